This design comes from an exercise in tuning for small area, a short achievable clock period and few clock cycles per item on the open sky130 flow, not from production work. RTL that was checked went through simulation tests only; none was proved equivalent to the original. The runs stand in the order in which they began. Some may have run side by side, so a run need not build on the results above it, and the first need not be the original design. Not every run is shown, and edits may drop behaviour that the tests do not exercise. Only the layout flow was run in runs 2 and 3; the RTL was not checked for function there. Power and IR drop assume default switching activity.

==> flow/design.v <==
`timescale 1ns/10ps
module IOTDF( clk, rst, in_en, iot_in, fn_sel, busy, valid, iot_out);
input          clk;
input          rst;
input          in_en;
input  [7:0]   iot_in;
input  [2:0]   fn_sel;
output         busy;
output         valid;
output [127:0] iot_out;
localparam ENCRYPT = 1, DECRYPT = 2, CRC_GEN = 3, TOP2MAX = 4, LAST2MIN = 5;
localparam FUNC_LEFT_1 = 0, FUNC_LEFT_2 = 1, FUNC_RIGHT_1 = 2, FUNC_RIGHT_2 = 3, FUNC_KEEP = 4;
reg [3:0]cnt_read_r, cnt_read_w;  
reg [2:0]cnt_round_r, cnt_round_w;  
reg [1:0]start_output_flag_r, start_output_flag_w;  
reg [2:0] fn_sel_r;
wire [2:0]fn_sel_w = fn_sel;
reg [127:0]iot_in_r, iot_in_w;
reg valid_r;
reg [127:0]iot_out1_r, iot_out1_w;
reg [127:0]iot_out2_r, iot_out2_w;
wire [63:0]IP_out;
wire [31:0]IP_out_L, IP_out_R;
wire [63:0]FP_in, FP_out;
wire [31:0]XOR_out, XOR_in1, XOR_in2;
reg [31:0]MUX_out1_63_32, MUX_out1_31_0;
wire [63:0]MUX_out1_127_64;
wire [55:0]MUX_sub_key_gen_in;
reg [2:0]sub_key_gen_func;
wire [55:0]PC1_out;
wire [47:0]KEY;
wire [55:0]KEY_before_PC2_w, KEY_before_PC2_r;  
wire [2:0]CRC_remainder;
reg [10:0]crc_dividend_in;
reg [127:0]crc_iot_out1_w;
reg Is_in_biggerthan_out1_r, Is_in_biggerthan_out1_w;  
reg Is_in_biggerthan_out2_r, Is_in_biggerthan_out2_w;  
wire Is_in_biggerthan_out1_8b, Is_in_biggerthan_out2_8b;  
wire Is_in_equal_out1_8b, Is_in_equal_out2_8b;  
reg [7:0]cmp_in_in, cmp_in_out1, cmp_in_out2;  
assign busy = 0;
assign valid = valid_r; 
assign iot_out = ((fn_sel_r==TOP2MAX || fn_sel_r==LAST2MIN) && cnt_read_r==1)? iot_out1_r:iot_out2_r;  
always@(*)begin
	cnt_read_w = (in_en)?cnt_read_r + 1'b1:cnt_read_r;
end
always@(posedge clk or posedge rst)begin
	if(rst) cnt_read_r <= 0;
	else cnt_read_r <= cnt_read_w;
end
always@(*)begin
	cnt_round_w = (cnt_read_r==15)? cnt_round_r + 1'b1:cnt_round_r;
end
always@(posedge clk or posedge rst)begin
	if(rst) cnt_round_r <= 0;
	else cnt_round_r <= cnt_round_w;
end
always@(*)begin
	if(start_output_flag_r==0 && cnt_read_r==15)start_output_flag_w = 1;
	else if(start_output_flag_r==1 && cnt_read_r==15)start_output_flag_w = 2;
	else start_output_flag_w = start_output_flag_r;
end
always@(posedge clk or posedge rst)begin
	if(rst) start_output_flag_r <= 0;
	else start_output_flag_r <= start_output_flag_w;
end
always@(posedge clk)begin  
	if(rst)begin end
	else fn_sel_r <= fn_sel_w;
end
always@(posedge clk or posedge rst)begin
	if(rst) valid_r <= 1'b0;
	else if((fn_sel_r==TOP2MAX || fn_sel_r==LAST2MIN))begin
		valid_r <= ((cnt_read_r==0 || cnt_read_r==1) && cnt_round_r==0 && start_output_flag_r == 2);
	end
	else begin
		valid_r <= (cnt_read_r==0 && start_output_flag_r == 2);
	end 
end
always@(posedge clk)begin
	if(rst)begin end
	else iot_in_r <= iot_in_w;
end
always@(*)begin
	iot_out1_w = iot_out1_r;
	if(fn_sel_r==ENCRYPT || fn_sel_r==DECRYPT)begin
		iot_out1_w[63:0] = {MUX_out1_63_32, MUX_out1_31_0};
		iot_out1_w[119:64] = KEY_before_PC2_w;
	end
	else if(fn_sel_r==CRC_GEN)begin
		if(cnt_read_r==0)iot_out1_w = iot_in_r;
		else iot_out1_w = crc_iot_out1_w;
	end
	else begin  
		if(cnt_round_r==1 && cnt_read_r==0)begin  
			iot_out1_w = iot_in_r; 
		end
		else if(cnt_read_r==0)begin  
			if((fn_sel_r==TOP2MAX  &&   Is_in_biggerthan_out1_w &&  Is_in_biggerthan_out2_w)||
			   (fn_sel_r==LAST2MIN && (!Is_in_biggerthan_out1_w)&&(!Is_in_biggerthan_out2_w))) iot_out1_w = iot_in_r;
		end
	end
end
always@(posedge clk)begin
	if(rst)begin end
	else iot_out1_r <= iot_out1_w;
end
always@(*)begin
	iot_out2_w = iot_out2_r;
	if(fn_sel_r==ENCRYPT || fn_sel_r==DECRYPT)begin
		if(cnt_read_r==0)iot_out2_w[63:0] = FP_out;  
		if(cnt_read_r==1)iot_out2_w[127:64] = iot_in_r[127:64];  
	end
	else if(fn_sel_r==CRC_GEN)begin
		if(cnt_read_r==0)iot_out2_w = CRC_remainder; 
	end
	else begin  
		if(cnt_round_r==1 && cnt_read_r==0)begin  
			iot_out2_w = (fn_sel_r==TOP2MAX)? 0:{128{1'b1}};  
		end
		else if(cnt_read_r==0)begin  
			if(fn_sel_r==TOP2MAX && Is_in_biggerthan_out2_w)begin
				if(Is_in_biggerthan_out1_w) iot_out2_w = iot_out1_r;
				else iot_out2_w = iot_in_r;
			end
			if(fn_sel_r==LAST2MIN && !Is_in_biggerthan_out2_w)begin
				if(!Is_in_biggerthan_out1_w) iot_out2_w = iot_out1_r;
				else iot_out2_w = iot_in_r;
			end
		end
	end
end
always@(posedge clk)begin
	if(rst)begin end
	else iot_out2_r <= iot_out2_w;
end
assign IP_out = {iot_in_r[ 6],iot_in_r[14],iot_in_r[22],iot_in_r[30]
			    ,iot_in_r[38],iot_in_r[46],iot_in_r[54],iot_in_r[62]
			    ,iot_in_r[ 4],iot_in_r[12],iot_in_r[20],iot_in_r[28]
			    ,iot_in_r[36],iot_in_r[44],iot_in_r[52],iot_in_r[60]
			    ,iot_in_r[ 2],iot_in_r[10],iot_in_r[18],iot_in_r[26]
			    ,iot_in_r[34],iot_in_r[42],iot_in_r[50],iot_in_r[58]
			    ,iot_in_r[ 0],iot_in_r[ 8],iot_in_r[16],iot_in_r[24]
			    ,iot_in_r[32],iot_in_r[40],iot_in_r[48],iot_in_r[56]
			    ,iot_in_r[ 7],iot_in_r[15],iot_in_r[23],iot_in_r[31]
			    ,iot_in_r[39],iot_in_r[47],iot_in_r[55],iot_in_r[63]
			    ,iot_in_r[ 5],iot_in_r[13],iot_in_r[21],iot_in_r[29]
			    ,iot_in_r[37],iot_in_r[45],iot_in_r[53],iot_in_r[61]
			    ,iot_in_r[ 3],iot_in_r[11],iot_in_r[19],iot_in_r[27]
			    ,iot_in_r[35],iot_in_r[43],iot_in_r[51],iot_in_r[59]
			    ,iot_in_r[ 1],iot_in_r[ 9],iot_in_r[17],iot_in_r[25]
			    ,iot_in_r[33],iot_in_r[41],iot_in_r[49],iot_in_r[57]};
assign 	{IP_out_L, IP_out_R} = IP_out;
assign FP_in = {XOR_out, iot_out1_r[31:0]};
assign FP_out = {FP_in[24],FP_in[56],FP_in[16],FP_in[48]
			    ,FP_in[ 8],FP_in[40],FP_in[ 0],FP_in[32]
			    ,FP_in[25],FP_in[57],FP_in[17],FP_in[49]
			    ,FP_in[ 9],FP_in[41],FP_in[ 1],FP_in[33]
			    ,FP_in[26],FP_in[58],FP_in[18],FP_in[50]
			    ,FP_in[10],FP_in[42],FP_in[ 2],FP_in[34]
			    ,FP_in[27],FP_in[59],FP_in[19],FP_in[51]
			    ,FP_in[11],FP_in[43],FP_in[ 3],FP_in[35]
			    ,FP_in[28],FP_in[60],FP_in[20],FP_in[52]
			    ,FP_in[12],FP_in[44],FP_in[ 4],FP_in[36]
			    ,FP_in[29],FP_in[61],FP_in[21],FP_in[53]
			    ,FP_in[13],FP_in[45],FP_in[ 5],FP_in[37]
			    ,FP_in[30],FP_in[62],FP_in[22],FP_in[54]
			    ,FP_in[14],FP_in[46],FP_in[ 6],FP_in[38]
			    ,FP_in[31],FP_in[63],FP_in[23],FP_in[55]
			    ,FP_in[15],FP_in[47],FP_in[ 7],FP_in[39]};
assign PC1_out = {iot_in_r[ 71],iot_in_r[ 79],iot_in_r[ 87],iot_in_r[95]
				 ,iot_in_r[103],iot_in_r[111],iot_in_r[119],iot_in_r[127]
				 ,iot_in_r[ 70],iot_in_r[ 78],iot_in_r[ 86],iot_in_r[94]
				 ,iot_in_r[102],iot_in_r[110],iot_in_r[118],iot_in_r[126]
				 ,iot_in_r[ 69],iot_in_r[ 77],iot_in_r[ 85],iot_in_r[93]
				 ,iot_in_r[101],iot_in_r[109],iot_in_r[117],iot_in_r[125]
				 ,iot_in_r[ 68],iot_in_r[ 76],iot_in_r[ 84],iot_in_r[92]
				 ,iot_in_r[ 65],iot_in_r[ 73],iot_in_r[ 81],iot_in_r[89]
				 ,iot_in_r[ 97],iot_in_r[105],iot_in_r[113],iot_in_r[121]
				 ,iot_in_r[ 66],iot_in_r[ 74],iot_in_r[ 82],iot_in_r[90]
				 ,iot_in_r[ 98],iot_in_r[106],iot_in_r[114],iot_in_r[122]
				 ,iot_in_r[ 67],iot_in_r[ 75],iot_in_r[ 83],iot_in_r[91]
				 ,iot_in_r[ 99],iot_in_r[107],iot_in_r[115],iot_in_r[123]
				 ,iot_in_r[100],iot_in_r[108],iot_in_r[116],iot_in_r[124]};
assign KEY_before_PC2_r = iot_out1_r[119:64];
assign KEY = {KEY_before_PC2_r[42],KEY_before_PC2_r[39],KEY_before_PC2_r[45],KEY_before_PC2_r[32]			     
			 ,KEY_before_PC2_r[55],KEY_before_PC2_r[51],KEY_before_PC2_r[53],KEY_before_PC2_r[28]			     
			 ,KEY_before_PC2_r[41],KEY_before_PC2_r[50],KEY_before_PC2_r[35],KEY_before_PC2_r[46]			     
			 ,KEY_before_PC2_r[33],KEY_before_PC2_r[37],KEY_before_PC2_r[44],KEY_before_PC2_r[52]			     
			 ,KEY_before_PC2_r[30],KEY_before_PC2_r[48],KEY_before_PC2_r[40],KEY_before_PC2_r[49]			     
			 ,KEY_before_PC2_r[29],KEY_before_PC2_r[36],KEY_before_PC2_r[43],KEY_before_PC2_r[54]			     
			 ,KEY_before_PC2_r[15],KEY_before_PC2_r[ 4],KEY_before_PC2_r[25],KEY_before_PC2_r[19]			     
			 ,KEY_before_PC2_r[ 9],KEY_before_PC2_r[ 1],KEY_before_PC2_r[26],KEY_before_PC2_r[16]			     
			 ,KEY_before_PC2_r[ 5],KEY_before_PC2_r[11],KEY_before_PC2_r[23],KEY_before_PC2_r[ 8]			     
			 ,KEY_before_PC2_r[12],KEY_before_PC2_r[ 7],KEY_before_PC2_r[17],KEY_before_PC2_r[ 0]			     
			 ,KEY_before_PC2_r[22],KEY_before_PC2_r[ 3],KEY_before_PC2_r[10],KEY_before_PC2_r[14]			
			 ,KEY_before_PC2_r[ 6],KEY_before_PC2_r[20],KEY_before_PC2_r[27],KEY_before_PC2_r[24]};
always@(*)begin
	if(fn_sel_r==1)begin  
		if(cnt_read_r==0||cnt_read_r==1||cnt_read_r==8||cnt_read_r==15) sub_key_gen_func = FUNC_LEFT_1;  
		else sub_key_gen_func = FUNC_LEFT_2;  
	end
	else begin  
		if(cnt_read_r==0||cnt_read_r==1||cnt_read_r==8||cnt_read_r==15) sub_key_gen_func = (cnt_read_r==0)? FUNC_KEEP:FUNC_RIGHT_1;  
		else sub_key_gen_func = FUNC_RIGHT_2;  
	end
end
Sub_Key Sub_Key_u(
	.sub_key_in(MUX_sub_key_gen_in),
	.func_in(sub_key_gen_func),
	.sub_key_out(KEY_before_PC2_w));	
F_Function F_Function_u(
.key_in(KEY),
.R_in(iot_out1_r[31:0]),
.F_out(XOR_in2));
assign XOR_in1 = iot_out1_r[63:32];
assign XOR_out = XOR_in1 ^ XOR_in2;
assign MUX_sub_key_gen_in = (cnt_read_r==0)? PC1_out:KEY_before_PC2_r;
always@(*)begin
	if(cnt_read_r==0)MUX_out1_63_32 = IP_out_L;
	else MUX_out1_63_32 = iot_out1_r[31:0];
end
always@(*)begin
	if(cnt_read_r==0)MUX_out1_31_0 = IP_out_R;
	else MUX_out1_31_0 = XOR_out;
end
CRC_Gen CRC_Gen_u(
.crc_dividend_in(crc_dividend_in),  
.crc_remainder_out(CRC_remainder));
always@(*)begin
	Is_in_biggerthan_out1_w = (Is_in_equal_out1_8b)? Is_in_biggerthan_out1_r:Is_in_biggerthan_out1_8b;
	Is_in_biggerthan_out2_w = (Is_in_equal_out2_8b)? Is_in_biggerthan_out2_r:Is_in_biggerthan_out2_8b;
end
always@(posedge clk)begin
	if(rst)begin end
	else begin
		Is_in_biggerthan_out1_r <= Is_in_biggerthan_out1_w;
		Is_in_biggerthan_out2_r <= Is_in_biggerthan_out2_w;
	end
end
always@(*)begin
	iot_in_w = iot_in_r;
	crc_iot_out1_w = iot_out1_r;
	case(cnt_read_r)
	1:begin
		cmp_in_in   =   iot_in_r[7:0];
		cmp_in_out1 = iot_out1_r[7:0];
		cmp_in_out2 = iot_out2_r[7:0];
		iot_in_w[15:8] = iot_in;
		crc_dividend_in = iot_out1_r[127:117];
		crc_iot_out1_w[119:117] = CRC_remainder;
	end
	2:begin
		cmp_in_in   =   iot_in_r[15:8];
		cmp_in_out1 = iot_out1_r[15:8];
		cmp_in_out2 = iot_out2_r[15:8];
		iot_in_w[23:16] = iot_in;
		crc_dividend_in = iot_out1_r[119:109];
		crc_iot_out1_w[111:109] = CRC_remainder;
	end
	3:begin
		cmp_in_in   =   iot_in_r[23:16];
		cmp_in_out1 = iot_out1_r[23:16];
		cmp_in_out2 = iot_out2_r[23:16];
		iot_in_w[31:24] = iot_in;
		crc_dividend_in = iot_out1_r[111:101];
		crc_iot_out1_w[103:101] = CRC_remainder;
	end
	4:begin
		cmp_in_in   =   iot_in_r[31:24];
		cmp_in_out1 = iot_out1_r[31:24];
		cmp_in_out2 = iot_out2_r[31:24];
		iot_in_w[39:32] = iot_in;
		crc_dividend_in = iot_out1_r[103:93];
		crc_iot_out1_w[95:93] = CRC_remainder;
	end
	5:begin
		cmp_in_in   =   iot_in_r[39:32];
		cmp_in_out1 = iot_out1_r[39:32];
		cmp_in_out2 = iot_out2_r[39:32];
		iot_in_w[47:40] = iot_in;
		crc_dividend_in = iot_out1_r[95:85];
		crc_iot_out1_w[87:85] = CRC_remainder;
	end
	6:begin
		cmp_in_in   =   iot_in_r[47:40];
		cmp_in_out1 = iot_out1_r[47:40];
		cmp_in_out2 = iot_out2_r[47:40];
		iot_in_w[55:48] = iot_in;
		crc_dividend_in = iot_out1_r[87:77];
		crc_iot_out1_w[79:77] = CRC_remainder;
	end
	7:begin
		cmp_in_in   =   iot_in_r[55:48];
		cmp_in_out1 = iot_out1_r[55:48];
		cmp_in_out2 = iot_out2_r[55:48];
		iot_in_w[63:56] = iot_in;
		crc_dividend_in = iot_out1_r[79:69];
		crc_iot_out1_w[71:69] = CRC_remainder;
	end
	8:begin
		cmp_in_in   =   iot_in_r[63:56];
		cmp_in_out1 = iot_out1_r[63:56];
		cmp_in_out2 = iot_out2_r[63:56];
		iot_in_w[71:64] = iot_in;
		crc_dividend_in = iot_out1_r[71:61];
		crc_iot_out1_w[63:61] = CRC_remainder;
	end
	9:begin
		cmp_in_in   =   iot_in_r[71:64];
		cmp_in_out1 = iot_out1_r[71:64];
		cmp_in_out2 = iot_out2_r[71:64];
		iot_in_w[79:72] = iot_in;
		crc_dividend_in = iot_out1_r[63:53];
		crc_iot_out1_w[55:53] = CRC_remainder;
	end
	10:begin
		cmp_in_in   =   iot_in_r[79:72];
		cmp_in_out1 = iot_out1_r[79:72];
		cmp_in_out2 = iot_out2_r[79:72];
		iot_in_w[87:80] = iot_in;
		crc_dividend_in = iot_out1_r[55:45];
		crc_iot_out1_w[47:45] = CRC_remainder;
	end
	11:begin
		cmp_in_in   =   iot_in_r[87:80];
		cmp_in_out1 = iot_out1_r[87:80];
		cmp_in_out2 = iot_out2_r[87:80];
		iot_in_w[95:88] = iot_in;
		crc_dividend_in = iot_out1_r[47:37];
		crc_iot_out1_w[39:37] = CRC_remainder;
	end
	12:begin
		cmp_in_in   =   iot_in_r[95:88];
		cmp_in_out1 = iot_out1_r[95:88];
		cmp_in_out2 = iot_out2_r[95:88];
		iot_in_w[103:96] = iot_in;
		crc_dividend_in = iot_out1_r[39:29];
		crc_iot_out1_w[31:29] = CRC_remainder;
	end
	13:begin
		cmp_in_in   =   iot_in_r[103:96];
		cmp_in_out1 = iot_out1_r[103:96];
		cmp_in_out2 = iot_out2_r[103:96];
		iot_in_w[111:104] = iot_in;
		crc_dividend_in = iot_out1_r[31:21];
		crc_iot_out1_w[23:21] = CRC_remainder;
	end
	14:begin
		cmp_in_in   =   iot_in_r[111:104];
		cmp_in_out1 = iot_out1_r[111:104];
		cmp_in_out2 = iot_out2_r[111:104];
		iot_in_w[119:112] = iot_in;
		crc_dividend_in = iot_out1_r[23:13];
		crc_iot_out1_w[15:13] = CRC_remainder;
	end
	15:begin
		cmp_in_in   =   iot_in_r[119:112];
		cmp_in_out1 = iot_out1_r[119:112];
		cmp_in_out2 = iot_out2_r[119:112];
		iot_in_w[127:120] = iot_in;
		crc_dividend_in = iot_out1_r[15:5];
		crc_iot_out1_w[7:5] = CRC_remainder;
	end
	0:begin
		cmp_in_in   =   iot_in_r[127:120];
		cmp_in_out1 = iot_out1_r[127:120];
		cmp_in_out2 = iot_out2_r[127:120];
		iot_in_w[7:0] = iot_in;
		crc_dividend_in = {iot_out1_r[7:0], 3'b0};
	end
	endcase
end
assign Is_in_biggerthan_out1_8b = (cmp_in_in > cmp_in_out1);
assign Is_in_biggerthan_out2_8b = (cmp_in_in > cmp_in_out2);
assign Is_in_equal_out1_8b = (cmp_in_in == cmp_in_out1);
assign Is_in_equal_out2_8b = (cmp_in_in == cmp_in_out2);
endmodule
module F_Function(
input   [47:0] key_in,
input   [31:0] R_in,
output  [31:0] F_out);
wire [47:0]expansion_out = {R_in[ 0],R_in[31],R_in[30],R_in[29]
						   ,R_in[28],R_in[27],R_in[28],R_in[27]
						   ,R_in[26],R_in[25],R_in[24],R_in[23]
						   ,R_in[24],R_in[23],R_in[22],R_in[21]
						   ,R_in[20],R_in[19],R_in[20],R_in[19]
						   ,R_in[18],R_in[17],R_in[16],R_in[15]
						   ,R_in[16],R_in[15],R_in[14],R_in[13]
						   ,R_in[12],R_in[11],R_in[12],R_in[11]
						   ,R_in[10],R_in[ 9],R_in[ 8],R_in[ 7]
						   ,R_in[ 8],R_in[ 7],R_in[ 6],R_in[ 5]
						   ,R_in[ 4],R_in[ 3],R_in[ 4],R_in[ 3]
						   ,R_in[ 2],R_in[ 1],R_in[ 0],R_in[31]};
wire [47:0]xor_out = key_in ^ expansion_out;
wire [5:0]S1_in = xor_out[47:42];
wire [5:0]S2_in = xor_out[41:36];
wire [5:0]S3_in = xor_out[35:30];
wire [5:0]S4_in = xor_out[29:24];
wire [5:0]S5_in = xor_out[23:18];
wire [5:0]S6_in = xor_out[17:12];
wire [5:0]S7_in = xor_out[11: 6];
wire [5:0]S8_in = xor_out[ 5: 0];
reg [3:0]S1_out;
reg [3:0]S2_out;
reg [3:0]S3_out;
reg [3:0]S4_out;
reg [3:0]S5_out;
reg [3:0]S6_out;
reg [3:0]S7_out;
reg [3:0]S8_out;
always@(*)begin
	case({S1_in[5], S1_in[0]})
		2'b00:begin
			case(S1_in[4:1])
				4'b0000: S1_out = 14;
				4'b0001: S1_out = 4;
				4'b0010: S1_out = 13;
				4'b0011: S1_out = 1;
				4'b0100: S1_out = 2;
				4'b0101: S1_out = 15;
				4'b0110: S1_out = 11;
				4'b0111: S1_out = 8;
				4'b1000: S1_out = 3;
				4'b1001: S1_out = 10;
				4'b1010: S1_out = 6;
				4'b1011: S1_out = 12;
				4'b1100: S1_out = 5;
				4'b1101: S1_out = 9;
				4'b1110: S1_out = 0;
				4'b1111: S1_out = 7;
			endcase
		end
		2'b01:begin
			case(S1_in[4:1])
				4'b0000: S1_out = 0;
				4'b0001: S1_out = 15;
				4'b0010: S1_out = 7;
				4'b0011: S1_out = 4;
				4'b0100: S1_out = 14;
				4'b0101: S1_out = 2;
				4'b0110: S1_out = 13;
				4'b0111: S1_out = 1;
				4'b1000: S1_out = 10;
				4'b1001: S1_out = 6;
				4'b1010: S1_out = 12;
				4'b1011: S1_out = 11;
				4'b1100: S1_out = 9;
				4'b1101: S1_out = 5;
				4'b1110: S1_out = 3;
				4'b1111: S1_out = 8;
			endcase
		end
		2'b10:begin
			case(S1_in[4:1])
				4'b0000: S1_out = 4;
				4'b0001: S1_out = 1;
				4'b0010: S1_out = 14;
				4'b0011: S1_out = 8;
				4'b0100: S1_out = 13;
				4'b0101: S1_out = 6;
				4'b0110: S1_out = 2;
				4'b0111: S1_out = 11;
				4'b1000: S1_out = 15;
				4'b1001: S1_out = 12;
				4'b1010: S1_out = 9;
				4'b1011: S1_out = 7;
				4'b1100: S1_out = 3;
				4'b1101: S1_out = 10;
				4'b1110: S1_out = 5;
				4'b1111: S1_out = 0;
			endcase
		end
		2'b11:begin
			case(S1_in[4:1])
				4'b0000: S1_out = 15;
				4'b0001: S1_out = 12;
				4'b0010: S1_out = 8;
				4'b0011: S1_out = 2;
				4'b0100: S1_out = 4;
				4'b0101: S1_out = 9;
				4'b0110: S1_out = 1;
				4'b0111: S1_out = 7;
				4'b1000: S1_out = 5;
				4'b1001: S1_out = 11;
				4'b1010: S1_out = 3;
				4'b1011: S1_out = 14;
				4'b1100: S1_out = 10;
				4'b1101: S1_out = 0;
				4'b1110: S1_out = 6;
				4'b1111: S1_out = 13;
			endcase
		end
	endcase
end
always@(*)begin
	case({S2_in[5], S2_in[0]})
		2'b00:begin
			case(S2_in[4:1])
				4'b0000: S2_out = 15;
				4'b0001: S2_out = 1;
				4'b0010: S2_out = 8;
				4'b0011: S2_out = 14;
				4'b0100: S2_out = 6;
				4'b0101: S2_out = 11;
				4'b0110: S2_out = 3;
				4'b0111: S2_out = 4;
				4'b1000: S2_out = 9;
				4'b1001: S2_out = 7;
				4'b1010: S2_out = 2;
				4'b1011: S2_out = 13;
				4'b1100: S2_out = 12;
				4'b1101: S2_out = 0;
				4'b1110: S2_out = 5;
				4'b1111: S2_out = 10;
			endcase
		end
		2'b01:begin
			case(S2_in[4:1])
				4'b0000: S2_out = 3;
				4'b0001: S2_out = 13;
				4'b0010: S2_out = 4;
				4'b0011: S2_out = 7;
				4'b0100: S2_out = 15;
				4'b0101: S2_out = 2;
				4'b0110: S2_out = 8;
				4'b0111: S2_out = 14;
				4'b1000: S2_out = 12;
				4'b1001: S2_out = 0;
				4'b1010: S2_out = 1;
				4'b1011: S2_out = 10;
				4'b1100: S2_out = 6;
				4'b1101: S2_out = 9;
				4'b1110: S2_out = 11;
				4'b1111: S2_out = 5;
			endcase
		end
		2'b10:begin
			case(S2_in[4:1])
				4'b0000: S2_out = 0;
				4'b0001: S2_out = 14;
				4'b0010: S2_out = 7;
				4'b0011: S2_out = 11;
				4'b0100: S2_out = 10;
				4'b0101: S2_out = 4;
				4'b0110: S2_out = 13;
				4'b0111: S2_out = 1;
				4'b1000: S2_out = 5;
				4'b1001: S2_out = 8;
				4'b1010: S2_out = 12;
				4'b1011: S2_out = 6;
				4'b1100: S2_out = 9;
				4'b1101: S2_out = 3;
				4'b1110: S2_out = 2;
				4'b1111: S2_out = 15;
			endcase
		end
		2'b11:begin
			case(S2_in[4:1])
				4'b0000: S2_out = 13;
				4'b0001: S2_out = 8;
				4'b0010: S2_out = 10;
				4'b0011: S2_out = 1;
				4'b0100: S2_out = 3;
				4'b0101: S2_out = 15;
				4'b0110: S2_out = 4;
				4'b0111: S2_out = 2;
				4'b1000: S2_out = 11;
				4'b1001: S2_out = 6;
				4'b1010: S2_out = 7;
				4'b1011: S2_out = 12;
				4'b1100: S2_out = 0;
				4'b1101: S2_out = 5;
				4'b1110: S2_out = 14;
				4'b1111: S2_out = 9;
			endcase
		end
	endcase
end
always@(*)begin
	case({S3_in[5], S3_in[0]})
		2'b00:begin
			case(S3_in[4:1])
				4'b0000: S3_out = 10;
				4'b0001: S3_out = 0;
				4'b0010: S3_out = 9;
				4'b0011: S3_out = 14;
				4'b0100: S3_out = 6;
				4'b0101: S3_out = 3;
				4'b0110: S3_out = 15;
				4'b0111: S3_out = 5;
				4'b1000: S3_out = 1;
				4'b1001: S3_out = 13;
				4'b1010: S3_out = 12;
				4'b1011: S3_out = 7;
				4'b1100: S3_out = 11;
				4'b1101: S3_out = 4;
				4'b1110: S3_out = 2;
				4'b1111: S3_out = 8;
			endcase
		end
		2'b01:begin
			case(S3_in[4:1])
				4'b0000: S3_out = 13;
				4'b0001: S3_out = 7;
				4'b0010: S3_out = 0;
				4'b0011: S3_out = 9;
				4'b0100: S3_out = 3;
				4'b0101: S3_out = 4;
				4'b0110: S3_out = 6;
				4'b0111: S3_out = 10;
				4'b1000: S3_out = 2;
				4'b1001: S3_out = 8;
				4'b1010: S3_out = 5;
				4'b1011: S3_out = 14;
				4'b1100: S3_out = 12;
				4'b1101: S3_out = 11;
				4'b1110: S3_out = 15;
				4'b1111: S3_out = 1;
			endcase
		end
		2'b10:begin
			case(S3_in[4:1])
				4'b0000: S3_out = 13;
				4'b0001: S3_out = 6;
				4'b0010: S3_out = 4;
				4'b0011: S3_out = 9;
				4'b0100: S3_out = 8;
				4'b0101: S3_out = 15;
				4'b0110: S3_out = 3;
				4'b0111: S3_out = 0;
				4'b1000: S3_out = 11;
				4'b1001: S3_out = 1;
				4'b1010: S3_out = 2;
				4'b1011: S3_out = 12;
				4'b1100: S3_out = 5;
				4'b1101: S3_out = 10;
				4'b1110: S3_out = 14;
				4'b1111: S3_out = 7;
			endcase
		end
		2'b11:begin
			case(S3_in[4:1])
				4'b0000: S3_out = 1;
				4'b0001: S3_out = 10;
				4'b0010: S3_out = 13;
				4'b0011: S3_out = 0;
				4'b0100: S3_out = 6;
				4'b0101: S3_out = 9;
				4'b0110: S3_out = 8;
				4'b0111: S3_out = 7;
				4'b1000: S3_out = 4;
				4'b1001: S3_out = 15;
				4'b1010: S3_out = 14;
				4'b1011: S3_out = 3;
				4'b1100: S3_out = 11;
				4'b1101: S3_out = 5;
				4'b1110: S3_out = 2;
				4'b1111: S3_out = 12;
			endcase
		end
	endcase
end
always@(*)begin
	case({S4_in[5], S4_in[0]})
		2'b00:begin
			case(S4_in[4:1])
				4'b0000: S4_out = 7;
				4'b0001: S4_out = 13;
				4'b0010: S4_out = 14;
				4'b0011: S4_out = 3;
				4'b0100: S4_out = 0;
				4'b0101: S4_out = 6;
				4'b0110: S4_out = 9;
				4'b0111: S4_out = 10;
				4'b1000: S4_out = 1;
				4'b1001: S4_out = 2;
				4'b1010: S4_out = 8;
				4'b1011: S4_out = 5;
				4'b1100: S4_out = 11;
				4'b1101: S4_out = 12;
				4'b1110: S4_out = 4;
				4'b1111: S4_out = 15;
			endcase
		end
		2'b01:begin
			case(S4_in[4:1])
				4'b0000: S4_out = 13;
				4'b0001: S4_out = 8;
				4'b0010: S4_out = 11;
				4'b0011: S4_out = 5;
				4'b0100: S4_out = 6;
				4'b0101: S4_out = 15;
				4'b0110: S4_out = 0;
				4'b0111: S4_out = 3;
				4'b1000: S4_out = 4;
				4'b1001: S4_out = 7;
				4'b1010: S4_out = 2;
				4'b1011: S4_out = 12;
				4'b1100: S4_out = 1;
				4'b1101: S4_out = 10;
				4'b1110: S4_out = 14;
				4'b1111: S4_out = 9;
			endcase
		end
		2'b10:begin
			case(S4_in[4:1])
				4'b0000: S4_out = 10;
				4'b0001: S4_out = 6;
				4'b0010: S4_out = 9;
				4'b0011: S4_out = 0;
				4'b0100: S4_out = 12;
				4'b0101: S4_out = 11;
				4'b0110: S4_out = 7;
				4'b0111: S4_out = 13;
				4'b1000: S4_out = 15;
				4'b1001: S4_out = 1;
				4'b1010: S4_out = 3;
				4'b1011: S4_out = 14;
				4'b1100: S4_out = 5;
				4'b1101: S4_out = 2;
				4'b1110: S4_out = 8;
				4'b1111: S4_out = 4;
			endcase
		end
		2'b11:begin
			case(S4_in[4:1])
				4'b0000: S4_out = 3;
				4'b0001: S4_out = 15;
				4'b0010: S4_out = 0;
				4'b0011: S4_out = 6;
				4'b0100: S4_out = 10;
				4'b0101: S4_out = 1;
				4'b0110: S4_out = 13;
				4'b0111: S4_out = 8;
				4'b1000: S4_out = 9;
				4'b1001: S4_out = 4;
				4'b1010: S4_out = 5;
				4'b1011: S4_out = 11;
				4'b1100: S4_out = 12;
				4'b1101: S4_out = 7;
				4'b1110: S4_out = 2;
				4'b1111: S4_out = 14;
			endcase
		end
	endcase
end
always@(*)begin
	case({S5_in[5], S5_in[0]})
		2'b00:begin
			case(S5_in[4:1])
				4'b0000: S5_out = 2;
				4'b0001: S5_out = 12;
				4'b0010: S5_out = 4;
				4'b0011: S5_out = 1;
				4'b0100: S5_out = 7;
				4'b0101: S5_out = 10;
				4'b0110: S5_out = 11;
				4'b0111: S5_out = 6;
				4'b1000: S5_out = 8;
				4'b1001: S5_out = 5;
				4'b1010: S5_out = 3;
				4'b1011: S5_out = 15;
				4'b1100: S5_out = 13;
				4'b1101: S5_out = 0;
				4'b1110: S5_out = 14;
				4'b1111: S5_out = 9;
			endcase
		end
		2'b01:begin
			case(S5_in[4:1])
				4'b0000: S5_out = 14;
				4'b0001: S5_out = 11;
				4'b0010: S5_out = 2;
				4'b0011: S5_out = 12;
				4'b0100: S5_out = 4;
				4'b0101: S5_out = 7;
				4'b0110: S5_out = 13;
				4'b0111: S5_out = 1;
				4'b1000: S5_out = 5;
				4'b1001: S5_out = 0;
				4'b1010: S5_out = 15;
				4'b1011: S5_out = 10;
				4'b1100: S5_out = 3;
				4'b1101: S5_out = 9;
				4'b1110: S5_out = 8;
				4'b1111: S5_out = 6;
			endcase
		end
		2'b10:begin
			case(S5_in[4:1])
				4'b0000: S5_out = 4;
				4'b0001: S5_out = 2;
				4'b0010: S5_out = 1;
				4'b0011: S5_out = 11;
				4'b0100: S5_out = 10;
				4'b0101: S5_out = 13;
				4'b0110: S5_out = 7;
				4'b0111: S5_out = 8;
				4'b1000: S5_out = 15;
				4'b1001: S5_out = 9;
				4'b1010: S5_out = 12;
				4'b1011: S5_out = 5;
				4'b1100: S5_out = 6;
				4'b1101: S5_out = 3;
				4'b1110: S5_out = 0;
				4'b1111: S5_out = 14;
			endcase
		end
		2'b11:begin
			case(S5_in[4:1])
				4'b0000: S5_out = 11;
				4'b0001: S5_out = 8;
				4'b0010: S5_out = 12;
				4'b0011: S5_out = 7;
				4'b0100: S5_out = 1;
				4'b0101: S5_out = 14;
				4'b0110: S5_out = 2;
				4'b0111: S5_out = 13;
				4'b1000: S5_out = 6;
				4'b1001: S5_out = 15;
				4'b1010: S5_out = 0;
				4'b1011: S5_out = 9;
				4'b1100: S5_out = 10;
				4'b1101: S5_out = 4;
				4'b1110: S5_out = 5;
				4'b1111: S5_out = 3;
			endcase
		end
	endcase
end
always@(*)begin
	case({S6_in[5], S6_in[0]})
		2'b00:begin
			case(S6_in[4:1])
				4'b0000: S6_out = 12;
				4'b0001: S6_out = 1;
				4'b0010: S6_out = 10;
				4'b0011: S6_out = 15;
				4'b0100: S6_out = 9;
				4'b0101: S6_out = 2;
				4'b0110: S6_out = 6;
				4'b0111: S6_out = 8;
				4'b1000: S6_out = 0;
				4'b1001: S6_out = 13;
				4'b1010: S6_out = 3;
				4'b1011: S6_out = 4;
				4'b1100: S6_out = 14;
				4'b1101: S6_out = 7;
				4'b1110: S6_out = 5;
				4'b1111: S6_out = 11;
			endcase
		end
		2'b01:begin
			case(S6_in[4:1])
				4'b0000: S6_out = 10;
				4'b0001: S6_out = 15;
				4'b0010: S6_out = 4;
				4'b0011: S6_out = 2;
				4'b0100: S6_out = 7;
				4'b0101: S6_out = 12;
				4'b0110: S6_out = 9;
				4'b0111: S6_out = 5;
				4'b1000: S6_out = 6;
				4'b1001: S6_out = 1;
				4'b1010: S6_out = 13;
				4'b1011: S6_out = 14;
				4'b1100: S6_out = 0;
				4'b1101: S6_out = 11;
				4'b1110: S6_out = 3;
				4'b1111: S6_out = 8;
			endcase
		end
		2'b10:begin
			case(S6_in[4:1])
				4'b0000: S6_out = 9;
				4'b0001: S6_out = 14;
				4'b0010: S6_out = 15;
				4'b0011: S6_out = 5;
				4'b0100: S6_out = 2;
				4'b0101: S6_out = 8;
				4'b0110: S6_out = 12;
				4'b0111: S6_out = 3;
				4'b1000: S6_out = 7;
				4'b1001: S6_out = 0;
				4'b1010: S6_out = 4;
				4'b1011: S6_out = 10;
				4'b1100: S6_out = 1;
				4'b1101: S6_out = 13;
				4'b1110: S6_out = 11;
				4'b1111: S6_out = 6;
			endcase
		end
		2'b11:begin
			case(S6_in[4:1])
				4'b0000: S6_out = 4;
				4'b0001: S6_out = 3;
				4'b0010: S6_out = 2;
				4'b0011: S6_out = 12;
				4'b0100: S6_out = 9;
				4'b0101: S6_out = 5;
				4'b0110: S6_out = 15;
				4'b0111: S6_out = 10;
				4'b1000: S6_out = 11;
				4'b1001: S6_out = 14;
				4'b1010: S6_out = 1;
				4'b1011: S6_out = 7;
				4'b1100: S6_out = 6;
				4'b1101: S6_out = 0;
				4'b1110: S6_out = 8;
				4'b1111: S6_out = 13;
			endcase
		end
	endcase
end
always@(*)begin
	case({S7_in[5], S7_in[0]})
		2'b00:begin
			case(S7_in[4:1])
				4'b0000: S7_out = 4;
				4'b0001: S7_out = 11;
				4'b0010: S7_out = 2;
				4'b0011: S7_out = 14;
				4'b0100: S7_out = 15;
				4'b0101: S7_out = 0;
				4'b0110: S7_out = 8;
				4'b0111: S7_out = 13;
				4'b1000: S7_out = 3;
				4'b1001: S7_out = 12;
				4'b1010: S7_out = 9;
				4'b1011: S7_out = 7;
				4'b1100: S7_out = 5;
				4'b1101: S7_out = 10;
				4'b1110: S7_out = 6;
				4'b1111: S7_out = 1;
			endcase
		end
		2'b01:begin
			case(S7_in[4:1])
				4'b0000: S7_out = 13;
				4'b0001: S7_out = 0;
				4'b0010: S7_out = 11;
				4'b0011: S7_out = 7;
				4'b0100: S7_out = 4;
				4'b0101: S7_out = 9;
				4'b0110: S7_out = 1;
				4'b0111: S7_out = 10;
				4'b1000: S7_out = 14;
				4'b1001: S7_out = 3;
				4'b1010: S7_out = 5;
				4'b1011: S7_out = 12;
				4'b1100: S7_out = 2;
				4'b1101: S7_out = 15;
				4'b1110: S7_out = 8;
				4'b1111: S7_out = 6;
			endcase
		end
		2'b10:begin
			case(S7_in[4:1])
				4'b0000: S7_out = 1;
				4'b0001: S7_out = 4;
				4'b0010: S7_out = 11;
				4'b0011: S7_out = 13;
				4'b0100: S7_out = 12;
				4'b0101: S7_out = 3;
				4'b0110: S7_out = 7;
				4'b0111: S7_out = 14;
				4'b1000: S7_out = 10;
				4'b1001: S7_out = 15;
				4'b1010: S7_out = 6;
				4'b1011: S7_out = 8;
				4'b1100: S7_out = 0;
				4'b1101: S7_out = 5;
				4'b1110: S7_out = 9;
				4'b1111: S7_out = 2;
			endcase
		end
		2'b11:begin
			case(S7_in[4:1])
				4'b0000: S7_out = 6;
				4'b0001: S7_out = 11;
				4'b0010: S7_out = 13;
				4'b0011: S7_out = 8;
				4'b0100: S7_out = 1;
				4'b0101: S7_out = 4;
				4'b0110: S7_out = 10;
				4'b0111: S7_out = 7;
				4'b1000: S7_out = 9;
				4'b1001: S7_out = 5;
				4'b1010: S7_out = 0;
				4'b1011: S7_out = 15;
				4'b1100: S7_out = 14;
				4'b1101: S7_out = 2;
				4'b1110: S7_out = 3;
				4'b1111: S7_out = 12;
			endcase
		end
	endcase
end
always@(*)begin
	case({S8_in[5], S8_in[0]})
		2'b00:begin
			case(S8_in[4:1])
				4'b0000: S8_out = 13;
				4'b0001: S8_out = 2;
				4'b0010: S8_out = 8;
				4'b0011: S8_out = 4;
				4'b0100: S8_out = 6;
				4'b0101: S8_out = 15;
				4'b0110: S8_out = 11;
				4'b0111: S8_out = 1;
				4'b1000: S8_out = 10;
				4'b1001: S8_out = 9;
				4'b1010: S8_out = 3;
				4'b1011: S8_out = 14;
				4'b1100: S8_out = 5;
				4'b1101: S8_out = 0;
				4'b1110: S8_out = 12;
				4'b1111: S8_out = 7;
			endcase
		end
		2'b01:begin
			case(S8_in[4:1])
				4'b0000: S8_out = 1;
				4'b0001: S8_out = 15;
				4'b0010: S8_out = 13;
				4'b0011: S8_out = 8;
				4'b0100: S8_out = 10;
				4'b0101: S8_out = 3;
				4'b0110: S8_out = 7;
				4'b0111: S8_out = 4;
				4'b1000: S8_out = 12;
				4'b1001: S8_out = 5;
				4'b1010: S8_out = 6;
				4'b1011: S8_out = 11;
				4'b1100: S8_out = 0;
				4'b1101: S8_out = 14;
				4'b1110: S8_out = 9;
				4'b1111: S8_out = 2;
			endcase
		end
		2'b10:begin
			case(S8_in[4:1])
				4'b0000: S8_out = 7;
				4'b0001: S8_out = 11;
				4'b0010: S8_out = 4;
				4'b0011: S8_out = 1;
				4'b0100: S8_out = 9;
				4'b0101: S8_out = 12;
				4'b0110: S8_out = 14;
				4'b0111: S8_out = 2;
				4'b1000: S8_out = 0;
				4'b1001: S8_out = 6;
				4'b1010: S8_out = 10;
				4'b1011: S8_out = 13;
				4'b1100: S8_out = 15;
				4'b1101: S8_out = 3;
				4'b1110: S8_out = 5;
				4'b1111: S8_out = 8;
			endcase
		end
		2'b11:begin
			case(S8_in[4:1])
				4'b0000: S8_out = 2;
				4'b0001: S8_out = 1;
				4'b0010: S8_out = 14;
				4'b0011: S8_out = 7;
				4'b0100: S8_out = 4;
				4'b0101: S8_out = 10;
				4'b0110: S8_out = 8;
				4'b0111: S8_out = 13;
				4'b1000: S8_out = 15;
				4'b1001: S8_out = 12;
				4'b1010: S8_out = 9;
				4'b1011: S8_out = 0;
				4'b1100: S8_out = 3;
				4'b1101: S8_out = 5;
				4'b1110: S8_out = 6;
				4'b1111: S8_out = 11;
			endcase
		end
	endcase
end
wire [31:0]P_in = {S1_out,S2_out,S3_out,S4_out,S5_out,S6_out,S7_out,S8_out};
assign F_out = {P_in[16],P_in[25],P_in[12],P_in[11]
			   ,P_in[ 3],P_in[20],P_in[ 4],P_in[15]
			   ,P_in[31],P_in[17],P_in[ 9],P_in[ 6]
			   ,P_in[27],P_in[14],P_in[ 1],P_in[22]
			   ,P_in[30],P_in[24],P_in[ 8],P_in[18]
			   ,P_in[ 0],P_in[ 5],P_in[29],P_in[23]
			   ,P_in[13],P_in[19],P_in[ 2],P_in[26]
			   ,P_in[10],P_in[21],P_in[28],P_in[ 7]};
endmodule
module Sub_Key(
input   [55:0] sub_key_in,
input   [2:0] func_in,
output  reg[55:0] sub_key_out);
localparam FUNC_LEFT_1 = 0, FUNC_LEFT_2 = 1, FUNC_RIGHT_1 = 2, FUNC_RIGHT_2 = 3, FUNC_KEEP = 4;
wire [27:0]sub_key_in_msb = sub_key_in[55:28];
wire [27:0]sub_key_in_lsb = sub_key_in[27:0];
wire [27:0]sub_key_in_msb_left_1 = {sub_key_in_msb[26:0], sub_key_in_msb[27]};
wire [27:0]sub_key_in_lsb_left_1 = {sub_key_in_lsb[26:0], sub_key_in_lsb[27]};
wire [27:0]sub_key_in_msb_left_2 = {sub_key_in_msb[25:0], sub_key_in_msb[27:26]};
wire [27:0]sub_key_in_lsb_left_2 = {sub_key_in_lsb[25:0], sub_key_in_lsb[27:26]};
wire [27:0]sub_key_in_msb_right_1 = {sub_key_in_msb[0], sub_key_in_msb[27:1]};
wire [27:0]sub_key_in_lsb_right_1 = {sub_key_in_lsb[0], sub_key_in_lsb[27:1]};
wire [27:0]sub_key_in_msb_right_2 = {sub_key_in_msb[1:0], sub_key_in_msb[27:2]};
wire [27:0]sub_key_in_lsb_right_2 = {sub_key_in_lsb[1:0], sub_key_in_lsb[27:2]};
always@(*)begin
	case(func_in)
		FUNC_LEFT_1: sub_key_out = {sub_key_in_msb_left_1, sub_key_in_lsb_left_1};
		FUNC_LEFT_2: sub_key_out = {sub_key_in_msb_left_2, sub_key_in_lsb_left_2};
		FUNC_RIGHT_1: sub_key_out = {sub_key_in_msb_right_1, sub_key_in_lsb_right_1};
		FUNC_RIGHT_2: sub_key_out = {sub_key_in_msb_right_2, sub_key_in_lsb_right_2};
		FUNC_KEEP: sub_key_out = sub_key_in;
		default: sub_key_out = sub_key_in;
	endcase
end
endmodule
module CRC_Gen(
input   [10:0] crc_dividend_in,
output   [2:0] crc_remainder_out);
assign crc_remainder_out[2] =  crc_dividend_in[9] ^ crc_dividend_in[8] ^ crc_dividend_in[6] ^ crc_dividend_in[5] ^ crc_dividend_in[3] ^ crc_dividend_in[2];
assign crc_remainder_out[1] =  crc_dividend_in[10] ^ crc_dividend_in[9] ^ crc_dividend_in[7] ^ crc_dividend_in[6] ^ crc_dividend_in[4] ^ crc_dividend_in[3] ^ crc_dividend_in[1];
assign crc_remainder_out[0] =  crc_dividend_in[0];
endmodule
==> flow/run.sh <==
#!/bin/bash
# synth_recipe.tcl (not shown) runs the flow's synth.tcl, then flattens the netlist and writes it again
# the make line also repeats each setting of config.mk as NAME=value (left out here)
make -C /OpenROAD-flow-scripts/flow DESIGN_CONFIG=/design/flow/config.mk WORK_HOME=/design/flow/orfs CLKGATE_MAP_FILE= SYNTH_SCRIPT=/design/flow/synth_recipe.tcl finish
==> flow/config.mk <==
export PLATFORM = sky130hd
export DESIGN_NAME = IOTDF
export DESIGN_NICKNAME = IOTDF
export VERILOG_FILES = /design/flow/design.v
export SDC_FILE = /design/flow/constraint.sdc
export NUM_CORES = 4
export LEC_CHECK = 0
export CAP_MARGIN = 20
export CORE_MARGIN = 2
export CORE_UTILIZATION = 30
export SETUP_SLACK_MARGIN = 0.1
export SLEW_MARGIN = 20
==> flow/constraint.sdc <==
create_clock -name core_clock -period 6.0 [get_ports {clk}]
set_input_delay 1.2000 -clock core_clock [delete_from_list [all_inputs] [get_ports {clk}]]
set_output_delay 1.2000 -clock core_clock [all_outputs]
set_load 0.01 [all_outputs]
==> results of run 1 <==
==> through the flow <==
step           hold WS, ns  setup slack, ns
3_5_place_dp         0.480           -0.147
2_1_floorplan        0.450            0.101
4_1_cts              0.493            0.105
6_report             0.490            0.189
3_3_place_gp         0.471           -0.289
5_1_grt              0.518           0.0553
==> per-layer routing <==
| metal | vias to the layer above | GRT usage (%) |
|---|---|---|
| li1 | 13400 | - |
| met1 | 16800 | 49.0 |
| met2 | 3100 | 54.1 |
| met3 | 710 | 13.0 |
| met4 | 10 | 25.5 |
| met5 | - | 0 |
==> repair_timing <==
item | CTS | global route
cloned | 0 | 0
setup endpoints to repair | 241 | 348
hold buffers | 0 | 0
pin swaps | 0 | 3
gates resized for setup | 2 | 14
==> flip-flops by register name, indices dropped and copies added (netlist names) <==
signal and count:
Is_in_biggerthan_out1_r 1, start_output_flag_r 2, Is_in_biggerthan_out2_r 1, cnt_round_r 3, iot_out1_r 128, iot_in_r 128
valid_r 1, iot_out2_r 128, fn_sel_r 3, cnt_read_r 4
==> cell usage in the layout, fill, tap and decap left out, drive strengths merged, types with 50 or more instances in the layout <==
cell / netlist / layout
xor2: 66 / 66
a22o: 50 / 50
edfxtp: 389 / 389
clkdlybuf4s50: 0 / 142
a22oi: 98 / 98
mux2: 130 / 130
a221oi: 57 / 57
a31oi: 88 / 88
nand2: 499 / 499
o21ai: 319 / 319
a21oi: 297 / 297
nor2: 210 / 210
and3: 51 / 51
nand3: 71 / 71
buf: 72 / 233
a21o: 56 / 56
ha: 85 / 85
xnor2: 74 / 74
a211oi: 54 / 54
clkbuf: 306 / 55
==> worst max-delay path, cell delays in order, from the launching register on <==
cell and delay [ns]:
dfrtp_1 0.48, inv_1 0.11, ha_2 0.31, and2_1 0.29, buf_12 0.21, a22oi_1 0.48
nand4_1 0.20, nor3_2 0.42, buf_4 0.20, a21oi_1 0.09, ha_1 0.32, nand4_1 0.13
nor4_2 0.36, a2111oi_2 0.10, buf_4 0.15, o211ai_1 0.48, xor2_4 0.30, buf_12 0.30
buf_12 0.18, nand2_1 0.06, and3_1 0.23, o22ai_1 0.10
==> area by class of cell <==
type                    instances  area [um2]
diodes                         13        32.5
flip-flops and latches        399       11900
multi-input cells            2674       17700
well taps                    1368        1710
inverters                      43         161
fillers                     10500       65300
repair buffers                375        3510
clock buffers                  55        1250
clock inverters                31         495
==> worst paths after layout <==
kind	start	to	slack, ns	cells after the start
min in group asynchronous	rst	cnt_read_r[2]$_DFFE_PP0P_	1.51	2
max in group asynchronous	rst	cnt_read_r[3]$_DFFE_PP0P_	3.90	2
setup reg to reg	cnt_read_r[0]$_DFFE_PP0P_	iot_out2_r[48]$_DFFE_PP_	0.19	21
hold reg to reg	start_output_flag_r[1]$_DFFE_PP0P_	start_output_flag_r[1]$_DFFE_PP0P_	0.49	1
setup / recovery	cnt_read_r[0]$_DFFE_PP0P_	iot_out2_r[48]$_DFFE_PP_	0.19	21
hold / removal	start_output_flag_r[1]$_DFFE_PP0P_	start_output_flag_r[1]$_DFFE_PP0P_	0.49	1
==> cells by family after synthesis <==
group / synth area share [%]
XOR/XNOR: 4.08
adder cells (fa/ha/maj): 3.44
multiplexers: 7.86
flip-flops: 38.6
buffers and inverters: 5.43
other: 0.0121
AND/OR/NAND/NOR: 13.9
AO/OA/AOI/OAI: 26.8
==> run summary, run 1 <==
Status
The run finished with no timing, DRC or antenna violations.

Timing
The setup clock skew after layout is 0.0235 ns. Of the available clock period, the critical path in the final layout requires 96.9%. The normalized max-slew margin is 15.4%. The final count of hold timing violations came to 0. The final sum of negative setup slack is 0 ns.

The routed design could run at a clock period as short as 5.81 ns. The final count of pins violating max slew is 0. Based on the critical path, the design can be clocked at up to 172 MHz. The transition time at the pin with the least slew margin is 1.26 ns. Setup violations remaining at the end of the flow were counted as 0. Setup repair after global routing left no endpoint under its margin.

Placement
In this run, placement finished with an instance count of 4,859. Once placement finished, the instance area stood at 34,900 um2. The sum of net half-perimeters after detailed placement is 158,000 um.

The congestion estimate from routability-driven global placement came to 1.08. Input and output buffers added on the ports amount to 142.

CTS
The TritonCTS buffer count is 49. The tree is rooted in a clkbuf_16. The number of buffers inserted to repair setup after CTS is 0.

The clock latency on the worst-skew pair is 0.67 ns. The total number of clock tree sinks is 399. The longest clock path from root to sink contains 3 buffers. After clock tree synthesis, the clock-pin slew on the worst setup and hold paths is 0.07 ns. TritonCTS built the clock tree. The H-tree was split into 2 levels.

Synth
Synthesis produced a netlist with a net count of 3,593. The library cell with the largest summed area after synthesis is edfxtp_1. For this run, the register share of the synthesized area comes to 38.6%. The most frequently used cell type in the post-synthesis netlist is nand2_1. The number of synthesis warnings is 3. Of all flip-flops after synthesis, the portion carrying an async set or reset was 2.51%. The number of distinct library cells after synthesis is 82. In the synthesized netlist, the cells that appear most often are nand2_1 (499), edfxtp_1 (389), o21ai_0 (315). The top cell type's share of synthesized area is 37.8%. The most frequently used flop master after synthesis is edfxtp_1. The number of enable flip-flop cells after synthesis is 389. In this run the mean area of a mapped cell was 8.85 um2. In the synthesized netlist, the number of instances is 3,494. In this run, synthesis produced a sequential element count of 399. Summing every instance area after synthesis gives 30,900 um2. Ranked by total cell area, the synthesized netlist is headed by edfxtp_1 (38%), nand2_1 (6.1%), o21ai_0 (5.1%), a21oi_1 (4.8%), mux2_2 (4.7%).

Floorplanning
144 I/O pins were placed. The die covers 106,000 um2. The horizontal die dimension is 325 um. Once the floorplan was initialized, standard cells occupied 30.3% of the core. The core area is 102,000 um2. The row count is 117. The die is 325 um tall.

Routing
The met2 routed wirelength is 85,400 um. The final routed wire length divided by cell count is 42.5 um. After detailed routing, the number of remaining DRC violations is 0. The detail route stage leaves a number of antenna-violating nets equal to 0.

For this block, wires on met1 add up to 80,000 um. The pre-antenna-repair detailed-routing pass consisted of 9 iterations. The top layer used by detailed routing is met5. After the first detailed-routing iteration, the DRC count stood at 6,445.

The detailed-route wire length is 211,000 um. The amount of wire on met3 after detailed routing is 28,200 um. The routed layout has 34,000 vias. The detail-routed via count per cell is 6.85.

Cells and area
The count of placed standard cells in the final layout, fillers left out is 4,958. The fraction of layout cells with a size suffix above 1 is 15.2%. Measured on the finished design, the core utilization comes to 36.0%. The layout overhead on the synthesized area is 18.8%. The cell area after layout is 36,800 um2.

The final layout net count is 3,641.

GRT
The residual overflow from global routing is 0. The pin count of the biggest net entering global routing is 160. In the global route stage, overall resource usage came out at 38.2%. The via count of the first global-routing pass came to 30,500. The first global-routing pass estimated 278,000 um of wire.

The initial antenna violation count is 19.

Critical path
The worst endpoint required time is 6.48 ns. The type of origin of the critical path is a flip-flop. The arrival time of data at the critical path endpoint is 6.29 ns. The biggest fanout along the worst timing path is 48. The critical path is of the flip-flop to flip-flop type. The type of element capturing the critical path is a flip-flop.

Min path
The worst hold-check path type is flip-flop to flip-flop.

Run
The reported max-cap violation count is 0.
Testbench counts, summed over its fixed seeds: cycles 41,440, items 1,792.
Power of run 1 is not shown: the default activity estimate is doubtful for this run.
==> run 2: changes to the inputs <==
--- a/flow/design.v
+++ b/flow/design.v
@@ -8,373 +8,521 @@
 output         busy;
 output         valid;
 output [127:0] iot_out;
-localparam ENCRYPT = 1, DECRYPT = 2, CRC_GEN = 3, TOP2MAX = 4, LAST2MIN = 5;
-localparam FUNC_LEFT_1 = 0, FUNC_LEFT_2 = 1, FUNC_RIGHT_1 = 2, FUNC_RIGHT_2 = 3, FUNC_KEEP = 4;
-reg [3:0]cnt_read_r, cnt_read_w;  
-reg [2:0]cnt_round_r, cnt_round_w;  
-reg [1:0]start_output_flag_r, start_output_flag_w;  
-reg [2:0] fn_sel_r;
-wire [2:0]fn_sel_w = fn_sel;
-reg [127:0]iot_in_r, iot_in_w;
-reg valid_r;
-reg [127:0]iot_out1_r, iot_out1_w;
-reg [127:0]iot_out2_r, iot_out2_w;
-wire [63:0]IP_out;
-wire [31:0]IP_out_L, IP_out_R;
-wire [63:0]FP_in, FP_out;
-wire [31:0]XOR_out, XOR_in1, XOR_in2;
-reg [31:0]MUX_out1_63_32, MUX_out1_31_0;
-wire [63:0]MUX_out1_127_64;
-wire [55:0]MUX_sub_key_gen_in;
-reg [2:0]sub_key_gen_func;
-wire [55:0]PC1_out;
-wire [47:0]KEY;
-wire [55:0]KEY_before_PC2_w, KEY_before_PC2_r;  
-wire [2:0]CRC_remainder;
-reg [10:0]crc_dividend_in;
-reg [127:0]crc_iot_out1_w;
-reg Is_in_biggerthan_out1_r, Is_in_biggerthan_out1_w;  
-reg Is_in_biggerthan_out2_r, Is_in_biggerthan_out2_w;  
-wire Is_in_biggerthan_out1_8b, Is_in_biggerthan_out2_8b;  
-wire Is_in_equal_out1_8b, Is_in_equal_out2_8b;  
-reg [7:0]cmp_in_in, cmp_in_out1, cmp_in_out2;  
-assign busy = 0;
-assign valid = valid_r; 
-assign iot_out = ((fn_sel_r==TOP2MAX || fn_sel_r==LAST2MIN) && cnt_read_r==1)? iot_out1_r:iot_out2_r;  
-always@(*)begin
-	cnt_read_w = (in_en)?cnt_read_r + 1'b1:cnt_read_r;
-end
-always@(posedge clk or posedge rst)begin
-	if(rst) cnt_read_r <= 0;
-	else cnt_read_r <= cnt_read_w;
-end
-always@(*)begin
-	cnt_round_w = (cnt_read_r==15)? cnt_round_r + 1'b1:cnt_round_r;
-end
-always@(posedge clk or posedge rst)begin
-	if(rst) cnt_round_r <= 0;
-	else cnt_round_r <= cnt_round_w;
-end
-always@(*)begin
-	if(start_output_flag_r==0 && cnt_read_r==15)start_output_flag_w = 1;
-	else if(start_output_flag_r==1 && cnt_read_r==15)start_output_flag_w = 2;
-	else start_output_flag_w = start_output_flag_r;
-end
-always@(posedge clk or posedge rst)begin
-	if(rst) start_output_flag_r <= 0;
-	else start_output_flag_r <= start_output_flag_w;
-end
-always@(posedge clk)begin  
-	if(rst)begin end
-	else fn_sel_r <= fn_sel_w;
-end
-always@(posedge clk or posedge rst)begin
-	if(rst) valid_r <= 1'b0;
-	else if((fn_sel_r==TOP2MAX || fn_sel_r==LAST2MIN))begin
-		valid_r <= ((cnt_read_r==0 || cnt_read_r==1) && cnt_round_r==0 && start_output_flag_r == 2);
-	end
-	else begin
-		valid_r <= (cnt_read_r==0 && start_output_flag_r == 2);
-	end 
-end
-always@(posedge clk)begin
-	if(rst)begin end
-	else iot_in_r <= iot_in_w;
-end
-always@(*)begin
-	iot_out1_w = iot_out1_r;
-	if(fn_sel_r==ENCRYPT || fn_sel_r==DECRYPT)begin
-		iot_out1_w[63:0] = {MUX_out1_63_32, MUX_out1_31_0};
-		iot_out1_w[119:64] = KEY_before_PC2_w;
-	end
-	else if(fn_sel_r==CRC_GEN)begin
-		if(cnt_read_r==0)iot_out1_w = iot_in_r;
-		else iot_out1_w = crc_iot_out1_w;
-	end
-	else begin  
-		if(cnt_round_r==1 && cnt_read_r==0)begin  
-			iot_out1_w = iot_in_r; 
-		end
-		else if(cnt_read_r==0)begin  
-			if((fn_sel_r==TOP2MAX  &&   Is_in_biggerthan_out1_w &&  Is_in_biggerthan_out2_w)||
-			   (fn_sel_r==LAST2MIN && (!Is_in_biggerthan_out1_w)&&(!Is_in_biggerthan_out2_w))) iot_out1_w = iot_in_r;
-		end
-	end
-end
-always@(posedge clk)begin
-	if(rst)begin end
-	else iot_out1_r <= iot_out1_w;
-end
-always@(*)begin
-	iot_out2_w = iot_out2_r;
-	if(fn_sel_r==ENCRYPT || fn_sel_r==DECRYPT)begin
-		if(cnt_read_r==0)iot_out2_w[63:0] = FP_out;  
-		if(cnt_read_r==1)iot_out2_w[127:64] = iot_in_r[127:64];  
-	end
-	else if(fn_sel_r==CRC_GEN)begin
-		if(cnt_read_r==0)iot_out2_w = CRC_remainder; 
-	end
-	else begin  
-		if(cnt_round_r==1 && cnt_read_r==0)begin  
-			iot_out2_w = (fn_sel_r==TOP2MAX)? 0:{128{1'b1}};  
-		end
-		else if(cnt_read_r==0)begin  
-			if(fn_sel_r==TOP2MAX && Is_in_biggerthan_out2_w)begin
-				if(Is_in_biggerthan_out1_w) iot_out2_w = iot_out1_r;
-				else iot_out2_w = iot_in_r;
-			end
-			if(fn_sel_r==LAST2MIN && !Is_in_biggerthan_out2_w)begin
-				if(!Is_in_biggerthan_out1_w) iot_out2_w = iot_out1_r;
-				else iot_out2_w = iot_in_r;
-			end
-		end
-	end
-end
-always@(posedge clk)begin
-	if(rst)begin end
-	else iot_out2_r <= iot_out2_w;
-end
-assign IP_out = {iot_in_r[ 6],iot_in_r[14],iot_in_r[22],iot_in_r[30]
-			    ,iot_in_r[38],iot_in_r[46],iot_in_r[54],iot_in_r[62]
-			    ,iot_in_r[ 4],iot_in_r[12],iot_in_r[20],iot_in_r[28]
-			    ,iot_in_r[36],iot_in_r[44],iot_in_r[52],iot_in_r[60]
-			    ,iot_in_r[ 2],iot_in_r[10],iot_in_r[18],iot_in_r[26]
-			    ,iot_in_r[34],iot_in_r[42],iot_in_r[50],iot_in_r[58]
-			    ,iot_in_r[ 0],iot_in_r[ 8],iot_in_r[16],iot_in_r[24]
-			    ,iot_in_r[32],iot_in_r[40],iot_in_r[48],iot_in_r[56]
-			    ,iot_in_r[ 7],iot_in_r[15],iot_in_r[23],iot_in_r[31]
-			    ,iot_in_r[39],iot_in_r[47],iot_in_r[55],iot_in_r[63]
-			    ,iot_in_r[ 5],iot_in_r[13],iot_in_r[21],iot_in_r[29]
-			    ,iot_in_r[37],iot_in_r[45],iot_in_r[53],iot_in_r[61]
-			    ,iot_in_r[ 3],iot_in_r[11],iot_in_r[19],iot_in_r[27]
-			    ,iot_in_r[35],iot_in_r[43],iot_in_r[51],iot_in_r[59]
-			    ,iot_in_r[ 1],iot_in_r[ 9],iot_in_r[17],iot_in_r[25]
-			    ,iot_in_r[33],iot_in_r[41],iot_in_r[49],iot_in_r[57]};
-assign 	{IP_out_L, IP_out_R} = IP_out;
-assign FP_in = {XOR_out, iot_out1_r[31:0]};
-assign FP_out = {FP_in[24],FP_in[56],FP_in[16],FP_in[48]
-			    ,FP_in[ 8],FP_in[40],FP_in[ 0],FP_in[32]
-			    ,FP_in[25],FP_in[57],FP_in[17],FP_in[49]
-			    ,FP_in[ 9],FP_in[41],FP_in[ 1],FP_in[33]
-			    ,FP_in[26],FP_in[58],FP_in[18],FP_in[50]
-			    ,FP_in[10],FP_in[42],FP_in[ 2],FP_in[34]
-			    ,FP_in[27],FP_in[59],FP_in[19],FP_in[51]
-			    ,FP_in[11],FP_in[43],FP_in[ 3],FP_in[35]
-			    ,FP_in[28],FP_in[60],FP_in[20],FP_in[52]
-			    ,FP_in[12],FP_in[44],FP_in[ 4],FP_in[36]
-			    ,FP_in[29],FP_in[61],FP_in[21],FP_in[53]
-			    ,FP_in[13],FP_in[45],FP_in[ 5],FP_in[37]
-			    ,FP_in[30],FP_in[62],FP_in[22],FP_in[54]
-			    ,FP_in[14],FP_in[46],FP_in[ 6],FP_in[38]
-			    ,FP_in[31],FP_in[63],FP_in[23],FP_in[55]
-			    ,FP_in[15],FP_in[47],FP_in[ 7],FP_in[39]};
-assign PC1_out = {iot_in_r[ 71],iot_in_r[ 79],iot_in_r[ 87],iot_in_r[95]
-				 ,iot_in_r[103],iot_in_r[111],iot_in_r[119],iot_in_r[127]
-				 ,iot_in_r[ 70],iot_in_r[ 78],iot_in_r[ 86],iot_in_r[94]
-				 ,iot_in_r[102],iot_in_r[110],iot_in_r[118],iot_in_r[126]
-				 ,iot_in_r[ 69],iot_in_r[ 77],iot_in_r[ 85],iot_in_r[93]
-				 ,iot_in_r[101],iot_in_r[109],iot_in_r[117],iot_in_r[125]
-				 ,iot_in_r[ 68],iot_in_r[ 76],iot_in_r[ 84],iot_in_r[92]
-				 ,iot_in_r[ 65],iot_in_r[ 73],iot_in_r[ 81],iot_in_r[89]
-				 ,iot_in_r[ 97],iot_in_r[105],iot_in_r[113],iot_in_r[121]
-				 ,iot_in_r[ 66],iot_in_r[ 74],iot_in_r[ 82],iot_in_r[90]
-				 ,iot_in_r[ 98],iot_in_r[106],iot_in_r[114],iot_in_r[122]
-				 ,iot_in_r[ 67],iot_in_r[ 75],iot_in_r[ 83],iot_in_r[91]
-				 ,iot_in_r[ 99],iot_in_r[107],iot_in_r[115],iot_in_r[123]
-				 ,iot_in_r[100],iot_in_r[108],iot_in_r[116],iot_in_r[124]};
-assign KEY_before_PC2_r = iot_out1_r[119:64];
-assign KEY = {KEY_before_PC2_r[42],KEY_before_PC2_r[39],KEY_before_PC2_r[45],KEY_before_PC2_r[32]			     
-			 ,KEY_before_PC2_r[55],KEY_before_PC2_r[51],KEY_before_PC2_r[53],KEY_before_PC2_r[28]			     
-			 ,KEY_before_PC2_r[41],KEY_before_PC2_r[50],KEY_before_PC2_r[35],KEY_before_PC2_r[46]			     
-			 ,KEY_before_PC2_r[33],KEY_before_PC2_r[37],KEY_before_PC2_r[44],KEY_before_PC2_r[52]			     
-			 ,KEY_before_PC2_r[30],KEY_before_PC2_r[48],KEY_before_PC2_r[40],KEY_before_PC2_r[49]			     
-			 ,KEY_before_PC2_r[29],KEY_before_PC2_r[36],KEY_before_PC2_r[43],KEY_before_PC2_r[54]			     
-			 ,KEY_before_PC2_r[15],KEY_before_PC2_r[ 4],KEY_before_PC2_r[25],KEY_before_PC2_r[19]			     
-			 ,KEY_before_PC2_r[ 9],KEY_before_PC2_r[ 1],KEY_before_PC2_r[26],KEY_before_PC2_r[16]			     
-			 ,KEY_before_PC2_r[ 5],KEY_before_PC2_r[11],KEY_before_PC2_r[23],KEY_before_PC2_r[ 8]			     
-			 ,KEY_before_PC2_r[12],KEY_before_PC2_r[ 7],KEY_before_PC2_r[17],KEY_before_PC2_r[ 0]			     
-			 ,KEY_before_PC2_r[22],KEY_before_PC2_r[ 3],KEY_before_PC2_r[10],KEY_before_PC2_r[14]			
-			 ,KEY_before_PC2_r[ 6],KEY_before_PC2_r[20],KEY_before_PC2_r[27],KEY_before_PC2_r[24]};
-always@(*)begin
-	if(fn_sel_r==1)begin  
-		if(cnt_read_r==0||cnt_read_r==1||cnt_read_r==8||cnt_read_r==15) sub_key_gen_func = FUNC_LEFT_1;  
-		else sub_key_gen_func = FUNC_LEFT_2;  
-	end
-	else begin  
-		if(cnt_read_r==0||cnt_read_r==1||cnt_read_r==8||cnt_read_r==15) sub_key_gen_func = (cnt_read_r==0)? FUNC_KEEP:FUNC_RIGHT_1;  
-		else sub_key_gen_func = FUNC_RIGHT_2;  
-	end
-end
-Sub_Key Sub_Key_u(
-	.sub_key_in(MUX_sub_key_gen_in),
-	.func_in(sub_key_gen_func),
-	.sub_key_out(KEY_before_PC2_w));	
-F_Function F_Function_u(
-.key_in(KEY),
-.R_in(iot_out1_r[31:0]),
-.F_out(XOR_in2));
-assign XOR_in1 = iot_out1_r[63:32];
-assign XOR_out = XOR_in1 ^ XOR_in2;
-assign MUX_sub_key_gen_in = (cnt_read_r==0)? PC1_out:KEY_before_PC2_r;
-always@(*)begin
-	if(cnt_read_r==0)MUX_out1_63_32 = IP_out_L;
-	else MUX_out1_63_32 = iot_out1_r[31:0];
-end
-always@(*)begin
-	if(cnt_read_r==0)MUX_out1_31_0 = IP_out_R;
-	else MUX_out1_31_0 = XOR_out;
-end
-CRC_Gen CRC_Gen_u(
-.crc_dividend_in(crc_dividend_in),  
-.crc_remainder_out(CRC_remainder));
-always@(*)begin
-	Is_in_biggerthan_out1_w = (Is_in_equal_out1_8b)? Is_in_biggerthan_out1_r:Is_in_biggerthan_out1_8b;
-	Is_in_biggerthan_out2_w = (Is_in_equal_out2_8b)? Is_in_biggerthan_out2_r:Is_in_biggerthan_out2_8b;
-end
-always@(posedge clk)begin
-	if(rst)begin end
-	else begin
-		Is_in_biggerthan_out1_r <= Is_in_biggerthan_out1_w;
-		Is_in_biggerthan_out2_r <= Is_in_biggerthan_out2_w;
-	end
-end
-always@(*)begin
-	iot_in_w = iot_in_r;
-	crc_iot_out1_w = iot_out1_r;
-	case(cnt_read_r)
-	1:begin
-		cmp_in_in   =   iot_in_r[7:0];
-		cmp_in_out1 = iot_out1_r[7:0];
-		cmp_in_out2 = iot_out2_r[7:0];
-		iot_in_w[15:8] = iot_in;
-		crc_dividend_in = iot_out1_r[127:117];
-		crc_iot_out1_w[119:117] = CRC_remainder;
-	end
-	2:begin
-		cmp_in_in   =   iot_in_r[15:8];
-		cmp_in_out1 = iot_out1_r[15:8];
-		cmp_in_out2 = iot_out2_r[15:8];
-		iot_in_w[23:16] = iot_in;
-		crc_dividend_in = iot_out1_r[119:109];
-		crc_iot_out1_w[111:109] = CRC_remainder;
-	end
-	3:begin
-		cmp_in_in   =   iot_in_r[23:16];
-		cmp_in_out1 = iot_out1_r[23:16];
-		cmp_in_out2 = iot_out2_r[23:16];
-		iot_in_w[31:24] = iot_in;
-		crc_dividend_in = iot_out1_r[111:101];
-		crc_iot_out1_w[103:101] = CRC_remainder;
-	end
-	4:begin
-		cmp_in_in   =   iot_in_r[31:24];
-		cmp_in_out1 = iot_out1_r[31:24];
-		cmp_in_out2 = iot_out2_r[31:24];
-		iot_in_w[39:32] = iot_in;
-		crc_dividend_in = iot_out1_r[103:93];
-		crc_iot_out1_w[95:93] = CRC_remainder;
-	end
-	5:begin
-		cmp_in_in   =   iot_in_r[39:32];
-		cmp_in_out1 = iot_out1_r[39:32];
-		cmp_in_out2 = iot_out2_r[39:32];
-		iot_in_w[47:40] = iot_in;
-		crc_dividend_in = iot_out1_r[95:85];
-		crc_iot_out1_w[87:85] = CRC_remainder;
-	end
-	6:begin
-		cmp_in_in   =   iot_in_r[47:40];
-		cmp_in_out1 = iot_out1_r[47:40];
-		cmp_in_out2 = iot_out2_r[47:40];
-		iot_in_w[55:48] = iot_in;
-		crc_dividend_in = iot_out1_r[87:77];
-		crc_iot_out1_w[79:77] = CRC_remainder;
-	end
-	7:begin
-		cmp_in_in   =   iot_in_r[55:48];
-		cmp_in_out1 = iot_out1_r[55:48];
-		cmp_in_out2 = iot_out2_r[55:48];
-		iot_in_w[63:56] = iot_in;
-		crc_dividend_in = iot_out1_r[79:69];
-		crc_iot_out1_w[71:69] = CRC_remainder;
-	end
-	8:begin
-		cmp_in_in   =   iot_in_r[63:56];
-		cmp_in_out1 = iot_out1_r[63:56];
-		cmp_in_out2 = iot_out2_r[63:56];
-		iot_in_w[71:64] = iot_in;
-		crc_dividend_in = iot_out1_r[71:61];
-		crc_iot_out1_w[63:61] = CRC_remainder;
-	end
-	9:begin
-		cmp_in_in   =   iot_in_r[71:64];
-		cmp_in_out1 = iot_out1_r[71:64];
-		cmp_in_out2 = iot_out2_r[71:64];
-		iot_in_w[79:72] = iot_in;
-		crc_dividend_in = iot_out1_r[63:53];
-		crc_iot_out1_w[55:53] = CRC_remainder;
-	end
-	10:begin
-		cmp_in_in   =   iot_in_r[79:72];
-		cmp_in_out1 = iot_out1_r[79:72];
-		cmp_in_out2 = iot_out2_r[79:72];
-		iot_in_w[87:80] = iot_in;
-		crc_dividend_in = iot_out1_r[55:45];
-		crc_iot_out1_w[47:45] = CRC_remainder;
-	end
-	11:begin
-		cmp_in_in   =   iot_in_r[87:80];
-		cmp_in_out1 = iot_out1_r[87:80];
-		cmp_in_out2 = iot_out2_r[87:80];
-		iot_in_w[95:88] = iot_in;
-		crc_dividend_in = iot_out1_r[47:37];
-		crc_iot_out1_w[39:37] = CRC_remainder;
-	end
-	12:begin
-		cmp_in_in   =   iot_in_r[95:88];
-		cmp_in_out1 = iot_out1_r[95:88];
-		cmp_in_out2 = iot_out2_r[95:88];
-		iot_in_w[103:96] = iot_in;
-		crc_dividend_in = iot_out1_r[39:29];
-		crc_iot_out1_w[31:29] = CRC_remainder;
-	end
-	13:begin
-		cmp_in_in   =   iot_in_r[103:96];
-		cmp_in_out1 = iot_out1_r[103:96];
-		cmp_in_out2 = iot_out2_r[103:96];
-		iot_in_w[111:104] = iot_in;
-		crc_dividend_in = iot_out1_r[31:21];
-		crc_iot_out1_w[23:21] = CRC_remainder;
-	end
-	14:begin
-		cmp_in_in   =   iot_in_r[111:104];
-		cmp_in_out1 = iot_out1_r[111:104];
-		cmp_in_out2 = iot_out2_r[111:104];
-		iot_in_w[119:112] = iot_in;
-		crc_dividend_in = iot_out1_r[23:13];
-		crc_iot_out1_w[15:13] = CRC_remainder;
-	end
-	15:begin
-		cmp_in_in   =   iot_in_r[119:112];
-		cmp_in_out1 = iot_out1_r[119:112];
-		cmp_in_out2 = iot_out2_r[119:112];
-		iot_in_w[127:120] = iot_in;
-		crc_dividend_in = iot_out1_r[15:5];
-		crc_iot_out1_w[7:5] = CRC_remainder;
-	end
-	0:begin
-		cmp_in_in   =   iot_in_r[127:120];
-		cmp_in_out1 = iot_out1_r[127:120];
-		cmp_in_out2 = iot_out2_r[127:120];
-		iot_in_w[7:0] = iot_in;
-		crc_dividend_in = {iot_out1_r[7:0], 3'b0};
-	end
+reg [127:0] A, B, C;
+reg [3:0] cnt;
+reg dcy, ld, valid_r, vfirst, binv, gt1, gt2;
+reg [2:0] grp;
+reg f12, fdec, f3, f45, fmin;
+assign busy = 1'b0;
+assign valid = valid_r;
+assign iot_out = {C[119:0], C[127:120]};
+always @(posedge clk) begin
+	f12  <= (fn_sel == 3'd1) || (fn_sel == 3'd2);
+	fdec <= (fn_sel == 3'd2);
+	f3   <= (fn_sel == 3'd3);
+	f45  <= (fn_sel == 3'd4) || (fn_sel == 3'd5);
+	fmin <= (fn_sel == 3'd5);
+end
+always @(posedge clk) A <= {iot_in, A[127:8]};
+wire [7:0] a8 = A[127:120];
+wire [7:0] c8 = C[127:120];
+wire [7:0] b8 = B[127:120];
+wire g1 = (a8 > c8) | ((a8 == c8) & gt1);
+wire g2 = (a8 > b8) | ((a8 == b8) & gt2);
+wire first = (grp == 3'd0);
+wire x1 = g1 ^ fmin;
+wire x2 = g2 ^ fmin;
+wire upd1 = first | x1;
+wire upd2 = ~first & ~x1 & (x2 | binv);
+wire wdone = in_en & (cnt == 4'd15);
+always @(posedge clk or posedge rst) begin
+	if (rst) begin
+		cnt <= 4'd0; dcy <= 1'b0; ld <= 1'b0; valid_r <= 1'b0; vfirst <= 1'b0;
+		grp <= 3'd0; binv <= 1'b0; gt1 <= 1'b0; gt2 <= 1'b0;
+	end else begin
+		cnt <= cnt + {3'd0, in_en};
+		dcy <= wdone;
+		if (dcy) ld <= 1'b1;
+		if (dcy) grp <= grp + 3'd1;
+		if (dcy) binv <= first;
+		gt1 <= g1 & ~dcy;
+		gt2 <= g2 & ~dcy;
+		vfirst <= f45 & dcy & (grp == 3'd7);
+		valid_r <= (f12 & dcy & ld) | (f3 & wdone) | (f45 & dcy & (grp == 3'd7)) | (f45 & vfirst);
+	end
+end
+wire s1 = (cnt == 4'd1) | (cnt == 4'd8) | (cnt == 4'd15);
+wire [31:0] Lr, Rr, F, newR;
+wire [55:0] CD;
+wire [47:0] K;
+assign Lr[0] = B[48];
+assign Rr[0] = B[49];
+assign Lr[1] = B[40];
+assign Rr[1] = B[41];
+assign Lr[2] = B[32];
+assign Rr[2] = B[33];
+assign Lr[3] = B[24];
+assign Rr[3] = B[25];
+assign Lr[4] = B[16];
+assign Rr[4] = B[17];
+assign Lr[5] = B[8];
+assign Rr[5] = B[9];
+assign Lr[6] = B[0];
+assign Rr[6] = B[1];
+assign Lr[7] = B[120];
+assign Rr[7] = B[121];
+assign Lr[8] = B[50];
+assign Rr[8] = B[51];
+assign Lr[9] = B[42];
+assign Rr[9] = B[43];
+assign Lr[10] = B[34];
+assign Rr[10] = B[35];
+assign Lr[11] = B[26];
+assign Rr[11] = B[27];
+assign Lr[12] = B[18];
+assign Rr[12] = B[19];
+assign Lr[13] = B[10];
+assign Rr[13] = B[11];
+assign Lr[14] = B[2];
+assign Rr[14] = B[3];
+assign Lr[15] = B[122];
+assign Rr[15] = B[123];
+assign Lr[16] = B[52];
+assign Rr[16] = B[53];
+assign Lr[17] = B[44];
+assign Rr[17] = B[45];
+assign Lr[18] = B[36];
+assign Rr[18] = B[37];
+assign Lr[19] = B[28];
+assign Rr[19] = B[29];
+assign Lr[20] = B[20];
+assign Rr[20] = B[21];
+assign Lr[21] = B[12];
+assign Rr[21] = B[13];
+assign Lr[22] = B[4];
+assign Rr[22] = B[5];
+assign Lr[23] = B[124];
+assign Rr[23] = B[125];
+assign Lr[24] = B[54];
+assign Rr[24] = B[55];
+assign Lr[25] = B[46];
+assign Rr[25] = B[47];
+assign Lr[26] = B[38];
+assign Rr[26] = B[39];
+assign Lr[27] = B[30];
+assign Rr[27] = B[31];
+assign Lr[28] = B[22];
+assign Rr[28] = B[23];
+assign Lr[29] = B[14];
+assign Rr[29] = B[15];
+assign Lr[30] = B[6];
+assign Rr[30] = B[7];
+assign Lr[31] = B[126];
+assign Rr[31] = B[127];
+assign CD[0] = B[57];
+assign CD[1] = B[116];
+assign CD[2] = B[108];
+assign CD[3] = B[100];
+assign CD[4] = B[92];
+assign CD[5] = B[115];
+assign CD[6] = B[107];
+assign CD[7] = B[99];
+assign CD[8] = B[91];
+assign CD[9] = B[83];
+assign CD[10] = B[75];
+assign CD[11] = B[67];
+assign CD[12] = B[59];
+assign CD[13] = B[114];
+assign CD[14] = B[106];
+assign CD[15] = B[98];
+assign CD[16] = B[90];
+assign CD[17] = B[82];
+assign CD[18] = B[74];
+assign CD[19] = B[66];
+assign CD[20] = B[58];
+assign CD[21] = B[113];
+assign CD[22] = B[105];
+assign CD[23] = B[97];
+assign CD[24] = B[89];
+assign CD[25] = B[81];
+assign CD[26] = B[73];
+assign CD[27] = B[65];
+assign CD[28] = B[63];
+assign CD[29] = B[84];
+assign CD[30] = B[76];
+assign CD[31] = B[68];
+assign CD[32] = B[60];
+assign CD[33] = B[117];
+assign CD[34] = B[109];
+assign CD[35] = B[101];
+assign CD[36] = B[93];
+assign CD[37] = B[85];
+assign CD[38] = B[77];
+assign CD[39] = B[69];
+assign CD[40] = B[61];
+assign CD[41] = B[118];
+assign CD[42] = B[110];
+assign CD[43] = B[102];
+assign CD[44] = B[94];
+assign CD[45] = B[86];
+assign CD[46] = B[78];
+assign CD[47] = B[70];
+assign CD[48] = B[62];
+assign CD[49] = B[119];
+assign CD[50] = B[111];
+assign CD[51] = B[103];
+assign CD[52] = B[95];
+assign CD[53] = B[87];
+assign CD[54] = B[79];
+assign CD[55] = B[71];
+assign K[0] = CD[24];
+assign K[1] = CD[27];
+assign K[2] = CD[20];
+assign K[3] = CD[6];
+assign K[4] = CD[14];
+assign K[5] = CD[10];
+assign K[6] = CD[3];
+assign K[7] = CD[22];
+assign K[8] = CD[0];
+assign K[9] = CD[17];
+assign K[10] = CD[7];
+assign K[11] = CD[12];
+assign K[12] = CD[8];
+assign K[13] = CD[23];
+assign K[14] = CD[11];
+assign K[15] = CD[5];
+assign K[16] = CD[16];
+assign K[17] = CD[26];
+assign K[18] = CD[1];
+assign K[19] = CD[9];
+assign K[20] = CD[19];
+assign K[21] = CD[25];
+assign K[22] = CD[4];
+assign K[23] = CD[15];
+assign K[24] = CD[54];
+assign K[25] = CD[43];
+assign K[26] = CD[36];
+assign K[27] = CD[29];
+assign K[28] = CD[49];
+assign K[29] = CD[40];
+assign K[30] = CD[48];
+assign K[31] = CD[30];
+assign K[32] = CD[52];
+assign K[33] = CD[44];
+assign K[34] = CD[37];
+assign K[35] = CD[33];
+assign K[36] = CD[46];
+assign K[37] = CD[35];
+assign K[38] = CD[50];
+assign K[39] = CD[41];
+assign K[40] = CD[28];
+assign K[41] = CD[53];
+assign K[42] = CD[51];
+assign K[43] = CD[55];
+assign K[44] = CD[32];
+assign K[45] = CD[45];
+assign K[46] = CD[39];
+assign K[47] = CD[42];
+F_Function F_Function_u(.key_in(K), .R_in(Rr), .F_out(F));
+assign newR = Lr ^ F;
+wire bAe  = (f12 & ~fdec & dcy) | (f45 & dcy & upd2);
+wire bAd  = f12 & fdec & dcy;
+wire bA   = (f12 & dcy) | (f45 & dcy & upd2);
+wire bRnd = f12 & ~dcy;
+wire e1 = bRnd & ~fdec & s1, e2 = bRnd & ~fdec & ~s1;
+wire d1 = bRnd & fdec & s1,  d2 = bRnd & fdec & ~s1;
+wire bRot = f45 & ~(dcy & (upd1 | upd2));
+wire bC   = f45 & dcy & upd1;
+wire cA   = f45 & dcy & upd1;
+wire cRot = f45 & ~(dcy & upd1) & ~vfirst;
+wire cB   = f45 & vfirst;
+wire cDe  = f12 & ~fdec & dcy;
+wire cDd  = f12 & fdec & dcy;
+wire cD   = f12 & dcy;
+reg [1:0] crc_in;
+always @(*) begin
+	case (cnt)
+	4'd0: crc_in = {iot_in[0] ^ iot_in[2] ^ iot_in[3] ^ iot_in[5] ^ iot_in[6], iot_in[0] ^ iot_in[1] ^ iot_in[3] ^ iot_in[4] ^ iot_in[6] ^ iot_in[7]};
+	4'd1: crc_in = {iot_in[0] ^ iot_in[1] ^ iot_in[3] ^ iot_in[4] ^ iot_in[6] ^ iot_in[7], iot_in[1] ^ iot_in[2] ^ iot_in[4] ^ iot_in[5] ^ iot_in[7]};
+	4'd2: crc_in = {iot_in[1] ^ iot_in[2] ^ iot_in[4] ^ iot_in[5] ^ iot_in[7], iot_in[0] ^ iot_in[2] ^ iot_in[3] ^ iot_in[5] ^ iot_in[6]};
+	4'd3: crc_in = {iot_in[0] ^ iot_in[2] ^ iot_in[3] ^ iot_in[5] ^ iot_in[6], iot_in[0] ^ iot_in[1] ^ iot_in[3] ^ iot_in[4] ^ iot_in[6] ^ iot_in[7]};
+	4'd4: crc_in = {iot_in[0] ^ iot_in[1] ^ iot_in[3] ^ iot_in[4] ^ iot_in[6] ^ iot_in[7], iot_in[1] ^ iot_in[2] ^ iot_in[4] ^ iot_in[5] ^ iot_in[7]};
+	4'd5: crc_in = {iot_in[1] ^ iot_in[2] ^ iot_in[4] ^ iot_in[5] ^ iot_in[7], iot_in[0] ^ iot_in[2] ^ iot_in[3] ^ iot_in[5] ^ iot_in[6]};
+	4'd6: crc_in = {iot_in[0] ^ iot_in[2] ^ iot_in[3] ^ iot_in[5] ^ iot_in[6], iot_in[0] ^ iot_in[1] ^ iot_in[3] ^ iot_in[4] ^ iot_in[6] ^ iot_in[7]};
+	4'd7: crc_in = {iot_in[0] ^ iot_in[1] ^ iot_in[3] ^ iot_in[4] ^ iot_in[6] ^ iot_in[7], iot_in[1] ^ iot_in[2] ^ iot_in[4] ^ iot_in[5] ^ iot_in[7]};
+	4'd8: crc_in = {iot_in[1] ^ iot_in[2] ^ iot_in[4] ^ iot_in[5] ^ iot_in[7], iot_in[0] ^ iot_in[2] ^ iot_in[3] ^ iot_in[5] ^ iot_in[6]};
+	4'd9: crc_in = {iot_in[0] ^ iot_in[2] ^ iot_in[3] ^ iot_in[5] ^ iot_in[6], iot_in[0] ^ iot_in[1] ^ iot_in[3] ^ iot_in[4] ^ iot_in[6] ^ iot_in[7]};
+	4'd10: crc_in = {iot_in[0] ^ iot_in[1] ^ iot_in[3] ^ iot_in[4] ^ iot_in[6] ^ iot_in[7], iot_in[1] ^ iot_in[2] ^ iot_in[4] ^ iot_in[5] ^ iot_in[7]};
+	4'd11: crc_in = {iot_in[1] ^ iot_in[2] ^ iot_in[4] ^ iot_in[5] ^ iot_in[7], iot_in[0] ^ iot_in[2] ^ iot_in[3] ^ iot_in[5] ^ iot_in[6]};
+	4'd12: crc_in = {iot_in[0] ^ iot_in[2] ^ iot_in[3] ^ iot_in[5] ^ iot_in[6], iot_in[0] ^ iot_in[1] ^ iot_in[3] ^ iot_in[4] ^ iot_in[6] ^ iot_in[7]};
+	4'd13: crc_in = {iot_in[0] ^ iot_in[1] ^ iot_in[3] ^ iot_in[4] ^ iot_in[6] ^ iot_in[7], iot_in[1] ^ iot_in[2] ^ iot_in[4] ^ iot_in[5] ^ iot_in[7]};
+	4'd14: crc_in = {iot_in[1] ^ iot_in[2] ^ iot_in[4] ^ iot_in[5] ^ iot_in[7], iot_in[0] ^ iot_in[2] ^ iot_in[3] ^ iot_in[5] ^ iot_in[6]};
+	4'd15: crc_in = {iot_in[0] ^ iot_in[2] ^ iot_in[3] ^ iot_in[5] ^ iot_in[6], iot_in[0] ^ iot_in[1] ^ iot_in[3] ^ iot_in[4] ^ iot_in[6] ^ iot_in[7]};
 	endcase
 end
-assign Is_in_biggerthan_out1_8b = (cmp_in_in > cmp_in_out1);
-assign Is_in_biggerthan_out2_8b = (cmp_in_in > cmp_in_out2);
-assign Is_in_equal_out1_8b = (cmp_in_in == cmp_in_out1);
-assign Is_in_equal_out2_8b = (cmp_in_in == cmp_in_out2);
+wire [1:0] crc_old = (cnt == 4'd0) ? 2'b00 : {C[122], C[121]};
+wire [1:0] crc_new = crc_old ^ crc_in;
+wire [127:0] Bn, Cn;
+assign Bn[0] = (bA & A[8]) | (bRnd & B[1]) | (bRot & B[8]) | (bC & C[8]);
+assign Bn[1] = (bA & A[9]) | (bRnd & newR[6]) | (bRot & B[9]) | (bC & C[9]);
+assign Bn[2] = (bA & A[10]) | (bRnd & B[3]) | (bRot & B[10]) | (bC & C[10]);
+assign Bn[3] = (bA & A[11]) | (bRnd & newR[14]) | (bRot & B[11]) | (bC & C[11]);
+assign Bn[4] = (bA & A[12]) | (bRnd & B[5]) | (bRot & B[12]) | (bC & C[12]);
+assign Bn[5] = (bA & A[13]) | (bRnd & newR[22]) | (bRot & B[13]) | (bC & C[13]);
+assign Bn[6] = (bA & A[14]) | (bRnd & B[7]) | (bRot & B[14]) | (bC & C[14]);
+assign Bn[7] = (bA & A[15]) | (bRnd & newR[30]) | (bRot & B[15]) | (bC & C[15]);
+assign Bn[8] = (bA & A[16]) | (bRnd & B[9]) | (bRot & B[16]) | (bC & C[16]);
+assign Bn[9] = (bA & A[17]) | (bRnd & newR[5]) | (bRot & B[17]) | (bC & C[17]);
+assign Bn[10] = (bA & A[18]) | (bRnd & B[11]) | (bRot & B[18]) | (bC & C[18]);
+assign Bn[11] = (bA & A[19]) | (bRnd & newR[13]) | (bRot & B[19]) | (bC & C[19]);
+assign Bn[12] = (bA & A[20]) | (bRnd & B[13]) | (bRot & B[20]) | (bC & C[20]);
+assign Bn[13] = (bA & A[21]) | (bRnd & newR[21]) | (bRot & B[21]) | (bC & C[21]);
+assign Bn[14] = (bA & A[22]) | (bRnd & B[15]) | (bRot & B[22]) | (bC & C[22]);
+assign Bn[15] = (bA & A[23]) | (bRnd & newR[29]) | (bRot & B[23]) | (bC & C[23]);
+assign Bn[16] = (bA & A[24]) | (bRnd & B[17]) | (bRot & B[24]) | (bC & C[24]);
+assign Bn[17] = (bA & A[25]) | (bRnd & newR[4]) | (bRot & B[25]) | (bC & C[25]);
+assign Bn[18] = (bA & A[26]) | (bRnd & B[19]) | (bRot & B[26]) | (bC & C[26]);
+assign Bn[19] = (bA & A[27]) | (bRnd & newR[12]) | (bRot & B[27]) | (bC & C[27]);
+assign Bn[20] = (bA & A[28]) | (bRnd & B[21]) | (bRot & B[28]) | (bC & C[28]);
+assign Bn[21] = (bA & A[29]) | (bRnd & newR[20]) | (bRot & B[29]) | (bC & C[29]);
+assign Bn[22] = (bA & A[30]) | (bRnd & B[23]) | (bRot & B[30]) | (bC & C[30]);
+assign Bn[23] = (bA & A[31]) | (bRnd & newR[28]) | (bRot & B[31]) | (bC & C[31]);
+assign Bn[24] = (bA & A[32]) | (bRnd & B[25]) | (bRot & B[32]) | (bC & C[32]);
+assign Bn[25] = (bA & A[33]) | (bRnd & newR[3]) | (bRot & B[33]) | (bC & C[33]);
+assign Bn[26] = (bA & A[34]) | (bRnd & B[27]) | (bRot & B[34]) | (bC & C[34]);
+assign Bn[27] = (bA & A[35]) | (bRnd & newR[11]) | (bRot & B[35]) | (bC & C[35]);
+assign Bn[28] = (bA & A[36]) | (bRnd & B[29]) | (bRot & B[36]) | (bC & C[36]);
+assign Bn[29] = (bA & A[37]) | (bRnd & newR[19]) | (bRot & B[37]) | (bC & C[37]);
+assign Bn[30] = (bA & A[38]) | (bRnd & B[31]) | (bRot & B[38]) | (bC & C[38]);
+assign Bn[31] = (bA & A[39]) | (bRnd & newR[27]) | (bRot & B[39]) | (bC & C[39]);
+assign Bn[32] = (bA & A[40]) | (bRnd & B[33]) | (bRot & B[40]) | (bC & C[40]);
+assign Bn[33] = (bA & A[41]) | (bRnd & newR[2]) | (bRot & B[41]) | (bC & C[41]);
+assign Bn[34] = (bA & A[42]) | (bRnd & B[35]) | (bRot & B[42]) | (bC & C[42]);
+assign Bn[35] = (bA & A[43]) | (bRnd & newR[10]) | (bRot & B[43]) | (bC & C[43]);
+assign Bn[36] = (bA & A[44]) | (bRnd & B[37]) | (bRot & B[44]) | (bC & C[44]);
+assign Bn[37] = (bA & A[45]) | (bRnd & newR[18]) | (bRot & B[45]) | (bC & C[45]);
+assign Bn[38] = (bA & A[46]) | (bRnd & B[39]) | (bRot & B[46]) | (bC & C[46]);
+assign Bn[39] = (bA & A[47]) | (bRnd & newR[26]) | (bRot & B[47]) | (bC & C[47]);
+assign Bn[40] = (bA & A[48]) | (bRnd & B[41]) | (bRot & B[48]) | (bC & C[48]);
+assign Bn[41] = (bA & A[49]) | (bRnd & newR[1]) | (bRot & B[49]) | (bC & C[49]);
+assign Bn[42] = (bA & A[50]) | (bRnd & B[43]) | (bRot & B[50]) | (bC & C[50]);
+assign Bn[43] = (bA & A[51]) | (bRnd & newR[9]) | (bRot & B[51]) | (bC & C[51]);
+assign Bn[44] = (bA & A[52]) | (bRnd & B[45]) | (bRot & B[52]) | (bC & C[52]);
+assign Bn[45] = (bA & A[53]) | (bRnd & newR[17]) | (bRot & B[53]) | (bC & C[53]);
+assign Bn[46] = (bA & A[54]) | (bRnd & B[47]) | (bRot & B[54]) | (bC & C[54]);
+assign Bn[47] = (bA & A[55]) | (bRnd & newR[25]) | (bRot & B[55]) | (bC & C[55]);
+assign Bn[48] = (bA & A[56]) | (bRnd & B[49]) | (bRot & B[56]) | (bC & C[56]);
+assign Bn[49] = (bA & A[57]) | (bRnd & newR[0]) | (bRot & B[57]) | (bC & C[57]);
+assign Bn[50] = (bA & A[58]) | (bRnd & B[51]) | (bRot & B[58]) | (bC & C[58]);
+assign Bn[51] = (bA & A[59]) | (bRnd & newR[8]) | (bRot & B[59]) | (bC & C[59]);
+assign Bn[52] = (bA & A[60]) | (bRnd & B[53]) | (bRot & B[60]) | (bC & C[60]);
+assign Bn[53] = (bA & A[61]) | (bRnd & newR[16]) | (bRot & B[61]) | (bC & C[61]);
+assign Bn[54] = (bA & A[62]) | (bRnd & B[55]) | (bRot & B[62]) | (bC & C[62]);
+assign Bn[55] = (bA & A[63]) | (bRnd & newR[24]) | (bRot & B[63]) | (bC & C[63]);
+assign Bn[56] = (bA & A[64]) | (bRnd & B[56]) | (bRot & B[64]) | (bC & C[64]);
+assign Bn[57] = (bAe & A[65]) | (bAd & A[124]) | (e1 & B[65]) | (e2 & B[73]) | (d1 & B[116]) | (d2 & B[108]) | (bRot & B[65]) | (bC & C[65]);
+assign Bn[58] = (bAe & A[66]) | (bAd & A[121]) | (e1 & B[66]) | (e2 & B[74]) | (d1 & B[113]) | (d2 & B[105]) | (bRot & B[66]) | (bC & C[66]);
+assign Bn[59] = (bAe & A[67]) | (bAd & A[122]) | (e1 & B[67]) | (e2 & B[75]) | (d1 & B[114]) | (d2 & B[106]) | (bRot & B[67]) | (bC & C[67]);
+assign Bn[60] = (bAe & A[68]) | (bAd & A[125]) | (e1 & B[68]) | (e2 & B[76]) | (d1 & B[117]) | (d2 & B[109]) | (bRot & B[68]) | (bC & C[68]);
+assign Bn[61] = (bAe & A[69]) | (bAd & A[126]) | (e1 & B[69]) | (e2 & B[77]) | (d1 & B[118]) | (d2 & B[110]) | (bRot & B[69]) | (bC & C[69]);
+assign Bn[62] = (bAe & A[70]) | (bAd & A[127]) | (e1 & B[70]) | (e2 & B[78]) | (d1 & B[119]) | (d2 & B[111]) | (bRot & B[70]) | (bC & C[70]);
+assign Bn[63] = (bAe & A[71]) | (bAd & A[92]) | (e1 & B[71]) | (e2 & B[79]) | (d1 & B[84]) | (d2 & B[76]) | (bRot & B[71]) | (bC & C[71]);
+assign Bn[64] = (bA & A[72]) | (bRnd & B[64]) | (bRot & B[72]) | (bC & C[72]);
+assign Bn[65] = (bAe & A[73]) | (bAd & A[65]) | (e1 & B[73]) | (e2 & B[81]) | (d1 & B[57]) | (d2 & B[116]) | (bRot & B[73]) | (bC & C[73]);
+assign Bn[66] = (bAe & A[74]) | (bAd & A[66]) | (e1 & B[74]) | (e2 & B[82]) | (d1 & B[58]) | (d2 & B[113]) | (bRot & B[74]) | (bC & C[74]);
+assign Bn[67] = (bAe & A[75]) | (bAd & A[67]) | (e1 & B[75]) | (e2 & B[83]) | (d1 & B[59]) | (d2 & B[114]) | (bRot & B[75]) | (bC & C[75]);
+assign Bn[68] = (bAe & A[76]) | (bAd & A[68]) | (e1 & B[76]) | (e2 & B[84]) | (d1 & B[60]) | (d2 & B[117]) | (bRot & B[76]) | (bC & C[76]);
+assign Bn[69] = (bAe & A[77]) | (bAd & A[69]) | (e1 & B[77]) | (e2 & B[85]) | (d1 & B[61]) | (d2 & B[118]) | (bRot & B[77]) | (bC & C[77]);
+assign Bn[70] = (bAe & A[78]) | (bAd & A[70]) | (e1 & B[78]) | (e2 & B[86]) | (d1 & B[62]) | (d2 & B[119]) | (bRot & B[78]) | (bC & C[78]);
+assign Bn[71] = (bAe & A[79]) | (bAd & A[71]) | (e1 & B[79]) | (e2 & B[87]) | (d1 & B[63]) | (d2 & B[84]) | (bRot & B[79]) | (bC & C[79]);
+assign Bn[72] = (bA & A[80]) | (bRnd & B[72]) | (bRot & B[80]) | (bC & C[80]);
+assign Bn[73] = (bAe & A[81]) | (bAd & A[73]) | (e1 & B[81]) | (e2 & B[89]) | (d1 & B[65]) | (d2 & B[57]) | (bRot & B[81]) | (bC & C[81]);
+assign Bn[74] = (bAe & A[82]) | (bAd & A[74]) | (e1 & B[82]) | (e2 & B[90]) | (d1 & B[66]) | (d2 & B[58]) | (bRot & B[82]) | (bC & C[82]);
+assign Bn[75] = (bAe & A[83]) | (bAd & A[75]) | (e1 & B[83]) | (e2 & B[91]) | (d1 & B[67]) | (d2 & B[59]) | (bRot & B[83]) | (bC & C[83]);
+assign Bn[76] = (bAe & A[84]) | (bAd & A[76]) | (e1 & B[84]) | (e2 & B[63]) | (d1 & B[68]) | (d2 & B[60]) | (bRot & B[84]) | (bC & C[84]);
+assign Bn[77] = (bAe & A[85]) | (bAd & A[77]) | (e1 & B[85]) | (e2 & B[93]) | (d1 & B[69]) | (d2 & B[61]) | (bRot & B[85]) | (bC & C[85]);
+assign Bn[78] = (bAe & A[86]) | (bAd & A[78]) | (e1 & B[86]) | (e2 & B[94]) | (d1 & B[70]) | (d2 & B[62]) | (bRot & B[86]) | (bC & C[86]);
+assign Bn[79] = (bAe & A[87]) | (bAd & A[79]) | (e1 & B[87]) | (e2 & B[95]) | (d1 & B[71]) | (d2 & B[63]) | (bRot & B[87]) | (bC & C[87]);
+assign Bn[80] = (bA & A[88]) | (bRnd & B[80]) | (bRot & B[88]) | (bC & C[88]);
+assign Bn[81] = (bAe & A[89]) | (bAd & A[81]) | (e1 & B[89]) | (e2 & B[97]) | (d1 & B[73]) | (d2 & B[65]) | (bRot & B[89]) | (bC & C[89]);
+assign Bn[82] = (bAe & A[90]) | (bAd & A[82]) | (e1 & B[90]) | (e2 & B[98]) | (d1 & B[74]) | (d2 & B[66]) | (bRot & B[90]) | (bC & C[90]);
+assign Bn[83] = (bAe & A[91]) | (bAd & A[83]) | (e1 & B[91]) | (e2 & B[99]) | (d1 & B[75]) | (d2 & B[67]) | (bRot & B[91]) | (bC & C[91]);
+assign Bn[84] = (bAe & A[92]) | (bAd & A[84]) | (e1 & B[63]) | (e2 & B[71]) | (d1 & B[76]) | (d2 & B[68]) | (bRot & B[92]) | (bC & C[92]);
+assign Bn[85] = (bAe & A[93]) | (bAd & A[85]) | (e1 & B[93]) | (e2 & B[101]) | (d1 & B[77]) | (d2 & B[69]) | (bRot & B[93]) | (bC & C[93]);
+assign Bn[86] = (bAe & A[94]) | (bAd & A[86]) | (e1 & B[94]) | (e2 & B[102]) | (d1 & B[78]) | (d2 & B[70]) | (bRot & B[94]) | (bC & C[94]);
+assign Bn[87] = (bAe & A[95]) | (bAd & A[87]) | (e1 & B[95]) | (e2 & B[103]) | (d1 & B[79]) | (d2 & B[71]) | (bRot & B[95]) | (bC & C[95]);
+assign Bn[88] = (bA & A[96]) | (bRnd & B[88]) | (bRot & B[96]) | (bC & C[96]);
+assign Bn[89] = (bAe & A[97]) | (bAd & A[89]) | (e1 & B[97]) | (e2 & B[105]) | (d1 & B[81]) | (d2 & B[73]) | (bRot & B[97]) | (bC & C[97]);
+assign Bn[90] = (bAe & A[98]) | (bAd & A[90]) | (e1 & B[98]) | (e2 & B[106]) | (d1 & B[82]) | (d2 & B[74]) | (bRot & B[98]) | (bC & C[98]);
+assign Bn[91] = (bAe & A[99]) | (bAd & A[91]) | (e1 & B[99]) | (e2 & B[107]) | (d1 & B[83]) | (d2 & B[75]) | (bRot & B[99]) | (bC & C[99]);
+assign Bn[92] = (bAe & A[100]) | (bAd & A[123]) | (e1 & B[100]) | (e2 & B[108]) | (d1 & B[115]) | (d2 & B[107]) | (bRot & B[100]) | (bC & C[100]);
+assign Bn[93] = (bAe & A[101]) | (bAd & A[93]) | (e1 & B[101]) | (e2 & B[109]) | (d1 & B[85]) | (d2 & B[77]) | (bRot & B[101]) | (bC & C[101]);
+assign Bn[94] = (bAe & A[102]) | (bAd & A[94]) | (e1 & B[102]) | (e2 & B[110]) | (d1 & B[86]) | (d2 & B[78]) | (bRot & B[102]) | (bC & C[102]);
+assign Bn[95] = (bAe & A[103]) | (bAd & A[95]) | (e1 & B[103]) | (e2 & B[111]) | (d1 & B[87]) | (d2 & B[79]) | (bRot & B[103]) | (bC & C[103]);
+assign Bn[96] = (bA & A[104]) | (bRnd & B[96]) | (bRot & B[104]) | (bC & C[104]);
+assign Bn[97] = (bAe & A[105]) | (bAd & A[97]) | (e1 & B[105]) | (e2 & B[113]) | (d1 & B[89]) | (d2 & B[81]) | (bRot & B[105]) | (bC & C[105]);
+assign Bn[98] = (bAe & A[106]) | (bAd & A[98]) | (e1 & B[106]) | (e2 & B[114]) | (d1 & B[90]) | (d2 & B[82]) | (bRot & B[106]) | (bC & C[106]);
+assign Bn[99] = (bAe & A[107]) | (bAd & A[99]) | (e1 & B[107]) | (e2 & B[115]) | (d1 & B[91]) | (d2 & B[83]) | (bRot & B[107]) | (bC & C[107]);
+assign Bn[100] = (bAe & A[108]) | (bAd & A[100]) | (e1 & B[108]) | (e2 & B[116]) | (d1 & B[92]) | (d2 & B[115]) | (bRot & B[108]) | (bC & C[108]);
+assign Bn[101] = (bAe & A[109]) | (bAd & A[101]) | (e1 & B[109]) | (e2 & B[117]) | (d1 & B[93]) | (d2 & B[85]) | (bRot & B[109]) | (bC & C[109]);
+assign Bn[102] = (bAe & A[110]) | (bAd & A[102]) | (e1 & B[110]) | (e2 & B[118]) | (d1 & B[94]) | (d2 & B[86]) | (bRot & B[110]) | (bC & C[110]);
+assign Bn[103] = (bAe & A[111]) | (bAd & A[103]) | (e1 & B[111]) | (e2 & B[119]) | (d1 & B[95]) | (d2 & B[87]) | (bRot & B[111]) | (bC & C[111]);
+assign Bn[104] = (bA & A[112]) | (bRnd & B[104]) | (bRot & B[112]) | (bC & C[112]);
+assign Bn[105] = (bAe & A[113]) | (bAd & A[105]) | (e1 & B[113]) | (e2 & B[58]) | (d1 & B[97]) | (d2 & B[89]) | (bRot & B[113]) | (bC & C[113]);
+assign Bn[106] = (bAe & A[114]) | (bAd & A[106]) | (e1 & B[114]) | (e2 & B[59]) | (d1 & B[98]) | (d2 & B[90]) | (bRot & B[114]) | (bC & C[114]);
+assign Bn[107] = (bAe & A[115]) | (bAd & A[107]) | (e1 & B[115]) | (e2 & B[92]) | (d1 & B[99]) | (d2 & B[91]) | (bRot & B[115]) | (bC & C[115]);
+assign Bn[108] = (bAe & A[116]) | (bAd & A[108]) | (e1 & B[116]) | (e2 & B[57]) | (d1 & B[100]) | (d2 & B[92]) | (bRot & B[116]) | (bC & C[116]);
+assign Bn[109] = (bAe & A[117]) | (bAd & A[109]) | (e1 & B[117]) | (e2 & B[60]) | (d1 & B[101]) | (d2 & B[93]) | (bRot & B[117]) | (bC & C[117]);
+assign Bn[110] = (bAe & A[118]) | (bAd & A[110]) | (e1 & B[118]) | (e2 & B[61]) | (d1 & B[102]) | (d2 & B[94]) | (bRot & B[118]) | (bC & C[118]);
+assign Bn[111] = (bAe & A[119]) | (bAd & A[111]) | (e1 & B[119]) | (e2 & B[62]) | (d1 & B[103]) | (d2 & B[95]) | (bRot & B[119]) | (bC & C[119]);
+assign Bn[112] = (bA & A[120]) | (bRnd & B[112]) | (bRot & B[120]) | (bC & C[120]);
+assign Bn[113] = (bAe & A[121]) | (bAd & A[113]) | (e1 & B[58]) | (e2 & B[66]) | (d1 & B[105]) | (d2 & B[97]) | (bRot & B[121]) | (bC & C[121]);
+assign Bn[114] = (bAe & A[122]) | (bAd & A[114]) | (e1 & B[59]) | (e2 & B[67]) | (d1 & B[106]) | (d2 & B[98]) | (bRot & B[122]) | (bC & C[122]);
+assign Bn[115] = (bAe & A[123]) | (bAd & A[115]) | (e1 & B[92]) | (e2 & B[100]) | (d1 & B[107]) | (d2 & B[99]) | (bRot & B[123]) | (bC & C[123]);
+assign Bn[116] = (bAe & A[124]) | (bAd & A[116]) | (e1 & B[57]) | (e2 & B[65]) | (d1 & B[108]) | (d2 & B[100]) | (bRot & B[124]) | (bC & C[124]);
+assign Bn[117] = (bAe & A[125]) | (bAd & A[117]) | (e1 & B[60]) | (e2 & B[68]) | (d1 & B[109]) | (d2 & B[101]) | (bRot & B[125]) | (bC & C[125]);
+assign Bn[118] = (bAe & A[126]) | (bAd & A[118]) | (e1 & B[61]) | (e2 & B[69]) | (d1 & B[110]) | (d2 & B[102]) | (bRot & B[126]) | (bC & C[126]);
+assign Bn[119] = (bAe & A[127]) | (bAd & A[119]) | (e1 & B[62]) | (e2 & B[70]) | (d1 & B[111]) | (d2 & B[103]) | (bRot & B[127]) | (bC & C[127]);
+assign Bn[120] = (bA & A[0]) | (bRnd & B[121]) | (bRot & B[0]) | (bC & C[0]);
+assign Bn[121] = (bA & A[1]) | (bRnd & newR[7]) | (bRot & B[1]) | (bC & C[1]);
+assign Bn[122] = (bA & A[2]) | (bRnd & B[123]) | (bRot & B[2]) | (bC & C[2]);
+assign Bn[123] = (bA & A[3]) | (bRnd & newR[15]) | (bRot & B[3]) | (bC & C[3]);
+assign Bn[124] = (bA & A[4]) | (bRnd & B[125]) | (bRot & B[4]) | (bC & C[4]);
+assign Bn[125] = (bA & A[5]) | (bRnd & newR[23]) | (bRot & B[5]) | (bC & C[5]);
+assign Bn[126] = (bA & A[6]) | (bRnd & B[127]) | (bRot & B[6]) | (bC & C[6]);
+assign Bn[127] = (bA & A[7]) | (bRnd & newR[31]) | (bRot & B[7]) | (bC & C[7]);
+assign Cn[0] = (cA & A[8]) | (cRot & C[8]) | (cB & B[0]) | (cD & newR[6]);
+assign Cn[1] = (cA & A[9]) | (cRot & C[9]) | (cB & B[1]) | (cD & B[1]);
+assign Cn[2] = (cA & A[10]) | (cRot & C[10]) | (cB & B[2]) | (cD & newR[14]);
+assign Cn[3] = (cA & A[11]) | (cRot & C[11]) | (cB & B[3]) | (cD & B[3]);
+assign Cn[4] = (cA & A[12]) | (cRot & C[12]) | (cB & B[4]) | (cD & newR[22]);
+assign Cn[5] = (cA & A[13]) | (cRot & C[13]) | (cB & B[5]) | (cD & B[5]);
+assign Cn[6] = (cA & A[14]) | (cRot & C[14]) | (cB & B[6]) | (cD & newR[30]);
+assign Cn[7] = (cA & A[15]) | (cRot & C[15]) | (cB & B[7]) | (cD & B[7]);
+assign Cn[8] = (cA & A[16]) | (cRot & C[16]) | (cB & B[8]) | (cD & newR[5]);
+assign Cn[9] = (cA & A[17]) | (cRot & C[17]) | (cB & B[9]) | (cD & B[9]);
+assign Cn[10] = (cA & A[18]) | (cRot & C[18]) | (cB & B[10]) | (cD & newR[13]);
+assign Cn[11] = (cA & A[19]) | (cRot & C[19]) | (cB & B[11]) | (cD & B[11]);
+assign Cn[12] = (cA & A[20]) | (cRot & C[20]) | (cB & B[12]) | (cD & newR[21]);
+assign Cn[13] = (cA & A[21]) | (cRot & C[21]) | (cB & B[13]) | (cD & B[13]);
+assign Cn[14] = (cA & A[22]) | (cRot & C[22]) | (cB & B[14]) | (cD & newR[29]);
+assign Cn[15] = (cA & A[23]) | (cRot & C[23]) | (cB & B[15]) | (cD & B[15]);
+assign Cn[16] = (cA & A[24]) | (cRot & C[24]) | (cB & B[16]) | (cD & newR[4]);
+assign Cn[17] = (cA & A[25]) | (cRot & C[25]) | (cB & B[17]) | (cD & B[17]);
+assign Cn[18] = (cA & A[26]) | (cRot & C[26]) | (cB & B[18]) | (cD & newR[12]);
+assign Cn[19] = (cA & A[27]) | (cRot & C[27]) | (cB & B[19]) | (cD & B[19]);
+assign Cn[20] = (cA & A[28]) | (cRot & C[28]) | (cB & B[20]) | (cD & newR[20]);
+assign Cn[21] = (cA & A[29]) | (cRot & C[29]) | (cB & B[21]) | (cD & B[21]);
+assign Cn[22] = (cA & A[30]) | (cRot & C[30]) | (cB & B[22]) | (cD & newR[28]);
+assign Cn[23] = (cA & A[31]) | (cRot & C[31]) | (cB & B[23]) | (cD & B[23]);
+assign Cn[24] = (cA & A[32]) | (cRot & C[32]) | (cB & B[24]) | (cD & newR[3]);
+assign Cn[25] = (cA & A[33]) | (cRot & C[33]) | (cB & B[25]) | (cD & B[25]);
+assign Cn[26] = (cA & A[34]) | (cRot & C[34]) | (cB & B[26]) | (cD & newR[11]);
+assign Cn[27] = (cA & A[35]) | (cRot & C[35]) | (cB & B[27]) | (cD & B[27]);
+assign Cn[28] = (cA & A[36]) | (cRot & C[36]) | (cB & B[28]) | (cD & newR[19]);
+assign Cn[29] = (cA & A[37]) | (cRot & C[37]) | (cB & B[29]) | (cD & B[29]);
+assign Cn[30] = (cA & A[38]) | (cRot & C[38]) | (cB & B[30]) | (cD & newR[27]);
+assign Cn[31] = (cA & A[39]) | (cRot & C[39]) | (cB & B[31]) | (cD & B[31]);
+assign Cn[32] = (cA & A[40]) | (cRot & C[40]) | (cB & B[32]) | (cD & newR[2]);
+assign Cn[33] = (cA & A[41]) | (cRot & C[41]) | (cB & B[33]) | (cD & B[33]);
+assign Cn[34] = (cA & A[42]) | (cRot & C[42]) | (cB & B[34]) | (cD & newR[10]);
+assign Cn[35] = (cA & A[43]) | (cRot & C[43]) | (cB & B[35]) | (cD & B[35]);
+assign Cn[36] = (cA & A[44]) | (cRot & C[44]) | (cB & B[36]) | (cD & newR[18]);
+assign Cn[37] = (cA & A[45]) | (cRot & C[45]) | (cB & B[37]) | (cD & B[37]);
+assign Cn[38] = (cA & A[46]) | (cRot & C[46]) | (cB & B[38]) | (cD & newR[26]);
+assign Cn[39] = (cA & A[47]) | (cRot & C[47]) | (cB & B[39]) | (cD & B[39]);
+assign Cn[40] = (cA & A[48]) | (cRot & C[48]) | (cB & B[40]) | (cD & newR[1]);
+assign Cn[41] = (cA & A[49]) | (cRot & C[49]) | (cB & B[41]) | (cD & B[41]);
+assign Cn[42] = (cA & A[50]) | (cRot & C[50]) | (cB & B[42]) | (cD & newR[9]);
+assign Cn[43] = (cA & A[51]) | (cRot & C[51]) | (cB & B[43]) | (cD & B[43]);
+assign Cn[44] = (cA & A[52]) | (cRot & C[52]) | (cB & B[44]) | (cD & newR[17]);
+assign Cn[45] = (cA & A[53]) | (cRot & C[53]) | (cB & B[45]) | (cD & B[45]);
+assign Cn[46] = (cA & A[54]) | (cRot & C[54]) | (cB & B[46]) | (cD & newR[25]);
+assign Cn[47] = (cA & A[55]) | (cRot & C[55]) | (cB & B[47]) | (cD & B[47]);
+assign Cn[48] = (cA & A[56]) | (cRot & C[56]) | (cB & B[48]) | (cD & newR[0]);
+assign Cn[49] = (cA & A[57]) | (cRot & C[57]) | (cB & B[49]) | (cD & B[49]);
+assign Cn[50] = (cA & A[58]) | (cRot & C[58]) | (cB & B[50]) | (cD & newR[8]);
+assign Cn[51] = (cA & A[59]) | (cRot & C[59]) | (cB & B[51]) | (cD & B[51]);
+assign Cn[52] = (cA & A[60]) | (cRot & C[60]) | (cB & B[52]) | (cD & newR[16]);
+assign Cn[53] = (cA & A[61]) | (cRot & C[61]) | (cB & B[53]) | (cD & B[53]);
+assign Cn[54] = (cA & A[62]) | (cRot & C[62]) | (cB & B[54]) | (cD & newR[24]);
+assign Cn[55] = (cA & A[63]) | (cRot & C[63]) | (cB & B[55]) | (cD & B[55]);
+assign Cn[56] = (cA & A[64]) | (cRot & C[64]) | (cB & B[56]) | (cD & B[56]);
+assign Cn[57] = (cA & A[65]) | (cRot & C[65]) | (cB & B[57]) | (cDe & B[65]) | (cDd & B[57]);
+assign Cn[58] = (cA & A[66]) | (cRot & C[66]) | (cB & B[58]) | (cDe & B[66]) | (cDd & B[58]);
+assign Cn[59] = (cA & A[67]) | (cRot & C[67]) | (cB & B[59]) | (cDe & B[67]) | (cDd & B[59]);
+assign Cn[60] = (cA & A[68]) | (cRot & C[68]) | (cB & B[60]) | (cDe & B[68]) | (cDd & B[60]);
+assign Cn[61] = (cA & A[69]) | (cRot & C[69]) | (cB & B[61]) | (cDe & B[69]) | (cDd & B[61]);
+assign Cn[62] = (cA & A[70]) | (cRot & C[70]) | (cB & B[62]) | (cDe & B[70]) | (cDd & B[62]);
+assign Cn[63] = (cA & A[71]) | (cRot & C[71]) | (cB & B[63]) | (cDe & B[71]) | (cDd & B[63]);
+assign Cn[64] = (cA & A[72]) | (cRot & C[72]) | (cB & B[64]) | (cD & B[64]);
+assign Cn[65] = (cA & A[73]) | (cRot & C[73]) | (cB & B[65]) | (cDe & B[73]) | (cDd & B[65]);
+assign Cn[66] = (cA & A[74]) | (cRot & C[74]) | (cB & B[66]) | (cDe & B[74]) | (cDd & B[66]);
+assign Cn[67] = (cA & A[75]) | (cRot & C[75]) | (cB & B[67]) | (cDe & B[75]) | (cDd & B[67]);
+assign Cn[68] = (cA & A[76]) | (cRot & C[76]) | (cB & B[68]) | (cDe & B[76]) | (cDd & B[68]);
+assign Cn[69] = (cA & A[77]) | (cRot & C[77]) | (cB & B[69]) | (cDe & B[77]) | (cDd & B[69]);
+assign Cn[70] = (cA & A[78]) | (cRot & C[78]) | (cB & B[70]) | (cDe & B[78]) | (cDd & B[70]);
+assign Cn[71] = (cA & A[79]) | (cRot & C[79]) | (cB & B[71]) | (cDe & B[79]) | (cDd & B[71]);
+assign Cn[72] = (cA & A[80]) | (cRot & C[80]) | (cB & B[72]) | (cD & B[72]);
+assign Cn[73] = (cA & A[81]) | (cRot & C[81]) | (cB & B[73]) | (cDe & B[81]) | (cDd & B[73]);
+assign Cn[74] = (cA & A[82]) | (cRot & C[82]) | (cB & B[74]) | (cDe & B[82]) | (cDd & B[74]);
+assign Cn[75] = (cA & A[83]) | (cRot & C[83]) | (cB & B[75]) | (cDe & B[83]) | (cDd & B[75]);
+assign Cn[76] = (cA & A[84]) | (cRot & C[84]) | (cB & B[76]) | (cDe & B[84]) | (cDd & B[76]);
+assign Cn[77] = (cA & A[85]) | (cRot & C[85]) | (cB & B[77]) | (cDe & B[85]) | (cDd & B[77]);
+assign Cn[78] = (cA & A[86]) | (cRot & C[86]) | (cB & B[78]) | (cDe & B[86]) | (cDd & B[78]);
+assign Cn[79] = (cA & A[87]) | (cRot & C[87]) | (cB & B[79]) | (cDe & B[87]) | (cDd & B[79]);
+assign Cn[80] = (cA & A[88]) | (cRot & C[88]) | (cB & B[80]) | (cD & B[80]);
+assign Cn[81] = (cA & A[89]) | (cRot & C[89]) | (cB & B[81]) | (cDe & B[89]) | (cDd & B[81]);
+assign Cn[82] = (cA & A[90]) | (cRot & C[90]) | (cB & B[82]) | (cDe & B[90]) | (cDd & B[82]);
+assign Cn[83] = (cA & A[91]) | (cRot & C[91]) | (cB & B[83]) | (cDe & B[91]) | (cDd & B[83]);
+assign Cn[84] = (cA & A[92]) | (cRot & C[92]) | (cB & B[84]) | (cDe & B[63]) | (cDd & B[84]);
+assign Cn[85] = (cA & A[93]) | (cRot & C[93]) | (cB & B[85]) | (cDe & B[93]) | (cDd & B[85]);
+assign Cn[86] = (cA & A[94]) | (cRot & C[94]) | (cB & B[86]) | (cDe & B[94]) | (cDd & B[86]);
+assign Cn[87] = (cA & A[95]) | (cRot & C[95]) | (cB & B[87]) | (cDe & B[95]) | (cDd & B[87]);
+assign Cn[88] = (cA & A[96]) | (cRot & C[96]) | (cB & B[88]) | (cD & B[88]);
+assign Cn[89] = (cA & A[97]) | (cRot & C[97]) | (cB & B[89]) | (cDe & B[97]) | (cDd & B[89]);
+assign Cn[90] = (cA & A[98]) | (cRot & C[98]) | (cB & B[90]) | (cDe & B[98]) | (cDd & B[90]);
+assign Cn[91] = (cA & A[99]) | (cRot & C[99]) | (cB & B[91]) | (cDe & B[99]) | (cDd & B[91]);
+assign Cn[92] = (cA & A[100]) | (cRot & C[100]) | (cB & B[92]) | (cDe & B[100]) | (cDd & B[92]);
+assign Cn[93] = (cA & A[101]) | (cRot & C[101]) | (cB & B[93]) | (cDe & B[101]) | (cDd & B[93]);
+assign Cn[94] = (cA & A[102]) | (cRot & C[102]) | (cB & B[94]) | (cDe & B[102]) | (cDd & B[94]);
+assign Cn[95] = (cA & A[103]) | (cRot & C[103]) | (cB & B[95]) | (cDe & B[103]) | (cDd & B[95]);
+assign Cn[96] = (cA & A[104]) | (cRot & C[104]) | (cB & B[96]) | (cD & B[96]);
+assign Cn[97] = (cA & A[105]) | (cRot & C[105]) | (cB & B[97]) | (cDe & B[105]) | (cDd & B[97]);
+assign Cn[98] = (cA & A[106]) | (cRot & C[106]) | (cB & B[98]) | (cDe & B[106]) | (cDd & B[98]);
+assign Cn[99] = (cA & A[107]) | (cRot & C[107]) | (cB & B[99]) | (cDe & B[107]) | (cDd & B[99]);
+assign Cn[100] = (cA & A[108]) | (cRot & C[108]) | (cB & B[100]) | (cDe & B[108]) | (cDd & B[100]);
+assign Cn[101] = (cA & A[109]) | (cRot & C[109]) | (cB & B[101]) | (cDe & B[109]) | (cDd & B[101]);
+assign Cn[102] = (cA & A[110]) | (cRot & C[110]) | (cB & B[102]) | (cDe & B[110]) | (cDd & B[102]);
+assign Cn[103] = (cA & A[111]) | (cRot & C[111]) | (cB & B[103]) | (cDe & B[111]) | (cDd & B[103]);
+assign Cn[104] = (cA & A[112]) | (cRot & C[112]) | (cB & B[104]) | (cD & B[104]);
+assign Cn[105] = (cA & A[113]) | (cRot & C[113]) | (cB & B[105]) | (cDe & B[113]) | (cDd & B[105]);
+assign Cn[106] = (cA & A[114]) | (cRot & C[114]) | (cB & B[106]) | (cDe & B[114]) | (cDd & B[106]);
+assign Cn[107] = (cA & A[115]) | (cRot & C[115]) | (cB & B[107]) | (cDe & B[115]) | (cDd & B[107]);
+assign Cn[108] = (cA & A[116]) | (cRot & C[116]) | (cB & B[108]) | (cDe & B[116]) | (cDd & B[108]);
+assign Cn[109] = (cA & A[117]) | (cRot & C[117]) | (cB & B[109]) | (cDe & B[117]) | (cDd & B[109]);
+assign Cn[110] = (cA & A[118]) | (cRot & C[118]) | (cB & B[110]) | (cDe & B[118]) | (cDd & B[110]);
+assign Cn[111] = (cA & A[119]) | (cRot & C[119]) | (cB & B[111]) | (cDe & B[119]) | (cDd & B[111]);
+assign Cn[112] = (cA & A[120]) | (cRot & C[120]) | (cB & B[112]) | (cD & B[112]);
+assign Cn[113] = (cA & A[121]) | (cRot & C[121]) | (cB & B[113]) | (cDe & B[58]) | (cDd & B[113]);
+assign Cn[114] = (cA & A[122]) | (cRot & C[122]) | (cB & B[114]) | (cDe & B[59]) | (cDd & B[114]);
+assign Cn[115] = (cA & A[123]) | (cRot & C[123]) | (cB & B[115]) | (cDe & B[92]) | (cDd & B[115]);
+assign Cn[116] = (cA & A[124]) | (cRot & C[124]) | (cB & B[116]) | (cDe & B[57]) | (cDd & B[116]);
+assign Cn[117] = (cA & A[125]) | (cRot & C[125]) | (cB & B[117]) | (cDe & B[60]) | (cDd & B[117]);
+assign Cn[118] = (cA & A[126]) | (cRot & C[126]) | (cB & B[118]) | (cDe & B[61]) | (cDd & B[118]);
+assign Cn[119] = (cA & A[127]) | (cRot & C[127]) | (cB & B[119]) | (cDe & B[62]) | (cDd & B[119]);
+assign Cn[120] = (cA & A[0]) | (cRot & C[0]) | (cB & B[120]) | (cD & newR[7]);
+assign Cn[121] = (cA & A[1]) | (cRot & C[1]) | (cB & B[121]) | (cD & B[121]) | (f3 & crc_new[0]);
+assign Cn[122] = (cA & A[2]) | (cRot & C[2]) | (cB & B[122]) | (cD & newR[15]) | (f3 & crc_new[1]);
+assign Cn[123] = (cA & A[3]) | (cRot & C[3]) | (cB & B[123]) | (cD & B[123]);
+assign Cn[124] = (cA & A[4]) | (cRot & C[4]) | (cB & B[124]) | (cD & newR[23]);
+assign Cn[125] = (cA & A[5]) | (cRot & C[5]) | (cB & B[125]) | (cD & B[125]);
+assign Cn[126] = (cA & A[6]) | (cRot & C[6]) | (cB & B[126]) | (cD & newR[31]);
+assign Cn[127] = (cA & A[7]) | (cRot & C[7]) | (cB & B[127]) | (cD & B[127]);
+always @(posedge clk) begin
+	B <= Bn;
+	C <= Cn;
+end
 endmodule
 module F_Function(
 input   [47:0] key_in,
==> flow/config.mk (replaced) <==
export PLATFORM = sky130hd
export DESIGN_NAME = IOTDF
export DESIGN_NICKNAME = IOTDF
export VERILOG_FILES = /design/flow/design.v
export SDC_FILE = /design/flow/constraint.sdc
export NUM_CORES = 4
export LEC_CHECK = 0
export ABC_CLOCK_PERIOD_IN_PS = 2200
export CAP_MARGIN = 20
export CORE_MARGIN = 2
export CORE_UTILIZATION = 45
export SETUP_SLACK_MARGIN = 3.8
export SLEW_MARGIN = 20
==> run 2 against run 1 <==
Against the previous run: sequential cell count grew 4; global-route usage rose by 0.63 points; first-iteration DRC count decreased by 30%; critical endpoint is now C[117]$_DFF_P_; still clean; die area is 52% lower; synthesized area fell by 29%; critical path type unchanged; highest routed layer unchanged; count of clock-buffer cells in the layout grew 14; largest cell class unchanged.
==> run summary, run 2 <==
Status
The run finished with no timing, DRC or antenna violations.

GRT
The residual overflow from global routing is 0. The initial antenna violation count is 2. The via count of the first global-routing pass is 22,100. The global-route total usage across every layer is 38.8%. The global-route wire length before repair is 147,000 um. The pin count of the biggest net entering global routing is 58.

Synth
The mapped netlist covers 22,000 um2. For this run, the leading register cell type out of synthesis is dfxtp_1. The most common cell in the synthesized netlist is nand2_1. In the synthesized netlist, the cells that appear most often are nand2_1 (614), dfxtp_1 (389), a222oi_1 (199). The fraction of the mapped netlist area in compound gates is 25.2%.

The average instance in the mapped netlist occupies 8.60 um2. By area the synthesized netlist is led by dfxtp_1 (35%), nand2_1 (10%), a222oi_1 (9.1%), ha_1 (4.7%), a22oi_1 (2.8%). The number of distinct library cells after synthesis is 81. Counting flops and latches in the post-synthesis netlist gives 403. The synthesized-area fraction occupied by and/or/nand/nor cells is 14.7%. The largest total area in the synthesized netlist belongs to dfxtp_1.

The area share of fa/ha/maj cells after synthesis is 4.71%. After synthesis, the largest family of logic cells by area is compound AO/OA/AOI/OAI gates. In the synthesized netlist, the number of instances is 2,556. Summing the areas of all xor and xnor instances in the mapped netlist gives 6.61% of the synthesized area. The net count of the mapped netlist is 2,652. The top cell type's share of synthesized area is 35.4%. The sequential fraction of the synthesis area is 37.0%. The proportion of synthesized flip-flops having asynchronous set or reset is 3.47%. The number of synthesis warnings is 2. Counting flops with a built-in enable in the synthesized netlist gives 0. The mux contribution to synthesized area is 4.94%.

Cells and area
The final layout net count is 2,965. Cells with a size suffix above 1 make up 36.6% of the layout. In the layout the commonest cells are nand2_1 (566), buf_4 (257), a222oi_1 (199). In the final layout, the registers with the most flip-flops are A: 128 flops, B: 128 flops, C: 128 flops. The most frequent standard cell in the layout excluding fill and tap cells is nand2_1. The area taken by flip-flops and latches is 8660 um2. With fillers left out, the area of the finished cells amounts to 31,400 um2. The footprint of the multi-input gates is 14,200 um2. The layout overhead on the synthesized area is 43.1%. The antenna diode count is 0. The fill cell instance count of the final layout is 3,795.

Critical path
The type of origin of the critical path is a flip-flop. For the worst setup path, the data arrival time is 3.58 ns. The slowest stage of the critical path is the or4_4 cell. The biggest cell delay along the critical path is 0.49 ns. The startpoint of the worst register-to-register path is C[123]$_DFF_P_. The timing startpoint of the critical path is C[123]$_DFF_P_. The number of cells on the worst reg-to-reg path is 14.

The last element of the critical path is C[117]$_DFF_P_. In this run the critical register-to-register path is captured at C[117]$_DFF_P_. The setup check on the worst reg-to-reg path leaves a slack of 2.88 ns.

Walking the worst path, the cells encountered are inv_2 -> ha_4 -> or4_4 -> a21oi_4 -> buf_6 -> o32ai_4 -> buf_4 -> nand3_4 -> a31oi_4 -> buf_4 -> clkbuf_16 -> buf_6 -> a222oi_1 -> nand2_1. The worst endpoint required time is 6.46 ns. The type of element capturing the critical path is a flip-flop.

The startpoint-to-endpoint class of the critical path is flip-flop to flip-flop. The number of gates on the worst path with buffers counted is 14. Counting both buffers and inverters, the worst setup path holds a total of 6.

In this run the worst path has a maximum fanout of 5. The kind of cell adding the most delay to the critical path is buffers and inverters.

Timing
The final count of hold timing violations is 0. The transition time at the pin with the least slew margin is 1.17 ns. The worst path needs 3.12 ns of the cycle, external delays included.

After routing, the total negative slack on setup checks comes to 0 ns. Setup slack on the critical path of the routed design comes to 2.88 ns. The maximum achievable frequency is 320 MHz. Setup violations remaining at the end of the flow were counted as 0. The normalized max-slew margin is 22.1%.

The final count of pins violating max slew is 0. The final worst-path cycle share is 52.1%. The setup clock skew after layout is 0.0292 ns. Setup repair after global routing could not meet its margin everywhere.

Placement
In this run the cell area measured after placement is 24,300 um2. The setup slack at placement is 2.10 ns. After legalization and detailed placement, the total HPWL measured 58,700 um. The number of port buffers is 142. The congestion estimate from routability-driven global placement came to 0.932.

Routing
After detailed routing, the number of remaining DRC violations is 0. The routed via count is 24,300. The number of DRC markers after the initial detailed-route iteration is 4,498. The final routed wire length divided by cell count is 31.4 um.

For this block, the routed nets add up to 111,000 um of wire. For this run, the detailed router's first-pass iteration total came to 14. The detail-routed via count per cell is 6.91. The number of nets with antenna violations after detailed routing is 0.

CTS
Clock-pin slew was measured on the worst setup and hold paths at 0.06 ns. In this run the deepest clock path goes through 3 buffers. The total number of clock tree sinks is 403. The clock tree root driver cell is clkbuf_16. The clock tree synthesis step divided the H-tree into 2 levels. The clock latency on the worst-skew pair is 0.60 ns.

The TritonCTS buffer count is 44. The TritonCTS clock tree is done.

Power and ir drop
In this run the static leakage power is 13.5 nW. The power per cell area is 467 nW/um2. Across the VDD grid, the largest voltage drop is 0.228 mV.

Floorplanning
The floorplan die height is 225 um. The row count is 80. The horizontal die dimension is 225 um. The initial cell density of the core is 45.8%. For this design the top-level I/O count stands at 144.

The core area is 47,900 um2. The area of the die is 50,600 um2.

Min path
The tightest min-delay check is of the flip-flop to flip-flop type.

Run
The tool flagged a number of max-cap violations equal to 0.
run 2: changes by cell type in the layout (fill, tap and decap cells not counted), moves of 71 or more:
| cell | delta |
|---|---|
| dfxtp_4 | +107 |
| a21oi_1 | -241 |
| dfxtp_2 | +85 |
| clkdlybuf4s50_1 | -131 |
| dfxtp_1 | +197 |
| nand2_1 | +71 |
| buf_6 | +152 |
| o21ai_0 | -227 |
| mux2_2 | -125 |
| a222oi_1 | +166 |
| edfxtp_1 | -389 |
| nor2_1 | -146 |
run 2: report_power, final:
group / leakage [nW] / internal [mW] / switching [mW]
Combinational: 9.25 / 3.53 / 4.61
Sequential: 3.48 / 3.00 / 0.715
Clock: 0.719 / 1.63 / 1.19
Total: 13.5 / 8.16 / 6.51
run 2: layout make-up:
type	instances	share of cell area [%]
Clock buffer	69	4.29
Clock inverter	10	0.362
Inverter	106	1.37
Multi-Input combinational cell	1801	45.1
Sequential cell	403	27.5
Tap cell	615	2.45
Timing Repair Buffer	513	18.9
run 2: logic make-up (layout without fill, tap and decap cells):
group                    after synthesis  count (layout)
AND/OR/NAND/NOR                      795             795
other                                  1               1
adder cells (fa/ha/maj)               83              83
multiplexers                          76              76
buffers and inverters                354             698
flip-flops                           403             403
AO/OA/AOI/OAI                        704             705
XOR/XNOR                             140             141
run 2: timing repair:
| action | CTS | global route |
|---|---|---|
| gates resized for setup | 1122 | 111 |
| pin swaps | 85 | 130 |
| setup buffers | 200 | 54 |
| hold buffers | 0 | 0 |
| cloned | 31 | 37 |
| setup endpoints to repair | 386 | 385 |
run 2: worst min path at each step:
stage                         from        endpoint  slack (ns)  cells past startpoint
floorplan           A[112]$_DFF_P_  A[104]$_DFF_P_        0.35                      0
global placement     A[80]$_DFF_P_   A[72]$_DFF_P_        0.36                      0
detailed placement   A[80]$_DFF_P_   A[72]$_DFF_P_        0.36                      0
CTS                  A[39]$_DFF_P_   A[31]$_DFF_P_        0.36                      0
global route         A[39]$_DFF_P_   A[31]$_DFF_P_        0.37                      0
finish               A[39]$_DFF_P_   A[31]$_DFF_P_        0.36                      0
run 2: per-stage QoR:
stage               power (mW)  utilization [%]  hold slack, ns  cells
floorplan                 8.46                -           0.350   2556
global placement          10.0             50.7           0.358   3116
detailed placement        10.1             50.8           0.358   3116
CTS                       13.8             62.0           0.362   3426
global route              15.3             65.6           0.371   3517
finish                    14.7             65.6           0.359   3517
run 2: per-layer routing:
metal	track usage (%)	wire length [um]	vias up	part of all wire (%)
met5	0	103	-	0.093
met4	24.3	9990	6	9.0
met3	8.66	15300	600	14
met2	60.9	47200	2072	43
met1	48.6	38000	11500	34
li1	-	-	10100	-
==> run 3: too many edits to list; what changed since run 2 <==
flow/design.v: 1274 -> 665 lines; modules unchanged: 2
  IOTDF: edited, 525 -> 540 lines
  F_Function: edited, 715 -> 91 lines, shown in part
==> module IOTDF as of run 3 <==
module IOTDF( clk, rst, in_en, iot_in, fn_sel, busy, valid, iot_out);
input          clk;
input          rst;
input          in_en;
input  [7:0]   iot_in;
input  [2:0]   fn_sel;
output         busy;
output         valid;
output [127:0] iot_out;
reg [127:0] A, B, C;
reg [7:0] Ax;
reg [3:0] cnt;
reg dcy, ld, valid_r, pg, gt1, gt2;
reg [2:0] grp;
reg f12, fdec, f3, f45, fmin;
assign busy = 1'b0;
assign valid = valid_r;
assign iot_out = C;
always @(posedge clk) begin
	f12  <= (fn_sel == 3'd1) || (fn_sel == 3'd2);
	fdec <= (fn_sel == 3'd2);
	f3   <= (fn_sel == 3'd3);
	f45  <= (fn_sel == 3'd4) || (fn_sel == 3'd5);
	fmin <= (fn_sel == 3'd5);
end
always @(posedge clk) A <= {iot_in, A[127:8]};
always @(posedge clk) Ax <= A[7:0];
reg mBA, mBC, mBB, mCA, mCB, mCC;
wire [7:0] Bin = ({8{mBA}} & Ax) | ({8{mBC}} & C[7:0]) | ({8{mBB}} & B[7:0]);
wire [7:0] Cin = ({8{mCA}} & Ax) | ({8{mCB}} & B[7:0]) | ({8{mCC}} & C[7:0]);
wire [7:0] a8 = A[127:120];
wire c1 = (cnt == 4'd1);
wire g1 = (a8 > Cin) | ((a8 == Cin) & gt1 & ~c1);
wire g2 = (a8 > Bin) | ((a8 == Bin) & gt2 & ~c1);
wire x1 = g1 ^ fmin;    
wire x2 = g2 ^ fmin;    
wire first = (grp == 3'd0);
wire second = (grp == 3'd1);
wire nCA = first ? 1'b0 : second ? x2 : x1;
wire nCB = first ? 1'b1 : second ? ~x2 : 1'b0;
wire nBA = first ? 1'b1 : second ? ~x2 : (~x1 & x2);
wire nBC = first ? 1'b0 : second ? 1'b0 : x1;
wire wdone = in_en & (cnt == 4'd15);
always @(posedge clk) begin
	if (dcy) begin
		mCA <= nCA; mCB <= nCB; mCC <= ~(nCA | nCB);
		mBA <= nBA; mBC <= nBC; mBB <= ~(nBA | nBC);
	end
end
always @(posedge clk or posedge rst) begin
	if (rst) begin
		cnt <= 4'd0; dcy <= 1'b0; ld <= 1'b0; valid_r <= 1'b0; pg <= 1'b0;
		grp <= 3'd0; gt1 <= 1'b0; gt2 <= 1'b0;
	end else begin
		cnt <= cnt + {3'd0, in_en};
		dcy <= wdone;
		if (dcy) ld <= 1'b1;
		if (dcy) grp <= grp + 3'd1;
		if (dcy & (grp == 3'd7)) pg <= 1'b1;
		gt1 <= g1;
		gt2 <= g2;
		valid_r <= (f12 & dcy & ld) | (f3 & dcy) | (f45 & dcy & pg & (first | second));
	end
end
wire [3:0] cntn = cnt + {3'd0, in_en};
wire s1n = (cntn == 4'd1) | (cntn == 4'd8) | (cntn == 4'd15);
reg bLe, bLd, bLp, bRnd, sh, sh1, e1, e2, d1, d2, cD, cDe, cDd;
always @(posedge clk) begin
	bLp  <= f12 & wdone;
	bLe  <= f12 & ~fdec & wdone;
	bLd  <= f12 & fdec & wdone;
	bRnd <= f12 & ~wdone;
	sh   <= f45 | (f12 & ~wdone);
	sh1  <= f45 | (f12 & ~wdone & ~fdec & s1n);
	e1   <= f12 & ~wdone & ~fdec & s1n;
	e2   <= f12 & ~wdone & ~fdec & ~s1n;
	d1   <= f12 & ~wdone & fdec & s1n;
	d2   <= f12 & ~wdone & fdec & ~s1n;
	cD   <= f12 & wdone;
	cDe  <= f12 & ~fdec & wdone;
	cDd  <= f12 & fdec & wdone;
end
wire [31:0] Lr, Rr, F, newR;
wire [55:0] CD;
wire [47:0] K;
assign Lr[0] = B[0];
assign Rr[0] = B[8];
assign Lr[1] = B[16];
assign Rr[1] = B[24];
assign Lr[2] = B[32];
assign Rr[2] = B[40];
assign Lr[3] = B[48];
assign Rr[3] = B[56];
assign Lr[4] = B[64];
assign Rr[4] = B[72];
assign Lr[5] = B[80];
assign Rr[5] = B[88];
assign Lr[6] = B[96];
assign Rr[6] = B[104];
assign Lr[7] = B[112];
assign Rr[7] = B[120];
assign Lr[8] = B[1];
assign Rr[8] = B[9];
assign Lr[9] = B[17];
assign Rr[9] = B[25];
assign Lr[10] = B[33];
assign Rr[10] = B[41];
assign Lr[11] = B[49];
assign Rr[11] = B[57];
assign Lr[12] = B[65];
assign Rr[12] = B[73];
assign Lr[13] = B[81];
assign Rr[13] = B[89];
assign Lr[14] = B[97];
assign Rr[14] = B[105];
assign Lr[15] = B[113];
assign Rr[15] = B[121];
assign Lr[16] = B[2];
assign Rr[16] = B[10];
assign Lr[17] = B[18];
assign Rr[17] = B[26];
assign Lr[18] = B[34];
assign Rr[18] = B[42];
assign Lr[19] = B[50];
assign Rr[19] = B[58];
assign Lr[20] = B[66];
assign Rr[20] = B[74];
assign Lr[21] = B[82];
assign Rr[21] = B[90];
assign Lr[22] = B[98];
assign Rr[22] = B[106];
assign Lr[23] = B[114];
assign Rr[23] = B[122];
assign Lr[24] = B[3];
assign Rr[24] = B[11];
assign Lr[25] = B[19];
assign Rr[25] = B[27];
assign Lr[26] = B[35];
assign Rr[26] = B[43];
assign Lr[27] = B[51];
assign Rr[27] = B[59];
assign Lr[28] = B[67];
assign Rr[28] = B[75];
assign Lr[29] = B[83];
assign Rr[29] = B[91];
assign Lr[30] = B[99];
assign Rr[30] = B[107];
assign Lr[31] = B[115];
assign Rr[31] = B[123];
assign CD[0] = B[95];
assign CD[1] = B[87];
assign CD[2] = B[79];
assign CD[3] = B[71];
assign CD[4] = B[63];
assign CD[5] = B[55];
assign CD[6] = B[47];
assign CD[7] = B[39];
assign CD[8] = B[31];
assign CD[9] = B[23];
assign CD[10] = B[15];
assign CD[11] = B[7];
assign CD[12] = B[126];
assign CD[13] = B[118];
assign CD[14] = B[110];
assign CD[15] = B[102];
assign CD[16] = B[94];
assign CD[17] = B[86];
assign CD[18] = B[78];
assign CD[19] = B[70];
assign CD[20] = B[62];
assign CD[21] = B[54];
assign CD[22] = B[46];
assign CD[23] = B[38];
assign CD[24] = B[30];
assign CD[25] = B[22];
assign CD[26] = B[14];
assign CD[27] = B[6];
assign CD[28] = B[93];
assign CD[29] = B[85];
assign CD[30] = B[77];
assign CD[31] = B[69];
assign CD[32] = B[61];
assign CD[33] = B[53];
assign CD[34] = B[45];
assign CD[35] = B[37];
assign CD[36] = B[29];
assign CD[37] = B[21];
assign CD[38] = B[13];
assign CD[39] = B[5];
assign CD[40] = B[124];
assign CD[41] = B[116];
assign CD[42] = B[108];
assign CD[43] = B[100];
assign CD[44] = B[92];
assign CD[45] = B[84];
assign CD[46] = B[76];
assign CD[47] = B[68];
assign CD[48] = B[60];
assign CD[49] = B[52];
assign CD[50] = B[44];
assign CD[51] = B[36];
assign CD[52] = B[28];
assign CD[53] = B[20];
assign CD[54] = B[12];
assign CD[55] = B[4];
assign K[0] = CD[24];
assign K[1] = CD[27];
assign K[2] = CD[20];
assign K[3] = CD[6];
assign K[4] = CD[14];
assign K[5] = CD[10];
assign K[6] = CD[3];
assign K[7] = CD[22];
assign K[8] = CD[0];
assign K[9] = CD[17];
assign K[10] = CD[7];
assign K[11] = CD[12];
assign K[12] = CD[8];
assign K[13] = CD[23];
assign K[14] = CD[11];
assign K[15] = CD[5];
assign K[16] = CD[16];
assign K[17] = CD[26];
assign K[18] = CD[1];
assign K[19] = CD[9];
assign K[20] = CD[19];
assign K[21] = CD[25];
assign K[22] = CD[4];
assign K[23] = CD[15];
assign K[24] = CD[54];
assign K[25] = CD[43];
assign K[26] = CD[36];
assign K[27] = CD[29];
assign K[28] = CD[49];
assign K[29] = CD[40];
assign K[30] = CD[48];
assign K[31] = CD[30];
assign K[32] = CD[52];
assign K[33] = CD[44];
assign K[34] = CD[37];
assign K[35] = CD[33];
assign K[36] = CD[46];
assign K[37] = CD[35];
assign K[38] = CD[50];
assign K[39] = CD[41];
assign K[40] = CD[28];
assign K[41] = CD[53];
assign K[42] = CD[51];
assign K[43] = CD[55];
assign K[44] = CD[32];
assign K[45] = CD[45];
assign K[46] = CD[39];
assign K[47] = CD[42];
F_Function F_Function_u(.key_in(K), .R_in(Rr), .F_out(F));
assign newR = Lr ^ F;
reg [1:0] crc_in;
always @(*) begin
	case (cnt)
	4'd1: crc_in = {a8[0] ^ a8[2] ^ a8[3] ^ a8[5] ^ a8[6], a8[0] ^ a8[1] ^ a8[3] ^ a8[4] ^ a8[6] ^ a8[7]};
	4'd2: crc_in = {a8[0] ^ a8[1] ^ a8[3] ^ a8[4] ^ a8[6] ^ a8[7], a8[1] ^ a8[2] ^ a8[4] ^ a8[5] ^ a8[7]};
	4'd3: crc_in = {a8[1] ^ a8[2] ^ a8[4] ^ a8[5] ^ a8[7], a8[0] ^ a8[2] ^ a8[3] ^ a8[5] ^ a8[6]};
	4'd4: crc_in = {a8[0] ^ a8[2] ^ a8[3] ^ a8[5] ^ a8[6], a8[0] ^ a8[1] ^ a8[3] ^ a8[4] ^ a8[6] ^ a8[7]};
	4'd5: crc_in = {a8[0] ^ a8[1] ^ a8[3] ^ a8[4] ^ a8[6] ^ a8[7], a8[1] ^ a8[2] ^ a8[4] ^ a8[5] ^ a8[7]};
	4'd6: crc_in = {a8[1] ^ a8[2] ^ a8[4] ^ a8[5] ^ a8[7], a8[0] ^ a8[2] ^ a8[3] ^ a8[5] ^ a8[6]};
	4'd7: crc_in = {a8[0] ^ a8[2] ^ a8[3] ^ a8[5] ^ a8[6], a8[0] ^ a8[1] ^ a8[3] ^ a8[4] ^ a8[6] ^ a8[7]};
	4'd8: crc_in = {a8[0] ^ a8[1] ^ a8[3] ^ a8[4] ^ a8[6] ^ a8[7], a8[1] ^ a8[2] ^ a8[4] ^ a8[5] ^ a8[7]};
	4'd9: crc_in = {a8[1] ^ a8[2] ^ a8[4] ^ a8[5] ^ a8[7], a8[0] ^ a8[2] ^ a8[3] ^ a8[5] ^ a8[6]};
	4'd10: crc_in = {a8[0] ^ a8[2] ^ a8[3] ^ a8[5] ^ a8[6], a8[0] ^ a8[1] ^ a8[3] ^ a8[4] ^ a8[6] ^ a8[7]};
	4'd11: crc_in = {a8[0] ^ a8[1] ^ a8[3] ^ a8[4] ^ a8[6] ^ a8[7], a8[1] ^ a8[2] ^ a8[4] ^ a8[5] ^ a8[7]};
	4'd12: crc_in = {a8[1] ^ a8[2] ^ a8[4] ^ a8[5] ^ a8[7], a8[0] ^ a8[2] ^ a8[3] ^ a8[5] ^ a8[6]};
	4'd13: crc_in = {a8[0] ^ a8[2] ^ a8[3] ^ a8[5] ^ a8[6], a8[0] ^ a8[1] ^ a8[3] ^ a8[4] ^ a8[6] ^ a8[7]};
	4'd14: crc_in = {a8[0] ^ a8[1] ^ a8[3] ^ a8[4] ^ a8[6] ^ a8[7], a8[1] ^ a8[2] ^ a8[4] ^ a8[5] ^ a8[7]};
	4'd15: crc_in = {a8[1] ^ a8[2] ^ a8[4] ^ a8[5] ^ a8[7], a8[0] ^ a8[2] ^ a8[3] ^ a8[5] ^ a8[6]};
	4'd0: crc_in = {a8[0] ^ a8[2] ^ a8[3] ^ a8[5] ^ a8[6], a8[0] ^ a8[1] ^ a8[3] ^ a8[4] ^ a8[6] ^ a8[7]};
	endcase
end
wire [1:0] crc_old = (cnt == 4'd1) ? 2'b00 : C[2:1];
wire [1:0] crc_new = crc_old ^ crc_in;
wire [127:0] Bn, Cn;
assign Bn[0] = (sh & B[8]) | (bLp & A[56]);
assign Bn[1] = (sh & B[9]) | (bLp & A[58]);
assign Bn[2] = (sh & B[10]) | (bLp & A[60]);
assign Bn[3] = (sh & B[11]) | (bLp & A[62]);
assign Bn[4] = (bLe & A[79]) | (bLd & A[71]) | (sh1 & B[12]) | (e2 & B[20]) | (d1 & B[93]) | (d2 & B[85]);
assign Bn[5] = (bLe & A[77]) | (bLd & A[69]) | (sh1 & B[13]) | (e2 & B[21]) | (d1 & B[124]) | (d2 & B[116]);
assign Bn[6] = (bLe & A[73]) | (bLd & A[65]) | (sh1 & B[14]) | (e2 & B[22]) | (d1 & B[95]) | (d2 & B[87]);
assign Bn[7] = (bLe & A[75]) | (bLd & A[67]) | (sh1 & B[15]) | (e2 & B[23]) | (d1 & B[126]) | (d2 & B[118]);
assign Bn[8] = (bLp & A[57]) | (bRnd & newR[0]) | (f45 & B[16]);
assign Bn[9] = (bLp & A[59]) | (bRnd & newR[8]) | (f45 & B[17]);
assign Bn[10] = (bLp & A[61]) | (bRnd & newR[16]) | (f45 & B[18]);
assign Bn[11] = (bLp & A[63]) | (bRnd & newR[24]) | (f45 & B[19]);
assign Bn[12] = (bLe & A[87]) | (bLd & A[79]) | (sh1 & B[20]) | (e2 & B[28]) | (d1 & B[4]) | (d2 & B[93]);
assign Bn[13] = (bLe & A[85]) | (bLd & A[77]) | (sh1 & B[21]) | (e2 & B[29]) | (d1 & B[5]) | (d2 & B[124]);
assign Bn[14] = (bLe & A[81]) | (bLd & A[73]) | (sh1 & B[22]) | (e2 & B[30]) | (d1 & B[6]) | (d2 & B[95]);
assign Bn[15] = (bLe & A[83]) | (bLd & A[75]) | (sh1 & B[23]) | (e2 & B[31]) | (d1 & B[7]) | (d2 & B[126]);
assign Bn[16] = (sh & B[24]) | (bLp & A[48]);
assign Bn[17] = (sh & B[25]) | (bLp & A[50]);
assign Bn[18] = (sh & B[26]) | (bLp & A[52]);
assign Bn[19] = (sh & B[27]) | (bLp & A[54]);
assign Bn[20] = (bLe & A[95]) | (bLd & A[87]) | (sh1 & B[28]) | (e2 & B[36]) | (d1 & B[12]) | (d2 & B[4]);
assign Bn[21] = (bLe & A[93]) | (bLd & A[85]) | (sh1 & B[29]) | (e2 & B[37]) | (d1 & B[13]) | (d2 & B[5]);
assign Bn[22] = (bLe & A[89]) | (bLd & A[81]) | (sh1 & B[30]) | (e2 & B[38]) | (d1 & B[14]) | (d2 & B[6]);
assign Bn[23] = (bLe & A[91]) | (bLd & A[83]) | (sh1 & B[31]) | (e2 & B[39]) | (d1 & B[15]) | (d2 & B[7]);
assign Bn[24] = (bLp & A[49]) | (bRnd & newR[1]) | (f45 & B[32]);
assign Bn[25] = (bLp & A[51]) | (bRnd & newR[9]) | (f45 & B[33]);
assign Bn[26] = (bLp & A[53]) | (bRnd & newR[17]) | (f45 & B[34]);
assign Bn[27] = (bLp & A[55]) | (bRnd & newR[25]) | (f45 & B[35]);
assign Bn[28] = (bLe & A[103]) | (bLd & A[95]) | (sh1 & B[36]) | (e2 & B[44]) | (d1 & B[20]) | (d2 & B[12]);
assign Bn[29] = (bLe & A[101]) | (bLd & A[93]) | (sh1 & B[37]) | (e2 & B[45]) | (d1 & B[21]) | (d2 & B[13]);
assign Bn[30] = (bLe & A[97]) | (bLd & A[89]) | (sh1 & B[38]) | (e2 & B[46]) | (d1 & B[22]) | (d2 & B[14]);
assign Bn[31] = (bLe & A[99]) | (bLd & A[91]) | (sh1 & B[39]) | (e2 & B[47]) | (d1 & B[23]) | (d2 & B[15]);
assign Bn[32] = (sh & B[40]) | (bLp & A[40]);
assign Bn[33] = (sh & B[41]) | (bLp & A[42]);
assign Bn[34] = (sh & B[42]) | (bLp & A[44]);
assign Bn[35] = (sh & B[43]) | (bLp & A[46]);
assign Bn[36] = (bLe & A[111]) | (bLd & A[103]) | (sh1 & B[44]) | (e2 & B[52]) | (d1 & B[28]) | (d2 & B[20]);
assign Bn[37] = (bLe & A[109]) | (bLd & A[101]) | (sh1 & B[45]) | (e2 & B[53]) | (d1 & B[29]) | (d2 & B[21]);
assign Bn[38] = (bLe & A[105]) | (bLd & A[97]) | (sh1 & B[46]) | (e2 & B[54]) | (d1 & B[30]) | (d2 & B[22]);
assign Bn[39] = (bLe & A[107]) | (bLd & A[99]) | (sh1 & B[47]) | (e2 & B[55]) | (d1 & B[31]) | (d2 & B[23]);
assign Bn[40] = (bLp & A[41]) | (bRnd & newR[2]) | (f45 & B[48]);
assign Bn[41] = (bLp & A[43]) | (bRnd & newR[10]) | (f45 & B[49]);
assign Bn[42] = (bLp & A[45]) | (bRnd & newR[18]) | (f45 & B[50]);
assign Bn[43] = (bLp & A[47]) | (bRnd & newR[26]) | (f45 & B[51]);
assign Bn[44] = (bLe & A[119]) | (bLd & A[111]) | (sh1 & B[52]) | (e2 & B[60]) | (d1 & B[36]) | (d2 & B[28]);
assign Bn[45] = (bLe & A[117]) | (bLd & A[109]) | (sh1 & B[53]) | (e2 & B[61]) | (d1 & B[37]) | (d2 & B[29]);
assign Bn[46] = (bLe & A[113]) | (bLd & A[105]) | (sh1 & B[54]) | (e2 & B[62]) | (d1 & B[38]) | (d2 & B[30]);
assign Bn[47] = (bLe & A[115]) | (bLd & A[107]) | (sh1 & B[55]) | (e2 & B[63]) | (d1 & B[39]) | (d2 & B[31]);
assign Bn[48] = (sh & B[56]) | (bLp & A[32]);
assign Bn[49] = (sh & B[57]) | (bLp & A[34]);
assign Bn[50] = (sh & B[58]) | (bLp & A[36]);
assign Bn[51] = (sh & B[59]) | (bLp & A[38]);
assign Bn[52] = (bLe & A[127]) | (bLd & A[119]) | (sh1 & B[60]) | (e2 & B[68]) | (d1 & B[44]) | (d2 & B[36]);
assign Bn[53] = (bLe & A[125]) | (bLd & A[117]) | (sh1 & B[61]) | (e2 & B[69]) | (d1 & B[45]) | (d2 & B[37]);
assign Bn[54] = (bLe & A[121]) | (bLd & A[113]) | (sh1 & B[62]) | (e2 & B[70]) | (d1 & B[46]) | (d2 & B[38]);
assign Bn[55] = (bLe & A[123]) | (bLd & A[115]) | (sh1 & B[63]) | (e2 & B[71]) | (d1 & B[47]) | (d2 & B[39]);
assign Bn[56] = (bLp & A[33]) | (bRnd & newR[3]) | (f45 & B[64]);
assign Bn[57] = (bLp & A[35]) | (bRnd & newR[11]) | (f45 & B[65]);
assign Bn[58] = (bLp & A[37]) | (bRnd & newR[19]) | (f45 & B[66]);
assign Bn[59] = (bLp & A[39]) | (bRnd & newR[27]) | (f45 & B[67]);
assign Bn[60] = (bLe & A[70]) | (bLd & A[127]) | (sh1 & B[68]) | (e2 & B[76]) | (d1 & B[52]) | (d2 & B[44]);
assign Bn[61] = (bLe & A[68]) | (bLd & A[125]) | (sh1 & B[69]) | (e2 & B[77]) | (d1 & B[53]) | (d2 & B[45]);
assign Bn[62] = (bLe & A[66]) | (bLd & A[121]) | (sh1 & B[70]) | (e2 & B[78]) | (d1 & B[54]) | (d2 & B[46]);
assign Bn[63] = (bLe & A[100]) | (bLd & A[123]) | (sh1 & B[71]) | (e2 & B[79]) | (d1 & B[55]) | (d2 & B[47]);
assign Bn[64] = (sh & B[72]) | (bLp & A[24]);
assign Bn[65] = (sh & B[73]) | (bLp & A[26]);
assign Bn[66] = (sh & B[74]) | (bLp & A[28]);
assign Bn[67] = (sh & B[75]) | (bLp & A[30]);
assign Bn[68] = (bLe & A[78]) | (bLd & A[70]) | (sh1 & B[76]) | (e2 & B[84]) | (d1 & B[60]) | (d2 & B[52]);
assign Bn[69] = (bLe & A[76]) | (bLd & A[68]) | (sh1 & B[77]) | (e2 & B[85]) | (d1 & B[61]) | (d2 & B[53]);
assign Bn[70] = (bLe & A[74]) | (bLd & A[66]) | (sh1 & B[78]) | (e2 & B[86]) | (d1 & B[62]) | (d2 & B[54]);
assign Bn[71] = (bLe & A[108]) | (bLd & A[100]) | (sh1 & B[79]) | (e2 & B[87]) | (d1 & B[63]) | (d2 & B[55]);
assign Bn[72] = (bLp & A[25]) | (bRnd & newR[4]) | (f45 & B[80]);
assign Bn[73] = (bLp & A[27]) | (bRnd & newR[12]) | (f45 & B[81]);
assign Bn[74] = (bLp & A[29]) | (bRnd & newR[20]) | (f45 & B[82]);
assign Bn[75] = (bLp & A[31]) | (bRnd & newR[28]) | (f45 & B[83]);
assign Bn[76] = (bLe & A[86]) | (bLd & A[78]) | (sh1 & B[84]) | (e2 & B[92]) | (d1 & B[68]) | (d2 & B[60]);
assign Bn[77] = (bLe & A[84]) | (bLd & A[76]) | (sh1 & B[85]) | (e2 & B[93]) | (d1 & B[69]) | (d2 & B[61]);
assign Bn[78] = (bLe & A[82]) | (bLd & A[74]) | (sh1 & B[86]) | (e2 & B[94]) | (d1 & B[70]) | (d2 & B[62]);
assign Bn[79] = (bLe & A[116]) | (bLd & A[108]) | (sh1 & B[87]) | (e2 & B[95]) | (d1 & B[71]) | (d2 & B[63]);
assign Bn[80] = (sh & B[88]) | (bLp & A[16]);
assign Bn[81] = (sh & B[89]) | (bLp & A[18]);
assign Bn[82] = (sh & B[90]) | (bLp & A[20]);
assign Bn[83] = (sh & B[91]) | (bLp & A[22]);
assign Bn[84] = (bLe & A[94]) | (bLd & A[86]) | (sh1 & B[92]) | (e2 & B[100]) | (d1 & B[76]) | (d2 & B[68]);
assign Bn[85] = (bLe & A[92]) | (bLd & A[84]) | (sh1 & B[93]) | (e2 & B[4]) | (d1 & B[77]) | (d2 & B[69]);
assign Bn[86] = (bLe & A[90]) | (bLd & A[82]) | (sh1 & B[94]) | (e2 & B[102]) | (d1 & B[78]) | (d2 & B[70]);
assign Bn[87] = (bLe & A[124]) | (bLd & A[116]) | (sh1 & B[95]) | (e2 & B[6]) | (d1 & B[79]) | (d2 & B[71]);
assign Bn[88] = (bLp & A[17]) | (bRnd & newR[5]) | (f45 & B[96]);
assign Bn[89] = (bLp & A[19]) | (bRnd & newR[13]) | (f45 & B[97]);
assign Bn[90] = (bLp & A[21]) | (bRnd & newR[21]) | (f45 & B[98]);
assign Bn[91] = (bLp & A[23]) | (bRnd & newR[29]) | (f45 & B[99]);
assign Bn[92] = (bLe & A[102]) | (bLd & A[94]) | (sh1 & B[100]) | (e2 & B[108]) | (d1 & B[84]) | (d2 & B[76]);
assign Bn[93] = (bLe & A[71]) | (bLd & A[92]) | (e1 & B[4]) | (e2 & B[12]) | (d1 & B[85]) | (d2 & B[77]) | (f45 & B[101]);
assign Bn[94] = (bLe & A[98]) | (bLd & A[90]) | (sh1 & B[102]) | (e2 & B[110]) | (d1 & B[86]) | (d2 & B[78]);
assign Bn[95] = (bLe & A[65]) | (bLd & A[124]) | (e1 & B[6]) | (e2 & B[14]) | (d1 & B[87]) | (d2 & B[79]) | (f45 & B[103]);
assign Bn[96] = (sh & B[104]) | (bLp & A[8]);
assign Bn[97] = (sh & B[105]) | (bLp & A[10]);
assign Bn[98] = (sh & B[106]) | (bLp & A[12]);
assign Bn[99] = (sh & B[107]) | (bLp & A[14]);
assign Bn[100] = (bLe & A[110]) | (bLd & A[102]) | (sh1 & B[108]) | (e2 & B[116]) | (d1 & B[92]) | (d2 & B[84]);
assign Bn[101] = (bLp & A[64]) | (bRnd & B[101]) | (f45 & B[109]);
assign Bn[102] = (bLe & A[106]) | (bLd & A[98]) | (sh1 & B[110]) | (e2 & B[118]) | (d1 & B[94]) | (d2 & B[86]);
assign Bn[103] = (bLp & A[96]) | (bRnd & B[103]) | (f45 & B[111]);
assign Bn[104] = (bLp & A[9]) | (bRnd & newR[6]) | (f45 & B[112]);
assign Bn[105] = (bLp & A[11]) | (bRnd & newR[14]) | (f45 & B[113]);
assign Bn[106] = (bLp & A[13]) | (bRnd & newR[22]) | (f45 & B[114]);
assign Bn[107] = (bLp & A[15]) | (bRnd & newR[30]) | (f45 & B[115]);
assign Bn[108] = (bLe & A[118]) | (bLd & A[110]) | (sh1 & B[116]) | (e2 & B[124]) | (d1 & B[100]) | (d2 & B[92]);
assign Bn[109] = (bLp & A[72]) | (bRnd & B[109]) | (f45 & B[117]);
assign Bn[110] = (bLe & A[114]) | (bLd & A[106]) | (sh1 & B[118]) | (e2 & B[126]) | (d1 & B[102]) | (d2 & B[94]);
assign Bn[111] = (bLp & A[104]) | (bRnd & B[111]) | (f45 & B[119]);
assign Bn[112] = (sh & B[120]) | (bLp & A[0]);
assign Bn[113] = (sh & B[121]) | (bLp & A[2]);
assign Bn[114] = (sh & B[122]) | (bLp & A[4]);
assign Bn[115] = (sh & B[123]) | (bLp & A[6]);
assign Bn[116] = (bLe & A[126]) | (bLd & A[118]) | (sh1 & B[124]) | (e2 & B[5]) | (d1 & B[108]) | (d2 & B[100]);
assign Bn[117] = (bLp & A[80]) | (bRnd & B[117]) | (f45 & B[125]);
assign Bn[118] = (bLe & A[122]) | (bLd & A[114]) | (sh1 & B[126]) | (e2 & B[7]) | (d1 & B[110]) | (d2 & B[102]);
assign Bn[119] = (bLp & A[112]) | (bRnd & B[119]) | (f45 & B[127]);
assign Bn[120] = (bLp & A[1]) | (bRnd & newR[7]) | (f45 & Bin[0]);
assign Bn[121] = (bLp & A[3]) | (bRnd & newR[15]) | (f45 & Bin[1]);
assign Bn[122] = (bLp & A[5]) | (bRnd & newR[23]) | (f45 & Bin[2]);
assign Bn[123] = (bLp & A[7]) | (bRnd & newR[31]) | (f45 & Bin[3]);
assign Bn[124] = (bLe & A[69]) | (bLd & A[126]) | (e1 & B[5]) | (e2 & B[13]) | (d1 & B[116]) | (d2 & B[108]) | (f45 & Bin[4]);
assign Bn[125] = (bLp & A[88]) | (bRnd & B[125]) | (f45 & Bin[5]);
assign Bn[126] = (bLe & A[67]) | (bLd & A[122]) | (e1 & B[7]) | (e2 & B[15]) | (d1 & B[118]) | (d2 & B[110]) | (f45 & Bin[6]);
assign Bn[127] = (bLp & A[120]) | (bRnd & B[127]) | (f45 & Bin[7]);
assign Cn[0] = (f45 & C[8]) | (cD & newR[7]);
assign Cn[1] = (f45 & C[9]) | (cD & B[120]) | (f3 & crc_new[0]);
assign Cn[2] = (f45 & C[10]) | (cD & newR[15]) | (f3 & crc_new[1]);
assign Cn[3] = (f45 & C[11]) | (cD & B[121]);
assign Cn[4] = (f45 & C[12]) | (cD & newR[23]);
assign Cn[5] = (f45 & C[13]) | (cD & B[122]);
assign Cn[6] = (f45 & C[14]) | (cD & newR[31]);
assign Cn[7] = (f45 & C[15]) | (cD & B[123]);
assign Cn[8] = (f45 & C[16]) | (cD & newR[6]);
assign Cn[9] = (f45 & C[17]) | (cD & B[104]);
assign Cn[10] = (f45 & C[18]) | (cD & newR[14]);
assign Cn[11] = (f45 & C[19]) | (cD & B[105]);
assign Cn[12] = (f45 & C[20]) | (cD & newR[22]);
assign Cn[13] = (f45 & C[21]) | (cD & B[106]);
assign Cn[14] = (f45 & C[22]) | (cD & newR[30]);
assign Cn[15] = (f45 & C[23]) | (cD & B[107]);
assign Cn[16] = (f45 & C[24]) | (cD & newR[5]);
assign Cn[17] = (f45 & C[25]) | (cD & B[88]);
assign Cn[18] = (f45 & C[26]) | (cD & newR[13]);
assign Cn[19] = (f45 & C[27]) | (cD & B[89]);
assign Cn[20] = (f45 & C[28]) | (cD & newR[21]);
assign Cn[21] = (f45 & C[29]) | (cD & B[90]);
assign Cn[22] = (f45 & C[30]) | (cD & newR[29]);
assign Cn[23] = (f45 & C[31]) | (cD & B[91]);
assign Cn[24] = (f45 & C[32]) | (cD & newR[4]);
assign Cn[25] = (f45 & C[33]) | (cD & B[72]);
assign Cn[26] = (f45 & C[34]) | (cD & newR[12]);
assign Cn[27] = (f45 & C[35]) | (cD & B[73]);
assign Cn[28] = (f45 & C[36]) | (cD & newR[20]);
assign Cn[29] = (f45 & C[37]) | (cD & B[74]);
assign Cn[30] = (f45 & C[38]) | (cD & newR[28]);
assign Cn[31] = (f45 & C[39]) | (cD & B[75]);
assign Cn[32] = (f45 & C[40]) | (cD & newR[3]);
assign Cn[33] = (f45 & C[41]) | (cD & B[56]);
assign Cn[34] = (f45 & C[42]) | (cD & newR[11]);
assign Cn[35] = (f45 & C[43]) | (cD & B[57]);
assign Cn[36] = (f45 & C[44]) | (cD & newR[19]);
assign Cn[37] = (f45 & C[45]) | (cD & B[58]);
assign Cn[38] = (f45 & C[46]) | (cD & newR[27]);
assign Cn[39] = (f45 & C[47]) | (cD & B[59]);
assign Cn[40] = (f45 & C[48]) | (cD & newR[2]);
assign Cn[41] = (f45 & C[49]) | (cD & B[40]);
assign Cn[42] = (f45 & C[50]) | (cD & newR[10]);
assign Cn[43] = (f45 & C[51]) | (cD & B[41]);
assign Cn[44] = (f45 & C[52]) | (cD & newR[18]);
assign Cn[45] = (f45 & C[53]) | (cD & B[42]);
assign Cn[46] = (f45 & C[54]) | (cD & newR[26]);
assign Cn[47] = (f45 & C[55]) | (cD & B[43]);
assign Cn[48] = (f45 & C[56]) | (cD & newR[1]);
assign Cn[49] = (f45 & C[57]) | (cD & B[24]);
assign Cn[50] = (f45 & C[58]) | (cD & newR[9]);
assign Cn[51] = (f45 & C[59]) | (cD & B[25]);
assign Cn[52] = (f45 & C[60]) | (cD & newR[17]);
assign Cn[53] = (f45 & C[61]) | (cD & B[26]);
assign Cn[54] = (f45 & C[62]) | (cD & newR[25]);
assign Cn[55] = (f45 & C[63]) | (cD & B[27]);
assign Cn[56] = (f45 & C[64]) | (cD & newR[0]);
assign Cn[57] = (f45 & C[65]) | (cD & B[8]);
assign Cn[58] = (f45 & C[66]) | (cD & newR[8]);
assign Cn[59] = (f45 & C[67]) | (cD & B[9]);
assign Cn[60] = (f45 & C[68]) | (cD & newR[16]);
assign Cn[61] = (f45 & C[69]) | (cD & B[10]);
assign Cn[62] = (f45 & C[70]) | (cD & newR[24]);
assign Cn[63] = (f45 & C[71]) | (cD & B[11]);
assign Cn[64] = (f45 & C[72]) | (cD & B[101]);
assign Cn[65] = (f45 & C[73]) | (cDe & B[6]) | (cDd & B[95]);
assign Cn[66] = (f45 & C[74]) | (cDe & B[70]) | (cDd & B[62]);
assign Cn[67] = (f45 & C[75]) | (cDe & B[7]) | (cDd & B[126]);
assign Cn[68] = (f45 & C[76]) | (cDe & B[69]) | (cDd & B[61]);
assign Cn[69] = (f45 & C[77]) | (cDe & B[5]) | (cDd & B[124]);
assign Cn[70] = (f45 & C[78]) | (cDe & B[68]) | (cDd & B[60]);
assign Cn[71] = (f45 & C[79]) | (cDe & B[4]) | (cDd & B[93]);
assign Cn[72] = (f45 & C[80]) | (cD & B[109]);
assign Cn[73] = (f45 & C[81]) | (cDe & B[14]) | (cDd & B[6]);
assign Cn[74] = (f45 & C[82]) | (cDe & B[78]) | (cDd & B[70]);
assign Cn[75] = (f45 & C[83]) | (cDe & B[15]) | (cDd & B[7]);
assign Cn[76] = (f45 & C[84]) | (cDe & B[77]) | (cDd & B[69]);
assign Cn[77] = (f45 & C[85]) | (cDe & B[13]) | (cDd & B[5]);
assign Cn[78] = (f45 & C[86]) | (cDe & B[76]) | (cDd & B[68]);
assign Cn[79] = (f45 & C[87]) | (cDe & B[12]) | (cDd & B[4]);
assign Cn[80] = (f45 & C[88]) | (cD & B[117]);
assign Cn[81] = (f45 & C[89]) | (cDe & B[22]) | (cDd & B[14]);
assign Cn[82] = (f45 & C[90]) | (cDe & B[86]) | (cDd & B[78]);
assign Cn[83] = (f45 & C[91]) | (cDe & B[23]) | (cDd & B[15]);
assign Cn[84] = (f45 & C[92]) | (cDe & B[85]) | (cDd & B[77]);
assign Cn[85] = (f45 & C[93]) | (cDe & B[21]) | (cDd & B[13]);
assign Cn[86] = (f45 & C[94]) | (cDe & B[84]) | (cDd & B[76]);
assign Cn[87] = (f45 & C[95]) | (cDe & B[20]) | (cDd & B[12]);
assign Cn[88] = (f45 & C[96]) | (cD & B[125]);
assign Cn[89] = (f45 & C[97]) | (cDe & B[30]) | (cDd & B[22]);
assign Cn[90] = (f45 & C[98]) | (cDe & B[94]) | (cDd & B[86]);
assign Cn[91] = (f45 & C[99]) | (cDe & B[31]) | (cDd & B[23]);
assign Cn[92] = (f45 & C[100]) | (cDe & B[93]) | (cDd & B[85]);
assign Cn[93] = (f45 & C[101]) | (cDe & B[29]) | (cDd & B[21]);
assign Cn[94] = (f45 & C[102]) | (cDe & B[92]) | (cDd & B[84]);
assign Cn[95] = (f45 & C[103]) | (cDe & B[28]) | (cDd & B[20]);
assign Cn[96] = (f45 & C[104]) | (cD & B[103]);
assign Cn[97] = (f45 & C[105]) | (cDe & B[38]) | (cDd & B[30]);
assign Cn[98] = (f45 & C[106]) | (cDe & B[102]) | (cDd & B[94]);
assign Cn[99] = (f45 & C[107]) | (cDe & B[39]) | (cDd & B[31]);
assign Cn[100] = (f45 & C[108]) | (cDe & B[71]) | (cDd & B[63]);
assign Cn[101] = (f45 & C[109]) | (cDe & B[37]) | (cDd & B[29]);
assign Cn[102] = (f45 & C[110]) | (cDe & B[100]) | (cDd & B[92]);
assign Cn[103] = (f45 & C[111]) | (cDe & B[36]) | (cDd & B[28]);
assign Cn[104] = (f45 & C[112]) | (cD & B[111]);
assign Cn[105] = (f45 & C[113]) | (cDe & B[46]) | (cDd & B[38]);
assign Cn[106] = (f45 & C[114]) | (cDe & B[110]) | (cDd & B[102]);
assign Cn[107] = (f45 & C[115]) | (cDe & B[47]) | (cDd & B[39]);
assign Cn[108] = (f45 & C[116]) | (cDe & B[79]) | (cDd & B[71]);
assign Cn[109] = (f45 & C[117]) | (cDe & B[45]) | (cDd & B[37]);
assign Cn[110] = (f45 & C[118]) | (cDe & B[108]) | (cDd & B[100]);
assign Cn[111] = (f45 & C[119]) | (cDe & B[44]) | (cDd & B[36]);
assign Cn[112] = (f45 & C[120]) | (cD & B[119]);
assign Cn[113] = (f45 & C[121]) | (cDe & B[54]) | (cDd & B[46]);
assign Cn[114] = (f45 & C[122]) | (cDe & B[118]) | (cDd & B[110]);
assign Cn[115] = (f45 & C[123]) | (cDe & B[55]) | (cDd & B[47]);
assign Cn[116] = (f45 & C[124]) | (cDe & B[87]) | (cDd & B[79]);
assign Cn[117] = (f45 & C[125]) | (cDe & B[53]) | (cDd & B[45]);
assign Cn[118] = (f45 & C[126]) | (cDe & B[116]) | (cDd & B[108]);
assign Cn[119] = (f45 & C[127]) | (cDe & B[52]) | (cDd & B[44]);
assign Cn[120] = (f45 & Cin[0]) | (cD & B[127]);
assign Cn[121] = (f45 & Cin[1]) | (cDe & B[62]) | (cDd & B[54]);
assign Cn[122] = (f45 & Cin[2]) | (cDe & B[126]) | (cDd & B[118]);
assign Cn[123] = (f45 & Cin[3]) | (cDe & B[63]) | (cDd & B[55]);
assign Cn[124] = (f45 & Cin[4]) | (cDe & B[95]) | (cDd & B[87]);
assign Cn[125] = (f45 & Cin[5]) | (cDe & B[61]) | (cDd & B[53]);
assign Cn[126] = (f45 & Cin[6]) | (cDe & B[124]) | (cDd & B[116]);
assign Cn[127] = (f45 & Cin[7]) | (cDe & B[60]) | (cDd & B[52]);
always @(posedge clk) begin
	B <= Bn;
	C <= Cn;
end
endmodule
==> module F_Function as of run 3, first 27 of 91 lines <==
module F_Function(
input   [47:0] key_in,
input   [31:0] R_in,
output  [31:0] F_out);
wire [47:0]expansion_out = {R_in[ 0],R_in[31],R_in[30],R_in[29]
						   ,R_in[28],R_in[27],R_in[28],R_in[27]
						   ,R_in[26],R_in[25],R_in[24],R_in[23]
						   ,R_in[24],R_in[23],R_in[22],R_in[21]
						   ,R_in[20],R_in[19],R_in[20],R_in[19]
						   ,R_in[18],R_in[17],R_in[16],R_in[15]
						   ,R_in[16],R_in[15],R_in[14],R_in[13]
						   ,R_in[12],R_in[11],R_in[12],R_in[11]
						   ,R_in[10],R_in[ 9],R_in[ 8],R_in[ 7]
						   ,R_in[ 8],R_in[ 7],R_in[ 6],R_in[ 5]
						   ,R_in[ 4],R_in[ 3],R_in[ 4],R_in[ 3]
						   ,R_in[ 2],R_in[ 1],R_in[ 0],R_in[31]};
wire [47:0]xor_out = key_in ^ expansion_out;
wire [5:0]S1_in = xor_out[47:42];
wire [5:0]S2_in = xor_out[41:36];
wire [5:0]S3_in = xor_out[35:30];
wire [5:0]S4_in = xor_out[29:24];
wire [5:0]S5_in = xor_out[23:18];
wire [5:0]S6_in = xor_out[17:12];
wire [5:0]S7_in = xor_out[11: 6];
wire [5:0]S8_in = xor_out[ 5: 0];
wire [5:0] s1 = S1_in;
wire [5:0] n1 = ~S1_in;
==> flow/config.mk (replaced) <==
export PLATFORM = sky130hd
export DESIGN_NAME = IOTDF
export DESIGN_NICKNAME = IOTDF
export VERILOG_FILES = /design/flow/design.v
export SDC_FILE = /design/flow/constraint.sdc
export NUM_CORES = 4
export LEC_CHECK = 0
export CAP_MARGIN = 20
export CORE_MARGIN = 2
export CORE_UTILIZATION = 35
export SETUP_SLACK_MARGIN = 3.6
export SLEW_MARGIN = 20
==> run 3 against run 2 <==
Against the previous run: largest cell class unchanged; fmax rose by 6.3%; first-iteration DRC count down 41%; sequential cell count rose by 23; sequential power rose by 6.7%; wire length is 28% lower; count of clock-buffer cells in the layout decreased by 2; critical endpoint is now mBB$_DFFE_PP_; synthesized cell count shrank 13%; clock power decreased by 2%.
==> run summary, run 3 <==
Power and ir drop
The switching part of the total is 42.2%. The combinational cell fraction of total power is 48.5%. The portion of total power attributed to sequential cells is 30.3%.

The internal portion of the total power is 7.54 mW. Power spread over the standard cell area amounts to 480 nW/um2. The clock network power share is 21.2%.

The static leakage is 10.6 nW. Across the VDD grid, the largest voltage drop is 0.205 mV. The power dissipated by switching net loads is 5.52 mW.

Routing
Summing over every cut layer, the via total after detailed routing is 20,000. The first detailed-routing pass took 9 iterations. Dividing the detail-routed wire length by the instance count gives 24.3 um. The detail route stage leaves a number of antenna-violating nets equal to 0. The number of DRC markers after the initial detailed-route iteration is 2,661. The detail-routed via count per cell is 6.15.

After detailed routing, the number of remaining DRC violations is 0. The detailed-route wire length is 79,200 um.

Cells and area
The library cell used most frequently in the layout, excluding fill and tap cells, is buf_4. The count of placed standard cells in the final layout, fillers left out is 3,253. In the layout the commonest cells are buf_4 (223), dfxtp_1 (220), a22oi_1 (202). The largest registers in the layout are A: 128 flops, B: 128 flops, C: 128 flops. The final cell utilization of the core is 46.3%. The layout overhead on the synthesized area is 31.2%. The final layout net count is 2,479. Cells with a size suffix above 1 make up 32.2% of the layout.

Timing
In this run the tightest slew margin relative to its limit is 40.8%. The final sum of negative setup slack is 0 ns. Setup violations remaining at the end of the flow were counted as 0. The final count of pins violating max slew is 0.

The final critical path takes up 49.0% of the cycle. The clock period could shrink to 2.94 ns. The final count of hold timing violations is 0.

Setup repair after global routing could not meet its margin everywhere. At the pin with the least slew margin, the transition time is 0.889 ns. The final setup slack of the worst path is 3.06 ns. For this run, the top clock speed supported by timing is 340 MHz. The setup clock skew after layout is 0.0412 ns.

GRT
The first global-routing pass estimated 116,000 um of wire. The initial antenna violation count came to 4. The layer carrying the most global-route usage is met2. The global-route total usage across every layer is 24.6%.

Entering global routing, the biggest net connects 96 pins. Global routing consumed, on the met2 layer, 38.8% of the routing resources. The residual overflow from global routing is 0. The via count of the first global-routing pass is 18,200. In the global route stage, met1 resource usage came out at 33.9%.

The met3 track demand over resource is 3.97%.

Synth
The average size of a mapped cell is 9.28 um2. The proportion of synthesized flip-flops having asynchronous set or reset is 3.05%. By area the synthesized netlist is led by dfxtp_1 (39%), a22oi_1 (7.4%), a22o_1 (3.8%), a222oi_1 (3.6%), nand3_1 (2.8%).

The synthesized netlist contains 89 unique library cells. The number of enable flip-flop cells after synthesis is 6. The share of synthesized area in the top cell type comes to 39.3%. The number of synthesis warnings is 1. The most frequently used flop master after synthesis is dfxtp_1.

The sequential fraction of the synthesis area is 41.7%. The net count of the mapped netlist is 2,272. By count the netlist is led by dfxtp_1 (407), a22oi_1 (204), clkbuf_1 (123).

Counting every instance in the synthesized netlist gives 2,236. Summed over all instances, the cell type with the most area after synthesis is dfxtp_1. The most frequently used cell type in the post-synthesis netlist is dfxtp_1. The flip-flop and latch count after synthesis is 426.

The mapped netlist covers 20,700 um2.

Floorplanning
In this run the horizontal extent of the chip is 247 um. The floorplan step set the die height to 247 um. The number of ports placed on the die boundary is 144. The initial cell density of the core is 35.3%. The row count is 89. The die covers 61,200 um2. The region available for standard cell placement spans 58,800 um2.

CTS
The TritonCTS clock tree is done. In this run, post-CTS hold repair placed 0 buffers. The clock tree buffer depth is 3. The number of H-tree levels is 2. Clock-pin slew was measured on the worst setup and hold paths at 0.07 ns. Counting the buffers created by CTS gives 46. Clock tree synthesis found a total of 426 sinks.

For the worst-skew pair, the clock arrives at the later sink with an insertion delay of 0.61 ns. The clock tree root driver cell is clkbuf_16.

Status
The run finished with no timing, DRC or antenna violations.

Placement
The number of placed cells counting well taps is 2,932. The setup slack at placement is 2.58 ns. The sum of net half-perimeters after detailed placement is 52,400 um. The global placer's final weighted congestion is 0.888. The number of port buffers is 142.

Min path
Counting instances, the worst hold path has a depth of 0. The worst hold path belongs to the class flip-flop to flip-flop. The worst min-delay path endpoint is A[31]$_DFF_P_. The worst hold path begins at A[39]$_DFF_P_.

Critical path
In this run the worst path has a maximum fanout of 4. Traced cell by cell, the critical path runs through a222oi_1 -> buf_4 -> ha_4 -> a21o_1 -> a21o_1 -> a21oi_2 -> o211ai_1 -> and2_4 -> or4b_4 -> o2111ai_2. The worst register-to-register path ends at mBB$_DFFE_PP_.

In this design, the critical path's most frequently occurring cell is a21o_1. The biggest cell delay along the critical path is 0.51 ns. The number of cells on the worst reg-to-reg path is 10. The startpoint-to-endpoint class of the critical path is flip-flop to flip-flop. At the worst endpoint, the required time is 6.43 ns. The internal reg-to-reg setup slack is 3.06 ns. Data on the critical path arrives at its endpoint at 3.37 ns.

In this run the critical register-to-register path is launched from mCA$_DFFE_PP_. The type of element capturing the critical path is a flip-flop. The type of origin of the critical path is a flip-flop. The slowest stage of the critical path is the or4b_4 cell.

Run
Max-cap violations in this run came to 0.
## run 3: changes by cell type after synthesis, moves of 48 or more
cell and change:
nand3_1 +90, ha_1 -60, a22o_1 +87, a222oi_1 -124, nor2_1 +48, a22oi_1 +122, nand2_1 -500
## run 3: critical path: cells and delay by family (launching register included)
family	cells	cell delay, ns
buffers and inverters	1	0.20
AND/OR/NAND/NOR	2	0.72
flip-flops	1	0.50
AO/OA/AOI/OAI	6	1.16
adder cells (fa/ha/maj)	1	0.20
## run 3: area by class of cell
class                   instances  area, um2
multi-input cells            1497      12200
repair buffers                402       3270
inverters                      70        263
well taps                     773        967
flip-flops and latches        426       9090
diodes                          1       2.50
fillers                      5486      31600
clock buffers                  67       1280
clock inverters                17        174
## run 3: timing repair
item                       CTS  global route
cloned                       4             2
setup endpoints to repair  206            99
pin swaps                   45            55
setup buffers              127           103
resized for setup          783           118
## run 3: kinds of logic (layout without fill, tap and decap cells)
logic type / Yosys count / count (layout) / share of synthesized area (%)
multiplexers: 25 / 25 / 1.29
other: 1 / 2 / 0.0181
adder cells (fa/ha/maj): 26 / 26 / 1.52
flip-flops: 426 / 426 / 41.7
buffers and inverters: 318 / 556 / 7.10
AO/OA/AOI/OAI: 789 / 789 / 28.6
XOR/XNOR: 152 / 157 / 8.23
AND/OR/NAND/NOR: 499 / 499 / 11.5
## run 3: power groups by stage
stage	sequential (mW)	combinational, mW	clock [mW]
after CTS	3.91	5.51	2.81
after floorplan	3.35	3.99	0
after global placement	3.79	4.69	0
final	3.96	6.33	2.77
after global routing	4.00	6.75	2.92
after detailed placement	3.79	4.76	0
## run 3: metal layers
layer | part of all wire (%) | wire length, um
met4 | 3.9 | 3130
met1 | 42 | 33400
met3 | 8.2 | 6470
met5 | 0 | 0
met2 | 46 | 36200
## run 3: per-stage QoR
stage	hold WS, ns	instance area, um2	total power, mW
6_report	0.334	27200	13.1
5_1_grt	0.348	27200	13.7
4_1_cts	0.344	26100	12.2
3_5_place_dp	0.337	22300	8.56
3_3_place_gp	0.335	22200	8.48
2_1_floorplan	0.330	20800	7.34
## run 3: worst max-delay path by stage
stage	from	slack [ns]	cells after the start	end
floorplan	mBA$_DFFE_PP_	3.36	10	mBB$_DFFE_PP_
global placement	mCA$_DFFE_PP_	2.66	8	mBB$_DFFE_PP_
detailed placement	mCA$_DFFE_PP_	2.58	8	mBB$_DFFE_PP_
CTS	mBA$_DFFE_PP_	3.17	10	mBA$_DFFE_PP_
global route	mBA$_DFFE_PP_	2.93	9	mBB$_DFFE_PP_
finish	mCA$_DFFE_PP_	3.06	10	mBB$_DFFE_PP_
==> run 4: changes to the inputs <==
--- a/flow/design.v
+++ b/flow/design.v
@@ -31,8 +31,15 @@
 wire [7:0] Cin = ({8{mCA}} & Ax) | ({8{mCB}} & B[7:0]) | ({8{mCC}} & C[7:0]);
 wire [7:0] a8 = A[127:120];
 wire c1 = (cnt == 4'd1);
-wire g1 = (a8 > Cin) | ((a8 == Cin) & gt1 & ~c1);
-wire g2 = (a8 > Bin) | ((a8 == Bin) & gt2 & ~c1);
+wire gtA = (a8 > Ax), eqA = (a8 == Ax);
+wire gtB = (a8 > B[7:0]), eqB = (a8 == B[7:0]);
+wire gtC = (a8 > C[7:0]), eqC = (a8 == C[7:0]);
+wire gtCin = (mCA & gtA) | (mCB & gtB) | (mCC & gtC);
+wire eqCin = (mCA & eqA) | (mCB & eqB) | (mCC & eqC);
+wire gtBin = (mBA & gtA) | (mBC & gtC) | (mBB & gtB);
+wire eqBin = (mBA & eqA) | (mBC & eqC) | (mBB & eqB);
+wire g1 = gtCin | (eqCin & gt1 & ~c1);
+wire g2 = gtBin | (eqBin & gt2 & ~c1);
 wire x1 = g1 ^ fmin;    
 wire x2 = g2 ^ fmin;    
 wire first = (grp == 3'd0);
@@ -42,8 +49,11 @@
 wire nBA = first ? 1'b1 : second ? ~x2 : (~x1 & x2);
 wire nBC = first ? 1'b0 : second ? 1'b0 : x1;
 wire wdone = in_en & (cnt == 4'd15);
-always @(posedge clk) begin
-	if (dcy) begin
+always @(posedge clk or posedge rst) begin
+	if (rst) begin
+		mCA <= 1'b0; mCB <= 1'b0; mCC <= 1'b1;
+		mBA <= 1'b0; mBC <= 1'b0; mBB <= 1'b1;
+	end else if (dcy) begin
 		mCA <= nCA; mCB <= nCB; mCC <= ~(nCA | nCB);
 		mBA <= nBA; mBC <= nBC; mBB <= ~(nBA | nBC);
 	end
--- a/flow/config.mk
+++ b/flow/config.mk
@@ -8,5 +8,8 @@
 export CAP_MARGIN = 20
 export CORE_MARGIN = 2
 export CORE_UTILIZATION = 35
-export SETUP_SLACK_MARGIN = 3.6
+export CTS_CLUSTER_DIAMETER = 100
+export CTS_CLUSTER_SIZE = 20
+export SETUP_SLACK_MARGIN = 3.8
 export SLEW_MARGIN = 20
+export TNS_END_PERCENT = 0
==> run 4 against run 3 <==
Against the previous run: still clean on timing, DRC and antenna; critical path type unchanged; worst hold slack gained 0.021 ns; critical endpoint is now mBB$_DFFE_PP1P_; utilization decreased by 2.1 points; sequential cell count is the same.
==> run summary, run 4 <==
Synth
Sorting the synthesized cells by area gives the leading types as dfxtp_1 (39%), a22oi_1 (7.0%), a22o_1 (4.1%), a222oi_1 (3.6%), xnor2_1 (3.2%). For this run, asynchronously set or reset flops after synthesis account for 4.46%. The synthesized-area fraction occupied by and/or/nand/nor cells is 10.7%. In the synthesized netlist, the cells that appear most often are dfxtp_1 (407), a22oi_1 (197), clkbuf_1 (127). The synthesized netlist occupies a cell area of 21,100 um2. The sequential fraction of the synthesis area is 40.8%. After synthesis the netlist holds a flip-flop and latch count of 426. Among all flip-flop cells after synthesis, the most frequent one is dfxtp_1.

For this run, the number of Yosys warnings is 1. Of the total synthesized cell area, the portion taken by XOR and XNOR cells is 8.30%. In this run, synthesis inferred 0 flip-flops with an integrated enable.

When the netlist entered floorplanning its net count stood at 2,349. Summing the areas of all compound-gate instances in the mapped netlist gives 30.2% of the synthesized area. Synthesis produced 2,305 cells.

The average size of a mapped cell is 9.17 um2. The mux contribution to synthesized area is 0.924%. The area share of fa/ha/maj cells after synthesis is 1.82%. The top cell type's share of synthesized area is 38.6%. After synthesis, the largest family of logic cells by area is compound AO/OA/AOI/OAI gates. dfxtp_1 takes more of the synthesized area than any other cell. The number of distinct library cells after synthesis is 96.

In the post-synthesis netlist, the cell with the most instances is dfxtp_1.

Placement
The congestion estimate from routability-driven global placement came to 0.863. Once detailed placement completed, the half-perimeter wirelength came to 54,100 um. The number of port buffers is 142.

CTS
In this run the number of H-tree levels came out at 1. Counting the buffers created by CTS gives 26. The clock tree root driver cell is clkbuf_16. In this run, post-CTS hold repair placed 0 buffers. The TritonCTS clock tree is done. The clock slew at the register clock pins of the worst setup and hold paths is 0.09 ns. The clock latency on the worst-skew pair is 0.59 ns. Counting every sink on the clock net gives 426. The clock tree buffer depth is 3.

Critical path
The biggest fanout along the worst timing path is 5. Measured in cells, the most critical reg-to-reg path has a length of 10. The cell with the biggest individual delay on the critical path is dfxtp_4. The worst register-to-register path ends at mBB$_DFFE_PP1P_.

The type of origin of the critical path is a flip-flop. The last element of the critical path is mBB$_DFFE_PP1P_. Data on the critical path is required at its endpoint by 6.50 ns. Walking the worst path, the cells encountered are inv_2 -> ha_1 -> and4_4 -> nand2_2 -> and2_0 -> a222oi_1 -> buf_4 -> nand4_1 -> o211a_1 -> o32ai_2. The worst setup path is of the flip-flop to flip-flop kind. The type of element capturing the critical path is a flip-flop.

The largest single stage delay on the critical path is 0.42 ns. For the worst setup path, the data arrival time is 2.97 ns. The timing startpoint of the critical path is C[4]$_DFF_P_. The startpoint of the worst register-to-register path is C[4]$_DFF_P_. The internal reg-to-reg setup slack is 3.53 ns.

Timing
In the finished design, the share of the clock period the worst path needs comes to 41.1%. Setup violations remaining at the end of the flow were counted as 0. The post-route worst hold slack is 0.354 ns.

Setup repair after global routing could not meet its margin everywhere. Headroom to the max-slew limit came out at 28.6%. The time the worst path needs with I/O delays and setup is 2.47 ns.

The final count of pins violating max slew is 0. After routing, the total negative slack on setup checks comes to 0 ns. The transition time at the pin with the least slew margin is 1.07 ns.

The maximum achievable frequency is 405 MHz. The final count of hold timing violations is 0. The setup clock skew after layout is 0.0188 ns.

Routing
The number of DRC markers after the initial detailed-route iteration is 2,909. The routed layout has 20,200 vias. The final routed wire length divided by cell count is 25.3 um. For this block, the routed nets add up to 81,500 um of wire. The DRC violation count after routing is 0.

The count of nets left with antenna violations once routing finished came out at 0. After detailed routing, the number of vias per cell comes to 6.28. The first-pass detailed-route iteration total is 12.

Cells and area
The area growth from synthesis to layout is 25.5%. The fraction of layout cells with a size suffix above 1 is 31.0%. The final layout net count is 2,478. Cells fill 44.2% of the core in the end. The library cell used most frequently in the layout, excluding fill and tap cells, is buf_4. In the layout the commonest cells are buf_4 (199), dfxtp_1 (197), a22oi_1 (196). The largest registers in the layout are A: 128 flops, B: 128 flops, C: 128 flops.

GRT
The via count of the first global-routing pass came to 18,900. The global-route wire length before repair is 122,000 um. The residual overflow from global routing is 0. The pin count of the biggest net entering global routing is 100. The initial antenna violation count is 2. The global-route total usage across every layer is 25.0%.

Power and ir drop
The power per cell area is 427 nW/um2. The analysis attributes to cell leakage a power of 10.2 nW. The maximum vdd ir drop is 0.209 mV.

Floorplanning
The area of the die is 62,400 um2. The row count is 90. The floorplan die height is 250 um. The horizontal die dimension is 250 um. The core area is 60,000 um2. The number of ports placed on the die boundary is 144. The initial cell density of the core is 35.2%.

Min path
In this run the worst hold path is classified as flip-flop to flip-flop.

Run
The reported max-cap violation count is 0.

Status
The run finished with no timing, DRC or antenna violations.
## run 4: cell count changes after synthesis, sizes merged, moves of 7 or more
cell / delta
o2111ai: +9
inv: +20
a22oi: -7
nand2b: -7
o21ai: +7
ha: +8
nor2: -26
a21oi: +22
nand2: -11
o211ai: +9
xnor2: +10
nand4: -7
## run 4: per-stage QoR
step                worst slack [ns]  instance area (um2)  total power [mW]  cells
detailed placement              2.69                22700              8.25   3003
global placement                2.75                22600              8.15   3002
global route                    3.45                26500              11.9   3221
CTS                             3.64                26100              11.0   3192
finish                          3.53                26500              11.3   3222
floorplan                       3.42                21200              7.05   2305
## run 4: power by group
part,total (mW),switching [mW],internal (mW)
clock network,1.81,0.990,0.820
registers,3.87,0.746,3.13
logic,5.65,3.24,2.41
## run 4: final cells by class
class	count	area (um2)
Fill cell	5638	33500
Multi-Input combinational cell	1534	12600
Sequential cell	426	9140
Timing Repair Buffer	356	2760
Tap cell	782	978
Clock buffer	30	687
Inverter	90	340
Clock inverter	3	41.3
Antenna cell	1	2.50
## run 4: logic make-up after synthesis
logic type	count (synthesis)
buf+inv	348
compound gates	854
other cells	1
xor+xnor	162
simple gates	465
fa+ha+maj	31
mux	18
flops	426
## run 4: worst max-delay path: cells and delay by family (launching register included)
kind | cells | cell delay (ns)
AO/OA/AOI/OAI | 3 | 0.78
adder cells (fa/ha/maj) | 1 | 0.27
buffers and inverters | 2 | 0.23
flip-flops | 1 | 0.42
AND/OR/NAND/NOR | 4 | 0.66
## run 4: worst min-delay path by stage
stage / start / to / depth (start not counted)
2_1_floorplan: A[33]$_DFF_P_ / A[25]$_DFF_P_ / 0
3_3_place_gp: A[36]$_DFF_P_ / A[28]$_DFF_P_ / 0
3_5_place_dp: A[36]$_DFF_P_ / A[28]$_DFF_P_ / 0
4_1_cts: A[34]$_DFF_P_ / A[26]$_DFF_P_ / 0
5_1_grt: A[34]$_DFF_P_ / A[26]$_DFF_P_ / 0
6_report: A[40]$_DFF_P_ / A[32]$_DFF_P_ / 0
## run 4: layer usage
layer / track usage, % / vias to the layer above / wire length (um)
li1: - / 9035 / -
met1: 34.1 / 9930 / 33700
met2: 38.7 / 1114 / 36200
met3: 4.59 / 162 / 7530
met4: 10.8 / 0 / 4030
met5: 0 / - / 0
## run 4: repair_timing
action / 4_1_cts / 5_1_grt
setup buffers: 152 / 29
setup endpoints to repair: 236 / 207
resized for setup: 948 / 28
pin swaps: 47 / 22
gates cloned: 4 / 0
Testbench counts for the RTL of run 4, summed over its fixed seeds: cycles 41,936, items 1,792.
==> run 5: changes to the inputs <==
--- a/flow/config.mk
+++ b/flow/config.mk
@@ -10,6 +10,6 @@
 export CORE_UTILIZATION = 35
 export CTS_CLUSTER_DIAMETER = 100
 export CTS_CLUSTER_SIZE = 20
-export SETUP_SLACK_MARGIN = 3.8
+export SETUP_SLACK_MARGIN = 4.5
 export SLEW_MARGIN = 20
 export TNS_END_PERCENT = 0
==> run 5 against run 4 <==
Against the previous run: via count stayed put; synthesized cell count unchanged; combinational power about the same; count of clock-buffer cells in the layout is the same; largest power group unchanged.
==> run summary, run 5 <==
Power and ir drop
In this run the power spent charging and discharging nets is 4.97 mW. The switching part of the total is 43.9%. The share of total power dissipated in the clock network is 16.0%.

The static leakage is 10.2 nW. The power per cell area is 427 nW/um2. Per report_power, the sequential group accounts for 34.2% of the total. The maximum vdd ir drop is 0.209 mV. The post-route total power is 11.3 mW. The combinational cell fraction of total power is 49.8%. The internal cell power is 6.36 mW.

Placement
The global placer's final weighted congestion is 0.863. The number of port buffers is 142. The sum of net half-perimeters after detailed placement is 54,100 um.

CTS
The clock tree buffer depth is 3. The total number of clock tree sinks is 426. The tree is rooted in a clkbuf_16. Buffers inserted during clock tree synthesis total 26. The TritonCTS clock tree is done. Clock-pin slew was measured on the worst setup and hold paths at 0.09 ns. The clock reaches the later pin of the worst-skew pair after 0.59 ns. The number of H-tree levels is 1.

Floorplanning
After floorplanning, the core was sized to cover 60,000 um2. The row count is 90. From bottom edge to top edge, the die measures 250 um. The initial cell density of the core is 35.2%. The area of the die is 62,400 um2.

The number of ports placed on the die boundary is 144. The die is 250 um wide.

Timing
For the final database, setup skew stands at 0.0188 ns. The time the worst path needs with I/O delays and setup is 2.47 ns. The final sum of negative setup slack is 0 ns. Setup repair after global routing could not meet its margin everywhere. The final count of pins violating max slew is 0. Measured against its own limit, the worst slew margin works out to 28.6%. The final critical path takes up 41.1% of the cycle. Based on the critical path, the design can be clocked at up to 405 MHz. The count of endpoints failing setup in the final report is 0.

The final count of hold timing violations is 0. The transition time at the pin with the least slew margin is 1.07 ns.

Synth
Among all cell types in the netlist, the one instantiated most often is dfxtp_1. After synthesis, the cell types taking the most area are dfxtp_1 (39%), a22oi_1 (7.0%), a22o_1 (4.1%), a222oi_1 (3.6%), xnor2_1 (3.2%). Ranked by instance count, the synthesized netlist is headed by dfxtp_1 (407), a22oi_1 (197), clkbuf_1 (127). The mux contribution to synthesized area is 0.924%. For this run, the number of Yosys warnings is 1. The synthesized-area fraction occupied by and/or/nand/nor cells is 10.7%. The number of enable flip-flop cells after synthesis is 0. The top cell type's share of synthesized area is 38.6%. The xor/xnor share of the synthesized area is 8.30%. The sequential fraction of the synthesis area is 40.8%. The most frequently used flop master after synthesis is dfxtp_1. The dominant combinational cell family by area after synthesis is compound AO/OA/AOI/OAI gates. The instance count of the mapped netlist is 2,305. After synthesis the cells add up to 21,100 um2. dfxtp_1 takes more of the synthesized area than any other cell.

The area share of fa/ha/maj cells after synthesis is 1.82%. Of all flip-flops after synthesis, the portion carrying an async set or reset was 4.46%. The number of distinct library cells after synthesis is 96. The synthesized design contains 426 register bits.

Synthesis produced a netlist with a net count of 2,349. Summing the areas of all compound-gate instances in the mapped netlist gives 30.2% of the synthesized area. A synthesized cell averages 9.17 um2.

Critical path
The worst setup path is launched from a flip-flop. The critical path is of the flip-flop to flip-flop type. The capture point of the worst reg-to-reg path is mBB$_DFFE_PP1P_. The worst register-to-register path begins at C[4]$_DFF_P_. At the worst endpoint, the arrival time is 2.97 ns.

The worst setup path is captured at a flip-flop. The worst endpoint required time is 6.50 ns. The number of cell instances on the worst register-to-register path is 10. The biggest fanout along the worst timing path is 5. Across all register-to-register paths, the minimum setup slack is 3.53 ns.

Cells and area
For this run, the share of the core covered by cells in the final layout is 44.2%. The area growth from synthesis to layout is 25.5%. The library cell used most frequently in the layout, excluding fill and tap cells, is buf_4.

The final layout net count is 2,478. In the final layout, the registers with the most flip-flops are A: 128 flops, B: 128 flops, C: 128 flops. The post-route netlist has 31.0% of its cells at a drive strength greater than 1. The fill cell instance count of the final layout is 5,638.

In the layout the commonest cells are buf_4 (199), dfxtp_1 (197), a22oi_1 (196).

Routing
The final routed wire length divided by cell count is 25.3 um. The pre-antenna-repair detailed-routing pass consisted of 12 iterations. Dividing the detail-routed via count by the number of cells gives 6.28. The number of nets with antenna violations after detailed routing is 0.

After the first detailed-routing iteration, the DRC count stood at 2,909. The detailed router placed 20,200 vias in this run. After detailed routing, the total wire length is 81,500 um. In the routed design, unresolved DRC markers number 0.

Run
The reported max-cap violation count is 0.

GRT
For this run, the total global-route usage over all layers was measured as 25.0%. The residual overflow from global routing is 0. The pin count of the biggest net entering global routing is 100. The via count of the first global-routing pass was 18,900.

The initial antenna violation count is 2. The global-route wire length before repair is 122,000 um.

Status
The run finished with no timing, DRC or antenna violations.

Min path
For hold timing, the worst endpoint is A[32]$_DFF_P_. The worst hold path startpoint is A[40]$_DFF_P_. The instance count along the most critical hold path is 0.

The min-delay analysis places its worst path in the category flip-flop to flip-flop.
## run 5: cell counts after synthesis
Identical to the previous run, type by type.
## run 5: what timing repair did
item	4_1_cts	5_1_grt
cloned	4	0
gates resized for setup	948	28
pin swaps	47	22
hold buffers	0	0
setup endpoints to repair	386	406
buffers inserted	152	29
## run 5: worst max-delay path, cell delays in order (launching register included)
cell      delay, ns
dfxtp_4        0.42
inv_2          0.04
ha_1           0.27
and4_4         0.25
nand2_2        0.08
and2_0         0.16
a222oi_1       0.34
buf_4          0.19
nand4_1        0.17
o211a_1        0.19
o32ai_2        0.25
## run 5: kinds of logic after synthesis
family	count (synthesis)
muxes	18
buffers and inverters	348
adders and majority gates	31
xor gates and xnor gates	162
and+or+nand+nor	465
other	1
DFF	426
AOI/OAI and AO/OA	854
## run 5: per-layer routing
metal  vias up  part of all wire [%]  track usage [%]
li1       9035                     -                -
met2      1114                    44             38.7
met5         -                     0                0
met4         0                   4.9             10.8
met3       162                   9.2             4.59
met1      9930                    41             34.1
## run 5: how the worst max path moves through the flow
| stage | slack (ns) | depth (start not counted) | to | startpoint |
|---|---|---|---|---|
| final | 3.53 | 10 | mBB$_DFFE_PP1P_ | C[4]$_DFF_P_ |
| after global routing | 3.45 | 10 | mBB$_DFFE_PP1P_ | C[4]$_DFF_P_ |
| after CTS | 3.64 | 7 | C[2]$_DFF_P_ | A[127]$_DFF_P_ |
| after detailed placement | 2.69 | 9 | sh1$_DFF_P_ | in_en |
| after global placement | 2.75 | 9 | sh1$_DFF_P_ | in_en |
| after floorplan | 3.42 | 8 | sh1$_DFF_P_ | in_en |
## run 5: cell type report
cell class | instances | area, um2 | share of cell area, %
Timing Repair Buffer | 356 | 2760 | 10.4
Clock inverter | 3 | 41.3 | 0.156
Inverter | 90 | 340 | 1.28
Clock buffer | 30 | 687 | 2.59
Multi-Input combinational cell | 1534 | 12600 | 47.4
Tap cell | 782 | 978 | 3.69
Sequential cell | 426 | 9140 | 34.5
Antenna cell | 1 | 2.50 | 0.00944
## run 5: stage by stage
step	cells	setup slack, ns	instance area (um2)	hold WS, ns
2_1_floorplan	2305	3.42	21200	0.330
3_3_place_gp	3002	2.75	22600	0.337
3_5_place_dp	3003	2.69	22700	0.338
4_1_cts	3192	3.64	26100	0.351
5_1_grt	3221	3.45	26500	0.350
6_report	3222	3.53	26500	0.354
## run 5: power by group through the flow
stage	Combinational [mW]	Clock, mW	Sequential [mW]
3_5_place_dp	4.44	0	3.81
6_report	5.65	1.81	3.87
3_3_place_gp	4.33	0	3.82
4_1_cts	5.34	1.84	3.85
2_1_floorplan	3.70	0	3.35
5_1_grt	6.05	1.93	3.91
==> run 6: changes to the inputs <==
--- a/flow/config.mk
+++ b/flow/config.mk
@@ -7,9 +7,10 @@
 export LEC_CHECK = 0
 export CAP_MARGIN = 20
 export CORE_MARGIN = 2
-export CORE_UTILIZATION = 35
+export CORE_UTILIZATION = 50
 export CTS_CLUSTER_DIAMETER = 100
 export CTS_CLUSTER_SIZE = 20
-export SETUP_SLACK_MARGIN = 4.5
+export PLACE_DENSITY = 0.7
+export SETUP_SLACK_MARGIN = 3.8
 export SLEW_MARGIN = 20
 export TNS_END_PERCENT = 0
==> run 6 against run 5 <==
Against the previous run: fmax fell by 0.74%; cell count fell by 8.4%; still clean on timing, DRC and antenna; utilization rose by 18 points; count of clock-buffer cells in the layout did not move; worst hold slack got worse by 0.0040 ns; critical endpoint is now C[22]$_DFF_P_; register-to-register slack got worse by 0.02 ns; die area fell by 30%.
==> run summary, run 6 <==
Status
The run finished with no timing, DRC or antenna violations.

GRT
The residual overflow from global routing is 0. The first global-routing pass estimated 114,000 um of wire. The via count of the first global-routing pass is 18,300. The pin count of the biggest net entering global routing is 82. The global-route total usage across every layer is 33.1%.

The initial antenna violation count was 1.

Synth
When the netlist entered floorplanning its net count stood at 2,349. Of the post-synthesis cell area, the part taken by muxes is 0.924%. The top cell type's share of synthesized area is 38.6%. The netlist area before placement is 21,100 um2. Counting instances in the post-synthesis netlist gives the leading cell types as dfxtp_1 (407), a22oi_1 (197), clkbuf_1 (127). The synthesized netlist devotes 1.82% of its cell area to adder and majority cells. By area, the combinational part of the netlist is dominated by compound AO/OA/AOI/OAI gates. After synthesis, the share of flip-flops with an asynchronous set or reset is 4.46%. The number of enable flip-flop cells after synthesis is 0.

The fraction of the mapped netlist area in compound gates is 30.2%. The sequential fraction of the synthesis area is 40.8%. The most frequently used cell type in the post-synthesis netlist is dfxtp_1.

The instance count of the mapped netlist is 2,305. The flip-flop and latch count after synthesis is 426. The synthesized netlist devotes 10.7% of its cell area to simple gates. The number of distinct library cells after synthesis is 96. Summed over all instances, the cell type with the most area after synthesis is dfxtp_1. The average size of a mapped cell is 9.17 um2. The number of synthesis warnings is 1. In the post-synthesis netlist, the biggest area contributors are dfxtp_1 (39%), a22oi_1 (7.0%), a22o_1 (4.1%), a222oi_1 (3.6%), xnor2_1 (3.2%). The most frequently used flop master after synthesis is dfxtp_1.

Summing the areas of all xor and xnor instances in the mapped netlist gives 8.30% of the synthesized area.

Critical path
The startpoint-to-endpoint class of the critical path is flip-flop to flip-flop. Among all stages on the critical path, the largest delay is contributed by dfxtp_4. The number of buffers and inverters on the critical path is 1. Broken down by cell family, the worst path's largest delay share belongs to XOR/XNOR gates. In this run the register-to-register setup slack is 3.51 ns. The worst setup path is captured at a flip-flop. The critical path goes through xor2_4 -> buf_12 -> nor2_2 -> mux2_2 -> o221ai_1 -> a21oi_1 -> xnor2_1 -> o21ai_0. In this run the worst path has a maximum fanout of 8. The startpoint of the worst register-to-register path is B[57]$_DFF_P_.

The worst setup path is launched from a flip-flop. The worst endpoint required time is 6.44 ns. For this run, the slowest stage of the critical path takes 0.54 ns. The arrival time of data at the critical path endpoint is 2.93 ns. The capture point of the worst reg-to-reg path is C[22]$_DFF_P_. The number of cell instances on the worst register-to-register path is 8.

Routing
The detail-routed via count per cell is 6.80. The routed layout has 20,100 vias. The first-pass detailed-route iteration total is 11. The number of nets with antenna violations after detailed routing is 0.

The detailed-route wire length is 75,800 um. The first routing iteration left 3,234 violations. The DRC violation count after routing is 0. The final routed wire length divided by cell count is 25.7 um.

Cells and area
In the final layout, flip-flops and latches occupy 9070 um2. In the layout the commonest cells are dfxtp_1 (213), a22oi_1 (196), buf_4 (173). For this run, the share of the core covered by cells in the final layout is 61.9%.

The fill cell instance count of the final layout is 3,515. The largest registers in the layout are A: 128 flops, B: 128 flops, C: 128 flops. The fraction of layout cells with a size suffix above 1 is 28.5%. The antenna diode count is 0. The multi-input combinational cells in the finished layout cover a total of 12,500 um2. The layout overhead on the synthesized area is 22.7%. The library cell used most frequently in the layout, excluding fill and tap cells, is dfxtp_1. After the last flow step, the layout net total stands at 2,449.

CTS
The tree is rooted in a clkbuf_16. In this run the number of H-tree levels came out at 1. The clock latency on the worst-skew pair is 0.60 ns.

The total number of clock tree sinks is 426. Hold repair after CTS inserted 0 buffers. The clock passes through at most 3 buffers. The TritonCTS buffer count is 26.

TritonCTS built the clock tree. The clock slew at the register clock pins of the worst setup and hold paths is 0.09 ns.

Floorplanning
The die is 210 um tall. For this design the top-level I/O count stands at 144. The area of the die is 43,900 um2. The horizontal die dimension is 210 um. The core area is 41,900 um2. In this run the core area contains 75 standard-cell rows. Once the floorplan was initialized, standard cells occupied 50.5% of the core.

Placement
The congestion estimate from routability-driven global placement came to 0.927. The number of port buffers is 142. Detailed placement finished with a half-perimeter wire length of 50,700 um.

Timing
The clock arrives with 0.0302 ns of skew. Summed over all failing endpoints, the final setup total negative slack is 0 ns. Setup violations remaining at the end of the flow were counted as 0. The final count of pins violating max slew is 0. The normalized max-slew margin is 39.4%. For the pin with the worst max-slew slack, the measured transition is 0.909 ns. The final worst-path cycle share is 41.4%. For the finished layout, the period the worst path requires is 2.49 ns. The final count of hold timing violations is 0. Static timing analysis puts the maximum clock frequency at 402 MHz. Setup repair after global routing could not meet its margin everywhere.

Min path
The worst hold-check path type is flip-flop to flip-flop. The path with the worst hold slack has its endpoint at A[64]$_DFF_P_. The worst hold path begins at A[72]$_DFF_P_.

The worst hold path passes through 0 cells.

Power and ir drop
The static leakage is 10.0 nW. In this run the power density over the cells is 425 nW/um2. The maximum vdd ir drop is 0.250 mV.

The post-route total power is 11.0 mW.

Run
The reported max-cap violation count is 0.
run 6: cell type report:
type	count	area share [%]
clock inverters	4	0.251
flip-flops and latches	426	35.0
well taps	539	2.60
repair buffers	328	10.2
clock buffers	30	2.57
inverters	90	1.30
multi-input cells	1533	48.1
run 6: worst max-delay path by stage:
stage	slack, ns	endpoint	cells after the start	from
3_3_place_gp	2.75	sh1$_DFF_P_	9	in_en
5_1_grt	3.48	mCA$_DFFE_PP0P_	11	C[7]$_DFF_P_
4_1_cts	3.63	mBB$_DFFE_PP1P_	9	B[2]$_DFF_P_
2_1_floorplan	3.42	sh1$_DFF_P_	8	in_en
3_5_place_dp	2.68	sh1$_DFF_P_	9	in_en
6_report	3.51	C[22]$_DFF_P_	8	B[57]$_DFF_P_
run 6: timing repair:
item,in CTS,in global routing
endpoints found under the setup margin,210,206
setup buffers,114,43
pin swaps,31,16
cloned,2,0
resized for setup,842,50
run 6: kinds of logic after synthesis:
family,count (synthesis)
AOI/OAI and AO/OA,854
and+or+nand+nor,465
DFF,426
buffers and inverters,348
xor gates and xnor gates,162
adders and majority gates,31
muxes,18
other,1
run 6: worst reg2reg max path, delay by kind of cell (launching register included):
kind,cells,cell delay [ns]
AOI/OAI and AO/OA,3,0.49
xor gates and xnor gates,2,0.55
buffers and inverters,1,0.16
DFF,1,0.54
muxes,1,0.37
and+or+nand+nor,1,0.25
run 6: metal layers:
layer / global-route usage [%] / share of wire [%] / up-vias
li1: - / - / 8963
met5: 0 / 0 / -
met4: 15.6 / 5.3 / 0
met1: 46.1 / 41 / 9753
met3: 4.73 / 8.7 / 183
met2: 51.1 / 45 / 1174
run 6: per-stage QoR:
stage | instance area [um2] | cells | hold slack (ns) | worst slack (ns)
after floorplan | 21200 | 2305 | 0.330 | 3.42
after global placement | 22300 | 2755 | 0.335 | 2.75
after detailed placement | 22400 | 2757 | 0.338 | 2.68
after CTS | 25300 | 2907 | 0.353 | 3.63
after global routing | 25900 | 2950 | 0.355 | 3.48
final | 25900 | 2950 | 0.350 | 3.51
run 6: where the power goes:
part           internal (mW)  total [mW]  switching, mW
registers               3.13        3.88          0.755
logic                   2.29        5.35           3.06
clock network          0.800        1.80          0.995
==> run 7: changes to the inputs <==
--- a/flow/design.v
+++ b/flow/design.v
@@ -11,7 +11,7 @@
 reg [127:0] A, B, C;
 reg [7:0] Ax;
 reg [3:0] cnt;
-reg dcy, ld, valid_r, pg, gt1, gt2;
+reg dcy, dcy_d, ld, valid_r, pg, gt1, gt2;
 reg [2:0] grp;
 reg f12, fdec, f3, f45, fmin;
 assign busy = 1'b0;
@@ -60,17 +60,18 @@
 end
 always @(posedge clk or posedge rst) begin
 	if (rst) begin
-		cnt <= 4'd0; dcy <= 1'b0; ld <= 1'b0; valid_r <= 1'b0; pg <= 1'b0;
+		cnt <= 4'd0; dcy <= 1'b0; dcy_d <= 1'b0; ld <= 1'b0; valid_r <= 1'b0; pg <= 1'b0;
 		grp <= 3'd0; gt1 <= 1'b0; gt2 <= 1'b0;
 	end else begin
 		cnt <= cnt + {3'd0, in_en};
 		dcy <= wdone;
+		dcy_d <= dcy;
 		if (dcy) ld <= 1'b1;
 		if (dcy) grp <= grp + 3'd1;
 		if (dcy & (grp == 3'd7)) pg <= 1'b1;
 		gt1 <= g1;
 		gt2 <= g2;
-		valid_r <= (f12 & dcy & ld) | (f3 & dcy) | (f45 & dcy & pg & (first | second));
+		valid_r <= (f12 & dcy & ld) | (f3 & dcy_d) | (f45 & dcy & pg & (first | second));
 	end
 end
 wire [3:0] cntn = cnt + {3'd0, in_en};
@@ -285,8 +286,10 @@
 	4'd0: crc_in = {a8[0] ^ a8[2] ^ a8[3] ^ a8[5] ^ a8[6], a8[0] ^ a8[1] ^ a8[3] ^ a8[4] ^ a8[6] ^ a8[7]};
 	endcase
 end
-wire [1:0] crc_old = (cnt == 4'd1) ? 2'b00 : C[2:1];
-wire [1:0] crc_new = crc_old ^ crc_in;
+reg [1:0] crc_c;
+always @(posedge clk) crc_c <= crc_in;
+wire [1:0] crc_old = (cnt == 4'd2) ? 2'b00 : C[2:1];
+wire [1:0] crc_new = crc_old ^ crc_c;
 wire [127:0] Bn, Cn;
 assign Bn[0] = (sh & B[8]) | (bLp & A[56]);
 assign Bn[1] = (sh & B[9]) | (bLp & A[58]);
--- a/flow/config.mk
+++ b/flow/config.mk
@@ -5,12 +5,12 @@
 export SDC_FILE = /design/flow/constraint.sdc
 export NUM_CORES = 4
 export LEC_CHECK = 0
-export CAP_MARGIN = 20
+export CAP_MARGIN = 0
 export CORE_MARGIN = 2
 export CORE_UTILIZATION = 50
 export CTS_CLUSTER_DIAMETER = 100
 export CTS_CLUSTER_SIZE = 20
 export PLACE_DENSITY = 0.7
 export SETUP_SLACK_MARGIN = 3.8
-export SLEW_MARGIN = 20
+export SLEW_MARGIN = 0
 export TNS_END_PERCENT = 0
==> run 7 against run 6 <==
Against the previous run: still clean; worst hold slack worse by 0.031 ns; fmax increased by 2.5%; count of clock-buffer cells in the layout grew 1; sequential share of layout area up 1.2 points; utilization is 1.5 points higher; via count fell by 4.3%; cell count down 2.5%; critical endpoint is now C[26]$_DFF_P_; largest cell class unchanged.
==> run summary, run 7 <==
Status
The run finished with no timing, DRC or antenna violations.

Synth
Of all cell types, the one taking the most synthesized area is dfxtp_1. For this run, the number of Yosys warnings is 1. The number of enable flip-flop cells after synthesis is 0. The sequential fraction of the synthesis area is 42.9%. The flip-flop and latch count after synthesis is 429. The instance count of the mapped netlist is 2,209.

The number of different library cells used by synthesis comes to 79. By area the synthesized netlist is led by dfxtp_1 (40%), a22oi_1 (7.2%), a22o_1 (4.5%), xnor2_1 (3.9%), a222oi_1 (3.8%). The most frequently used flop master after synthesis is dfxtp_1. By count the netlist is led by dfxtp_1 (409), a22oi_1 (195), clkbuf_1 (117). The proportion of synthesized flip-flops having asynchronous set or reset is 4.66%. The net count of the mapped netlist is 2,253. Dividing the synthesized area by the synthesized cell count gives 9.18 um2.

The most frequently used cell type in the post-synthesis netlist is dfxtp_1. The netlist area before placement is 20,300 um2. Of the post-synthesis cell area, the dominant cell type holds 40.4%.

CTS
The number of clock buffers added by TritonCTS is 25. The clock slew at the register clock pins of the worst setup and hold paths is 0.09 ns. The clock tree buffer depth is 3. The count of hold buffers inserted by post-cts repair is 0. The TritonCTS clock tree is done. The clock tree root driver cell is clkbuf_16. The clock drives 429 sinks. CTS built an H-tree with a depth of 1. The clock latency on the worst-skew pair is 0.61 ns.

Routing
After detailed routing, the number of remaining DRC violations is 0. The number of DRC markers after the initial detailed-route iteration is 3,060. The first detailed-routing pass took 12 iterations. The routed design has 70,900 um of wire. The routed via count is 19,200. In the routed layout, each cell is associated on average with a via count of 6.68. The number of nets with antenna violations after detailed routing is 0. In the final routed layout, each cell accounts on average for 24.7 um.

Floorplanning
The region available for standard cell placement spans 39,900 um2. The area of the die is 42,200 um2. The horizontal die dimension is 205 um. The floorplan step set the die height to 205 um. 144 I/O pins were placed. The row count is 73. The initial cell density of the core is 50.8%.

GRT
The initial antenna violation count was 2. Summed over all layers, the global routing overflow is 0. For this run, global-route usage on met2 was measured as 48.9%. For this run, global-route usage on met1 was measured as 45.9%. For met3 alone, demand over resource in global routing was 4.85%. The layer carrying the most global-route usage is met2. The first global-routing pass estimated 105,000 um of wire. In the global route stage, overall resource usage came out at 32.0%. The pin count of the biggest net entering global routing is 101. The via count of the first global-routing pass is 17,200.

Run
Across the run, the number of max-cap violations was 0.

Critical path
Across all register-to-register paths, the minimum setup slack is 3.57 ns. In this design, the stage delay of the slowest critical-path cell is 0.60 ns. The startpoint of the worst register-to-register path is B[29]$_DFF_P_. Measured in cells, the most critical reg-to-reg path has a length of 9. Walking the worst path, the cells encountered are xnor2_1 -> buf_4 -> nor2_4 -> a211oi_2 -> nor3_1 -> a311oi_1 -> o211ai_1 -> xor2_1 -> o21ai_1. STA classifies the critical path endpoint as a flip-flop.

The most critical setup path has its startpoint at B[29]$_DFF_P_. The most critical setup path has its endpoint at C[26]$_DFF_P_. Data arrives at the worst endpoint at 2.86 ns. The type of origin of the critical path is a flip-flop.

The startpoint-to-endpoint class of the critical path is flip-flop to flip-flop. Among all stages on the critical path, the largest delay is contributed by o211ai_1. At the worst endpoint, the required time is 6.44 ns. In this run the worst path has a maximum fanout of 10. The capture point of the worst reg-to-reg path is C[26]$_DFF_P_.

Power and ir drop
The maximum vdd ir drop is 0.265 mV. The power per cell area is 484 nW/um2. The post-route total power is 12.3 mW. Summed over all cells, the static leakage comes to 10.0 nW.

Timing
The setup clock skew after layout is 0.0429 ns. The final count of pins violating max slew is 0. Across all hold checks on the routed design, the worst slack comes to 0.319 ns. The worst path uses 40.4% of the clock period. Setup violations remaining at the end of the flow were counted as 0. The final sum of negative setup slack is 0 ns. The normalized max-slew margin is 18.5%.

The final count of hold timing violations is 0. The maximum achievable frequency is 412 MHz. Setup repair after global routing could not meet its margin everywhere.

Setup slack closes at 3.57 ns. The worst path in the final design needs a cycle of 2.43 ns, including I/O delays and setup. At the pin with the least slew margin, the transition time is 1.22 ns.

Cells and area
For this run, the post-layout net count is 2,387. The most frequent standard cell in the layout excluding fill and tap cells is dfxtp_1. The fraction of layout cells with a size suffix above 1 is 31.1%. The final cell utilization of the core is 63.4%. The layout has 3,177 filler cells. The top cell types in the final layout, fill and taps aside, are dfxtp_1 (203), a22oi_1 (194), buf_4 (181). The area growth from synthesis to layout is 24.9%.

The largest registers in the layout are A: 128 flops, B: 128 flops, C: 128 flops.

Placement
The global placer's final weighted congestion is 1.00. Detailed placement ended at an HPWL of 45,400 um. Prior to clock tree synthesis, the placed netlist has a worst setup slack of 2.80 ns. Port buffering added 142 buffers.

Min path
The worst hold path passes through 0 cells. The worst hold-check path type is flip-flop to flip-flop.
## run 7: cell count changes after synthesis, sizes merged, moves of 8 or more
cell     delta
xnor2      +13
clkbuf      -9
nand3      -16
o21ai       +8
nor3       -25
a21oi      +17
o211ai     -21
o2111ai    -10
mux2i       -8
## run 7: repair_timing
action,in CTS,in global routing
gates cloned,1,4
gates resized for setup,921,69
pin swaps,43,49
endpoints found under the setup margin,247,221
setup buffers,108,72
## run 7: logic make-up after synthesis
family	count (synthesis)	synth area share (%)
AOI/OAI and AO/OA	828	29.9
xor gates and xnor gates	169	8.36
adders and majority gates	34	2.06
buffers and inverters	334	7.14
DFF	429	42.9
muxes	7	0.346
other	1	0.0185
and+or+nand+nor	407	9.31
## run 7: stage by stage
stage | instance area, um2 | cells
floorplan | 20300 | 2209
global placement | 21500 | 2656
detailed placement | 21500 | 2656
CTS | 24300 | 2798
global route | 25300 | 2874
finish | 25300 | 2875
## run 7: final cells by class
type | instances | area (um2) | share of cell area [%]
well taps | 525 | 657 | 2.60
diodes | 1 | 2.50 | 0.00989
clock inverters | 2 | 28.8 | 0.114
flip-flops and latches | 429 | 9170 | 36.2
clock buffers | 31 | 668 | 2.64
repair buffers | 347 | 2660 | 10.5
multi-input cells | 1448 | 11800 | 46.6
inverters | 92 | 345 | 1.36
## run 7: worst min-delay path by stage
stage / from / end
3_5_place_dp: A[34]$_DFF_P_ / A[26]$_DFF_P_
6_report: A[13]$_DFF_P_ / A[5]$_DFF_P_
4_1_cts: A[13]$_DFF_P_ / A[5]$_DFF_P_
3_3_place_gp: A[112]$_DFF_P_ / A[104]$_DFF_P_
2_1_floorplan: A[57]$_DFF_P_ / A[49]$_DFF_P_
5_1_grt: A[13]$_DFF_P_ / A[5]$_DFF_P_
## run 7: power by group
| part | leakage, nW | internal (mW) | total, mW | switching (mW) |
|---|---|---|---|---|
| clock | 0.342 | 0.789 | 1.76 | 0.967 |
| sequential | 3.73 | 3.18 | 3.99 | 0.810 |
| combinational | 5.95 | 2.89 | 6.51 | 3.62 |
## run 7: worst max-delay path: cells and delay by family (launching register included)
kind | cells | cell delay (ns)
AO/OA/AOI/OAI | 4 | 0.84
flip-flops | 1 | 0.45
XOR/XNOR | 2 | 0.39
AND/OR/NAND/NOR | 2 | 0.37
buffers and inverters | 1 | 0.20
## run 7: layer usage
metal | vias to the layer above | share of wire (%)
li1 | 8563 | -
met1 | 9244 | 41
met2 | 1223 | 45
met3 | 182 | 9.7
met4 | 0 | 4.2
met5 | - | 0
Testbench counts for the RTL of run 7, summed over its fixed seeds: cycles 41,936, items 1,792.
==> run 8: changes to the inputs <==
--- a/flow/config.mk
+++ b/flow/config.mk
@@ -5,12 +5,12 @@
 export SDC_FILE = /design/flow/constraint.sdc
 export NUM_CORES = 4
 export LEC_CHECK = 0
-export CAP_MARGIN = 0
+export CAP_MARGIN = 20
 export CORE_MARGIN = 2
 export CORE_UTILIZATION = 50
 export CTS_CLUSTER_DIAMETER = 100
 export CTS_CLUSTER_SIZE = 20
 export PLACE_DENSITY = 0.7
 export SETUP_SLACK_MARGIN = 3.8
-export SLEW_MARGIN = 0
+export SLEW_MARGIN = 20
 export TNS_END_PERCENT = 0
==> run 8 against run 7 <==
Against the previous run: die area stayed put; cell count hardly changed; fmax is 1.1% higher; global-route usage stayed put; sequential share of layout area hardly changed; utilization hardly changed; combinational power hardly changed; power hardly changed; worst setup slack better by 0.026 ns; highest routed layer unchanged.
==> run summary, run 8 <==
Status
The run finished with no timing, DRC or antenna violations.

Critical path
The endpoint identified for the worst register-to-register timing path is C[26]$_DFF_P_. The number of cell instances on the worst register-to-register path is 9. The type of element capturing the critical path is an output port. The worst endpoint required time is 4.80 ns. STA classifies the critical path startpoint as a flip-flop.

Of all nets on the critical path, the largest fanout is 2. The worst register-to-register path has a setup slack of 3.60 ns. The startpoint of the worst register-to-register path is B[29]$_DFF_P_. The startpoint-to-endpoint class of the critical path is flip-flop to output port. The arrival time of data at the critical path endpoint is 1.20 ns.

Power and ir drop
IR analysis of the VDD net gives a maximum drop of 0.265 mV. In this run the static leakage power is 10.0 nW. Power comes to 12.3 mW. For this design the ratio of total power to cell area is 484 nW/um2.

Cells and area
From synthesis to final layout, the design area changed by 24.9%. Cells with a size suffix above 1 make up 31.1% of the layout. The finished cells cover 25,300 um2. Leaving out fill and tap cells, the most frequent cells in the layout are dfxtp_1 (203), a22oi_1 (194), buf_4 (181).

Leaving out fill and tap cells, the most frequent cell in the layout is dfxtp_1. The antenna diode count is 0. The final layout contains 2,387 nets. In the final layout, the registers with the most flip-flops are A: 128 flops, B: 128 flops, C: 128 flops. The fill cell instance count of the final layout is 3,176.

Timing
The final worst-path cycle share is 40.0%. Derived from the worst setup path, the maximum achievable clock frequency is 417 MHz. For the final database, setup skew stands at 0.0420 ns. The routed design could run at a clock period as short as 2.40 ns. In this run the tightest slew margin relative to its limit is 22.1%. The count of endpoints failing setup in the final report is 0. The final sum of negative setup slack is 0 ns. The final count of hold timing violations is 0. Setup repair after global routing could not meet its margin everywhere.

The transition time at the pin with the least slew margin is 1.17 ns. The final count of pins violating max slew came to 0.

Synth
The synthesized netlist devotes 2.06% of its cell area to adder and majority cells. Yosys attributes the largest share of cell area to dfxtp_1 (40%), a22oi_1 (7.2%), a22o_1 (4.5%), xnor2_1 (3.9%), a222oi_1 (3.8%). The most frequently used flop master after synthesis is dfxtp_1.

In this run, synthesis inferred 0 flip-flops with an integrated enable. The mux contribution to synthesized area is 0.346%. After synthesis, the largest area contributor takes up 40.4% of total cell area. Summing the areas of all and, or, nand and nor instances in the mapped netlist gives 9.31% of the synthesized area.

The fraction of the mapped netlist area in compound gates is 29.9%. The number of synthesis warnings is 1. The instance count of the mapped netlist is 2,209. After synthesis, the largest family of logic cells by area is compound AO/OA/AOI/OAI gates. The flip-flop and latch count after synthesis is 429. dfxtp_1 takes more of the synthesized area than any other cell. The sequential fraction of the synthesis area is 42.9%. The net count of the mapped netlist is 2,253. For this run, asynchronously set or reset flops after synthesis account for 4.66%.

The xor/xnor share of the synthesized area is 8.36%. The synthesized netlist occupies a cell area of 20,300 um2. Each instance of the synthesized netlist takes up on average 9.18 um2.

The synthesized netlist contains 79 unique library cells. Counting instances in the post-synthesis netlist gives the leading cell types as dfxtp_1 (409), a22oi_1 (195), clkbuf_1 (117). Among all cell types in the netlist, the one instantiated most often is dfxtp_1.

Placement
The placed instances occupy a cell area of 21,500 um2. The number of port buffers is 142. At the end of routability-driven placement, the weighted congestion stood at 1.00. Detailed placement ended at an HPWL of 45,400 um.

Routing
The first detailed-routing pass ran for 10 iterations. After detailed routing, the number of vias per cell comes to 6.67. The number of nets with antenna violations after detailed routing is 0.

In the routed design, unresolved DRC markers number 0. In this run, the number of DRC markers left after iteration 0 of detailed routing was 2,894. The routed via count is 19,200.

In the final routed layout, each cell accounts on average for 24.7 um. Summed over all layers, the routed wires come to 70,900 um.

Min path
The worst hold-check path type is flip-flop to flip-flop. The worst hold path terminates at A[5]$_DFF_P_. The instance count along the most critical hold path is 0.

The startpoint identified for the worst hold timing path is A[13]$_DFF_P_.

GRT
The initial antenna violation count is 2. The residual overflow from global routing is 0. The via count of the first global-routing pass is 17,200. The global-route total usage across every layer is 32.0%.

The global-route wire length before repair is 105,000 um. Entering global routing, the biggest net connects 101 pins.

Run
Across the run, the number of max-cap violations was 0.

Floorplanning
The die is 205 um tall. The core area is 39,900 um2. The floorplan step set the die width to 205 um. 144 I/O pins were placed. The initial utilization of the core area, before any placement, comes to 50.8%. The area of the die is 42,200 um2. The floorplan has 73 rows.

CTS
The longest clock path from root to sink contains 3 buffers. The clock tree root driver cell is clkbuf_16. TritonCTS built the clock tree. Clock tree synthesis inserted a total of 25 buffers. In this run the number of H-tree levels came out at 1. The later pin in the worst-skew pair is clocked with a latency of 0.61 ns. For this design, the sink count on the clock tree is 429. Hold repair after CTS inserted 0 buffers. The clock slew at the register clock pins of the worst setup and hold paths is 0.09 ns.
[run 8: cell counts after synthesis]
No cell type changed its count.
[run 8: stage by stage]
stage               setup slack, ns  utilization (%)  cells  hold slack (ns)
finish                         3.60             63.4   2874            0.323
global route                   3.55             63.4   2874            0.330
CTS                            3.66             60.9   2798            0.321
detailed placement             2.80             53.8   2656            0.339
global placement               2.82             53.8   2656            0.335
floorplan                      3.48                -   2209            0.330
[run 8: per-layer routing]
metal / up-vias / global-route usage, % / share of wire, %
met5: - / 0 / 0
met4: 0 / 11.5 / 4.0
met3: 160 / 4.85 / 9.6
met2: 1154 / 48.9 / 45
met1: 9286 / 45.9 / 41
li1: 8560 / - / -
[run 8: repair_timing]
| action | CTS | global route |
|---|---|---|
| endpoints found under the setup margin | 247 | 221 |
| gates resized for setup | 921 | 69 |
| setup buffers | 108 | 72 |
| pin swaps | 43 | 49 |
| cloned | 1 | 4 |
[run 8: kinds of logic after synthesis]
logic type	Yosys count
mux	7
compound gates	828
simple gates	407
other cells	1
buf+inv	334
flops	429
xor+xnor	169
fa+ha+maj	34
[run 8: how the worst max path moves through the flow]
stage,to,slack [ns],from
floorplan,sh1$_DFF_P_,3.48,in_en
global placement,sh1$_DFF_P_,2.82,in_en
detailed placement,sh1$_DFF_P_,2.80,in_en
CTS,iot_out[12],3.66,C[12]$_DFF_P_
global route,C[20]$_DFF_P_,3.55,B[14]$_DFF_P_
finish,iot_out[5],3.60,C[5]$_DFF_P_
[run 8: final cells by class]
class                           instances  area, um2  share of cell area, %
Clock inverter                          2       28.8                  0.114
Clock buffer                           31        668                   2.64
Multi-Input combinational cell       1448      11800                   46.5
Inverter                               92        345                   1.36
Timing Repair Buffer                  347       2660                   10.5
Sequential cell                       429       9170                   36.2
Tap cell                              525        657                   2.60
[run 8: worst max-delay path: stages (launching register included)]
cell and delay (ns):
dfxtp_4 0.36, buf_12 0.13, buf_6 0.11
[run 8: where the power goes]
part           switching, mW  internal [mW]
clock network          0.971          0.789
registers              0.809           3.18
logic                   3.61           2.89
total                   5.39           6.86
==> run 9: changes to the inputs <==
--- a/flow/config.mk
+++ b/flow/config.mk
@@ -7,10 +7,10 @@
 export LEC_CHECK = 0
 export CAP_MARGIN = 20
 export CORE_MARGIN = 2
-export CORE_UTILIZATION = 50
+export CORE_UTILIZATION = 60
 export CTS_CLUSTER_DIAMETER = 100
 export CTS_CLUSTER_SIZE = 20
-export PLACE_DENSITY = 0.7
+export PLACE_DENSITY = 0.8
 export SETUP_SLACK_MARGIN = 3.8
 export SLEW_MARGIN = 20
 export TNS_END_PERCENT = 0
==> run 9 against run 8 <==
Against the previous run: still clean; cell count down 3.1%; non-clock buffer count shrank 10; count of clock-buffer cells in the layout is 3 lower; via count grew 2.2%; design area shrank 1.3%; register-to-register slack worse by 0.03 ns; die area down 16%; synthesized area unchanged; clock power is 3% lower; fmax down 1.4%; sequential cell count unchanged; wire length is 1.1% lower; largest cell class unchanged.
==> run summary, run 9 <==
Status
The run finished with no timing, DRC or antenna violations.

Timing
The clock period could shrink to 2.44 ns. Setup repair after global routing could not meet its margin everywhere. After layout, the worst setup slack is 3.56 ns. The final count of hold timing violations is 0. On the final layout, the worst hold slack is 0.354 ns. In the final timing run, aggregate negative setup slack is 0 ns. Setup violations remaining at the end of the flow were counted as 0. Measured against its own limit, the worst slew margin works out to 40.8%. At the pin with the least slew margin, the transition time is 0.887 ns. The final count of pins violating max slew was 0. Timing would allow up to 411 MHz. Between clock sinks in the finished design, the worst skew comes to 0.0224 ns. The final worst-path cycle share is 40.6%.

Synth
The flip-flop and latch count after synthesis is 429. The library cell with the largest summed area after synthesis is dfxtp_1. The netlist area before placement is 20,300 um2. The most frequently used flop master after synthesis is dfxtp_1. A synthesized cell averages 9.18 um2. Synthesis produced a netlist whose cell count is 2,209.

The proportion of synthesized flip-flops having asynchronous set or reset is 4.66%. After synthesis, the most frequently instantiated cells are dfxtp_1 (409), a22oi_1 (195), clkbuf_1 (117). The number of synthesis warnings is 1. The number of nets in the synthesized netlist is 2,253. The sequential fraction of the synthesis area is 42.9%.

The number of enable flip-flop cells after synthesis is 0. The synthesized design devotes to its leading area cell type 40.4% of total area. Among all cell types in the netlist, the one instantiated most often is dfxtp_1. The number of distinct library cells after synthesis is 79. Sorting the synthesized cells by area gives the leading types as dfxtp_1 (40%), a22oi_1 (7.2%), a22o_1 (4.5%), xnor2_1 (3.9%), a222oi_1 (3.8%).

CTS
The clock latency on the worst-skew pair is 0.58 ns. The TritonCTS clock tree is done. The total number of clock tree sinks is 429. The clock slew at the register clock pins of the worst setup and hold paths is 0.08 ns. The number of H-tree levels is 1. Clock tree synthesis selected as its root buffer the cell clkbuf_16. The clock passes through at most 3 buffers. The TritonCTS buffer count is 25.

Critical path
STA classifies the critical path startpoint as a flip-flop. The biggest fanout along the worst timing path is 8. The worst endpoint required time is 6.43 ns.

The critical path is of the flip-flop to flip-flop type. Walking the worst path, the cells encountered are buf_12 -> xor2_4 -> mux2i_1 -> o22ai_1 -> a221oi_1 -> o32ai_1 -> a21oi_2 -> xor2_2 -> o21ai_1. On the worst path, the slowest cell contributes a delay of 0.39 ns. The type of element capturing the critical path is a flip-flop. The internal reg-to-reg setup slack is 3.56 ns.

At the worst endpoint, the arrival time is 2.86 ns. For this design, the slowest cell found on the critical path is dfxtp_4.

Cells and area
The area growth from synthesis to layout is 23.3%. The largest registers in the layout are A: 128 flops, B: 128 flops, C: 128 flops. The footprint of the multi-input gates is 11,800 um2. The fill cell instance count of the final layout is 2,351. The repair_antennas step left the layout with diodes totalling 0. The final layout net count is 2,378.

The most frequent standard cell in the layout excluding fill and tap cells is dfxtp_1. The area taken by flip-flops and latches is 9160 um2. The cell area after layout is 25,000 um2. Cells with a size suffix above 1 make up 30.6% of the layout. In the layout the commonest cells are dfxtp_1 (207), a22oi_1 (194), buf_4 (176).

Routing
For this block, the routed nets add up to 70,100 um of wire. The number of DRC markers after the initial detailed-route iteration is 3,585. The DRC violation count after routing is 0. The pre-antenna-repair detailed-routing pass consisted of 15 iterations. The final routed wire length divided by cell count is 25.2 um. The detail-routed via count per cell is 7.03. In this run the remaining antenna-violating nets after routing total 0. Across all layers, the routed design uses 19,600 vias.

Floorplanning
The die is 188 um wide. The die covers 35,300 um2. The number of ports placed on the die boundary is 144. The region available for standard cell placement spans 33,400 um2. The initial cell density of the core is 60.7%.

Measured along the y axis, the die boundary spans 188 um. The floorplan has 67 rows.

GRT
The initial antenna violation count is 0. The pin count of the biggest net entering global routing is 111. Summed over all layers, the global routing overflow is 0. The via count of the first global-routing pass is 17,700. The global-route wire length before repair is 104,000 um. For this run, the total global-route usage over all layers was measured as 37.2%.

Power and ir drop
The analysis attributes to cell leakage a power of 9.98 nW. The maximum vdd ir drop is 0.296 mV. For this design the ratio of total power to cell area is 492 nW/um2. The post-route total power is 12.3 mW.

Placement
Detailed placement ended at an HPWL of 43,800 um. During placement, the flow inserted port buffers numbering 142. The global placer's final weighted congestion is 0.972. Once placement finished, the instance area stood at 21,400 um2.

The setup slack at placement is 2.76 ns.

Run
Max-cap violations in this run came to 0.

Min path
The min-delay analysis places its worst path in the category flip-flop to flip-flop.
run 9: cell counts after synthesis:
Identical to the previous run, type by type.
run 9: final timing paths:
kind	start	endpoint	cells past startpoint
worst max-delay path	B[37]$_DFF_P_	C[14]$_DFF_P_	9
worst min-delay path	A[27]$_DFF_P_	A[19]$_DFF_P_	0
worst max register to register	B[37]$_DFF_P_	C[14]$_DFF_P_	9
worst min register to register	A[27]$_DFF_P_	A[19]$_DFF_P_	0
max in group asynchronous	rst	cnt[1]$_DFF_PP0_	2
min in group asynchronous	rst	mCB$_DFFE_PP0P_	2
run 9: repair_timing:
item	CTS	global route
resized for setup	940	71
hold buffers	0	0
pin swaps	46	45
buffers inserted	121	52
cloned	1	5
setup endpoints to repair	207	203
run 9: final cells by class:
type | count | area share [%]
well taps | 448 | 2.24
repair buffers | 337 | 9.74
flip-flops and latches | 429 | 36.7
multi-input cells | 1449 | 47.3
clock buffers | 28 | 2.55
inverters | 92 | 1.38
clock inverters | 2 | 0.145
run 9: cell families after synthesis:
logic type	share of synthesized area, %
xor+xnor	8.36
compound gates	29.9
buf+inv	7.14
mux	0.346
fa+ha+maj	2.06
other cells	0.0185
simple gates	9.31
flops	42.9
run 9: per-layer routing:
metal	part of all wire [%]	wire, um	GRT usage, %
met5	0	0	0
met4	5.7	4010	17.7
met3	10	7230	5.24
met2	45	31700	57.7
met1	39	27200	51.4
run 9: where the power goes:
group | internal (mW) | switching (mW) | leakage (nW)
Clock | 0.761 | 0.945 | 0.328
Sequential | 3.19 | 0.797 | 3.72
Combinational | 2.89 | 3.71 | 5.92
run 9: worst max-delay path: cells and delay by family (launching register included):
family          cells  cell delay, ns
compound gates      5            0.91
xor+xnor            2            0.59
flops               1            0.39
mux                 1            0.25
buf+inv             1            0.14
run 9: through the flow:
| stage | util (%) | instances |
|---|---|---|
| floorplan | - | 2209 |
| global placement | 64.0 | 2576 |
| detailed placement | 64.0 | 2576 |
| CTS | 72.5 | 2728 |
| global route | 74.9 | 2785 |
| finish | 74.9 | 2785 |
==> run 10: changes to the inputs <==
--- a/flow/config.mk
+++ b/flow/config.mk
@@ -7,10 +7,10 @@
 export LEC_CHECK = 0
 export CAP_MARGIN = 20
 export CORE_MARGIN = 2
-export CORE_UTILIZATION = 60
-export CTS_CLUSTER_DIAMETER = 100
-export CTS_CLUSTER_SIZE = 20
-export PLACE_DENSITY = 0.8
+export CORE_UTILIZATION = 50
+export CTS_CLUSTER_DIAMETER = 120
+export CTS_CLUSTER_SIZE = 25
+export PLACE_DENSITY = 0.7
 export SETUP_SLACK_MARGIN = 3.8
 export SLEW_MARGIN = 20
 export TNS_END_PERCENT = 0
==> run 10 against run 9 <==
Against the previous run: wire length rose by 1.0%; design area rose by 0.78%; first-iteration DRC count decreased by 24%; critical path depth down 2; synthesized cell count unchanged; fmax is 0.49% higher; sequential share of layout area fell by 0.17 points; clock skew increased by 0.013 ns; non-clock buffer count is 14 higher; register-to-register slack about the same.
==> run summary, run 10 <==
Status
The run finished with no timing, DRC or antenna violations.

Min path
The worst hold-check path type is flip-flop to flip-flop.

Critical path
By startpoint and endpoint, the worst setup path is classified as flip-flop to flip-flop. The buffer and inverter count on the worst path is 0. The internal reg-to-reg setup slack is 3.58 ns.

The endpoint identified for the worst register-to-register timing path is C[26]$_DFF_P_. The worst setup path is launched from a flip-flop. The number of gates on the worst path with buffers counted is 7. Data on the critical path is required at its endpoint by 6.42 ns. In this run the critical register-to-register path is launched from B[124]$_DFF_P_.

Broken down by cell family, the worst path's largest delay share belongs to compound AO/OA/AOI/OAI gates. The cell with the biggest individual delay on the critical path is o211ai_1. The biggest fanout along the worst timing path is 8.

The last element of the critical path is C[26]$_DFF_P_. The type of element capturing the critical path is a flip-flop. The biggest cell delay along the critical path is 0.59 ns. Counting cells, the worst reg-to-reg path comes to 7. The arrival time of data at the critical path endpoint is 2.84 ns. Traced cell by cell, the critical path runs through xor2_4 -> o22ai_1 -> a211oi_1 -> a311oi_1 -> o211ai_1 -> xor2_1 -> o21ai_1. The timing startpoint of the critical path is B[124]$_DFF_P_.

Routing
The detail route stage leaves a number of antenna-violating nets equal to 0. The first detailed-routing pass took 9 iterations. The routed via count is 19,300. The detail-routed via count per cell is 6.73. The detailed router finished its first iteration with 2,728 violations. Dividing the detail-routed wire length by the instance count gives 24.6 um. In the routed design, unresolved DRC markers number 0.

Summed over all layers, the routed wires come to 70,800 um.

CTS
The clock tree buffer depth is 3. The clock latency on the worst-skew pair is 0.58 ns. The clock drives 429 sinks. The tree is rooted in a clkbuf_16. The count of hold buffers inserted by post-cts repair is 0. The number of H-tree levels is 1. The TritonCTS buffer count is 21. Clock-pin slew was measured on the worst setup and hold paths at 0.10 ns. TritonCTS built the clock tree.

Synth
Summing the areas of all and, or, nand and nor instances in the mapped netlist gives 9.31% of the synthesized area. The commonest cells after synthesis are dfxtp_1 (409), a22oi_1 (195), clkbuf_1 (117). The most frequently used flop master after synthesis is dfxtp_1.

The portion of synthesized area spent on multiplexers is 0.346%. The net count of the mapped netlist is 2,253. The top cell type's share of synthesized area is 40.4%. The xor/xnor share of the synthesized area is 8.36%. The sequential fraction of the synthesis area is 42.9%. Yosys mapped a number of flops with a built-in enable equal to 0.

The average size of a mapped cell is 9.18 um2. The area share of fa/ha/maj cells after synthesis is 2.06%. The library cell with the largest summed area after synthesis is dfxtp_1. The flip-flop and latch count after synthesis is 429. Summing the areas of all compound-gate instances in the mapped netlist gives 29.9% of the synthesized area. The most frequently used cell type in the post-synthesis netlist is dfxtp_1. The instance count of the mapped netlist is 2,209. The number of distinct library cells after synthesis is 79.

The number of synthesis warnings is 1. Counting flops with an async set or reset pin after synthesis yields a share of 4.66%. After synthesis, the largest family of logic cells by area is compound AO/OA/AOI/OAI gates.

Yosys attributes the largest share of cell area to dfxtp_1 (40%), a22oi_1 (7.2%), a22o_1 (4.5%), xnor2_1 (3.9%), a222oi_1 (3.8%). The netlist area before placement is 20,300 um2.

Cells and area
The area taken by flip-flops and latches is 9190 um2. The top cell types in the final layout, fill and taps aside, are dfxtp_1 (196), a22oi_1 (193), buf_4 (181). The fraction of layout cells with a size suffix above 1 is 31.2%. Compared with the post-synthesis result, the final layout area differs by 24.2%. The largest registers in the layout are A: 128 flops, B: 128 flops, C: 128 flops. The footprint of the multi-input gates is 11,800 um2. The most frequent standard cell in the layout excluding fill and tap cells is dfxtp_1.

The fill cell instance count of the final layout is 3,174. The antenna diode count is 0. The final layout net count is 2,388.

Timing
For the final database, setup skew stands at 0.0351 ns. For the finished layout, the period the worst path requires is 2.42 ns. Setup repair after global routing could not meet its margin everywhere. The final count of hold timing violations is 0. For the pin with the worst max-slew slack, the measured transition is 1.17 ns. The final worst-path cycle share is 40.4%.

The post-route worst hold slack is 0.351 ns. The normalized max-slew margin is 21.8%. The maximum achievable frequency is 413 MHz. The final count of pins violating max slew is 0. Adding up every negative setup slack in the final design gives 0 ns. Setup violations remaining at the end of the flow were counted as 0.

Power and ir drop
The clock network is responsible for 13.1% of the overall power. The power per cell area is 480 nW/um2. The power dissipated by switching net loads is 5.37 mW. Per report_power, the combinational group accounts for 53.8% of the total. The static leakage is 9.97 nW. The maximum vdd ir drop is 0.240 mV. Sequential cells burn 33.1% of the power.

Internal power comes to 6.71 mW. The switching part of the total is 44.4%.

GRT
The initial antenna violation count is 1. The via count of the first global-routing pass is 17,300. The global-route total usage across every layer is 31.8%.

Summed over all layers, the global routing overflow is 0. The global-route wire length before repair is 104,000 um. The pin count of the biggest net entering global routing is 101.

Floorplanning
The die covers 42,200 um2. Measured along the x axis, the die boundary spans 205 um. The initial utilization of the core area, before any placement, comes to 50.8%. The floorplan die height is 205 um. During I/O placement, the number of pins put on the boundary was 144. In this run the core area contains 73 standard-cell rows. The core area is 39,900 um2.

Placement
Routability-driven placement finished with a final weighted congestion of 1.00. The wire-length estimate of the detail-placed layout is 45,400 um. During placement, the flow inserted port buffers numbering 142.

Run
Across the run, the number of max-cap violations was 0.
[run 10: how the worst min path moves through the flow]
stage | cells after the start | start | to | slack [ns]
floorplan | 0 | A[57]$_DFF_P_ | A[49]$_DFF_P_ | 0.33
global placement | 0 | A[112]$_DFF_P_ | A[104]$_DFF_P_ | 0.34
detailed placement | 0 | A[34]$_DFF_P_ | A[26]$_DFF_P_ | 0.34
CTS | 0 | A[45]$_DFF_P_ | A[37]$_DFF_P_ | 0.34
global route | 0 | A[20]$_DFF_P_ | A[12]$_DFF_P_ | 0.35
finish | 0 | A[47]$_DFF_P_ | A[39]$_DFF_P_ | 0.35
[run 10: final cells by class]
cell class	instances	share of cell area [%]
timing repair buffer	351	10.5
sequential	429	36.5
tap	525	2.61
inverter	92	1.37
clock inverter	4	0.144
multi-input combinational	1449	46.7
clock buffer	23	2.12
[run 10: stage by stage]
| step | utilization (%) | std cells | power (mW) | cell area, um2 | setup WS, ns |
|---|---|---|---|---|---|
| floorplan | - | 2209 | 7.59 | 20300 | 3.48 |
| global route | 63.1 | 2873 | 12.7 | 25200 | 3.51 |
| detailed placement | 53.8 | 2656 | 8.79 | 21500 | 2.80 |
| CTS | 61.0 | 2806 | 11.3 | 24400 | 3.68 |
| finish | 63.1 | 2873 | 12.1 | 25200 | 3.58 |
| global placement | 53.8 | 2656 | 8.71 | 21500 | 2.82 |
[run 10: kinds of logic (layout without fill, tap and decap cells)]
kind of cell / count (synthesis) / count (layout)
xor gates and xnor gates: 169 / 172
other: 1 / 1
DFF: 429 / 429
muxes: 7 / 7
and+or+nand+nor: 407 / 407
adders and majority gates: 34 / 34
AOI/OAI and AO/OA: 828 / 828
buffers and inverters: 334 / 470
[run 10: worst reg2reg max path, stage by stage (launching register included)]
cell and delay [ns]:
dfxtp_2 0.57, xor2_4 0.31, o22ai_1 0.15, a211oi_1 0.22, a311oi_1 0.07, o211ai_1 0.59
xor2_1 0.27, o21ai_1 0.10
[run 10: routing by layer]
| layer | track usage, % | share of wire (%) |
|---|---|---|
| met5 | 0 | 0 |
| met4 | 10.7 | 4.0 |
| met3 | 4.53 | 9.6 |
| met2 | 49.3 | 45 |
| met1 | 45.3 | 41 |
[run 10: power groups by stage]
stage	logic [mW]	clock network (mW)	registers, mW
2_1_floorplan	4.20	0	3.39
3_3_place_gp	4.87	0	3.84
6_report	6.50	1.58	3.99
3_5_place_dp	4.94	0	3.85
4_1_cts	5.79	1.58	3.96
5_1_grt	6.95	1.69	4.03
[run 10: timing repair]
action	CTS	global route
pin swaps	42	56
endpoints found under the setup margin	247	213
cloned	1	4
gates resized for setup	939	60
buffers inserted	122	63
endpoints found under the hold margin	0	0

[port drivers added, routing unchanged]
In the flow no input, the clock included, has a driving cell. The finished layouts below were timed again as built, in two steps. Step 1 assumes that a clkbuf_16 drives the clock port and a buf_2 every other input. Step 2 adds t to the input delays and takes it off the output delays; t is the mean of the earliest and latest rising clock arrival at the registers after step 1. Input paths then give back, and output paths get back, about the clock's delay inside the block. Three values: no drivers, after step 1, after step 2; two values: the first two.
run | t (ns) | setup slack, ns | worst data-port slew with drivers (ns)
run 1 | 0.722 | 0.189 / 0.189 / 0.189 | 0.05
run 2 | 0.643 | 2.877 / 2.877 / 2.668 | 0.03
run 3 | 0.651 | 3.062 / 3.062 / 3.062 | 0.04
run 4 | 0.636 | 3.532 / 3.488 / 3.046 | 0.03
run 5 | 0.636 | 3.532 / 3.488 / 3.046 | 0.03
run 6 | 0.636 | 3.513 / 3.513 / 3.035 | 0.04
run 7 | 0.637 | 3.573 / 3.549 / 3.122 | 0.03
run 8 | 0.637 | 3.599 / 3.546 / 3.125 | 0.03
run 9 | 0.625 | 3.564 / 3.564 / 3.102 | 0.03
run 10 | 0.613 | 3.576 / 3.576 / 3.107 | 0.03
After both steps setup and hold are still met in every run listed.
